This design comes from an exercise in tuning for small area on the open sky130 flow, not from production work.
RTL that was checked went through simulation tests only; none was proved equivalent to the original.
Order is by start time. A run may have started before the one above it ended, and the first run may already hold edits.
Not every run is shown, and edits may drop behaviour that the tests do not exercise.
Only the layout flow was run in run 3; the RTL was not checked for function there.
Power and IR drop assume default switching activity.

==> flow/design.v <==
`timescale 1ns/1ps
module fmul (
    input  wire        clk,
    input  wire [31:0] a,
    input  wire [31:0] b,
    output reg  [31:0] s
);
  reg [31:0] ra, rb;
  always @(posedge clk) begin
    ra <= a;
    rb <= b;
  end
  function [22:0] round_even(input [25:0] num);
    begin
      if ((4 < num[3:0] && num[3:0] < 8) || (11 < num[3:0]))
        round_even = num[25:3] + 23'd1;
      else
        round_even = num[25:3];
    end
  endfunction
  function round_even_carry(input [25:0] num);
    begin
      if (num[25:0] > 26'h3fffffb)
        round_even_carry = 1'b1;
      else
        round_even_carry = 1'b0;
    end
  endfunction
  localparam [31:0] NAN   = 32'h7fffffff;
  localparam [31:0] ZERO  = 32'h00000000;
  localparam [31:0] NZERO = 32'h80000000;
  localparam [31:0] INF   = 32'h7f800000;
  localparam [31:0] NINF  = 32'hff800000;
  reg [31:0] result;
  reg [8:0]  a_exp, b_exp, exp;
  reg [13:0] a_hmant, b_hmant, a_lmant, b_lmant;
  reg [27:0] product, ah_bh, ah_bl, al_bh;
  reg        s_bit;
  reg [25:0] mant;
  always @* begin
    result  = ZERO;
    a_exp   = 9'd0;
    b_exp   = 9'd0;
    exp     = 9'd0;
    a_hmant = 14'd0;
    b_hmant = 14'd0;
    a_lmant = 14'd0;
    b_lmant = 14'd0;
    product = 28'd0;
    ah_bh   = 28'd0;
    ah_bl   = 28'd0;
    al_bh   = 28'd0;
    s_bit   = 1'b0;
    mant    = 26'd0;
    if ((ra[30:23] == 8'd255 && ra[22:0] != 23'd0) ||
        (rb[30:23] == 8'd255 && rb[22:0] != 23'd0)) begin
      result = NAN;
    end else if ((ra[30:23] == 8'd255 && rb[30:23] == 8'd0) ||
                 (ra[30:23] == 8'd0 && rb[30:23] == 8'd255)) begin
      result = NAN;
    end else if (ra[30:23] == 8'd255 || rb[30:23] == 8'd255) begin
      if (ra[31] == rb[31])
        result = INF;
      else
        result = NINF;
    end else if (ra[30:23] == 8'd0 || rb[30:23] == 8'd0) begin
      if (ra[31] == rb[31])
        result = ZERO;
      else
        result = NZERO;
    end else begin
      result[31] = ra[31] ^ rb[31];
      a_exp = {1'b0, ra[30:23]};
      b_exp = {1'b0, rb[30:23]};
      exp   = a_exp + b_exp;
      a_hmant = {1'b1, ra[22:10]};
      b_hmant = {1'b1, rb[22:10]};
      a_lmant = {4'b0000, ra[9:0]};
      b_lmant = {4'b0000, rb[9:0]};
      ah_bh = a_hmant * b_hmant;
      ah_bl = a_hmant * b_lmant;
      al_bh = a_lmant * b_hmant;
      product = ah_bh + (ah_bl >> 10) + (al_bh >> 10);
      if (product[27] == 1'b1) begin
        s_bit = product[1] | product[0];
        mant  = {product[26:2], s_bit};
        result[22:0] = round_even(mant);
        exp = exp + 9'd1;
        if (round_even_carry(mant) == 1'b1)
          exp = exp + 9'd1;
      end else begin
        mant = product[25:0];
        result[22:0] = round_even(mant);
        if (round_even_carry(mant) == 1'b1)
          exp = exp + 9'd1;
      end
      if (exp > 9'd127) begin
        if ({1'b0, exp} - 10'd127 > 10'd254) begin
          if (ra[31] == rb[31])
            result = INF;
          else
            result = NINF;
        end else begin
          exp = exp - 9'd127;
          result[30:23] = exp[7:0];
        end
      end else begin
        if (ra[31] == rb[31])
          result = ZERO;
        else
          result = NZERO;
      end
    end
    s = result;
  end
endmodule
==> flow/run.sh <==
#!/bin/bash
# synth_recipe.tcl (not shown) runs the flow's synth.tcl, then flattens the netlist and writes it again
# the make line also repeats each setting of config.mk as NAME=value (left out here)
make -C /OpenROAD-flow-scripts/flow DESIGN_CONFIG=/design/flow/config.mk WORK_HOME=/design/flow/orfs CLKGATE_MAP_FILE= SYNTH_SCRIPT=/design/flow/synth_recipe.tcl finish
==> flow/config.mk <==
export PLATFORM = sky130hd
export DESIGN_NAME = fmul
export DESIGN_NICKNAME = fmul
export VERILOG_FILES = /design/flow/design.v
export SDC_FILE = /design/flow/constraint.sdc
export NUM_CORES = 4
export LEC_CHECK = 0
export CAP_MARGIN = 20
export CORE_MARGIN = 2
export CORE_UTILIZATION = 40
export SLEW_MARGIN = 20
==> flow/constraint.sdc <==
create_clock -name core_clock -period 18.0 [get_ports {clk}]
set_input_delay 3.6000 -clock core_clock [delete_from_list [all_inputs] [get_ports {clk}]]
set_output_delay 3.6000 -clock core_clock [all_outputs]
set_load 0.01 [all_outputs]
==> flow_summary_export.csv, run 1 <==
group,metric,value,unit
route,num_vias,16170,
clock_tree,clockBufferDepth,2,
route,drc,0,
synth,syn_area,19870,um2
setup_path,critical_path_required,14.40,ns
clock_tree,root_buffer,"clkbuf_16",
synth,avgSynthCellArea,8.594,um2
synth,ys.flop_type,"dfxtp_1",
setup_path,worstSetupStartpointType,"flip-flop",
setup_path,critPathCaptureType,"output port",
cells_and_area,nets,3048,
sta,setup_slack,0.4499,ns
route,via_per_inst,5.269,
setup_path,cp_common_cell,"fa_1",
floorplanning,die_area,51470,um2
run,maxCapViolCount,0,
synth,synth.largest_area_cell,"fa_1",
floorplanning,std_cell_rows,81,
floorplanning,die_y,226.9,um
cells_and_area,areaGrowthSynthToFinish,14.63,%
synth,synth_edf_count,0,
synth,synthCells,2312,
setup_path,critPathMaxFanout,8,
sta,finalCriticalPeriod,17.55,ns
placed_design,dp_hpwl,44.25,mm
cells_and_area,layout-drive-gt1-share,8.111,%
global_routing,grt_max_degree,41,
setup_path,critPathSlowestCell,"or4_4",
synth,synthDominantCellAreaShare,35.87,%
synth,synth-seq-cells,64,
synth,synth_warnings,1,
synth,synth_cell_types,80,
route,drtPass1Iterations,5,
sta,timing.slew.headroom,35.51,%
global_routing,overflow,0,
synth,yosysSeqAreaShare,6.448,%
setup_path,crit_path_max_incr_delay,0.62,ns
clock_tree,cts.clk_slew.worst_paths,0.07,ns
setup_path,cp.arrival,13.95,ns
placed_design,place_ws,-0.1860,ns
sta,finalMaxSlewViolations,0,
floorplanning,dieWidth,226.9,um
setup_path,critPathKind,"reg2out",
min_path,min_path_type,"in2reg",
placed_design,port_buffers,96,
sta,setup_viol,0,
min_path,holdPathStages,1,
floorplanning,initial_core_util,40.59,%
sta,hold_viol,0,
clock_tree,cts_tree,"built",
synth,synth_area_leaders,"fa_1 36%, ha_1 14%, inv_1 7.8%, and2_1 6.6%, dfxtp_1 6.4%",
sta,worst_pin_slew,0.9661,ns
sta,fmax,0.05698,GHz
route,wirelength,55.74,mm
clock_tree,cts_hold_buf,0,
global_routing,grt_use_total,22.62,%
floorplanning,core,48950,um2
route,drt_first_iter_violations,814,
placed_design,gp_congestion,0.8863,
route,ant_nets,0,
synth,ys_async_sr_fraction,0,%
clock_tree,clkSinkCount,64,
clock_tree,cts_buffers,9,
global_routing,grt_pass1_vias,16950,
global_routing,grt_pass1_wl,90.58,mm
clock_tree,cts_max_level,3,
floorplanning,ios,97,
global_routing,antenna_found_initial,1,
sta,fin_crit_sh,97.50,%
route,wl_per_cell,18.17,um
outcome,status,"finished clean",
cells_and_area,diodes,0,
-- per-stage QoR --
stage / TNS, ns / util (%) / instance area, um2 / instances / hold WS [ns]
finish: 0 / 46.53 / 22780 / 3068 / 3.651
global route: -0.8796 / 46.53 / 22780 / 3068 / 3.643
CTS: 0 / 45.21 / 22130 / 3045 / 3.630
detailed placement: -3.436 / 44.34 / 21700 / 3027 / 4.052
global placement: -0.06046 / 44.34 / 21700 / 3027 / 4.049
floorplan: 0 / - / 19870 / 2312 / 3.628
-- synth_stat cells, types with 10 or more instances --
library cell    n
a21o_1         17
fa_1          356
and3_1         14
or3_1          13
o21a_1         15
o21ai_0        38
nand3_1        34
o2111ai_1      19
nand2b_1       10
nand2_1       308
ha_1          227
nor3_1         28
inv_1         411
o21ai_1        27
or4_1          10
nor4_1         20
xnor2_1        55
nand4_1        17
a211oi_1       12
clkbuf_1       95
nor2_1         76
xor2_1         46
dfxtp_1        64
a21oi_1        58
and2_1        210
-- routing by layer --
layer | track usage [%] | share of wire (%) | vias up
met4 | 7.067 | 2.6 | 2
met2 | 37.89 | 49 | 443
met5 | 0 | 0.014 | -
met3 | 3.836 | 5.6 | 84
li1 | - | - | 7498
met1 | 29.78 | 43 | 8138
-- cell families after synthesis --
family                     synth area share, %
DFF                                      6.448
adders and majority gates                50.16
muxes                                   0.1511
AOI/OAI and AO/OA                        9.289
xor gates and xnor gates                 4.452
and+or+nand+nor                          19.48
buffers and inverters                    10.01
-- sequential cells by signal (all words and copies together), names as in the netlist --
register / cells
ra: 32
rb: 32
-- timing repair --
action / in CTS / in global routing
setup endpoints to repair: 31 / 31
buffers inserted: 2 / 20
resized for setup: 20 / 96
pin swaps: 3 / 24
hold endpoints to repair: 0 / 0
cloned: 1 / 3
-- cells in the final DEF, fill, tap and decap left out, types with 6 or more instances in the layout --
cell type / synthesis / layout
buf_6: 3 / 7
o21ai_0: 38 / 36
or3_1: 13 / 11
clkbuf_16: 0 / 12
o21ai_1: 27 / 26
or2_2: 7 / 6
nand3_1: 34 / 33
and3_1: 14 / 13
buf_4: 3 / 74
nor4_1: 20 / 17
or4_1: 10 / 7
dlymetal6s2s_1: 0 / 7
o211ai_1: 8 / 8
o21a_1: 15 / 14
nor3_1: 28 / 27
a211oi_1: 12 / 8
o31ai_1: 6 / 6
nand4_1: 17 / 17
inv_1: 411 / 411
nor2b_1: 7 / 7
xor2_1: 46 / 46
and2_1: 210 / 210
a21oi_1: 58 / 49
o21bai_1: 6 / 6
dfxtp_1: 64 / 54
ha_1: 227 / 221
nor2_1: 76 / 74
fa_1: 356 / 356
clkdlybuf4s50_1: 0 / 87
nand2b_1: 10 / 10
a21oi_2: 0 / 7
dfxtp_2: 0 / 9
xnor2_1: 55 / 48
a21o_1: 17 / 17
nand2_1: 308 / 307
xnor2_2: 0 / 7
o2111ai_1: 19 / 16
-- critical path, delay by kind of cell, from the launching register on --
| family | cells | cell delay (ns) |
|---|---|---|
| AOI/OAI and AO/OA | 14 | 2.38 |
| xor gates and xnor gates | 1 | 0.18 |
| adders and majority gates | 14 | 6.27 |
| buffers and inverters | 11 | 1.34 |
| DFF | 1 | 0.41 |
| and+or+nand+nor | 8 | 2.96 |
-- final cells by class --
type,count,area [um2]
well taps,664,830.8
multi-input cells,1730,17050
inverters,411,1543
repair buffers,184,1740
clock inverters,5,81.33
flip-flops and latches,64,1296
clock buffers,10,239.0
fillers,4855,26170
-- worst paths after layout --
kind | start | endpoint | slack, ns
setup / recovery | ra[15] | s[5] | 0.45
hold / removal | a[8] | ra[8] | 3.65
Power of run 1 is not shown: default switching activity piles up to over one toggle a cycle in this logic, so the estimate is an artifact.
==> run 2: changes to the inputs <==
==> flow/design.v (replaced) <==
`timescale 1ns/1ps
module fmul (
    input  wire        clk,
    input  wire [31:0] a,
    input  wire [31:0] b,
    output reg  [31:0] s
);
  wire [22:0] x = a[22:0];
  wire [22:0] y = b[22:0];
  wire q1;
  wire q2;
  wire q3;
  wire q4;
  wire q5;
  wire q6;
  wire q7;
  wire q8;
  wire q9;
  wire q10;
  wire q11;
  wire q12;
  wire q13;
  wire q14;
  wire q15;
  wire q16;
  wire q17;
  wire q18;
  wire q19;
  wire q20;
  wire q21;
  wire q22;
  wire q23;
  wire q24;
  wire q25;
  wire q26;
  wire q27;
  wire q28;
  wire q29;
  wire q30;
  wire q31;
  wire q32;
  wire q33;
  wire q34;
  wire q35;
  wire q36;
  wire q37;
  wire q38;
  wire q39;
  wire q40;
  wire q41;
  wire q42;
  wire q43;
  wire q44;
  wire q45;
  wire q46;
  wire q47;
  wire q48;
  wire q49;
  wire q50;
  wire q51;
  wire q52;
  wire q53;
  wire q54;
  wire q55;
  wire q56;
  wire q57;
  wire q58;
  wire q59;
  wire q60;
  wire q61;
  wire q62;
  wire q63;
  wire q64;
  wire q65;
  wire q66;
  wire q67;
  wire q68;
  wire q69;
  wire q70;
  wire q71;
  wire q72;
  wire q73;
  wire q74;
  wire q75;
  wire q76;
  wire q77;
  wire q78;
  wire q79;
  wire q80;
  wire q81;
  wire q82;
  wire q83;
  wire q84;
  wire q85;
  wire q86;
  wire q87;
  wire q88;
  wire q89;
  wire q90;
  wire q91;
  wire q92;
  wire q93;
  wire q94;
  wire q95;
  wire q96;
  wire q97;
  wire q98;
  wire q99;
  wire q100;
  wire q101;
  wire q102;
  wire q103;
  wire q104;
  wire q105;
  wire q106;
  wire q107;
  wire q108;
  wire q109;
  wire q110;
  wire q111;
  wire q112;
  wire q113;
  wire q114;
  wire q115;
  wire q116;
  wire q117;
  wire q118;
  wire q119;
  wire q120;
  wire q121;
  wire q122;
  wire q123;
  wire q124;
  wire q125;
  wire q126;
  wire q127;
  wire q128;
  wire q129;
  wire q130;
  wire q131;
  wire q132;
  wire q133;
  wire q134;
  wire q135;
  wire q136;
  wire q137;
  wire q138;
  wire q139;
  wire q140;
  wire q141;
  wire q142;
  wire q143;
  wire q144;
  wire q145;
  wire q146;
  wire q147;
  wire q148;
  wire q149;
  wire q150;
  wire q151;
  wire q152;
  wire q153;
  wire q154;
  wire q155;
  wire q156;
  wire q157;
  wire q158;
  wire q159;
  wire q160;
  wire q161;
  wire q162;
  wire q163;
  wire q164;
  wire q165;
  wire q166;
  wire q167;
  wire q168;
  wire q169;
  wire l170;
  wire l171;
  wire l172;
  wire l173;
  wire l174;
  wire l175;
  wire l176;
  wire l177;
  wire l178;
  wire l179;
  wire l180;
  wire l181;
  wire l182;
  wire l183;
  wire l184;
  wire l185;
  wire l186;
  wire l187;
  wire l188;
  wire l189;
  wire l190;
  wire l191;
  wire l192;
  wire l193;
  wire l194;
  wire l195;
  wire l196;
  wire l197;
  wire l198;
  wire l199;
  wire l200;
  wire l201;
  wire l202;
  wire l203;
  wire l204;
  wire l205;
  wire l206;
  wire l207;
  wire l208;
  wire l209;
  wire l210;
  wire l211;
  wire l212;
  wire l213;
  wire l214;
  wire l215;
  wire q216;
  wire q217;
  wire q218;
  wire q219;
  wire q220;
  wire q221;
  wire q222;
  wire q223;
  wire q224;
  wire q225;
  wire q226;
  wire q227;
  wire q228;
  wire q229;
  wire q230;
  wire q231;
  wire q232;
  wire q233;
  wire q234;
  wire q235;
  wire q236;
  wire q237;
  wire q238;
  wire q239;
  wire q240;
  wire q241;
  wire q242;
  wire q243;
  wire q244;
  wire q245;
  wire q246;
  wire q247;
  wire q248;
  wire q249;
  wire q250;
  wire q251;
  wire q252;
  wire q253;
  wire q254;
  wire q255;
  wire q256;
  wire q257;
  wire q258;
  wire q259;
  wire q260;
  wire q261;
  wire q262;
  wire q263;
  wire q264;
  wire q265;
  wire q266;
  wire q267;
  wire q268;
  wire q269;
  wire q270;
  wire q271;
  wire q272;
  wire q273;
  wire q274;
  wire q275;
  wire q276;
  wire q277;
  wire q278;
  wire q279;
  wire q280;
  wire q281;
  wire q282;
  wire q283;
  wire q284;
  wire q285;
  wire q286;
  wire q287;
  wire q288;
  wire q289;
  wire q290;
  wire q291;
  wire q292;
  wire q293;
  wire q294;
  wire q295;
  wire q296;
  wire q297;
  wire q298;
  wire q299;
  wire q300;
  wire q301;
  wire q302;
  wire q303;
  wire q304;
  wire q305;
  wire q306;
  wire q307;
  wire q308;
  wire q309;
  wire q310;
  wire q311;
  wire q312;
  wire q313;
  wire q314;
  wire q315;
  wire q316;
  wire q317;
  wire q318;
  wire q319;
  wire q320;
  wire q321;
  wire q322;
  wire q323;
  wire q324;
  wire q325;
  wire q326;
  wire q327;
  wire q328;
  wire q329;
  wire q330;
  wire q331;
  wire q332;
  wire q333;
  wire q334;
  wire q335;
  wire q336;
  wire q337;
  wire q338;
  wire q339;
  wire q340;
  wire q341;
  wire q342;
  wire q343;
  wire q344;
  wire q345;
  wire q346;
  wire q347;
  wire q348;
  wire q349;
  wire q350;
  wire q351;
  wire q352;
  wire q353;
  wire q354;
  wire q355;
  wire q356;
  wire q357;
  wire q358;
  wire q359;
  wire q360;
  wire q361;
  wire q362;
  wire q363;
  wire q364;
  wire q365;
  wire q366;
  wire q367;
  wire q368;
  wire q369;
  wire q370;
  wire q371;
  wire q372;
  wire q373;
  wire q374;
  wire q375;
  wire q376;
  wire q377;
  wire q378;
  wire q379;
  wire q380;
  wire q381;
  wire q382;
  wire q383;
  wire q384;
  wire q385;
  wire q386;
  wire q387;
  wire q388;
  wire q389;
  wire q390;
  wire q391;
  wire q392;
  wire q393;
  wire q394;
  wire q395;
  wire q396;
  wire q397;
  wire q398;
  wire q399;
  wire q400;
  wire q401;
  wire q402;
  wire q403;
  wire q404;
  wire q405;
  wire q406;
  wire q407;
  wire q408;
  wire q409;
  wire q410;
  wire q411;
  wire q412;
  wire q413;
  wire q414;
  wire q415;
  wire q416;
  wire q417;
  wire q418;
  wire q419;
  wire q420;
  wire q421;
  wire q422;
  wire q423;
  wire q424;
  wire q425;
  wire q426;
  wire q427;
  wire q428;
  wire q429;
  wire q430;
  wire q431;
  wire q432;
  wire q433;
  wire q434;
  wire q435;
  wire q436;
  wire q437;
  wire q438;
  wire q439;
  wire q440;
  wire q441;
  wire q442;
  wire q443;
  wire q444;
  wire q445;
  wire q446;
  wire q447;
  wire q448;
  wire q449;
  wire q450;
  wire q451;
  wire q452;
  wire q453;
  wire q454;
  wire q455;
  wire q456;
  wire q457;
  wire q458;
  wire q459;
  wire q460;
  wire q461;
  wire q462;
  wire q463;
  wire q464;
  wire q465;
  wire q466;
  wire q467;
  wire q468;
  wire q469;
  wire q470;
  wire q471;
  wire q472;
  wire q473;
  wire q474;
  wire q475;
  wire c476;
  wire s477;
  wire c478;
  wire c479;
  wire s480;
  wire c481;
  wire s482;
  wire c483;
  wire c484;
  wire s485;
  wire c486;
  wire s487;
  wire c488;
  wire s489;
  wire c490;
  wire c491;
  wire s492;
  wire c493;
  wire s494;
  wire c495;
  wire s496;
  wire c497;
  wire s498;
  wire c499;
  wire c500;
  wire s501;
  wire c502;
  wire s503;
  wire c504;
  wire s505;
  wire c506;
  wire s507;
  wire c508;
  wire s509;
  wire c510;
  wire c511;
  wire s512;
  wire c513;
  wire s514;
  wire c515;
  wire s516;
  wire c517;
  wire s518;
  wire c519;
  wire s520;
  wire c521;
  wire s522;
  wire c523;
  wire c524;
  wire s525;
  wire c526;
  wire s527;
  wire c528;
  wire s529;
  wire c530;
  wire s531;
  wire c532;
  wire s533;
  wire c534;
  wire s535;
  wire c536;
  wire s537;
  wire c538;
  wire c539;
  wire s540;
  wire c541;
  wire s542;
  wire c543;
  wire s544;
  wire c545;
  wire s546;
  wire c547;
  wire s548;
  wire c549;
  wire s550;
  wire c551;
  wire s552;
  wire c553;
  wire s554;
  wire c555;
  wire c556;
  wire c557;
  wire s558;
  wire c559;
  wire c560;
  wire s561;
  wire c562;
  wire s563;
  wire c564;
  wire c565;
  wire s566;
  wire c567;
  wire s568;
  wire c569;
  wire s570;
  wire c571;
  wire c572;
  wire s573;
  wire c574;
  wire s575;
  wire c576;
  wire s577;
  wire c578;
  wire s579;
  wire c580;
  wire c581;
  wire s582;
  wire c583;
  wire s584;
  wire c585;
  wire s586;
  wire c587;
  wire s588;
  wire c589;
  wire s590;
  wire c591;
  wire c592;
  wire s593;
  wire c594;
  wire s595;
  wire c596;
  wire s597;
  wire c598;
  wire s599;
  wire c600;
  wire s601;
  wire c602;
  wire s603;
  wire c604;
  wire c605;
  wire s606;
  wire c607;
  wire s608;
  wire c609;
  wire s610;
  wire c611;
  wire s612;
  wire c613;
  wire s614;
  wire c615;
  wire s616;
  wire c617;
  wire s618;
  wire c619;
  wire c620;
  wire s621;
  wire c622;
  wire s623;
  wire c624;
  wire s625;
  wire c626;
  wire s627;
  wire c628;
  wire s629;
  wire c630;
  wire s631;
  wire c632;
  wire s633;
  wire c634;
  wire s635;
  wire c636;
  wire c637;
  wire s638;
  wire c639;
  wire s640;
  wire c641;
  wire s642;
  wire c643;
  wire s644;
  wire c645;
  wire s646;
  wire c647;
  wire s648;
  wire c649;
  wire s650;
  wire c651;
  wire s652;
  wire c653;
  wire s654;
  wire c655;
  wire s656;
  wire c657;
  wire s658;
  wire c659;
  wire s660;
  wire c661;
  wire s662;
  wire c663;
  wire s664;
  wire c665;
  wire s666;
  wire c667;
  wire s668;
  wire c669;
  wire s670;
  wire c671;
  wire s672;
  wire c673;
  wire s674;
  wire c675;
  wire s676;
  wire c677;
  wire s678;
  wire c679;
  wire s680;
  wire c681;
  wire s682;
  wire c683;
  wire s684;
  wire c685;
  wire s686;
  wire c687;
  wire s688;
  wire c689;
  wire s690;
  wire c691;
  wire s692;
  wire c693;
  wire s694;
  wire c695;
  wire s696;
  wire c697;
  wire s698;
  wire c699;
  wire s700;
  wire c701;
  wire s702;
  wire c703;
  wire s704;
  wire c705;
  wire s706;
  wire c707;
  wire s708;
  wire c709;
  wire s710;
  wire c711;
  wire s712;
  wire c713;
  wire s714;
  wire c715;
  wire s716;
  wire c717;
  wire s718;
  wire c719;
  wire s720;
  wire c721;
  wire s722;
  wire c723;
  wire s724;
  wire c725;
  wire s726;
  wire c727;
  wire s728;
  wire c729;
  wire s730;
  wire c731;
  wire s732;
  wire c733;
  wire s734;
  wire c735;
  wire s736;
  wire c737;
  wire s738;
  wire c739;
  wire s740;
  wire c741;
  wire s742;
  wire c743;
  wire s744;
  wire c745;
  wire s746;
  wire c747;
  wire s748;
  wire c749;
  wire s750;
  wire c751;
  wire s752;
  wire c753;
  wire s754;
  wire c755;
  wire s756;
  wire c757;
  wire s758;
  wire c759;
  wire s760;
  wire c761;
  wire s762;
  wire c763;
  wire s764;
  wire c765;
  wire s766;
  wire c767;
  wire s768;
  wire c769;
  wire s770;
  wire c771;
  wire s772;
  wire c773;
  wire s774;
  wire c775;
  wire s776;
  wire c777;
  wire s778;
  wire c779;
  wire s780;
  wire c781;
  wire s782;
  wire c783;
  wire s784;
  wire c785;
  wire s786;
  wire c787;
  wire s788;
  wire c789;
  wire s790;
  wire c791;
  wire s792;
  wire c793;
  wire s794;
  wire c795;
  wire s796;
  wire c797;
  wire s798;
  wire c799;
  wire s800;
  wire c801;
  wire s802;
  wire c803;
  wire s804;
  wire c805;
  wire s806;
  wire c807;
  wire s808;
  wire c809;
  wire s810;
  wire c811;
  wire s812;
  wire c813;
  wire s814;
  wire c815;
  wire s816;
  wire c817;
  wire s818;
  wire c819;
  wire s820;
  wire c821;
  wire s822;
  wire c823;
  wire s824;
  wire c825;
  wire s826;
  wire c827;
  wire s828;
  wire c829;
  wire s830;
  wire c831;
  wire s832;
  wire c833;
  wire s834;
  wire c835;
  wire s836;
  wire c837;
  wire s838;
  wire c839;
  wire s840;
  wire c841;
  wire s842;
  wire c843;
  wire s844;
  wire c845;
  wire s846;
  wire c847;
  wire s848;
  wire c849;
  wire s850;
  wire c851;
  wire s852;
  wire c853;
  wire s854;
  wire c855;
  wire s856;
  wire c857;
  wire s858;
  wire c859;
  wire s860;
  wire c861;
  wire s862;
  wire c863;
  wire s864;
  wire c865;
  wire s866;
  wire c867;
  wire s868;
  wire c869;
  wire s870;
  wire c871;
  wire s872;
  wire c873;
  wire s874;
  wire c875;
  wire s876;
  wire c877;
  wire s878;
  wire c879;
  wire s880;
  wire c881;
  wire s882;
  wire c883;
  wire s884;
  wire c885;
  wire s886;
  wire c887;
  wire s888;
  wire c889;
  wire s890;
  wire c891;
  wire s892;
  wire c893;
  wire s894;
  wire c895;
  wire s896;
  wire c897;
  wire s898;
  wire c899;
  wire s900;
  wire c901;
  wire s902;
  wire c903;
  wire s904;
  wire c905;
  wire s906;
  wire c907;
  wire s908;
  wire c909;
  wire s910;
  wire c911;
  wire s912;
  wire c913;
  wire s914;
  wire c915;
  wire s916;
  wire c917;
  wire s918;
  wire c919;
  wire s920;
  wire c921;
  wire s922;
  wire c923;
  wire s924;
  wire c925;
  wire s926;
  wire c927;
  wire s928;
  wire c929;
  wire s930;
  wire c931;
  wire s932;
  wire c933;
  wire s934;
  wire c935;
  wire s936;
  wire c937;
  wire s938;
  wire c939;
  wire s940;
  wire c941;
  wire s942;
  wire c943;
  wire s944;
  wire c945;
  wire s946;
  wire c947;
  wire s948;
  wire c949;
  wire s950;
  wire c951;
  wire s952;
  wire c953;
  wire s954;
  wire c955;
  wire s956;
  wire c957;
  wire s958;
  wire c959;
  wire s960;
  wire c961;
  wire s962;
  wire c963;
  wire s964;
  wire c965;
  wire s966;
  wire c967;
  wire s968;
  wire c969;
  wire s970;
  wire c971;
  wire s972;
  wire c973;
  wire s974;
  wire c975;
  wire s976;
  wire c977;
  wire s978;
  wire c979;
  wire s980;
  wire c981;
  wire s982;
  wire c983;
  wire s984;
  wire c985;
  wire s986;
  wire c987;
  wire s988;
  wire c989;
  wire s990;
  wire c991;
  wire s992;
  wire c993;
  wire s994;
  wire c995;
  wire s996;
  wire c997;
  wire s998;
  wire c999;
  wire s1000;
  wire c1001;
  wire s1002;
  wire c1003;
  wire s1004;
  wire c1005;
  wire s1006;
  wire c1007;
  wire s1008;
  wire c1009;
  wire s1010;
  wire c1011;
  wire s1012;
  wire c1013;
  wire s1014;
  wire c1015;
  wire s1016;
  wire c1017;
  wire s1018;
  wire c1019;
  wire s1020;
  wire c1021;
  wire s1022;
  wire c1023;
  wire s1024;
  wire c1025;
  wire s1026;
  wire c1027;
  wire s1028;
  wire c1029;
  wire s1030;
  wire c1031;
  wire s1032;
  wire c1033;
  wire s1034;
  wire c1035;
  wire s1036;
  wire c1037;
  wire s1038;
  wire c1039;
  wire s1040;
  wire c1041;
  wire s1042;
  wire c1043;
  wire s1044;
  wire c1045;
  wire s1046;
  wire c1047;
  wire s1048;
  wire c1049;
  wire s1050;
  wire c1051;
  wire s1052;
  wire c1053;
  wire s1054;
  wire c1055;
  wire s1056;
  wire c1057;
  wire s1058;
  wire c1059;
  wire s1060;
  wire c1061;
  wire s1062;
  wire c1063;
  wire s1064;
  wire c1065;
  wire s1066;
  wire c1067;
  wire s1068;
  wire c1069;
  wire s1070;
  wire c1071;
  wire s1072;
  wire c1073;
  wire s1074;
  wire c1075;
  wire s1076;
  wire c1077;
  wire s1078;
  wire c1079;
  wire s1080;
  wire c1081;
  wire s1082;
  wire c1083;
  wire s1084;
  wire c1085;
  wire s1086;
  wire c1087;
  wire s1088;
  wire c1089;
  wire s1090;
  wire c1091;
  wire s1092;
  wire c1093;
  wire s1094;
  wire c1095;
  wire s1096;
  wire c1097;
  wire s1098;
  wire c1099;
  wire s1100;
  wire c1101;
  wire s1102;
  wire c1103;
  wire s1104;
  wire c1105;
  wire s1106;
  wire c1107;
  wire s1108;
  wire c1109;
  wire s1110;
  wire c1111;
  wire s1112;
  wire c1113;
  wire s1114;
  wire c1115;
  wire s1116;
  wire c1117;
  wire s1118;
  wire c1119;
  wire s1120;
  wire c1121;
  wire s1122;
  wire c1123;
  wire s1124;
  wire c1125;
  wire s1126;
  wire c1127;
  wire s1128;
  wire c1129;
  wire s1130;
  wire c1131;
  wire s1132;
  wire c1133;
  wire s1134;
  wire c1135;
  wire s1136;
  wire c1137;
  wire s1138;
  wire c1139;
  wire s1140;
  wire c1141;
  wire s1142;
  wire c1143;
  wire s1144;
  wire c1145;
  wire s1146;
  wire c1147;
  wire s1148;
  wire c1149;
  wire s1150;
  wire c1151;
  wire s1152;
  wire c1153;
  wire s1154;
  wire c1155;
  wire s1156;
  wire c1157;
  wire s1158;
  wire c1159;
  wire s1160;
  wire c1161;
  wire s1162;
  wire c1163;
  wire s1164;
  wire c1165;
  wire s1166;
  wire c1167;
  wire s1168;
  wire c1169;
  wire s1170;
  wire c1171;
  wire s1172;
  wire c1173;
  wire s1174;
  wire c1175;
  wire s1176;
  wire c1177;
  wire s1178;
  wire c1179;
  wire s1180;
  wire c1181;
  wire s1182;
  wire c1183;
  wire s1184;
  wire c1185;
  wire s1186;
  wire c1187;
  wire s1188;
  wire c1189;
  wire s1190;
  wire c1191;
  wire s1192;
  wire c1193;
  wire s1194;
  wire c1195;
  wire s1196;
  wire c1197;
  wire s1198;
  wire c1199;
  wire s1200;
  wire c1201;
  wire s1202;
  wire c1203;
  wire s1204;
  wire c1205;
  wire s1206;
  wire c1207;
  wire s1208;
  wire c1209;
  wire s1210;
  wire c1211;
  wire s1212;
  wire c1213;
  wire s1214;
  wire c1215;
  wire s1216;
  wire c1217;
  wire s1218;
  wire c1219;
  wire s1220;
  wire c1221;
  wire s1222;
  wire c1223;
  wire s1224;
  wire c1225;
  wire s1226;
  wire c1227;
  wire s1228;
  wire c1229;
  wire s1230;
  wire c1231;
  wire s1232;
  wire c1233;
  wire s1234;
  wire c1235;
  wire s1236;
  wire c1237;
  wire s1238;
  wire c1239;
  wire s1240;
  wire c1241;
  wire s1242;
  wire c1243;
  wire s1244;
  wire c1245;
  wire s1246;
  wire c1247;
  wire s1248;
  wire c1249;
  wire s1250;
  wire c1251;
  wire s1252;
  wire c1253;
  wire s1254;
  wire c1255;
  wire s1256;
  wire c1257;
  wire s1258;
  wire c1259;
  wire s1260;
  wire c1261;
  wire s1262;
  wire c1263;
  wire s1264;
  wire c1265;
  wire s1266;
  wire c1267;
  wire s1268;
  wire c1269;
  wire s1270;
  wire c1271;
  wire s1272;
  wire c1273;
  wire s1274;
  wire c1275;
  wire s1276;
  wire c1277;
  wire s1278;
  wire c1279;
  wire s1280;
  wire c1281;
  wire s1282;
  wire c1283;
  wire s1284;
  wire c1285;
  wire s1286;
  wire c1287;
  wire s1288;
  wire c1289;
  wire s1290;
  wire c1291;
  wire s1292;
  wire c1293;
  wire s1294;
  wire c1295;
  wire s1296;
  wire c1297;
  wire s1298;
  wire c1299;
  wire s1300;
  wire c1301;
  wire s1302;
  wire c1303;
  wire s1304;
  wire c1305;
  wire s1306;
  wire c1307;
  wire s1308;
  wire c1309;
  wire s1310;
  wire c1311;
  wire s1312;
  wire c1313;
  wire s1314;
  wire c1315;
  wire s1316;
  wire c1317;
  wire s1318;
  wire c1319;
  wire s1320;
  wire c1321;
  wire s1322;
  wire c1323;
  wire s1324;
  wire c1325;
  wire s1326;
  wire c1327;
  wire s1328;
  wire c1329;
  wire s1330;
  wire c1331;
  wire s1332;
  wire c1333;
  wire s1334;
  wire c1335;
  wire s1336;
  wire c1337;
  wire s1338;
  wire c1339;
  wire s1340;
  wire c1341;
  wire s1342;
  wire c1343;
  wire s1344;
  wire c1345;
  wire s1346;
  wire c1347;
  wire s1348;
  wire c1349;
  wire s1350;
  wire c1351;
  assign q1 = ~(x[10] & y[10]);
  assign q2 = ~(x[10] & y[11]);
  assign q3 = ~(x[10] & y[12]);
  assign q4 = ~(x[10] & y[13]);
  assign q5 = ~(x[10] & y[14]);
  assign q6 = ~(x[10] & y[15]);
  assign q7 = ~(x[10] & y[16]);
  assign q8 = ~(x[10] & y[17]);
  assign q9 = ~(x[10] & y[18]);
  assign q10 = ~(x[10] & y[19]);
  assign q11 = ~(x[10] & y[20]);
  assign q12 = ~(x[10] & y[21]);
  assign q13 = ~(x[10] & y[22]);
  assign q14 = ~(x[11] & y[10]);
  assign q15 = ~(x[11] & y[11]);
  assign q16 = ~(x[11] & y[12]);
  assign q17 = ~(x[11] & y[13]);
  assign q18 = ~(x[11] & y[14]);
  assign q19 = ~(x[11] & y[15]);
  assign q20 = ~(x[11] & y[16]);
  assign q21 = ~(x[11] & y[17]);
  assign q22 = ~(x[11] & y[18]);
  assign q23 = ~(x[11] & y[19]);
  assign q24 = ~(x[11] & y[20]);
  assign q25 = ~(x[11] & y[21]);
  assign q26 = ~(x[11] & y[22]);
  assign q27 = ~(x[12] & y[10]);
  assign q28 = ~(x[12] & y[11]);
  assign q29 = ~(x[12] & y[12]);
  assign q30 = ~(x[12] & y[13]);
  assign q31 = ~(x[12] & y[14]);
  assign q32 = ~(x[12] & y[15]);
  assign q33 = ~(x[12] & y[16]);
  assign q34 = ~(x[12] & y[17]);
  assign q35 = ~(x[12] & y[18]);
  assign q36 = ~(x[12] & y[19]);
  assign q37 = ~(x[12] & y[20]);
  assign q38 = ~(x[12] & y[21]);
  assign q39 = ~(x[12] & y[22]);
  assign q40 = ~(x[13] & y[10]);
  assign q41 = ~(x[13] & y[11]);
  assign q42 = ~(x[13] & y[12]);
  assign q43 = ~(x[13] & y[13]);
  assign q44 = ~(x[13] & y[14]);
  assign q45 = ~(x[13] & y[15]);
  assign q46 = ~(x[13] & y[16]);
  assign q47 = ~(x[13] & y[17]);
  assign q48 = ~(x[13] & y[18]);
  assign q49 = ~(x[13] & y[19]);
  assign q50 = ~(x[13] & y[20]);
  assign q51 = ~(x[13] & y[21]);
  assign q52 = ~(x[13] & y[22]);
  assign q53 = ~(x[14] & y[10]);
  assign q54 = ~(x[14] & y[11]);
  assign q55 = ~(x[14] & y[12]);
  assign q56 = ~(x[14] & y[13]);
  assign q57 = ~(x[14] & y[14]);
  assign q58 = ~(x[14] & y[15]);
  assign q59 = ~(x[14] & y[16]);
  assign q60 = ~(x[14] & y[17]);
  assign q61 = ~(x[14] & y[18]);
  assign q62 = ~(x[14] & y[19]);
  assign q63 = ~(x[14] & y[20]);
  assign q64 = ~(x[14] & y[21]);
  assign q65 = ~(x[14] & y[22]);
  assign q66 = ~(x[15] & y[10]);
  assign q67 = ~(x[15] & y[11]);
  assign q68 = ~(x[15] & y[12]);
  assign q69 = ~(x[15] & y[13]);
  assign q70 = ~(x[15] & y[14]);
  assign q71 = ~(x[15] & y[15]);
  assign q72 = ~(x[15] & y[16]);
  assign q73 = ~(x[15] & y[17]);
  assign q74 = ~(x[15] & y[18]);
  assign q75 = ~(x[15] & y[19]);
  assign q76 = ~(x[15] & y[20]);
  assign q77 = ~(x[15] & y[21]);
  assign q78 = ~(x[15] & y[22]);
  assign q79 = ~(x[16] & y[10]);
  assign q80 = ~(x[16] & y[11]);
  assign q81 = ~(x[16] & y[12]);
  assign q82 = ~(x[16] & y[13]);
  assign q83 = ~(x[16] & y[14]);
  assign q84 = ~(x[16] & y[15]);
  assign q85 = ~(x[16] & y[16]);
  assign q86 = ~(x[16] & y[17]);
  assign q87 = ~(x[16] & y[18]);
  assign q88 = ~(x[16] & y[19]);
  assign q89 = ~(x[16] & y[20]);
  assign q90 = ~(x[16] & y[21]);
  assign q91 = ~(x[16] & y[22]);
  assign q92 = ~(x[17] & y[10]);
  assign q93 = ~(x[17] & y[11]);
  assign q94 = ~(x[17] & y[12]);
  assign q95 = ~(x[17] & y[13]);
  assign q96 = ~(x[17] & y[14]);
  assign q97 = ~(x[17] & y[15]);
  assign q98 = ~(x[17] & y[16]);
  assign q99 = ~(x[17] & y[17]);
  assign q100 = ~(x[17] & y[18]);
  assign q101 = ~(x[17] & y[19]);
  assign q102 = ~(x[17] & y[20]);
  assign q103 = ~(x[17] & y[21]);
  assign q104 = ~(x[17] & y[22]);
  assign q105 = ~(x[18] & y[10]);
  assign q106 = ~(x[18] & y[11]);
  assign q107 = ~(x[18] & y[12]);
  assign q108 = ~(x[18] & y[13]);
  assign q109 = ~(x[18] & y[14]);
  assign q110 = ~(x[18] & y[15]);
  assign q111 = ~(x[18] & y[16]);
  assign q112 = ~(x[18] & y[17]);
  assign q113 = ~(x[18] & y[18]);
  assign q114 = ~(x[18] & y[19]);
  assign q115 = ~(x[18] & y[20]);
  assign q116 = ~(x[18] & y[21]);
  assign q117 = ~(x[18] & y[22]);
  assign q118 = ~(x[19] & y[10]);
  assign q119 = ~(x[19] & y[11]);
  assign q120 = ~(x[19] & y[12]);
  assign q121 = ~(x[19] & y[13]);
  assign q122 = ~(x[19] & y[14]);
  assign q123 = ~(x[19] & y[15]);
  assign q124 = ~(x[19] & y[16]);
  assign q125 = ~(x[19] & y[17]);
  assign q126 = ~(x[19] & y[18]);
  assign q127 = ~(x[19] & y[19]);
  assign q128 = ~(x[19] & y[20]);
  assign q129 = ~(x[19] & y[21]);
  assign q130 = ~(x[19] & y[22]);
  assign q131 = ~(x[20] & y[10]);
  assign q132 = ~(x[20] & y[11]);
  assign q133 = ~(x[20] & y[12]);
  assign q134 = ~(x[20] & y[13]);
  assign q135 = ~(x[20] & y[14]);
  assign q136 = ~(x[20] & y[15]);
  assign q137 = ~(x[20] & y[16]);
  assign q138 = ~(x[20] & y[17]);
  assign q139 = ~(x[20] & y[18]);
  assign q140 = ~(x[20] & y[19]);
  assign q141 = ~(x[20] & y[20]);
  assign q142 = ~(x[20] & y[21]);
  assign q143 = ~(x[20] & y[22]);
  assign q144 = ~(x[21] & y[10]);
  assign q145 = ~(x[21] & y[11]);
  assign q146 = ~(x[21] & y[12]);
  assign q147 = ~(x[21] & y[13]);
  assign q148 = ~(x[21] & y[14]);
  assign q149 = ~(x[21] & y[15]);
  assign q150 = ~(x[21] & y[16]);
  assign q151 = ~(x[21] & y[17]);
  assign q152 = ~(x[21] & y[18]);
  assign q153 = ~(x[21] & y[19]);
  assign q154 = ~(x[21] & y[20]);
  assign q155 = ~(x[21] & y[21]);
  assign q156 = ~(x[21] & y[22]);
  assign q157 = ~(x[22] & y[10]);
  assign q158 = ~(x[22] & y[11]);
  assign q159 = ~(x[22] & y[12]);
  assign q160 = ~(x[22] & y[13]);
  assign q161 = ~(x[22] & y[14]);
  assign q162 = ~(x[22] & y[15]);
  assign q163 = ~(x[22] & y[16]);
  assign q164 = ~(x[22] & y[17]);
  assign q165 = ~(x[22] & y[18]);
  assign q166 = ~(x[22] & y[19]);
  assign q167 = ~(x[22] & y[20]);
  assign q168 = ~(x[22] & y[21]);
  assign q169 = ~(x[22] & y[22]);
  assign l170 = ~x[10];
  assign l171 = ~y[10];
  assign l172 = ~x[11];
  assign l173 = ~y[11];
  assign l174 = ~x[12];
  assign l175 = ~y[12];
  assign l176 = ~x[13];
  assign l177 = ~y[13];
  assign l178 = ~x[14];
  assign l179 = ~y[14];
  assign l180 = ~x[15];
  assign l181 = ~y[15];
  assign l182 = ~x[16];
  assign l183 = ~y[16];
  assign l184 = ~x[17];
  assign l185 = ~y[17];
  assign l186 = ~x[18];
  assign l187 = ~y[18];
  assign l188 = ~x[19];
  assign l189 = ~y[19];
  assign l190 = ~x[20];
  assign l191 = ~y[20];
  assign l192 = ~x[21];
  assign l193 = ~y[21];
  assign l194 = ~x[22];
  assign l195 = ~y[22];
  assign l196 = ~y[0];
  assign l197 = ~x[0];
  assign l198 = ~y[1];
  assign l199 = ~x[1];
  assign l200 = ~y[2];
  assign l201 = ~x[2];
  assign l202 = ~y[3];
  assign l203 = ~x[3];
  assign l204 = ~y[4];
  assign l205 = ~x[4];
  assign l206 = ~y[5];
  assign l207 = ~x[5];
  assign l208 = ~y[6];
  assign l209 = ~x[6];
  assign l210 = ~y[7];
  assign l211 = ~x[7];
  assign l212 = ~y[8];
  assign l213 = ~x[8];
  assign l214 = ~y[9];
  assign l215 = ~x[9];
  assign q216 = ~(x[10] & y[0]);
  assign q217 = ~(y[10] & x[0]);
  assign q218 = ~(x[10] & y[1]);
  assign q219 = ~(y[10] & x[1]);
  assign q220 = ~(x[10] & y[2]);
  assign q221 = ~(y[10] & x[2]);
  assign q222 = ~(x[10] & y[3]);
  assign q223 = ~(y[10] & x[3]);
  assign q224 = ~(x[10] & y[4]);
  assign q225 = ~(y[10] & x[4]);
  assign q226 = ~(x[10] & y[5]);
  assign q227 = ~(y[10] & x[5]);
  assign q228 = ~(x[10] & y[6]);
  assign q229 = ~(y[10] & x[6]);
  assign q230 = ~(x[10] & y[7]);
  assign q231 = ~(y[10] & x[7]);
  assign q232 = ~(x[10] & y[8]);
  assign q233 = ~(y[10] & x[8]);
  assign q234 = ~(x[10] & y[9]);
  assign q235 = ~(y[10] & x[9]);
  assign q236 = ~(x[11] & y[0]);
  assign q237 = ~(y[11] & x[0]);
  assign q238 = ~(x[11] & y[1]);
  assign q239 = ~(y[11] & x[1]);
  assign q240 = ~(x[11] & y[2]);
  assign q241 = ~(y[11] & x[2]);
  assign q242 = ~(x[11] & y[3]);
  assign q243 = ~(y[11] & x[3]);
  assign q244 = ~(x[11] & y[4]);
  assign q245 = ~(y[11] & x[4]);
  assign q246 = ~(x[11] & y[5]);
  assign q247 = ~(y[11] & x[5]);
  assign q248 = ~(x[11] & y[6]);
  assign q249 = ~(y[11] & x[6]);
  assign q250 = ~(x[11] & y[7]);
  assign q251 = ~(y[11] & x[7]);
  assign q252 = ~(x[11] & y[8]);
  assign q253 = ~(y[11] & x[8]);
  assign q254 = ~(x[11] & y[9]);
  assign q255 = ~(y[11] & x[9]);
  assign q256 = ~(x[12] & y[0]);
  assign q257 = ~(y[12] & x[0]);
  assign q258 = ~(x[12] & y[1]);
  assign q259 = ~(y[12] & x[1]);
  assign q260 = ~(x[12] & y[2]);
  assign q261 = ~(y[12] & x[2]);
  assign q262 = ~(x[12] & y[3]);
  assign q263 = ~(y[12] & x[3]);
  assign q264 = ~(x[12] & y[4]);
  assign q265 = ~(y[12] & x[4]);
  assign q266 = ~(x[12] & y[5]);
  assign q267 = ~(y[12] & x[5]);
  assign q268 = ~(x[12] & y[6]);
  assign q269 = ~(y[12] & x[6]);
  assign q270 = ~(x[12] & y[7]);
  assign q271 = ~(y[12] & x[7]);
  assign q272 = ~(x[12] & y[8]);
  assign q273 = ~(y[12] & x[8]);
  assign q274 = ~(x[12] & y[9]);
  assign q275 = ~(y[12] & x[9]);
  assign q276 = ~(x[13] & y[0]);
  assign q277 = ~(y[13] & x[0]);
  assign q278 = ~(x[13] & y[1]);
  assign q279 = ~(y[13] & x[1]);
  assign q280 = ~(x[13] & y[2]);
  assign q281 = ~(y[13] & x[2]);
  assign q282 = ~(x[13] & y[3]);
  assign q283 = ~(y[13] & x[3]);
  assign q284 = ~(x[13] & y[4]);
  assign q285 = ~(y[13] & x[4]);
  assign q286 = ~(x[13] & y[5]);
  assign q287 = ~(y[13] & x[5]);
  assign q288 = ~(x[13] & y[6]);
  assign q289 = ~(y[13] & x[6]);
  assign q290 = ~(x[13] & y[7]);
  assign q291 = ~(y[13] & x[7]);
  assign q292 = ~(x[13] & y[8]);
  assign q293 = ~(y[13] & x[8]);
  assign q294 = ~(x[13] & y[9]);
  assign q295 = ~(y[13] & x[9]);
  assign q296 = ~(x[14] & y[0]);
  assign q297 = ~(y[14] & x[0]);
  assign q298 = ~(x[14] & y[1]);
  assign q299 = ~(y[14] & x[1]);
  assign q300 = ~(x[14] & y[2]);
  assign q301 = ~(y[14] & x[2]);
  assign q302 = ~(x[14] & y[3]);
  assign q303 = ~(y[14] & x[3]);
  assign q304 = ~(x[14] & y[4]);
  assign q305 = ~(y[14] & x[4]);
  assign q306 = ~(x[14] & y[5]);
  assign q307 = ~(y[14] & x[5]);
  assign q308 = ~(x[14] & y[6]);
  assign q309 = ~(y[14] & x[6]);
  assign q310 = ~(x[14] & y[7]);
  assign q311 = ~(y[14] & x[7]);
  assign q312 = ~(x[14] & y[8]);
  assign q313 = ~(y[14] & x[8]);
  assign q314 = ~(x[14] & y[9]);
  assign q315 = ~(y[14] & x[9]);
  assign q316 = ~(x[15] & y[0]);
  assign q317 = ~(y[15] & x[0]);
  assign q318 = ~(x[15] & y[1]);
  assign q319 = ~(y[15] & x[1]);
  assign q320 = ~(x[15] & y[2]);
  assign q321 = ~(y[15] & x[2]);
  assign q322 = ~(x[15] & y[3]);
  assign q323 = ~(y[15] & x[3]);
  assign q324 = ~(x[15] & y[4]);
  assign q325 = ~(y[15] & x[4]);
  assign q326 = ~(x[15] & y[5]);
  assign q327 = ~(y[15] & x[5]);
  assign q328 = ~(x[15] & y[6]);
  assign q329 = ~(y[15] & x[6]);
  assign q330 = ~(x[15] & y[7]);
  assign q331 = ~(y[15] & x[7]);
  assign q332 = ~(x[15] & y[8]);
  assign q333 = ~(y[15] & x[8]);
  assign q334 = ~(x[15] & y[9]);
  assign q335 = ~(y[15] & x[9]);
  assign q336 = ~(x[16] & y[0]);
  assign q337 = ~(y[16] & x[0]);
  assign q338 = ~(x[16] & y[1]);
  assign q339 = ~(y[16] & x[1]);
  assign q340 = ~(x[16] & y[2]);
  assign q341 = ~(y[16] & x[2]);
  assign q342 = ~(x[16] & y[3]);
  assign q343 = ~(y[16] & x[3]);
  assign q344 = ~(x[16] & y[4]);
  assign q345 = ~(y[16] & x[4]);
  assign q346 = ~(x[16] & y[5]);
  assign q347 = ~(y[16] & x[5]);
  assign q348 = ~(x[16] & y[6]);
  assign q349 = ~(y[16] & x[6]);
  assign q350 = ~(x[16] & y[7]);
  assign q351 = ~(y[16] & x[7]);
  assign q352 = ~(x[16] & y[8]);
  assign q353 = ~(y[16] & x[8]);
  assign q354 = ~(x[16] & y[9]);
  assign q355 = ~(y[16] & x[9]);
  assign q356 = ~(x[17] & y[0]);
  assign q357 = ~(y[17] & x[0]);
  assign q358 = ~(x[17] & y[1]);
  assign q359 = ~(y[17] & x[1]);
  assign q360 = ~(x[17] & y[2]);
  assign q361 = ~(y[17] & x[2]);
  assign q362 = ~(x[17] & y[3]);
  assign q363 = ~(y[17] & x[3]);
  assign q364 = ~(x[17] & y[4]);
  assign q365 = ~(y[17] & x[4]);
  assign q366 = ~(x[17] & y[5]);
  assign q367 = ~(y[17] & x[5]);
  assign q368 = ~(x[17] & y[6]);
  assign q369 = ~(y[17] & x[6]);
  assign q370 = ~(x[17] & y[7]);
  assign q371 = ~(y[17] & x[7]);
  assign q372 = ~(x[17] & y[8]);
  assign q373 = ~(y[17] & x[8]);
  assign q374 = ~(x[17] & y[9]);
  assign q375 = ~(y[17] & x[9]);
  assign q376 = ~(x[18] & y[0]);
  assign q377 = ~(y[18] & x[0]);
  assign q378 = ~(x[18] & y[1]);
  assign q379 = ~(y[18] & x[1]);
  assign q380 = ~(x[18] & y[2]);
  assign q381 = ~(y[18] & x[2]);
  assign q382 = ~(x[18] & y[3]);
  assign q383 = ~(y[18] & x[3]);
  assign q384 = ~(x[18] & y[4]);
  assign q385 = ~(y[18] & x[4]);
  assign q386 = ~(x[18] & y[5]);
  assign q387 = ~(y[18] & x[5]);
  assign q388 = ~(x[18] & y[6]);
  assign q389 = ~(y[18] & x[6]);
  assign q390 = ~(x[18] & y[7]);
  assign q391 = ~(y[18] & x[7]);
  assign q392 = ~(x[18] & y[8]);
  assign q393 = ~(y[18] & x[8]);
  assign q394 = ~(x[18] & y[9]);
  assign q395 = ~(y[18] & x[9]);
  assign q396 = ~(x[19] & y[0]);
  assign q397 = ~(y[19] & x[0]);
  assign q398 = ~(x[19] & y[1]);
  assign q399 = ~(y[19] & x[1]);
  assign q400 = ~(x[19] & y[2]);
  assign q401 = ~(y[19] & x[2]);
  assign q402 = ~(x[19] & y[3]);
  assign q403 = ~(y[19] & x[3]);
  assign q404 = ~(x[19] & y[4]);
  assign q405 = ~(y[19] & x[4]);
  assign q406 = ~(x[19] & y[5]);
  assign q407 = ~(y[19] & x[5]);
  assign q408 = ~(x[19] & y[6]);
  assign q409 = ~(y[19] & x[6]);
  assign q410 = ~(x[19] & y[7]);
  assign q411 = ~(y[19] & x[7]);
  assign q412 = ~(x[19] & y[8]);
  assign q413 = ~(y[19] & x[8]);
  assign q414 = ~(x[19] & y[9]);
  assign q415 = ~(y[19] & x[9]);
  assign q416 = ~(x[20] & y[0]);
  assign q417 = ~(y[20] & x[0]);
  assign q418 = ~(x[20] & y[1]);
  assign q419 = ~(y[20] & x[1]);
  assign q420 = ~(x[20] & y[2]);
  assign q421 = ~(y[20] & x[2]);
  assign q422 = ~(x[20] & y[3]);
  assign q423 = ~(y[20] & x[3]);
  assign q424 = ~(x[20] & y[4]);
  assign q425 = ~(y[20] & x[4]);
  assign q426 = ~(x[20] & y[5]);
  assign q427 = ~(y[20] & x[5]);
  assign q428 = ~(x[20] & y[6]);
  assign q429 = ~(y[20] & x[6]);
  assign q430 = ~(x[20] & y[7]);
  assign q431 = ~(y[20] & x[7]);
  assign q432 = ~(x[20] & y[8]);
  assign q433 = ~(y[20] & x[8]);
  assign q434 = ~(x[20] & y[9]);
  assign q435 = ~(y[20] & x[9]);
  assign q436 = ~(x[21] & y[0]);
  assign q437 = ~(y[21] & x[0]);
  assign q438 = ~(x[21] & y[1]);
  assign q439 = ~(y[21] & x[1]);
  assign q440 = ~(x[21] & y[2]);
  assign q441 = ~(y[21] & x[2]);
  assign q442 = ~(x[21] & y[3]);
  assign q443 = ~(y[21] & x[3]);
  assign q444 = ~(x[21] & y[4]);
  assign q445 = ~(y[21] & x[4]);
  assign q446 = ~(x[21] & y[5]);
  assign q447 = ~(y[21] & x[5]);
  assign q448 = ~(x[21] & y[6]);
  assign q449 = ~(y[21] & x[6]);
  assign q450 = ~(x[21] & y[7]);
  assign q451 = ~(y[21] & x[7]);
  assign q452 = ~(x[21] & y[8]);
  assign q453 = ~(y[21] & x[8]);
  assign q454 = ~(x[21] & y[9]);
  assign q455 = ~(y[21] & x[9]);
  assign q456 = ~(x[22] & y[0]);
  assign q457 = ~(y[22] & x[0]);
  assign q458 = ~(x[22] & y[1]);
  assign q459 = ~(y[22] & x[1]);
  assign q460 = ~(x[22] & y[2]);
  assign q461 = ~(y[22] & x[2]);
  assign q462 = ~(x[22] & y[3]);
  assign q463 = ~(y[22] & x[3]);
  assign q464 = ~(x[22] & y[4]);
  assign q465 = ~(y[22] & x[4]);
  assign q466 = ~(x[22] & y[5]);
  assign q467 = ~(y[22] & x[5]);
  assign q468 = ~(x[22] & y[6]);
  assign q469 = ~(y[22] & x[6]);
  assign q470 = ~(x[22] & y[7]);
  assign q471 = ~(y[22] & x[7]);
  assign q472 = ~(x[22] & y[8]);
  assign q473 = ~(y[22] & x[8]);
  assign q474 = ~(x[22] & y[9]);
  assign q475 = ~(y[22] & x[9]);
  assign c476 = q218 | q236;
  fmul_fa u478 (.a(q220), .b(q238), .ci(q256), .s(s477), .co(c478));
  assign c479 = c476 | s477;
  fmul_fa u481 (.a(q222), .b(q240), .ci(q258), .s(s480), .co(c481));
  fmul_fa u483 (.a(q276), .b(c478), .ci(s480), .s(s482), .co(c483));
  assign c484 = c479 | s482;
  fmul_fa u486 (.a(q224), .b(q242), .ci(q260), .s(s485), .co(c486));
  fmul_fa u488 (.a(q278), .b(q296), .ci(c481), .s(s487), .co(c488));
  fmul_fa u490 (.a(s485), .b(c483), .ci(s487), .s(s489), .co(c490));
  assign c491 = c484 | s489;
  fmul_fa u493 (.a(q226), .b(q244), .ci(q262), .s(s492), .co(c493));
  fmul_fa u495 (.a(q280), .b(q298), .ci(q316), .s(s494), .co(c495));
  fmul_fa u497 (.a(c486), .b(s492), .ci(s494), .s(s496), .co(c497));
  fmul_fa u499 (.a(c488), .b(s496), .ci(c490), .s(s498), .co(c499));
  assign c500 = c491 | s498;
  fmul_fa u502 (.a(q228), .b(q246), .ci(q264), .s(s501), .co(c502));
  fmul_fa u504 (.a(q282), .b(q300), .ci(q318), .s(s503), .co(c504));
  fmul_fa u506 (.a(q336), .b(c493), .ci(c495), .s(s505), .co(c506));
  fmul_fa u508 (.a(s501), .b(s503), .ci(c497), .s(s507), .co(c508));
  fmul_fa u510 (.a(s505), .b(s507), .ci(c499), .s(s509), .co(c510));
  assign c511 = c500 | s509;
  fmul_fa u513 (.a(q230), .b(q248), .ci(q266), .s(s512), .co(c513));
  fmul_fa u515 (.a(q284), .b(q302), .ci(q320), .s(s514), .co(c515));
  fmul_fa u517 (.a(q338), .b(q356), .ci(c502), .s(s516), .co(c517));
  fmul_fa u519 (.a(c504), .b(s512), .ci(s514), .s(s518), .co(c519));
  fmul_fa u521 (.a(c506), .b(s516), .ci(s518), .s(s520), .co(c521));
  fmul_fa u523 (.a(c508), .b(s520), .ci(c510), .s(s522), .co(c523));
  assign c524 = c511 | s522;
  fmul_fa u526 (.a(q232), .b(q250), .ci(q268), .s(s525), .co(c526));
  fmul_fa u528 (.a(q286), .b(q304), .ci(q322), .s(s527), .co(c528));
  fmul_fa u530 (.a(q340), .b(q358), .ci(q376), .s(s529), .co(c530));
  fmul_fa u532 (.a(c513), .b(c515), .ci(s525), .s(s531), .co(c532));
  fmul_fa u534 (.a(s527), .b(s529), .ci(c517), .s(s533), .co(c534));
  fmul_fa u536 (.a(c519), .b(s531), .ci(s533), .s(s535), .co(c536));
  fmul_fa u538 (.a(c521), .b(s535), .ci(c523), .s(s537), .co(c538));
  assign c539 = c524 | s537;
  fmul_fa u541 (.a(q234), .b(q252), .ci(q270), .s(s540), .co(c541));
  fmul_fa u543 (.a(q288), .b(q306), .ci(q324), .s(s542), .co(c543));
  fmul_fa u545 (.a(q342), .b(q360), .ci(q378), .s(s544), .co(c545));
  fmul_fa u547 (.a(q396), .b(c526), .ci(c528), .s(s546), .co(c547));
  fmul_fa u549 (.a(c530), .b(s540), .ci(s542), .s(s548), .co(c549));
  fmul_fa u551 (.a(s544), .b(c532), .ci(s546), .s(s550), .co(c551));
  fmul_fa u553 (.a(s548), .b(c534), .ci(s550), .s(s552), .co(c553));
  fmul_fa u555 (.a(c536), .b(s552), .ci(c538), .s(s554), .co(c555));
  assign c556 = c539 | s554;
  assign c557 = q219 | q237;
  fmul_fa u559 (.a(q221), .b(q239), .ci(q257), .s(s558), .co(c559));
  assign c560 = c557 | s558;
  fmul_fa u562 (.a(q223), .b(q241), .ci(q259), .s(s561), .co(c562));
  fmul_fa u564 (.a(q277), .b(c559), .ci(s561), .s(s563), .co(c564));
  assign c565 = c560 | s563;
  fmul_fa u567 (.a(q225), .b(q243), .ci(q261), .s(s566), .co(c567));
  fmul_fa u569 (.a(q279), .b(q297), .ci(c562), .s(s568), .co(c569));
  fmul_fa u571 (.a(s566), .b(c564), .ci(s568), .s(s570), .co(c571));
  assign c572 = c565 | s570;
  fmul_fa u574 (.a(q227), .b(q245), .ci(q263), .s(s573), .co(c574));
  fmul_fa u576 (.a(q281), .b(q299), .ci(q317), .s(s575), .co(c576));
  fmul_fa u578 (.a(c567), .b(s573), .ci(s575), .s(s577), .co(c578));
  fmul_fa u580 (.a(c569), .b(s577), .ci(c571), .s(s579), .co(c580));
  assign c581 = c572 | s579;
  fmul_fa u583 (.a(q229), .b(q247), .ci(q265), .s(s582), .co(c583));
  fmul_fa u585 (.a(q283), .b(q301), .ci(q319), .s(s584), .co(c585));
  fmul_fa u587 (.a(q337), .b(c574), .ci(c576), .s(s586), .co(c587));
  fmul_fa u589 (.a(s582), .b(s584), .ci(c578), .s(s588), .co(c589));
  fmul_fa u591 (.a(s586), .b(s588), .ci(c580), .s(s590), .co(c591));
  assign c592 = c581 | s590;
  fmul_fa u594 (.a(q231), .b(q249), .ci(q267), .s(s593), .co(c594));
  fmul_fa u596 (.a(q285), .b(q303), .ci(q321), .s(s595), .co(c596));
  fmul_fa u598 (.a(q339), .b(q357), .ci(c583), .s(s597), .co(c598));
  fmul_fa u600 (.a(c585), .b(s593), .ci(s595), .s(s599), .co(c600));
  fmul_fa u602 (.a(c587), .b(s597), .ci(s599), .s(s601), .co(c602));
  fmul_fa u604 (.a(c589), .b(s601), .ci(c591), .s(s603), .co(c604));
  assign c605 = c592 | s603;
  fmul_fa u607 (.a(q233), .b(q251), .ci(q269), .s(s606), .co(c607));
  fmul_fa u609 (.a(q287), .b(q305), .ci(q323), .s(s608), .co(c609));
  fmul_fa u611 (.a(q341), .b(q359), .ci(q377), .s(s610), .co(c611));
  fmul_fa u613 (.a(c594), .b(c596), .ci(s606), .s(s612), .co(c613));
  fmul_fa u615 (.a(s608), .b(s610), .ci(c598), .s(s614), .co(c615));
  fmul_fa u617 (.a(c600), .b(s612), .ci(s614), .s(s616), .co(c617));
  fmul_fa u619 (.a(c602), .b(s616), .ci(c604), .s(s618), .co(c619));
  assign c620 = c605 | s618;
  fmul_fa u622 (.a(q235), .b(q253), .ci(q271), .s(s621), .co(c622));
  fmul_fa u624 (.a(q289), .b(q307), .ci(q325), .s(s623), .co(c624));
  fmul_fa u626 (.a(q343), .b(q361), .ci(q379), .s(s625), .co(c626));
  fmul_fa u628 (.a(q397), .b(c607), .ci(c609), .s(s627), .co(c628));
  fmul_fa u630 (.a(c611), .b(s621), .ci(s623), .s(s629), .co(c630));
  fmul_fa u632 (.a(s625), .b(c613), .ci(s627), .s(s631), .co(c632));
  fmul_fa u634 (.a(s629), .b(c615), .ci(s631), .s(s633), .co(c634));
  fmul_fa u636 (.a(c617), .b(s633), .ci(c619), .s(s635), .co(c636));
  assign c637 = c620 | s635;
  fmul_fa u639 (.a(q1), .b(q254), .ci(q255), .s(s638), .co(c639));
  fmul_fa u641 (.a(q272), .b(q273), .ci(q290), .s(s640), .co(c641));
  fmul_fa u643 (.a(q291), .b(q308), .ci(q309), .s(s642), .co(c643));
  fmul_fa u645 (.a(q326), .b(q327), .ci(q344), .s(s644), .co(c645));
  fmul_fa u647 (.a(q345), .b(q362), .ci(q363), .s(s646), .co(c647));
  fmul_fa u649 (.a(q380), .b(q381), .ci(q398), .s(s648), .co(c649));
  fmul_fa u651 (.a(q399), .b(q416), .ci(q417), .s(s650), .co(c651));
  fmul_fa u653 (.a(c541), .b(c543), .ci(c545), .s(s652), .co(c653));
  fmul_fa u655 (.a(c622), .b(c624), .ci(c626), .s(s654), .co(c655));
  fmul_fa u657 (.a(s638), .b(s640), .ci(s642), .s(s656), .co(c657));
  fmul_fa u659 (.a(s644), .b(s646), .ci(s648), .s(s658), .co(c659));
  fmul_fa u661 (.a(s650), .b(c547), .ci(c628), .s(s660), .co(c661));
  fmul_fa u663 (.a(c549), .b(c630), .ci(s652), .s(s662), .co(c663));
  fmul_fa u665 (.a(s654), .b(s656), .ci(s658), .s(s664), .co(c665));
  fmul_fa u667 (.a(c551), .b(c632), .ci(s660), .s(s666), .co(c667));
  fmul_fa u669 (.a(s662), .b(s664), .ci(c553), .s(s668), .co(c669));
  fmul_fa u671 (.a(c634), .b(s666), .ci(s668), .s(s670), .co(c671));
  fmul_fa u673 (.a(s670), .b(c555), .ci(c636), .s(s672), .co(c673));
  fmul_fa u675 (.a(c556), .b(c637), .ci(s672), .s(s674), .co(c675));
  fmul_fa u677 (.a(q14), .b(q2), .ci(q274), .s(s676), .co(c677));
  fmul_fa u679 (.a(q275), .b(q292), .ci(q293), .s(s678), .co(c679));
  fmul_fa u681 (.a(q310), .b(q311), .ci(q328), .s(s680), .co(c681));
  fmul_fa u683 (.a(q329), .b(q346), .ci(q347), .s(s682), .co(c683));
  fmul_fa u685 (.a(q364), .b(q365), .ci(q382), .s(s684), .co(c685));
  fmul_fa u687 (.a(q383), .b(q400), .ci(q401), .s(s686), .co(c687));
  fmul_fa u689 (.a(q418), .b(q419), .ci(q436), .s(s688), .co(c689));
  fmul_fa u691 (.a(q437), .b(c639), .ci(c641), .s(s690), .co(c691));
  fmul_fa u693 (.a(c643), .b(c645), .ci(c647), .s(s692), .co(c693));
  fmul_fa u695 (.a(c649), .b(c651), .ci(s676), .s(s694), .co(c695));
  fmul_fa u697 (.a(s678), .b(s680), .ci(s682), .s(s696), .co(c697));
  fmul_fa u699 (.a(s684), .b(s686), .ci(s688), .s(s698), .co(c699));
  fmul_fa u701 (.a(c653), .b(c655), .ci(c657), .s(s700), .co(c701));
  fmul_fa u703 (.a(c659), .b(s690), .ci(s692), .s(s702), .co(c703));
  fmul_fa u705 (.a(s694), .b(s696), .ci(s698), .s(s704), .co(c705));
  fmul_fa u707 (.a(c661), .b(c663), .ci(s700), .s(s706), .co(c707));
  fmul_fa u709 (.a(s702), .b(c665), .ci(s704), .s(s708), .co(c709));
  fmul_fa u711 (.a(c667), .b(s706), .ci(s708), .s(s710), .co(c711));
  fmul_fa u713 (.a(c669), .b(s710), .ci(c671), .s(s712), .co(c713));
  fmul_fa u715 (.a(s712), .b(c673), .ci(c675), .s(s714), .co(c715));
  fmul_fa u717 (.a(q15), .b(q27), .ci(q294), .s(s716), .co(c717));
  fmul_fa u719 (.a(q295), .b(q3), .ci(q312), .s(s718), .co(c719));
  fmul_fa u721 (.a(q313), .b(q330), .ci(q331), .s(s720), .co(c721));
  fmul_fa u723 (.a(q348), .b(q349), .ci(q366), .s(s722), .co(c723));
  fmul_fa u725 (.a(q367), .b(q384), .ci(q385), .s(s724), .co(c725));
  fmul_fa u727 (.a(q402), .b(q403), .ci(q420), .s(s726), .co(c727));
  fmul_fa u729 (.a(q421), .b(q438), .ci(q439), .s(s728), .co(c729));
  fmul_fa u731 (.a(q456), .b(q457), .ci(c677), .s(s730), .co(c731));
  fmul_fa u733 (.a(c679), .b(c681), .ci(c683), .s(s732), .co(c733));
  fmul_fa u735 (.a(c685), .b(c687), .ci(c689), .s(s734), .co(c735));
  fmul_fa u737 (.a(s716), .b(s718), .ci(s720), .s(s736), .co(c737));
  fmul_fa u739 (.a(s722), .b(s724), .ci(s726), .s(s738), .co(c739));
  fmul_fa u741 (.a(s728), .b(c691), .ci(c693), .s(s740), .co(c741));
  fmul_fa u743 (.a(c695), .b(c697), .ci(c699), .s(s742), .co(c743));
  fmul_fa u745 (.a(s730), .b(s732), .ci(s734), .s(s744), .co(c745));
  fmul_fa u747 (.a(s736), .b(s738), .ci(c701), .s(s746), .co(c747));
  fmul_fa u749 (.a(c703), .b(s740), .ci(s742), .s(s748), .co(c749));
  fmul_fa u751 (.a(s744), .b(c705), .ci(s746), .s(s750), .co(c751));
  fmul_fa u753 (.a(c707), .b(c709), .ci(s748), .s(s752), .co(c753));
  fmul_fa u755 (.a(s750), .b(c711), .ci(s752), .s(s754), .co(c755));
  fmul_fa u757 (.a(s754), .b(c713), .ci(c715), .s(s756), .co(c757));
  fmul_fa u759 (.a(l196), .b(l197), .ci(q16), .s(s758), .co(c759));
  fmul_fa u761 (.a(q28), .b(q314), .ci(q315), .s(s760), .co(c761));
  fmul_fa u763 (.a(q332), .b(q333), .ci(q350), .s(s762), .co(c763));
  fmul_fa u765 (.a(q351), .b(q368), .ci(q369), .s(s764), .co(c765));
  fmul_fa u767 (.a(q386), .b(q387), .ci(q4), .s(s766), .co(c767));
  fmul_fa u769 (.a(q40), .b(q404), .ci(q405), .s(s768), .co(c769));
  fmul_fa u771 (.a(q422), .b(q423), .ci(q440), .s(s770), .co(c771));
  fmul_fa u773 (.a(q441), .b(q458), .ci(q459), .s(s772), .co(c773));
  fmul_fa u775 (.a(c717), .b(c719), .ci(c721), .s(s774), .co(c775));
  fmul_fa u777 (.a(c723), .b(c725), .ci(c727), .s(s776), .co(c777));
  fmul_fa u779 (.a(c729), .b(s758), .ci(s760), .s(s778), .co(c779));
  fmul_fa u781 (.a(s762), .b(s764), .ci(s766), .s(s780), .co(c781));
  fmul_fa u783 (.a(s768), .b(s770), .ci(s772), .s(s782), .co(c783));
  fmul_fa u785 (.a(c731), .b(c733), .ci(c735), .s(s784), .co(c785));
  fmul_fa u787 (.a(c737), .b(c739), .ci(s774), .s(s786), .co(c787));
  fmul_fa u789 (.a(s776), .b(s778), .ci(s780), .s(s788), .co(c789));
  fmul_fa u791 (.a(s782), .b(c741), .ci(c743), .s(s790), .co(c791));
  fmul_fa u793 (.a(c745), .b(s784), .ci(s786), .s(s792), .co(c793));
  fmul_fa u795 (.a(s788), .b(c747), .ci(s790), .s(s794), .co(c795));
  fmul_fa u797 (.a(c749), .b(s792), .ci(c751), .s(s796), .co(c797));
  fmul_fa u799 (.a(c753), .b(s794), .ci(s796), .s(s798), .co(c799));
  fmul_fa u801 (.a(c755), .b(s798), .ci(c757), .s(s800), .co(c801));
  fmul_fa u803 (.a(l198), .b(l199), .ci(q17), .s(s802), .co(c803));
  fmul_fa u805 (.a(q29), .b(q334), .ci(q335), .s(s804), .co(c805));
  fmul_fa u807 (.a(q352), .b(q353), .ci(q370), .s(s806), .co(c807));
  fmul_fa u809 (.a(q371), .b(q388), .ci(q389), .s(s808), .co(c809));
  fmul_fa u811 (.a(q406), .b(q407), .ci(q41), .s(s810), .co(c811));
  fmul_fa u813 (.a(q424), .b(q425), .ci(q442), .s(s812), .co(c813));
  fmul_fa u815 (.a(q443), .b(q460), .ci(q461), .s(s814), .co(c815));
  fmul_fa u817 (.a(q5), .b(q53), .ci(c759), .s(s816), .co(c817));
  fmul_fa u819 (.a(c761), .b(c763), .ci(c765), .s(s818), .co(c819));
  fmul_fa u821 (.a(c767), .b(c769), .ci(c771), .s(s820), .co(c821));
  fmul_fa u823 (.a(c773), .b(s802), .ci(s804), .s(s822), .co(c823));
  fmul_fa u825 (.a(s806), .b(s808), .ci(s810), .s(s824), .co(c825));
  fmul_fa u827 (.a(s812), .b(s814), .ci(c775), .s(s826), .co(c827));
  fmul_fa u829 (.a(c777), .b(c779), .ci(c781), .s(s828), .co(c829));
  fmul_fa u831 (.a(c783), .b(s816), .ci(s818), .s(s830), .co(c831));
  fmul_fa u833 (.a(s820), .b(s822), .ci(s824), .s(s832), .co(c833));
  fmul_fa u835 (.a(c785), .b(c787), .ci(s826), .s(s834), .co(c835));
  fmul_fa u837 (.a(s828), .b(s830), .ci(c789), .s(s836), .co(c837));
  fmul_fa u839 (.a(s832), .b(c791), .ci(c793), .s(s838), .co(c839));
  fmul_fa u841 (.a(s834), .b(s836), .ci(c795), .s(s840), .co(c841));
  fmul_fa u843 (.a(s838), .b(c797), .ci(s840), .s(s842), .co(c843));
  fmul_fa u845 (.a(c799), .b(s842), .ci(c801), .s(s844), .co(c845));
  fmul_fa u847 (.a(l200), .b(l201), .ci(q18), .s(s846), .co(c847));
  fmul_fa u849 (.a(q30), .b(q354), .ci(q355), .s(s848), .co(c849));
  fmul_fa u851 (.a(q372), .b(q373), .ci(q390), .s(s850), .co(c851));
  fmul_fa u853 (.a(q391), .b(q408), .ci(q409), .s(s852), .co(c853));
  fmul_fa u855 (.a(q42), .b(q426), .ci(q427), .s(s854), .co(c855));
  fmul_fa u857 (.a(q444), .b(q445), .ci(q462), .s(s856), .co(c857));
  fmul_fa u859 (.a(q463), .b(q54), .ci(q6), .s(s858), .co(c859));
  fmul_fa u861 (.a(q66), .b(c803), .ci(c805), .s(s860), .co(c861));
  fmul_fa u863 (.a(c807), .b(c809), .ci(c811), .s(s862), .co(c863));
  fmul_fa u865 (.a(c813), .b(c815), .ci(s846), .s(s864), .co(c865));
  fmul_fa u867 (.a(s848), .b(s850), .ci(s852), .s(s866), .co(c867));
  fmul_fa u869 (.a(s854), .b(s856), .ci(s858), .s(s868), .co(c869));
  fmul_fa u871 (.a(c817), .b(c819), .ci(c821), .s(s870), .co(c871));
  fmul_fa u873 (.a(c823), .b(c825), .ci(s860), .s(s872), .co(c873));
  fmul_fa u875 (.a(s862), .b(s864), .ci(s866), .s(s874), .co(c875));
  fmul_fa u877 (.a(s868), .b(c827), .ci(c829), .s(s876), .co(c877));
  fmul_fa u879 (.a(c831), .b(s870), .ci(s872), .s(s878), .co(c879));
  fmul_fa u881 (.a(c833), .b(s874), .ci(c835), .s(s880), .co(c881));
  fmul_fa u883 (.a(s876), .b(c837), .ci(s878), .s(s882), .co(c883));
  fmul_fa u885 (.a(c839), .b(s880), .ci(s882), .s(s884), .co(c885));
  fmul_fa u887 (.a(c841), .b(s884), .ci(c843), .s(s886), .co(c887));
  fmul_hn u889 (.a(s886), .b(c845), .s(s888), .co(c889));
  fmul_fa u891 (.a(l202), .b(l203), .ci(q19), .s(s890), .co(c891));
  fmul_fa u893 (.a(q31), .b(q374), .ci(q375), .s(s892), .co(c893));
  fmul_fa u895 (.a(q392), .b(q393), .ci(q410), .s(s894), .co(c895));
  fmul_fa u897 (.a(q411), .b(q428), .ci(q429), .s(s896), .co(c897));
  fmul_fa u899 (.a(q43), .b(q446), .ci(q447), .s(s898), .co(c899));
  fmul_fa u901 (.a(q464), .b(q465), .ci(q55), .s(s900), .co(c901));
  fmul_fa u903 (.a(q67), .b(q7), .ci(q79), .s(s902), .co(c903));
  fmul_fa u905 (.a(c847), .b(c849), .ci(c851), .s(s904), .co(c905));
  fmul_fa u907 (.a(c853), .b(c855), .ci(c857), .s(s906), .co(c907));
  fmul_fa u909 (.a(c859), .b(s890), .ci(s892), .s(s908), .co(c909));
  fmul_fa u911 (.a(s894), .b(s896), .ci(s898), .s(s910), .co(c911));
  fmul_fa u913 (.a(s900), .b(s902), .ci(c861), .s(s912), .co(c913));
  fmul_fa u915 (.a(c863), .b(c865), .ci(c867), .s(s914), .co(c915));
  fmul_fa u917 (.a(c869), .b(s904), .ci(s906), .s(s916), .co(c917));
  fmul_fa u919 (.a(s908), .b(s910), .ci(c871), .s(s918), .co(c919));
  fmul_fa u921 (.a(c873), .b(s912), .ci(s914), .s(s920), .co(c921));
  fmul_fa u923 (.a(s916), .b(c875), .ci(c877), .s(s922), .co(c923));
  fmul_fa u925 (.a(s918), .b(c879), .ci(s920), .s(s924), .co(c925));
  fmul_fa u927 (.a(c881), .b(s922), .ci(c883), .s(s926), .co(c927));
  fmul_fa u929 (.a(s924), .b(c885), .ci(s926), .s(s928), .co(c929));
  fmul_fa u931 (.a(s928), .b(c887), .ci(c889), .s(s930), .co(c931));
  fmul_fa u933 (.a(l204), .b(l205), .ci(q20), .s(s932), .co(c933));
  fmul_fa u935 (.a(q32), .b(q394), .ci(q395), .s(s934), .co(c935));
  fmul_fa u937 (.a(q412), .b(q413), .ci(q430), .s(s936), .co(c937));
  fmul_fa u939 (.a(q431), .b(q44), .ci(q448), .s(s938), .co(c939));
  fmul_fa u941 (.a(q449), .b(q466), .ci(q467), .s(s940), .co(c941));
  fmul_fa u943 (.a(q56), .b(q68), .ci(q8), .s(s942), .co(c943));
  fmul_fa u945 (.a(q80), .b(q92), .ci(c891), .s(s944), .co(c945));
  fmul_fa u947 (.a(c893), .b(c895), .ci(c897), .s(s946), .co(c947));
  fmul_fa u949 (.a(c899), .b(c901), .ci(c903), .s(s948), .co(c949));
  fmul_fa u951 (.a(s932), .b(s934), .ci(s936), .s(s950), .co(c951));
  fmul_fa u953 (.a(s938), .b(s940), .ci(s942), .s(s952), .co(c953));
  fmul_fa u955 (.a(c905), .b(c907), .ci(c909), .s(s954), .co(c955));
  fmul_fa u957 (.a(c911), .b(s944), .ci(s946), .s(s956), .co(c957));
  fmul_fa u959 (.a(s948), .b(s950), .ci(s952), .s(s958), .co(c959));
  fmul_fa u961 (.a(c913), .b(c915), .ci(c917), .s(s960), .co(c961));
  fmul_fa u963 (.a(s954), .b(s956), .ci(s958), .s(s962), .co(c963));
  fmul_fa u965 (.a(c919), .b(s960), .ci(c921), .s(s964), .co(c965));
  fmul_fa u967 (.a(s962), .b(c923), .ci(c925), .s(s966), .co(c967));
  fmul_fa u969 (.a(s964), .b(c927), .ci(s966), .s(s968), .co(c969));
  fmul_fa u971 (.a(c929), .b(s968), .ci(c931), .s(s970), .co(c971));
  fmul_fa u973 (.a(l206), .b(l207), .ci(q105), .s(s972), .co(c973));
  fmul_fa u975 (.a(q21), .b(q33), .ci(q414), .s(s974), .co(c975));
  fmul_fa u977 (.a(q415), .b(q432), .ci(q433), .s(s976), .co(c977));
  fmul_fa u979 (.a(q45), .b(q450), .ci(q451), .s(s978), .co(c979));
  fmul_fa u981 (.a(q468), .b(q469), .ci(q57), .s(s980), .co(c981));
  fmul_fa u983 (.a(q69), .b(q81), .ci(q9), .s(s982), .co(c983));
  fmul_fa u985 (.a(q93), .b(c933), .ci(c935), .s(s984), .co(c985));
  fmul_fa u987 (.a(c937), .b(c939), .ci(c941), .s(s986), .co(c987));
  fmul_fa u989 (.a(c943), .b(s972), .ci(s974), .s(s988), .co(c989));
  fmul_fa u991 (.a(s976), .b(s978), .ci(s980), .s(s990), .co(c991));
  fmul_fa u993 (.a(s982), .b(c945), .ci(c947), .s(s992), .co(c993));
  fmul_fa u995 (.a(c949), .b(c951), .ci(c953), .s(s994), .co(c995));
  fmul_fa u997 (.a(s984), .b(s986), .ci(s988), .s(s996), .co(c997));
  fmul_fa u999 (.a(s990), .b(c955), .ci(c957), .s(s998), .co(c999));
  fmul_fa u1001 (.a(s992), .b(s994), .ci(c959), .s(s1000), .co(c1001));
  fmul_fa u1003 (.a(s996), .b(c961), .ci(s998), .s(s1002), .co(c1003));
  fmul_fa u1005 (.a(c963), .b(s1000), .ci(c965), .s(s1004), .co(c1005));
  fmul_fa u1007 (.a(s1002), .b(c967), .ci(s1004), .s(s1006), .co(c1007));
  fmul_fa u1009 (.a(c969), .b(s1006), .ci(c971), .s(s1008), .co(c1009));
  fmul_fa u1011 (.a(l208), .b(l209), .ci(q10), .s(s1010), .co(c1011));
  fmul_fa u1013 (.a(q106), .b(q118), .ci(q22), .s(s1012), .co(c1013));
  fmul_fa u1015 (.a(q34), .b(q434), .ci(q435), .s(s1014), .co(c1015));
  fmul_fa u1017 (.a(q452), .b(q453), .ci(q46), .s(s1016), .co(c1017));
  fmul_fa u1019 (.a(q470), .b(q471), .ci(q58), .s(s1018), .co(c1019));
  fmul_fa u1021 (.a(q70), .b(q82), .ci(q94), .s(s1020), .co(c1021));
  fmul_fa u1023 (.a(c973), .b(c975), .ci(c977), .s(s1022), .co(c1023));
  fmul_fa u1025 (.a(c979), .b(c981), .ci(c983), .s(s1024), .co(c1025));
  fmul_fa u1027 (.a(s1010), .b(s1012), .ci(s1014), .s(s1026), .co(c1027));
  fmul_fa u1029 (.a(s1016), .b(s1018), .ci(s1020), .s(s1028), .co(c1029));
  fmul_fa u1031 (.a(c985), .b(c987), .ci(c989), .s(s1030), .co(c1031));
  fmul_fa u1033 (.a(c991), .b(s1022), .ci(s1024), .s(s1032), .co(c1033));
  fmul_fa u1035 (.a(s1026), .b(s1028), .ci(c993), .s(s1034), .co(c1035));
  fmul_fa u1037 (.a(c995), .b(s1030), .ci(s1032), .s(s1036), .co(c1037));
  fmul_fa u1039 (.a(c997), .b(c999), .ci(s1034), .s(s1038), .co(c1039));
  fmul_fa u1041 (.a(c1001), .b(s1036), .ci(c1003), .s(s1040), .co(c1041));
  fmul_fa u1043 (.a(s1038), .b(c1005), .ci(s1040), .s(s1042), .co(c1043));
  fmul_fa u1045 (.a(c1007), .b(s1042), .ci(c1009), .s(s1044), .co(c1045));
  fmul_fa u1047 (.a(l210), .b(l211), .ci(q107), .s(s1046), .co(c1047));
  fmul_fa u1049 (.a(q11), .b(q119), .ci(q131), .s(s1048), .co(c1049));
  fmul_fa u1051 (.a(q23), .b(q35), .ci(q454), .s(s1050), .co(c1051));
  fmul_fa u1053 (.a(q455), .b(q47), .ci(q472), .s(s1052), .co(c1053));
  fmul_fa u1055 (.a(q473), .b(q59), .ci(q71), .s(s1054), .co(c1055));
  fmul_fa u1057 (.a(q83), .b(q95), .ci(c1011), .s(s1056), .co(c1057));
  fmul_fa u1059 (.a(c1013), .b(c1015), .ci(c1017), .s(s1058), .co(c1059));
  fmul_fa u1061 (.a(c1019), .b(c1021), .ci(s1046), .s(s1060), .co(c1061));
  fmul_fa u1063 (.a(s1048), .b(s1050), .ci(s1052), .s(s1062), .co(c1063));
  fmul_fa u1065 (.a(s1054), .b(c1023), .ci(c1025), .s(s1064), .co(c1065));
  fmul_fa u1067 (.a(c1027), .b(c1029), .ci(s1056), .s(s1066), .co(c1067));
  fmul_fa u1069 (.a(s1058), .b(s1060), .ci(s1062), .s(s1068), .co(c1069));
  fmul_fa u1071 (.a(c1031), .b(c1033), .ci(s1064), .s(s1070), .co(c1071));
  fmul_fa u1073 (.a(s1066), .b(s1068), .ci(c1035), .s(s1072), .co(c1073));
  fmul_fa u1075 (.a(c1037), .b(s1070), .ci(c1039), .s(s1074), .co(c1075));
  fmul_fa u1077 (.a(s1072), .b(c1041), .ci(s1074), .s(s1076), .co(c1077));
  fmul_fa u1079 (.a(c1043), .b(s1076), .ci(c1045), .s(s1078), .co(c1079));
  fmul_fa u1081 (.a(l212), .b(l213), .ci(q108), .s(s1080), .co(c1081));
  fmul_fa u1083 (.a(q12), .b(q120), .ci(q132), .s(s1082), .co(c1083));
  fmul_fa u1085 (.a(q144), .b(q24), .ci(q36), .s(s1084), .co(c1085));
  fmul_fa u1087 (.a(q474), .b(q475), .ci(q48), .s(s1086), .co(c1087));
  fmul_fa u1089 (.a(q60), .b(q72), .ci(q84), .s(s1088), .co(c1089));
  fmul_fa u1091 (.a(q96), .b(c1047), .ci(c1049), .s(s1090), .co(c1091));
  fmul_fa u1093 (.a(c1051), .b(c1053), .ci(c1055), .s(s1092), .co(c1093));
  fmul_fa u1095 (.a(s1080), .b(s1082), .ci(s1084), .s(s1094), .co(c1095));
  fmul_fa u1097 (.a(s1086), .b(s1088), .ci(c1057), .s(s1096), .co(c1097));
  fmul_fa u1099 (.a(c1059), .b(c1061), .ci(c1063), .s(s1098), .co(c1099));
  fmul_fa u1101 (.a(s1090), .b(s1092), .ci(s1094), .s(s1100), .co(c1101));
  fmul_fa u1103 (.a(c1065), .b(c1067), .ci(s1096), .s(s1102), .co(c1103));
  fmul_fa u1105 (.a(s1098), .b(c1069), .ci(s1100), .s(s1104), .co(c1105));
  fmul_fa u1107 (.a(c1071), .b(s1102), .ci(s1104), .s(s1106), .co(c1107));
  fmul_fa u1109 (.a(c1073), .b(s1106), .ci(c1075), .s(s1108), .co(c1109));
  fmul_fa u1111 (.a(c1077), .b(s1108), .ci(c1079), .s(s1110), .co(c1111));
  fmul_fa u1113 (.a(l214), .b(l215), .ci(q109), .s(s1112), .co(c1113));
  fmul_fa u1115 (.a(q121), .b(q13), .ci(q133), .s(s1114), .co(c1115));
  fmul_fa u1117 (.a(q145), .b(q157), .ci(q25), .s(s1116), .co(c1117));
  fmul_fa u1119 (.a(q37), .b(q49), .ci(q61), .s(s1118), .co(c1119));
  fmul_fa u1121 (.a(q73), .b(q85), .ci(q97), .s(s1120), .co(c1121));
  fmul_fa u1123 (.a(c1081), .b(c1083), .ci(c1085), .s(s1122), .co(c1123));
  fmul_fa u1125 (.a(c1087), .b(c1089), .ci(s1112), .s(s1124), .co(c1125));
  fmul_fa u1127 (.a(s1114), .b(s1116), .ci(s1118), .s(s1126), .co(c1127));
  fmul_fa u1129 (.a(s1120), .b(c1091), .ci(c1093), .s(s1128), .co(c1129));
  fmul_fa u1131 (.a(c1095), .b(s1122), .ci(s1124), .s(s1130), .co(c1131));
  fmul_fa u1133 (.a(s1126), .b(c1097), .ci(c1099), .s(s1132), .co(c1133));
  fmul_fa u1135 (.a(s1128), .b(c1101), .ci(s1130), .s(s1134), .co(c1135));
  fmul_fa u1137 (.a(c1103), .b(s1132), .ci(c1105), .s(s1136), .co(c1137));
  fmul_fa u1139 (.a(s1134), .b(c1107), .ci(s1136), .s(s1138), .co(c1139));
  fmul_fa u1141 (.a(s1138), .b(c1109), .ci(c1111), .s(s1140), .co(c1141));
  fmul_fa u1143 (.a(l170), .b(l171), .ci(q110), .s(s1142), .co(c1143));
  fmul_fa u1145 (.a(q122), .b(q134), .ci(q146), .s(s1144), .co(c1145));
  fmul_fa u1147 (.a(q158), .b(q26), .ci(q38), .s(s1146), .co(c1147));
  fmul_fa u1149 (.a(q50), .b(q62), .ci(q74), .s(s1148), .co(c1149));
  fmul_fa u1151 (.a(q86), .b(q98), .ci(c1113), .s(s1150), .co(c1151));
  fmul_fa u1153 (.a(c1115), .b(c1117), .ci(c1119), .s(s1152), .co(c1153));
  fmul_fa u1155 (.a(c1121), .b(s1142), .ci(s1144), .s(s1154), .co(c1155));
  fmul_fa u1157 (.a(s1146), .b(s1148), .ci(c1123), .s(s1156), .co(c1157));
  fmul_fa u1159 (.a(c1125), .b(c1127), .ci(s1150), .s(s1158), .co(c1159));
  fmul_fa u1161 (.a(s1152), .b(s1154), .ci(c1129), .s(s1160), .co(c1161));
  fmul_fa u1163 (.a(s1156), .b(s1158), .ci(c1131), .s(s1162), .co(c1163));
  fmul_fa u1165 (.a(c1133), .b(s1160), .ci(c1135), .s(s1164), .co(c1165));
  fmul_fa u1167 (.a(s1162), .b(c1137), .ci(s1164), .s(s1166), .co(c1167));
  fmul_fa u1169 (.a(c1139), .b(s1166), .ci(c1141), .s(s1168), .co(c1169));
  fmul_fa u1171 (.a(l172), .b(l173), .ci(q111), .s(s1170), .co(c1171));
  fmul_fa u1173 (.a(q123), .b(q135), .ci(q147), .s(s1172), .co(c1173));
  fmul_fa u1175 (.a(q159), .b(q39), .ci(q51), .s(s1174), .co(c1175));
  fmul_fa u1177 (.a(q63), .b(q75), .ci(q87), .s(s1176), .co(c1177));
  fmul_fa u1179 (.a(q99), .b(c1143), .ci(c1145), .s(s1178), .co(c1179));
  fmul_fa u1181 (.a(c1147), .b(c1149), .ci(s1170), .s(s1180), .co(c1181));
  fmul_fa u1183 (.a(s1172), .b(s1174), .ci(s1176), .s(s1182), .co(c1183));
  fmul_fa u1185 (.a(c1151), .b(c1153), .ci(c1155), .s(s1184), .co(c1185));
  fmul_fa u1187 (.a(s1178), .b(s1180), .ci(s1182), .s(s1186), .co(c1187));
  fmul_fa u1189 (.a(c1157), .b(c1159), .ci(s1184), .s(s1188), .co(c1189));
  fmul_fa u1191 (.a(s1186), .b(c1161), .ci(c1163), .s(s1190), .co(c1191));
  fmul_fa u1193 (.a(s1188), .b(c1165), .ci(s1190), .s(s1192), .co(c1193));
  fmul_fa u1195 (.a(c1167), .b(s1192), .ci(c1169), .s(s1194), .co(c1195));
  fmul_fa u1197 (.a(l174), .b(l175), .ci(q100), .s(s1196), .co(c1197));
  fmul_fa u1199 (.a(q112), .b(q124), .ci(q136), .s(s1198), .co(c1199));
  fmul_fa u1201 (.a(q148), .b(q160), .ci(q52), .s(s1200), .co(c1201));
  fmul_fa u1203 (.a(q64), .b(q76), .ci(q88), .s(s1202), .co(c1203));
  fmul_fa u1205 (.a(c1171), .b(c1173), .ci(c1175), .s(s1204), .co(c1205));
  fmul_fa u1207 (.a(c1177), .b(s1196), .ci(s1198), .s(s1206), .co(c1207));
  fmul_fa u1209 (.a(s1200), .b(s1202), .ci(c1179), .s(s1208), .co(c1209));
  fmul_fa u1211 (.a(c1181), .b(c1183), .ci(s1204), .s(s1210), .co(c1211));
  fmul_fa u1213 (.a(s1206), .b(c1185), .ci(s1208), .s(s1212), .co(c1213));
  fmul_fa u1215 (.a(s1210), .b(c1187), .ci(c1189), .s(s1214), .co(c1215));
  fmul_fa u1217 (.a(s1212), .b(c1191), .ci(s1214), .s(s1216), .co(c1217));
  fmul_fa u1219 (.a(c1193), .b(s1216), .ci(c1195), .s(s1218), .co(c1219));
  fmul_fa u1221 (.a(l176), .b(l177), .ci(q101), .s(s1220), .co(c1221));
  fmul_fa u1223 (.a(q113), .b(q125), .ci(q137), .s(s1222), .co(c1223));
  fmul_fa u1225 (.a(q149), .b(q161), .ci(q65), .s(s1224), .co(c1225));
  fmul_fa u1227 (.a(q77), .b(q89), .ci(c1197), .s(s1226), .co(c1227));
  fmul_fa u1229 (.a(c1199), .b(c1201), .ci(c1203), .s(s1228), .co(c1229));
  fmul_fa u1231 (.a(s1220), .b(s1222), .ci(s1224), .s(s1230), .co(c1231));
  fmul_fa u1233 (.a(c1205), .b(c1207), .ci(s1226), .s(s1232), .co(c1233));
  fmul_fa u1235 (.a(s1228), .b(s1230), .ci(c1209), .s(s1234), .co(c1235));
  fmul_fa u1237 (.a(c1211), .b(s1232), .ci(s1234), .s(s1236), .co(c1237));
  fmul_fa u1239 (.a(c1213), .b(c1215), .ci(s1236), .s(s1238), .co(c1239));
  fmul_fa u1241 (.a(c1217), .b(s1238), .ci(c1219), .s(s1240), .co(c1241));
  fmul_fa u1243 (.a(l178), .b(l179), .ci(q102), .s(s1242), .co(c1243));
  fmul_fa u1245 (.a(q114), .b(q126), .ci(q138), .s(s1244), .co(c1245));
  fmul_fa u1247 (.a(q150), .b(q162), .ci(q78), .s(s1246), .co(c1247));
  fmul_fa u1249 (.a(q90), .b(c1221), .ci(c1223), .s(s1248), .co(c1249));
  fmul_fa u1251 (.a(c1225), .b(s1242), .ci(s1244), .s(s1250), .co(c1251));
  fmul_fa u1253 (.a(s1246), .b(c1227), .ci(c1229), .s(s1252), .co(c1253));
  fmul_fa u1255 (.a(c1231), .b(s1248), .ci(s1250), .s(s1254), .co(c1255));
  fmul_fa u1257 (.a(c1233), .b(s1252), .ci(s1254), .s(s1256), .co(c1257));
  fmul_fa u1259 (.a(c1235), .b(s1256), .ci(c1237), .s(s1258), .co(c1259));
  fmul_fa u1261 (.a(c1239), .b(s1258), .ci(c1241), .s(s1260), .co(c1261));
  fmul_fa u1263 (.a(l180), .b(l181), .ci(q103), .s(s1262), .co(c1263));
  fmul_fa u1265 (.a(q115), .b(q127), .ci(q139), .s(s1264), .co(c1265));
  fmul_fa u1267 (.a(q151), .b(q163), .ci(q91), .s(s1266), .co(c1267));
  fmul_fa u1269 (.a(c1243), .b(c1245), .ci(c1247), .s(s1268), .co(c1269));
  fmul_fa u1271 (.a(s1262), .b(s1264), .ci(s1266), .s(s1270), .co(c1271));
  fmul_fa u1273 (.a(c1249), .b(c1251), .ci(s1268), .s(s1272), .co(c1273));
  fmul_fa u1275 (.a(s1270), .b(c1253), .ci(s1272), .s(s1274), .co(c1275));
  fmul_fa u1277 (.a(c1255), .b(c1257), .ci(s1274), .s(s1276), .co(c1277));
  fmul_fa u1279 (.a(s1276), .b(c1259), .ci(c1261), .s(s1278), .co(c1279));
  fmul_fa u1281 (.a(l182), .b(l183), .ci(q104), .s(s1280), .co(c1281));
  fmul_fa u1283 (.a(q116), .b(q128), .ci(q140), .s(s1282), .co(c1283));
  fmul_fa u1285 (.a(q152), .b(q164), .ci(c1263), .s(s1284), .co(c1285));
  fmul_fa u1287 (.a(c1265), .b(c1267), .ci(s1280), .s(s1286), .co(c1287));
  fmul_fa u1289 (.a(s1282), .b(c1269), .ci(c1271), .s(s1288), .co(c1289));
  fmul_fa u1291 (.a(s1284), .b(s1286), .ci(c1273), .s(s1290), .co(c1291));
  fmul_fa u1293 (.a(s1288), .b(s1290), .ci(c1275), .s(s1292), .co(c1293));
  fmul_fa u1295 (.a(c1277), .b(s1292), .ci(c1279), .s(s1294), .co(c1295));
  fmul_fa u1297 (.a(l184), .b(l185), .ci(q117), .s(s1296), .co(c1297));
  fmul_fa u1299 (.a(q129), .b(q141), .ci(q153), .s(s1298), .co(c1299));
  fmul_fa u1301 (.a(q165), .b(c1281), .ci(c1283), .s(s1300), .co(c1301));
  fmul_fa u1303 (.a(s1296), .b(s1298), .ci(c1285), .s(s1302), .co(c1303));
  fmul_fa u1305 (.a(c1287), .b(s1300), .ci(c1289), .s(s1304), .co(c1305));
  fmul_fa u1307 (.a(s1302), .b(c1291), .ci(s1304), .s(s1306), .co(c1307));
  fmul_fa u1309 (.a(c1293), .b(s1306), .ci(c1295), .s(s1308), .co(c1309));
  fmul_fa u1311 (.a(l186), .b(l187), .ci(q130), .s(s1310), .co(c1311));
  fmul_fa u1313 (.a(q142), .b(q154), .ci(q166), .s(s1312), .co(c1313));
  fmul_fa u1315 (.a(c1297), .b(c1299), .ci(s1310), .s(s1314), .co(c1315));
  fmul_fa u1317 (.a(s1312), .b(c1301), .ci(s1314), .s(s1316), .co(c1317));
  fmul_fa u1319 (.a(c1303), .b(s1316), .ci(c1305), .s(s1318), .co(c1319));
  fmul_fa u1321 (.a(c1307), .b(s1318), .ci(c1309), .s(s1320), .co(c1321));
  fmul_fa u1323 (.a(l188), .b(l189), .ci(q143), .s(s1322), .co(c1323));
  fmul_fa u1325 (.a(q155), .b(q167), .ci(c1311), .s(s1324), .co(c1325));
  fmul_fa u1327 (.a(c1313), .b(s1322), .ci(c1315), .s(s1326), .co(c1327));
  fmul_fa u1329 (.a(s1324), .b(s1326), .ci(c1317), .s(s1328), .co(c1329));
  fmul_fa u1331 (.a(s1328), .b(c1319), .ci(c1321), .s(s1330), .co(c1331));
  fmul_fa u1333 (.a(l190), .b(l191), .ci(q156), .s(s1332), .co(c1333));
  fmul_fa u1335 (.a(q168), .b(c1323), .ci(s1332), .s(s1334), .co(c1335));
  fmul_fa u1337 (.a(c1325), .b(s1334), .ci(c1327), .s(s1336), .co(c1337));
  fmul_fa u1339 (.a(s1336), .b(c1329), .ci(c1331), .s(s1338), .co(c1339));
  fmul_fa u1341 (.a(l192), .b(l193), .ci(q169), .s(s1340), .co(c1341));
  fmul_fa u1343 (.a(c1333), .b(s1340), .ci(c1335), .s(s1342), .co(c1343));
  fmul_fa u1345 (.a(s1342), .b(c1337), .ci(c1339), .s(s1344), .co(c1345));
  fmul_fa u1347 (.a(l194), .b(l195), .ci(c1341), .s(s1346), .co(c1347));
  fmul_fa u1349 (.a(s1346), .b(c1343), .ci(c1345), .s(s1348), .co(c1349));
  fmul_ha u1351 (.a(c1347), .b(c1349), .s(s1350), .co(c1351));
  wire [27:0] pt;
  assign pt[0] = ~s674;
  assign pt[1] = ~s714;
  assign pt[2] = ~s756;
  assign pt[3] = ~s800;
  assign pt[4] = ~s844;
  assign pt[5] = ~s888;
  assign pt[6] = ~s930;
  assign pt[7] = ~s970;
  assign pt[8] = ~s1008;
  assign pt[9] = ~s1044;
  assign pt[10] = ~s1078;
  assign pt[11] = ~s1110;
  assign pt[12] = ~s1140;
  assign pt[13] = ~s1168;
  assign pt[14] = ~s1194;
  assign pt[15] = ~s1218;
  assign pt[16] = ~s1240;
  assign pt[17] = ~s1260;
  assign pt[18] = ~s1278;
  assign pt[19] = ~s1294;
  assign pt[20] = ~s1308;
  assign pt[21] = ~s1320;
  assign pt[22] = ~s1330;
  assign pt[23] = ~s1338;
  assign pt[24] = ~s1344;
  assign pt[25] = ~s1348;
  assign pt[26] = ~s1350;
  assign pt[27] = ~c1351;
  wire [7:0]  ea  = a[30:23];
  wire [7:0]  eb  = b[30:23];
  wire ea_max = &ea;
  wire eb_max = &eb;
  wire ea_z   = ~|ea;
  wire eb_z   = ~|eb;
  wire a_nan  = ea_max & (|a[22:0]);
  wire b_nan  = eb_max & (|b[22:0]);
  reg  [25:0] rp;
  reg         rst;
  reg  [8:0]  re0;
  reg         rsg, rnan, rinf, rzer;
  always @(posedge clk) begin
    rp   <= pt[27:2];
    rst  <= pt[1] | pt[0];
    re0  <= {1'b0, ea} + {1'b0, eb};
    rsg  <= a[31] ^ b[31];
    rnan <= a_nan | b_nan | (ea_max & eb_z) | (ea_z & eb_max);
    rinf <= ea_max | eb_max;
    rzer <= ea_z | eb_z;
  end
  wire        p27 = rp[25];
  wire [22:0] fr  = p27 ? rp[24:2] : rp[23:1];
  wire        g   = p27 ? rp[1] : rp[0];
  wire        st  = rst | (p27 & rp[0]);
  wire        rup = g & (fr[0] | st);
  wire [23:0] fi  = {1'b0, fr} + {23'd0, rup};
  wire        rc  = fi[23];
  wire [8:0]  e   = re0 + {8'd0, p27} + {8'd0, rc};
  wire [8:0]  em  = e - 9'd127;
  wire        uf  = (e <= 9'd127);
  wire        of  = (e > 9'd381);
  always @* begin
    if (rnan)
      s = 32'h7fffffff;
    else if (rinf)
      s = {rsg, 8'hff, 23'd0};
    else if (rzer || uf)
      s = {rsg, 31'd0};
    else if (of)
      s = {rsg, 8'hff, 23'd0};
    else
      s = {rsg, em[7:0], fi[22:0]};
  end
endmodule
module fmul_fa (input wire a, input wire b, input wire ci, output wire s, output wire co);
  assign s  = a ^ b ^ ci;
  assign co = (a & b) | (a & ci) | (b & ci);
endmodule
module fmul_ha (input wire a, input wire b, output wire s, output wire co);
  assign s  = a ^ b;
  assign co = a & b;
endmodule
module fmul_hn (input wire a, input wire b, output wire s, output wire co);
  assign s  = ~(a ^ b);
  assign co = a | b;
endmodule
--- a/flow/config.mk
+++ b/flow/config.mk
@@ -9,3 +9,4 @@
 export CORE_MARGIN = 2
 export CORE_UTILIZATION = 40
 export SLEW_MARGIN = 20
+export SYNTH_HIERARCHICAL = 1
==> run 2 against run 1 <==
  * Routed wire length shrank 18%
  * Count of clock-buffer cells in the layout shrank 5
  * Non-clock buffer count grew 14
  * Synthesized cell count shrank 39%
  * Critical path type is now in2reg
==> flow_summary_export.csv, run 2 <==
group,metric,value,unit
outcome,status,"finished clean",
clock_tree,cts_hold_buf,0,
cells_and_area,nets,2000,
cells_and_area,areaGrowthSynthToFinish,14.71,%
placed_design,port_buffers,96,
synth,synth_warnings,7,
synth,syn_area,13990,um2
placed_design,placed_cell_area,15800,um2
synth,synth_area_leaders,"fa_1 61%, nand2_1 12%, dfxtp_1 5.7%, clkbuf_1 2.6%, inv_1 2.3%",
cells_and_area,nFillCells,3191,
global_routing,antenna_found_initial,2,
min_path,min_path_type,"in2reg",
sta,setup_slack,0.4094,ns
route,drt_first_iter_violations,885,
clock_tree,clkSinkCount,40,
floorplanning,die_area,36490,um2
cells_and_area,final_area,16050,um2
sta,timing.slew.headroom,38.85,%
synth,synthDominantCellAreaShare,61.38,%
placed_design,gp_congestion,0.9976,
floorplanning,std_cell_rows,68,
setup_path,cp.arrival,17.78,ns
synth,synth.largest_area_cell,"fa_1",
synth,synth_cell_types,60,
setup_path,critical_path_required,18.18,ns
clock_tree,cts_tree,"built",
min_path,hold_end,"rsg",
synth,ys_async_sr_fraction,0,%
route,wirelength,45.79,mm
cells_and_area,mostFrequentLayoutCells,"456 x nand2_1, 404 x fa_1, 99 x buf_4",
clock_tree,postCtsSetupBuffers,0,
floorplanning,core,34460,um2
global_routing,overflow,0,
setup_path,critPathSlowestCell,"clkdlybuf4s50_1",
synth,synth-seq-cells,40,
synth,synth_edf_count,0,
route,via_per_inst,5.626,
cells_and_area,largest_reg_flops,26,
cells_and_area,layout_commonest_cell,"nand2_1",
global_routing,grt_pass1_wl,70.90,mm
synth,synthCells,1400,
synth,yosysSeqAreaShare,5.723,%
route,drc,0,
synth,avgSynthCellArea,9.994,um2
global_routing,grt_max_degree,38,
synth,synth.most_common_cell,"nand2_1",
sta,setup_viol,0,
clock_tree,root_buffer,"clkbuf_16",
min_path,holdPathStages,2,
setup_path,critPathCaptureType,"flip-flop",
sta,hold_viol,0,
setup_path,crit_start,"a[2]",
setup_path,crit_path_max_incr_delay,0.51,ns
sta,finalCriticalPeriod,17.59,ns
cells_and_area,layout-drive-gt1-share,10.52,%
route,wl_per_cell,23.49,um
cells_and_area,utilization,46.58,%
synth,synth_common_cells,"457 x nand2_1, 429 x fa_1, 98 x clkbuf_1",
route,ant_nets,0,
placed_design,place_ws,-0.9365,ns
clock_tree,cts.clk_slew.worst_paths,0.06,ns
sta,finalMaxSlewViolations,0,
cells_and_area,top_register,"rp",
clock_tree,clockBufferDepth,2,
min_path,min_from,"a[31]",
global_routing,grt_use_total,26.15,%
global_routing,grt_pass1_vias,12170,
clock_tree,cts_buffers,5,
sta,rsz0062_at_grt,"false",
floorplanning,initial_core_util,40.60,%
route,num_vias,10970,
sta,fin_crit_sh,97.73,%
run,maxCapViolCount,0,
sta,worst_pin_slew,0.9160,ns
floorplanning,ios,97,
setup_path,critPathKind,"in2reg",
setup_path,critPathMaxFanout,3,
placed_design,dp_hpwl,36.10,mm
route,drtPass1Iterations,6,
floorplanning,die_y,191.0,um
sta,fmax,0.05685,GHz
synth,ys.flop_type,"dfxtp_1",
floorplanning,dieWidth,191.0,um
setup_path,worstSetupStartpointType,"primary input",
cells_and_area,reg_top3,"rp x26, re0 x9",
clock_tree,cts_max_level,2,
sta,tns,0,ns
[run 2: area by class of cell]
class / count / area, um2 / area share [%]
Multi-Input combinational cell: 1161 / 12440 / 77.53
Clock inverter: 3 / 42.54 / 0.2651
Clock buffer: 5 / 125.1 / 0.7796
Inverter: 86 / 322.8 / 2.011
Antenna cell: 1 / 2.502 / 0.01559
Timing Repair Buffer: 198 / 1743 / 10.86
Sequential cell: 40 / 800.8 / 4.989
Tap cell: 455 / 569.3 / 3.547
[run 2: metal layers]
| layer | wire length, um | global-route usage [%] | vias up | part of all wire (%) |
|---|---|---|---|---|
| li1 | - | - | 4462 | - |
| met1 | 17930 | 34.44 | 5654 | 39 |
| met2 | 21060 | 42.47 | 717 | 46 |
| met3 | 4740 | 5.122 | 131 | 10 |
| met4 | 2044 | 10.61 | 2 | 4.5 |
| met5 | 13 | 0 | - | 0.028 |
[run 2: timing repair]
| item | 4_1_cts | 5_1_grt |
|---|---|---|
| endpoints found under the setup margin | 4 | 3 |
| cloned | 0 | 0 |
| pin swaps | 5 | 3 |
| resized for setup | 19 | 15 |
[run 2: per-stage QoR]
stage / hold slack, ns / cells
global route: 3.907 / 1948
CTS: 3.898 / 1947
detailed placement: 4.183 / 1939
finish: 3.898 / 1949
floorplan: 3.693 / 1400
global placement: 4.186 / 1939
[run 2: how the worst max path moves through the flow]
stage,endpoint,slack [ns],depth (start not counted)
6_report,rp[24],0.41,41
5_1_grt,rp[24],0.06,41
4_1_cts,rp[24],0.004,42
3_5_place_dp,rp[24],-0.94,41
3_3_place_gp,rp[24],-0.70,41
2_1_floorplan,rp[24],0.13,42
[run 2: cells by family (layout without fill, tap and decap cells)]
group | after synthesis | after routing | share of synthesized area [%]
simple gates | 575 | 575 | 17.62
fa+ha+maj | 443 | 443 | 62.64
buf+inv | 199 | 292 | 5.804
compound gates | 78 | 78 | 3.908
xor+xnor | 42 | 42 | 2.629
flops | 40 | 40 | 5.723
mux | 23 | 23 | 1.681
other cells | 0 | 1 | 0
[run 2: critical path, delay by kind of cell]
| kind | cells | cell delay (ns) |
|---|---|---|
| fa+ha+maj | 36 | 13.41 |
| simple gates | 1 | 0.09 |
| buf+inv | 4 | 0.66 |
[run 2: per-module statistics from Yosys, one instance, submodules excluded]
module	cell area [um2]	times used	flops+latches
fmul_hn	27.53	1	0
fmul_fa	20.02	427	0
fmul	5403	1	40
fmul_ha	12.51	1	0
Power of run 2 is not shown: the default activity estimate is doubtful for this run.
==> run 3: changes to the inputs <==
--- a/flow/design.v
+++ b/flow/design.v
@@ -2315,20 +2315,22 @@
   wire eb_max = &eb;
   wire ea_z   = ~|ea;
   wire eb_z   = ~|eb;
-  wire a_nan  = ea_max & (|a[22:0]);
-  wire b_nan  = eb_max & (|b[22:0]);
+  wire nan    = (ea_max & (|a[22:0])) | (eb_max & (|b[22:0])) |
+                (ea_max & eb_z) | (ea_z & eb_max);
+  wire inf    = ea_max | eb_max;
+  wire zer    = ea_z | eb_z;
+  wire [8:0]  es  = {1'b0, ea} + {1'b0, eb} + 9'd1;
+  wire [8:0]  ef  = zer ? 9'd0 : (inf ? 9'd400 : es);
   reg  [25:0] rp;
   reg         rst;
-  reg  [8:0]  re0;
-  reg         rsg, rnan, rinf, rzer;
+  reg  [8:0]  re;
+  reg         rsg, rnan;
   always @(posedge clk) begin
     rp   <= pt[27:2];
     rst  <= pt[1] | pt[0];
-    re0  <= {1'b0, ea} + {1'b0, eb};
-    rsg  <= a[31] ^ b[31];
-    rnan <= a_nan | b_nan | (ea_max & eb_z) | (ea_z & eb_max);
-    rinf <= ea_max | eb_max;
-    rzer <= ea_z | eb_z;
+    re   <= ef;
+    rsg  <= (a[31] ^ b[31]) & ~nan;
+    rnan <= nan;
   end
   wire        p27 = rp[25];
   wire [22:0] fr  = p27 ? rp[24:2] : rp[23:1];
@@ -2337,21 +2339,13 @@
   wire        rup = g & (fr[0] | st);
   wire [23:0] fi  = {1'b0, fr} + {23'd0, rup};
   wire        rc  = fi[23];
-  wire [8:0]  e   = re0 + {8'd0, p27} + {8'd0, rc};
-  wire [8:0]  em  = e - 9'd127;
-  wire        uf  = (e <= 9'd127);
-  wire        of  = (e > 9'd381);
+  wire [8:0]  xe  = re + {8'd0, p27} + {8'd0, rc};
+  wire        uf  = (xe <= 9'd128);
+  wire        of  = (xe >= 9'd383);
   always @* begin
-    if (rnan)
-      s = 32'h7fffffff;
-    else if (rinf)
-      s = {rsg, 8'hff, 23'd0};
-    else if (rzer || uf)
-      s = {rsg, 31'd0};
-    else if (of)
-      s = {rsg, 8'hff, 23'd0};
-    else
-      s = {rsg, em[7:0], fi[22:0]};
+    s[31]    = rsg;
+    s[30:23] = (rnan | of) ? 8'hff : (uf ? 8'h00 : {~xe[7], xe[6:0]});
+    s[22:0]  = rnan ? 23'h7fffff : ((uf | of) ? 23'd0 : fi[22:0]);
   end
 endmodule
 module fmul_fa (input wire a, input wire b, input wire ci, output wire s, output wire co);
==> flow/flow/run.sh (new file) <==
#!/bin/bash
# Layout flow: the standard flow (standard.sh, unchanged synthesis) with
# two placement settings changed:
#  - every input and output port is buffered with buf_2 (buffer_ports -buffer_cell)
#  - the buffers Yosys/ABC inserted are removed at floorplan (REMOVE_ABC_BUFFERS),
#    so repair_design re-buffers only where the layout needs it
# All make output goes to standard.log in the work folder; ORFS's per-step logs
# stay under orfs/logs.
set -euo pipefail
cd "$(dirname "$0")/.."
bash standard.sh \
  BUFFER_PORTS_ARGS="-buffer_cell sky130_fd_sc_hd__buf_2" \
  REMOVE_ABC_BUFFERS=1 \
  finish > standard.log 2>&1
==> flow/standard.sh (new file) <==
#!/bin/bash
# synth_recipe.tcl (not shown) runs the flow's synth.tcl, then flattens the netlist and writes it again
# the make line also repeats each setting of config.mk as NAME=value (left out here)
make -C /OpenROAD-flow-scripts/flow DESIGN_CONFIG=/design/flow/config.mk WORK_HOME=/design/flow/orfs CLKGATE_MAP_FILE= SYNTH_SCRIPT=/design/flow/synth_recipe.tcl "${@:-finish}"
--- a/flow/config.mk
+++ b/flow/config.mk
@@ -8,5 +8,6 @@
 export CAP_MARGIN = 20
 export CORE_MARGIN = 2
 export CORE_UTILIZATION = 40
+export GPL_TIMING_DRIVEN = 0
 export SLEW_MARGIN = 20
 export SYNTH_HIERARCHICAL = 1
removed: flow/run.sh
==> run 3 against run 2 <==
  * Routed wire length is 11% lower
  * Sequential share of layout area increased by 0.19 points
  * Design area is 8.3% lower
  * Still clean on timing, DRC and antenna
  * Synthesized cell count is 1.3% lower
  * Maximum frequency fell by 0.34%
  * Final cell count down 6.5%
  * Sequential cell count down 2
  * Utilization fell by 2.9 points
  * Setup slack lost 0.061 ns
  * Critical path depth is the same
==> flow_summary_export.csv, run 3 <==
group,metric,value,unit
outcome,status,"finished clean",
floorplanning,die_y,189.4,um
clock_tree,cts_hold_buf,0,
clock_tree,cts_tree,"built",
clock_tree,clockBufferDepth,2,
sta,hold_viol,0,
setup_path,cpLargestDelayFamily,"adder cells",
setup_path,critPathSlowestCell,"fa_1",
floorplanning,initial_core_util,40.79,%
setup_path,cp.arrival,17.83,ns
floorplanning,core,33700,um2
global_routing,grt_max_degree,34,
synth,synth_edf_count,0,
synth,avgSynthCellArea,9.946,um2
cells_and_area,layout_commonest_cell,"nand2_1",
route,drtPass1Iterations,5,
route,num_vias,10160,
global_routing,antenna_found_initial,0,
synth,synth.most_common_cell,"nand2_1",
clock_tree,clkSinkCount,38,
setup_path,cp_num_buf_inv,4,
synth,synthCells,1382,
synth,muxShareOfSynthArea,2.257,%
placed_design,port_buffers,96,
synth,synth_cell_types,52,
cells_and_area,layout-drive-gt1-share,9.818,%
cells_and_area,diodes,0,
cells_and_area,mostFrequentLayoutCells,"454 x nand2_1, 416 x fa_1, 88 x inv_1",
synth,yosysSeqAreaShare,5.534,%
sta,setup_slack,0.3487,ns
route,wl_per_cell,22.33,um
floorplanning,ios,97,
cells_and_area,nFillCells,3262,
setup_path,crit_path_max_incr_delay,0.49,ns
setup_path,cp_common_cell,"fa_1",
synth,ys_async_sr_fraction,0,%
synth,synth.largest_area_cell,"fa_1",
synth,synthAdderAreaFrac,63.57,%
sta,setup_viol,0,
synth,synth_common_cells,"454 x nand2_1, 429 x fa_1, 100 x clkbuf_1",
clock_tree,cts.clk_slew.worst_paths,0.05,ns
synth,syn_area,13750,um2
synth,synth-compound-area-share,2.931,%
clock_tree,cts_max_level,2,
setup_path,worstSetupStartpointType,"primary input",
cells_and_area,reg_top3,"rp x26, re x9",
sta,finalMaxSlewViolations,0,
floorplanning,die_area,35860,um2
run,maxCapViolCount,0,
global_routing,grt_pass1_vias,11390,
floorplanning,std_cell_rows,67,
synth,synth_xor_area_share,2.358,%
sta,fin_crit_sh,98.06,%
placed_design,gp_congestion,0.8370,
setup_path,critPathKind,"in2reg",
route,wirelength,40.71,mm
cells_and_area,fin_cells,1823,
cells_and_area,largest_reg_flops,26,
route,via_per_inst,5.574,
sta,finalCriticalPeriod,17.65,ns
sta,rsz0062_at_grt,"false",
setup_path,critical_path_required,18.18,ns
placed_design,dp_hpwl,29.37,mm
route,ant_nets,0,
synth,synth_area_leaders,"fa_1 62%, nand2_1 12%, dfxtp_1 5.5%, clkbuf_1 2.7%, inv_1 2.4%",
clock_tree,cts_buffers,5,
synth,synth_top_family_by_area,"adder cells",
sta,timing.slew.headroom,43.21,%
synth,ys.flop_type,"dfxtp_1",
global_routing,overflow,0,
cells_and_area,top_register,"rp",
route,drc,0,
cells_and_area,nets,1881,
setup_path,critPathMaxFanout,23,
synth,yosys.area_share.simple,17.70,%
global_routing,grt_pass1_wl,64.09,mm
min_path,min_from,"a[31]",
clock_tree,root_buffer,"clkbuf_16",
setup_path,critPathCaptureType,"flip-flop",
sta,fmax,0.05665,GHz
floorplanning,dieWidth,189.4,um
synth,synth-seq-cells,38,
synth,synthDominantCellAreaShare,62.48,%
placed_design,place_inst,1816,
placed_design,place_ws,-0.8317,ns
route,drt_first_iter_violations,733,
sta,worst_pin_slew,0.8440,ns
setup_path,crit_start,"b[10]",
cells_and_area,areaGrowthSynthToFinish,7.118,%
synth,synth_warnings,7,
global_routing,grt_use_total,23.44,%
sta,worst_hold_slack,3.556,ns
min_path,min_path_type,"in2reg",
==> run 3: cell count changes after synthesis, sizes merged, moves of 3 or more <==
cell,before,now
xor2,24,16
nor2b,7,4
nor3,14,18
a31o,7,2
mux2i,19,23
or4,0,6
nor4b,3,0
nand2,457,454
nand3,16,13
buf,14,11
inv,85,88
a21oi,13,7
o21ai,19,13
xnor2,18,21
==> run 3: layout make-up <==
class,count,area [um2],share of cell area [%]
clock buffers,6,138.9,0.9432
clock inverters,1,30.03,0.2039
inverters,89,334.1,2.269
multi-input cells,1144,12240,83.13
flip-flops and latches,38,762.0,5.175
well taps,448,560.5,3.807
repair buffers,97,658.1,4.470
==> run 3: stage by stage <==
stage               util, %  TNS, ns  cell area [um2]
floorplan                 -        0            13300
global placement      42.56   -2.030            14340
detailed placement    42.63   -2.455            14370
CTS                   43.48        0            14650
global route          43.69        0            14720
finish                43.69        0            14720
==> run 3: final timing paths <==
kind,end,cells after the start
worst min-delay path,rsg,3
worst max-delay path,rp[24],41
==> run 3: cells by family after synthesis <==
family / Yosys count
adder cells (fa/ha/maj): 441
AO/OA/AOI/OAI: 59
AND/OR/NAND/NOR: 578
multiplexers: 29
XOR/XNOR: 37
flip-flops: 38
buffers and inverters: 200
==> run 3: per-module statistics from Yosys, one instance, submodules excluded <==
| module | cells | copies in the design |
|---|---|---|
| fmul | 949 | 1 |
| fmul_ha | 1 | 1 |
| fmul_hn | 5 | 1 |
| fmul_fa | 1 | 427 |
==> run 3: timing repair <==
item,4_1_cts,5_1_grt
resized for setup,39,21
setup endpoints to repair,4,3
pin swaps,0,3
gates cloned,0,0
buffers inserted,0,0
==> run 3: per-layer routing <==
metal,up-vias,GRT usage [%],share of wire [%]
met5,-,0,0
met4,0,7.633,3.4
met3,101,5.320,8.2
met2,485,38.84,49
met1,5375,30.63,40
li1,4200,-,-
Power of run 3 is not shown: the default activity estimate is doubtful for this run.
==> run 4: changes to the inputs <==
--- a/flow/design.v
+++ b/flow/design.v
@@ -5,8 +5,6 @@
     input  wire [31:0] b,
     output reg  [31:0] s
 );
-  wire [22:0] x = a[22:0];
-  wire [22:0] y = b[22:0];
   wire q1;
   wire q2;
   wire q3;
@@ -1358,481 +1356,481 @@
   wire c1349;
   wire s1350;
   wire c1351;
-  assign q1 = ~(x[10] & y[10]);
-  assign q2 = ~(x[10] & y[11]);
-  assign q3 = ~(x[10] & y[12]);
-  assign q4 = ~(x[10] & y[13]);
-  assign q5 = ~(x[10] & y[14]);
-  assign q6 = ~(x[10] & y[15]);
-  assign q7 = ~(x[10] & y[16]);
-  assign q8 = ~(x[10] & y[17]);
-  assign q9 = ~(x[10] & y[18]);
-  assign q10 = ~(x[10] & y[19]);
-  assign q11 = ~(x[10] & y[20]);
-  assign q12 = ~(x[10] & y[21]);
-  assign q13 = ~(x[10] & y[22]);
-  assign q14 = ~(x[11] & y[10]);
-  assign q15 = ~(x[11] & y[11]);
-  assign q16 = ~(x[11] & y[12]);
-  assign q17 = ~(x[11] & y[13]);
-  assign q18 = ~(x[11] & y[14]);
-  assign q19 = ~(x[11] & y[15]);
-  assign q20 = ~(x[11] & y[16]);
-  assign q21 = ~(x[11] & y[17]);
-  assign q22 = ~(x[11] & y[18]);
-  assign q23 = ~(x[11] & y[19]);
-  assign q24 = ~(x[11] & y[20]);
-  assign q25 = ~(x[11] & y[21]);
-  assign q26 = ~(x[11] & y[22]);
-  assign q27 = ~(x[12] & y[10]);
-  assign q28 = ~(x[12] & y[11]);
-  assign q29 = ~(x[12] & y[12]);
-  assign q30 = ~(x[12] & y[13]);
-  assign q31 = ~(x[12] & y[14]);
-  assign q32 = ~(x[12] & y[15]);
-  assign q33 = ~(x[12] & y[16]);
-  assign q34 = ~(x[12] & y[17]);
-  assign q35 = ~(x[12] & y[18]);
-  assign q36 = ~(x[12] & y[19]);
-  assign q37 = ~(x[12] & y[20]);
-  assign q38 = ~(x[12] & y[21]);
-  assign q39 = ~(x[12] & y[22]);
-  assign q40 = ~(x[13] & y[10]);
-  assign q41 = ~(x[13] & y[11]);
-  assign q42 = ~(x[13] & y[12]);
-  assign q43 = ~(x[13] & y[13]);
-  assign q44 = ~(x[13] & y[14]);
-  assign q45 = ~(x[13] & y[15]);
-  assign q46 = ~(x[13] & y[16]);
-  assign q47 = ~(x[13] & y[17]);
-  assign q48 = ~(x[13] & y[18]);
-  assign q49 = ~(x[13] & y[19]);
-  assign q50 = ~(x[13] & y[20]);
-  assign q51 = ~(x[13] & y[21]);
-  assign q52 = ~(x[13] & y[22]);
-  assign q53 = ~(x[14] & y[10]);
-  assign q54 = ~(x[14] & y[11]);
-  assign q55 = ~(x[14] & y[12]);
-  assign q56 = ~(x[14] & y[13]);
-  assign q57 = ~(x[14] & y[14]);
-  assign q58 = ~(x[14] & y[15]);
-  assign q59 = ~(x[14] & y[16]);
-  assign q60 = ~(x[14] & y[17]);
-  assign q61 = ~(x[14] & y[18]);
-  assign q62 = ~(x[14] & y[19]);
-  assign q63 = ~(x[14] & y[20]);
-  assign q64 = ~(x[14] & y[21]);
-  assign q65 = ~(x[14] & y[22]);
-  assign q66 = ~(x[15] & y[10]);
-  assign q67 = ~(x[15] & y[11]);
-  assign q68 = ~(x[15] & y[12]);
-  assign q69 = ~(x[15] & y[13]);
-  assign q70 = ~(x[15] & y[14]);
-  assign q71 = ~(x[15] & y[15]);
-  assign q72 = ~(x[15] & y[16]);
-  assign q73 = ~(x[15] & y[17]);
-  assign q74 = ~(x[15] & y[18]);
-  assign q75 = ~(x[15] & y[19]);
-  assign q76 = ~(x[15] & y[20]);
-  assign q77 = ~(x[15] & y[21]);
-  assign q78 = ~(x[15] & y[22]);
-  assign q79 = ~(x[16] & y[10]);
-  assign q80 = ~(x[16] & y[11]);
-  assign q81 = ~(x[16] & y[12]);
-  assign q82 = ~(x[16] & y[13]);
-  assign q83 = ~(x[16] & y[14]);
-  assign q84 = ~(x[16] & y[15]);
-  assign q85 = ~(x[16] & y[16]);
-  assign q86 = ~(x[16] & y[17]);
-  assign q87 = ~(x[16] & y[18]);
-  assign q88 = ~(x[16] & y[19]);
-  assign q89 = ~(x[16] & y[20]);
-  assign q90 = ~(x[16] & y[21]);
-  assign q91 = ~(x[16] & y[22]);
-  assign q92 = ~(x[17] & y[10]);
-  assign q93 = ~(x[17] & y[11]);
-  assign q94 = ~(x[17] & y[12]);
-  assign q95 = ~(x[17] & y[13]);
-  assign q96 = ~(x[17] & y[14]);
-  assign q97 = ~(x[17] & y[15]);
-  assign q98 = ~(x[17] & y[16]);
-  assign q99 = ~(x[17] & y[17]);
-  assign q100 = ~(x[17] & y[18]);
-  assign q101 = ~(x[17] & y[19]);
-  assign q102 = ~(x[17] & y[20]);
-  assign q103 = ~(x[17] & y[21]);
-  assign q104 = ~(x[17] & y[22]);
-  assign q105 = ~(x[18] & y[10]);
-  assign q106 = ~(x[18] & y[11]);
-  assign q107 = ~(x[18] & y[12]);
-  assign q108 = ~(x[18] & y[13]);
-  assign q109 = ~(x[18] & y[14]);
-  assign q110 = ~(x[18] & y[15]);
-  assign q111 = ~(x[18] & y[16]);
-  assign q112 = ~(x[18] & y[17]);
-  assign q113 = ~(x[18] & y[18]);
-  assign q114 = ~(x[18] & y[19]);
-  assign q115 = ~(x[18] & y[20]);
-  assign q116 = ~(x[18] & y[21]);
-  assign q117 = ~(x[18] & y[22]);
-  assign q118 = ~(x[19] & y[10]);
-  assign q119 = ~(x[19] & y[11]);
-  assign q120 = ~(x[19] & y[12]);
-  assign q121 = ~(x[19] & y[13]);
-  assign q122 = ~(x[19] & y[14]);
-  assign q123 = ~(x[19] & y[15]);
-  assign q124 = ~(x[19] & y[16]);
-  assign q125 = ~(x[19] & y[17]);
-  assign q126 = ~(x[19] & y[18]);
-  assign q127 = ~(x[19] & y[19]);
-  assign q128 = ~(x[19] & y[20]);
-  assign q129 = ~(x[19] & y[21]);
-  assign q130 = ~(x[19] & y[22]);
-  assign q131 = ~(x[20] & y[10]);
-  assign q132 = ~(x[20] & y[11]);
-  assign q133 = ~(x[20] & y[12]);
-  assign q134 = ~(x[20] & y[13]);
-  assign q135 = ~(x[20] & y[14]);
-  assign q136 = ~(x[20] & y[15]);
-  assign q137 = ~(x[20] & y[16]);
-  assign q138 = ~(x[20] & y[17]);
-  assign q139 = ~(x[20] & y[18]);
-  assign q140 = ~(x[20] & y[19]);
-  assign q141 = ~(x[20] & y[20]);
-  assign q142 = ~(x[20] & y[21]);
-  assign q143 = ~(x[20] & y[22]);
-  assign q144 = ~(x[21] & y[10]);
-  assign q145 = ~(x[21] & y[11]);
-  assign q146 = ~(x[21] & y[12]);
-  assign q147 = ~(x[21] & y[13]);
-  assign q148 = ~(x[21] & y[14]);
-  assign q149 = ~(x[21] & y[15]);
-  assign q150 = ~(x[21] & y[16]);
-  assign q151 = ~(x[21] & y[17]);
-  assign q152 = ~(x[21] & y[18]);
-  assign q153 = ~(x[21] & y[19]);
-  assign q154 = ~(x[21] & y[20]);
-  assign q155 = ~(x[21] & y[21]);
-  assign q156 = ~(x[21] & y[22]);
-  assign q157 = ~(x[22] & y[10]);
-  assign q158 = ~(x[22] & y[11]);
-  assign q159 = ~(x[22] & y[12]);
-  assign q160 = ~(x[22] & y[13]);
-  assign q161 = ~(x[22] & y[14]);
-  assign q162 = ~(x[22] & y[15]);
-  assign q163 = ~(x[22] & y[16]);
-  assign q164 = ~(x[22] & y[17]);
-  assign q165 = ~(x[22] & y[18]);
-  assign q166 = ~(x[22] & y[19]);
-  assign q167 = ~(x[22] & y[20]);
-  assign q168 = ~(x[22] & y[21]);
-  assign q169 = ~(x[22] & y[22]);
-  assign l170 = ~x[10];
-  assign l171 = ~y[10];
-  assign l172 = ~x[11];
-  assign l173 = ~y[11];
-  assign l174 = ~x[12];
-  assign l175 = ~y[12];
-  assign l176 = ~x[13];
-  assign l177 = ~y[13];
-  assign l178 = ~x[14];
-  assign l179 = ~y[14];
-  assign l180 = ~x[15];
-  assign l181 = ~y[15];
-  assign l182 = ~x[16];
-  assign l183 = ~y[16];
-  assign l184 = ~x[17];
-  assign l185 = ~y[17];
-  assign l186 = ~x[18];
-  assign l187 = ~y[18];
-  assign l188 = ~x[19];
-  assign l189 = ~y[19];
-  assign l190 = ~x[20];
-  assign l191 = ~y[20];
-  assign l192 = ~x[21];
-  assign l193 = ~y[21];
-  assign l194 = ~x[22];
-  assign l195 = ~y[22];
-  assign l196 = ~y[0];
-  assign l197 = ~x[0];
-  assign l198 = ~y[1];
-  assign l199 = ~x[1];
-  assign l200 = ~y[2];
-  assign l201 = ~x[2];
-  assign l202 = ~y[3];
-  assign l203 = ~x[3];
-  assign l204 = ~y[4];
-  assign l205 = ~x[4];
-  assign l206 = ~y[5];
-  assign l207 = ~x[5];
-  assign l208 = ~y[6];
-  assign l209 = ~x[6];
-  assign l210 = ~y[7];
-  assign l211 = ~x[7];
-  assign l212 = ~y[8];
-  assign l213 = ~x[8];
-  assign l214 = ~y[9];
-  assign l215 = ~x[9];
-  assign q216 = ~(x[10] & y[0]);
-  assign q217 = ~(y[10] & x[0]);
-  assign q218 = ~(x[10] & y[1]);
-  assign q219 = ~(y[10] & x[1]);
-  assign q220 = ~(x[10] & y[2]);
-  assign q221 = ~(y[10] & x[2]);
-  assign q222 = ~(x[10] & y[3]);
-  assign q223 = ~(y[10] & x[3]);
-  assign q224 = ~(x[10] & y[4]);
-  assign q225 = ~(y[10] & x[4]);
-  assign q226 = ~(x[10] & y[5]);
-  assign q227 = ~(y[10] & x[5]);
-  assign q228 = ~(x[10] & y[6]);
-  assign q229 = ~(y[10] & x[6]);
-  assign q230 = ~(x[10] & y[7]);
-  assign q231 = ~(y[10] & x[7]);
-  assign q232 = ~(x[10] & y[8]);
-  assign q233 = ~(y[10] & x[8]);
-  assign q234 = ~(x[10] & y[9]);
-  assign q235 = ~(y[10] & x[9]);
-  assign q236 = ~(x[11] & y[0]);
-  assign q237 = ~(y[11] & x[0]);
-  assign q238 = ~(x[11] & y[1]);
-  assign q239 = ~(y[11] & x[1]);
-  assign q240 = ~(x[11] & y[2]);
-  assign q241 = ~(y[11] & x[2]);
-  assign q242 = ~(x[11] & y[3]);
-  assign q243 = ~(y[11] & x[3]);
-  assign q244 = ~(x[11] & y[4]);
-  assign q245 = ~(y[11] & x[4]);
-  assign q246 = ~(x[11] & y[5]);
-  assign q247 = ~(y[11] & x[5]);
-  assign q248 = ~(x[11] & y[6]);
-  assign q249 = ~(y[11] & x[6]);
-  assign q250 = ~(x[11] & y[7]);
-  assign q251 = ~(y[11] & x[7]);
-  assign q252 = ~(x[11] & y[8]);
-  assign q253 = ~(y[11] & x[8]);
-  assign q254 = ~(x[11] & y[9]);
-  assign q255 = ~(y[11] & x[9]);
-  assign q256 = ~(x[12] & y[0]);
-  assign q257 = ~(y[12] & x[0]);
-  assign q258 = ~(x[12] & y[1]);
-  assign q259 = ~(y[12] & x[1]);
-  assign q260 = ~(x[12] & y[2]);
-  assign q261 = ~(y[12] & x[2]);
-  assign q262 = ~(x[12] & y[3]);
-  assign q263 = ~(y[12] & x[3]);
-  assign q264 = ~(x[12] & y[4]);
-  assign q265 = ~(y[12] & x[4]);
-  assign q266 = ~(x[12] & y[5]);
-  assign q267 = ~(y[12] & x[5]);
-  assign q268 = ~(x[12] & y[6]);
-  assign q269 = ~(y[12] & x[6]);
-  assign q270 = ~(x[12] & y[7]);
-  assign q271 = ~(y[12] & x[7]);
-  assign q272 = ~(x[12] & y[8]);
-  assign q273 = ~(y[12] & x[8]);
-  assign q274 = ~(x[12] & y[9]);
-  assign q275 = ~(y[12] & x[9]);
-  assign q276 = ~(x[13] & y[0]);
-  assign q277 = ~(y[13] & x[0]);
-  assign q278 = ~(x[13] & y[1]);
-  assign q279 = ~(y[13] & x[1]);
-  assign q280 = ~(x[13] & y[2]);
-  assign q281 = ~(y[13] & x[2]);
-  assign q282 = ~(x[13] & y[3]);
-  assign q283 = ~(y[13] & x[3]);
-  assign q284 = ~(x[13] & y[4]);
-  assign q285 = ~(y[13] & x[4]);
-  assign q286 = ~(x[13] & y[5]);
-  assign q287 = ~(y[13] & x[5]);
-  assign q288 = ~(x[13] & y[6]);
-  assign q289 = ~(y[13] & x[6]);
-  assign q290 = ~(x[13] & y[7]);
-  assign q291 = ~(y[13] & x[7]);
-  assign q292 = ~(x[13] & y[8]);
-  assign q293 = ~(y[13] & x[8]);
-  assign q294 = ~(x[13] & y[9]);
-  assign q295 = ~(y[13] & x[9]);
-  assign q296 = ~(x[14] & y[0]);
-  assign q297 = ~(y[14] & x[0]);
-  assign q298 = ~(x[14] & y[1]);
-  assign q299 = ~(y[14] & x[1]);
-  assign q300 = ~(x[14] & y[2]);
-  assign q301 = ~(y[14] & x[2]);
-  assign q302 = ~(x[14] & y[3]);
-  assign q303 = ~(y[14] & x[3]);
-  assign q304 = ~(x[14] & y[4]);
-  assign q305 = ~(y[14] & x[4]);
-  assign q306 = ~(x[14] & y[5]);
-  assign q307 = ~(y[14] & x[5]);
-  assign q308 = ~(x[14] & y[6]);
-  assign q309 = ~(y[14] & x[6]);
-  assign q310 = ~(x[14] & y[7]);
-  assign q311 = ~(y[14] & x[7]);
-  assign q312 = ~(x[14] & y[8]);
-  assign q313 = ~(y[14] & x[8]);
-  assign q314 = ~(x[14] & y[9]);
-  assign q315 = ~(y[14] & x[9]);
-  assign q316 = ~(x[15] & y[0]);
-  assign q317 = ~(y[15] & x[0]);
-  assign q318 = ~(x[15] & y[1]);
-  assign q319 = ~(y[15] & x[1]);
-  assign q320 = ~(x[15] & y[2]);
-  assign q321 = ~(y[15] & x[2]);
-  assign q322 = ~(x[15] & y[3]);
-  assign q323 = ~(y[15] & x[3]);
-  assign q324 = ~(x[15] & y[4]);
-  assign q325 = ~(y[15] & x[4]);
-  assign q326 = ~(x[15] & y[5]);
-  assign q327 = ~(y[15] & x[5]);
-  assign q328 = ~(x[15] & y[6]);
-  assign q329 = ~(y[15] & x[6]);
-  assign q330 = ~(x[15] & y[7]);
-  assign q331 = ~(y[15] & x[7]);
-  assign q332 = ~(x[15] & y[8]);
-  assign q333 = ~(y[15] & x[8]);
-  assign q334 = ~(x[15] & y[9]);
-  assign q335 = ~(y[15] & x[9]);
-  assign q336 = ~(x[16] & y[0]);
-  assign q337 = ~(y[16] & x[0]);
-  assign q338 = ~(x[16] & y[1]);
-  assign q339 = ~(y[16] & x[1]);
-  assign q340 = ~(x[16] & y[2]);
-  assign q341 = ~(y[16] & x[2]);
-  assign q342 = ~(x[16] & y[3]);
-  assign q343 = ~(y[16] & x[3]);
-  assign q344 = ~(x[16] & y[4]);
-  assign q345 = ~(y[16] & x[4]);
-  assign q346 = ~(x[16] & y[5]);
-  assign q347 = ~(y[16] & x[5]);
-  assign q348 = ~(x[16] & y[6]);
-  assign q349 = ~(y[16] & x[6]);
-  assign q350 = ~(x[16] & y[7]);
-  assign q351 = ~(y[16] & x[7]);
-  assign q352 = ~(x[16] & y[8]);
-  assign q353 = ~(y[16] & x[8]);
-  assign q354 = ~(x[16] & y[9]);
-  assign q355 = ~(y[16] & x[9]);
-  assign q356 = ~(x[17] & y[0]);
-  assign q357 = ~(y[17] & x[0]);
-  assign q358 = ~(x[17] & y[1]);
-  assign q359 = ~(y[17] & x[1]);
-  assign q360 = ~(x[17] & y[2]);
-  assign q361 = ~(y[17] & x[2]);
-  assign q362 = ~(x[17] & y[3]);
-  assign q363 = ~(y[17] & x[3]);
-  assign q364 = ~(x[17] & y[4]);
-  assign q365 = ~(y[17] & x[4]);
-  assign q366 = ~(x[17] & y[5]);
-  assign q367 = ~(y[17] & x[5]);
-  assign q368 = ~(x[17] & y[6]);
-  assign q369 = ~(y[17] & x[6]);
-  assign q370 = ~(x[17] & y[7]);
-  assign q371 = ~(y[17] & x[7]);
-  assign q372 = ~(x[17] & y[8]);
-  assign q373 = ~(y[17] & x[8]);
-  assign q374 = ~(x[17] & y[9]);
-  assign q375 = ~(y[17] & x[9]);
-  assign q376 = ~(x[18] & y[0]);
-  assign q377 = ~(y[18] & x[0]);
-  assign q378 = ~(x[18] & y[1]);
-  assign q379 = ~(y[18] & x[1]);
-  assign q380 = ~(x[18] & y[2]);
-  assign q381 = ~(y[18] & x[2]);
-  assign q382 = ~(x[18] & y[3]);
-  assign q383 = ~(y[18] & x[3]);
-  assign q384 = ~(x[18] & y[4]);
-  assign q385 = ~(y[18] & x[4]);
-  assign q386 = ~(x[18] & y[5]);
-  assign q387 = ~(y[18] & x[5]);
-  assign q388 = ~(x[18] & y[6]);
-  assign q389 = ~(y[18] & x[6]);
-  assign q390 = ~(x[18] & y[7]);
-  assign q391 = ~(y[18] & x[7]);
-  assign q392 = ~(x[18] & y[8]);
-  assign q393 = ~(y[18] & x[8]);
-  assign q394 = ~(x[18] & y[9]);
-  assign q395 = ~(y[18] & x[9]);
-  assign q396 = ~(x[19] & y[0]);
-  assign q397 = ~(y[19] & x[0]);
-  assign q398 = ~(x[19] & y[1]);
-  assign q399 = ~(y[19] & x[1]);
-  assign q400 = ~(x[19] & y[2]);
-  assign q401 = ~(y[19] & x[2]);
-  assign q402 = ~(x[19] & y[3]);
-  assign q403 = ~(y[19] & x[3]);
-  assign q404 = ~(x[19] & y[4]);
-  assign q405 = ~(y[19] & x[4]);
-  assign q406 = ~(x[19] & y[5]);
-  assign q407 = ~(y[19] & x[5]);
-  assign q408 = ~(x[19] & y[6]);
-  assign q409 = ~(y[19] & x[6]);
-  assign q410 = ~(x[19] & y[7]);
-  assign q411 = ~(y[19] & x[7]);
-  assign q412 = ~(x[19] & y[8]);
-  assign q413 = ~(y[19] & x[8]);
-  assign q414 = ~(x[19] & y[9]);
-  assign q415 = ~(y[19] & x[9]);
-  assign q416 = ~(x[20] & y[0]);
-  assign q417 = ~(y[20] & x[0]);
-  assign q418 = ~(x[20] & y[1]);
-  assign q419 = ~(y[20] & x[1]);
-  assign q420 = ~(x[20] & y[2]);
-  assign q421 = ~(y[20] & x[2]);
-  assign q422 = ~(x[20] & y[3]);
-  assign q423 = ~(y[20] & x[3]);
-  assign q424 = ~(x[20] & y[4]);
-  assign q425 = ~(y[20] & x[4]);
-  assign q426 = ~(x[20] & y[5]);
-  assign q427 = ~(y[20] & x[5]);
-  assign q428 = ~(x[20] & y[6]);
-  assign q429 = ~(y[20] & x[6]);
-  assign q430 = ~(x[20] & y[7]);
-  assign q431 = ~(y[20] & x[7]);
-  assign q432 = ~(x[20] & y[8]);
-  assign q433 = ~(y[20] & x[8]);
-  assign q434 = ~(x[20] & y[9]);
-  assign q435 = ~(y[20] & x[9]);
-  assign q436 = ~(x[21] & y[0]);
-  assign q437 = ~(y[21] & x[0]);
-  assign q438 = ~(x[21] & y[1]);
-  assign q439 = ~(y[21] & x[1]);
-  assign q440 = ~(x[21] & y[2]);
-  assign q441 = ~(y[21] & x[2]);
-  assign q442 = ~(x[21] & y[3]);
-  assign q443 = ~(y[21] & x[3]);
-  assign q444 = ~(x[21] & y[4]);
-  assign q445 = ~(y[21] & x[4]);
-  assign q446 = ~(x[21] & y[5]);
-  assign q447 = ~(y[21] & x[5]);
-  assign q448 = ~(x[21] & y[6]);
-  assign q449 = ~(y[21] & x[6]);
-  assign q450 = ~(x[21] & y[7]);
-  assign q451 = ~(y[21] & x[7]);
-  assign q452 = ~(x[21] & y[8]);
-  assign q453 = ~(y[21] & x[8]);
-  assign q454 = ~(x[21] & y[9]);
-  assign q455 = ~(y[21] & x[9]);
-  assign q456 = ~(x[22] & y[0]);
-  assign q457 = ~(y[22] & x[0]);
-  assign q458 = ~(x[22] & y[1]);
-  assign q459 = ~(y[22] & x[1]);
-  assign q460 = ~(x[22] & y[2]);
-  assign q461 = ~(y[22] & x[2]);
-  assign q462 = ~(x[22] & y[3]);
-  assign q463 = ~(y[22] & x[3]);
-  assign q464 = ~(x[22] & y[4]);
-  assign q465 = ~(y[22] & x[4]);
-  assign q466 = ~(x[22] & y[5]);
-  assign q467 = ~(y[22] & x[5]);
-  assign q468 = ~(x[22] & y[6]);
-  assign q469 = ~(y[22] & x[6]);
-  assign q470 = ~(x[22] & y[7]);
-  assign q471 = ~(y[22] & x[7]);
-  assign q472 = ~(x[22] & y[8]);
-  assign q473 = ~(y[22] & x[8]);
-  assign q474 = ~(x[22] & y[9]);
-  assign q475 = ~(y[22] & x[9]);
+  assign q1 = ~(a[10] & b[10]);
+  assign q2 = ~(a[10] & b[11]);
+  assign q3 = ~(a[10] & b[12]);
+  assign q4 = ~(a[10] & b[13]);
+  assign q5 = ~(a[10] & b[14]);
+  assign q6 = ~(a[10] & b[15]);
+  assign q7 = ~(a[10] & b[16]);
+  assign q8 = ~(a[10] & b[17]);
+  assign q9 = ~(a[10] & b[18]);
+  assign q10 = ~(a[10] & b[19]);
+  assign q11 = ~(a[10] & b[20]);
+  assign q12 = ~(a[10] & b[21]);
+  assign q13 = ~(a[10] & b[22]);
+  assign q14 = ~(a[11] & b[10]);
+  assign q15 = ~(a[11] & b[11]);
+  assign q16 = ~(a[11] & b[12]);
+  assign q17 = ~(a[11] & b[13]);
+  assign q18 = ~(a[11] & b[14]);
+  assign q19 = ~(a[11] & b[15]);
+  assign q20 = ~(a[11] & b[16]);
+  assign q21 = ~(a[11] & b[17]);
+  assign q22 = ~(a[11] & b[18]);
+  assign q23 = ~(a[11] & b[19]);
+  assign q24 = ~(a[11] & b[20]);
+  assign q25 = ~(a[11] & b[21]);
+  assign q26 = ~(a[11] & b[22]);
+  assign q27 = ~(a[12] & b[10]);
+  assign q28 = ~(a[12] & b[11]);
+  assign q29 = ~(a[12] & b[12]);
+  assign q30 = ~(a[12] & b[13]);
+  assign q31 = ~(a[12] & b[14]);
+  assign q32 = ~(a[12] & b[15]);
+  assign q33 = ~(a[12] & b[16]);
+  assign q34 = ~(a[12] & b[17]);
+  assign q35 = ~(a[12] & b[18]);
+  assign q36 = ~(a[12] & b[19]);
+  assign q37 = ~(a[12] & b[20]);
+  assign q38 = ~(a[12] & b[21]);
+  assign q39 = ~(a[12] & b[22]);
+  assign q40 = ~(a[13] & b[10]);
+  assign q41 = ~(a[13] & b[11]);
+  assign q42 = ~(a[13] & b[12]);
+  assign q43 = ~(a[13] & b[13]);
+  assign q44 = ~(a[13] & b[14]);
+  assign q45 = ~(a[13] & b[15]);
+  assign q46 = ~(a[13] & b[16]);
+  assign q47 = ~(a[13] & b[17]);
+  assign q48 = ~(a[13] & b[18]);
+  assign q49 = ~(a[13] & b[19]);
+  assign q50 = ~(a[13] & b[20]);
+  assign q51 = ~(a[13] & b[21]);
+  assign q52 = ~(a[13] & b[22]);
+  assign q53 = ~(a[14] & b[10]);
+  assign q54 = ~(a[14] & b[11]);
+  assign q55 = ~(a[14] & b[12]);
+  assign q56 = ~(a[14] & b[13]);
+  assign q57 = ~(a[14] & b[14]);
+  assign q58 = ~(a[14] & b[15]);
+  assign q59 = ~(a[14] & b[16]);
+  assign q60 = ~(a[14] & b[17]);
+  assign q61 = ~(a[14] & b[18]);
+  assign q62 = ~(a[14] & b[19]);
+  assign q63 = ~(a[14] & b[20]);
+  assign q64 = ~(a[14] & b[21]);
+  assign q65 = ~(a[14] & b[22]);
+  assign q66 = ~(a[15] & b[10]);
+  assign q67 = ~(a[15] & b[11]);
+  assign q68 = ~(a[15] & b[12]);
+  assign q69 = ~(a[15] & b[13]);
+  assign q70 = ~(a[15] & b[14]);
+  assign q71 = ~(a[15] & b[15]);
+  assign q72 = ~(a[15] & b[16]);
+  assign q73 = ~(a[15] & b[17]);
+  assign q74 = ~(a[15] & b[18]);
+  assign q75 = ~(a[15] & b[19]);
+  assign q76 = ~(a[15] & b[20]);
+  assign q77 = ~(a[15] & b[21]);
+  assign q78 = ~(a[15] & b[22]);
+  assign q79 = ~(a[16] & b[10]);
+  assign q80 = ~(a[16] & b[11]);
+  assign q81 = ~(a[16] & b[12]);
+  assign q82 = ~(a[16] & b[13]);
+  assign q83 = ~(a[16] & b[14]);
+  assign q84 = ~(a[16] & b[15]);
+  assign q85 = ~(a[16] & b[16]);
+  assign q86 = ~(a[16] & b[17]);
+  assign q87 = ~(a[16] & b[18]);
+  assign q88 = ~(a[16] & b[19]);
+  assign q89 = ~(a[16] & b[20]);
+  assign q90 = ~(a[16] & b[21]);
+  assign q91 = ~(a[16] & b[22]);
+  assign q92 = ~(a[17] & b[10]);
+  assign q93 = ~(a[17] & b[11]);
+  assign q94 = ~(a[17] & b[12]);
+  assign q95 = ~(a[17] & b[13]);
+  assign q96 = ~(a[17] & b[14]);
+  assign q97 = ~(a[17] & b[15]);
+  assign q98 = ~(a[17] & b[16]);
+  assign q99 = ~(a[17] & b[17]);
+  assign q100 = ~(a[17] & b[18]);
+  assign q101 = ~(a[17] & b[19]);
+  assign q102 = ~(a[17] & b[20]);
+  assign q103 = ~(a[17] & b[21]);
+  assign q104 = ~(a[17] & b[22]);
+  assign q105 = ~(a[18] & b[10]);
+  assign q106 = ~(a[18] & b[11]);
+  assign q107 = ~(a[18] & b[12]);
+  assign q108 = ~(a[18] & b[13]);
+  assign q109 = ~(a[18] & b[14]);
+  assign q110 = ~(a[18] & b[15]);
+  assign q111 = ~(a[18] & b[16]);
+  assign q112 = ~(a[18] & b[17]);
+  assign q113 = ~(a[18] & b[18]);
+  assign q114 = ~(a[18] & b[19]);
+  assign q115 = ~(a[18] & b[20]);
+  assign q116 = ~(a[18] & b[21]);
+  assign q117 = ~(a[18] & b[22]);
+  assign q118 = ~(a[19] & b[10]);
+  assign q119 = ~(a[19] & b[11]);
+  assign q120 = ~(a[19] & b[12]);
+  assign q121 = ~(a[19] & b[13]);
+  assign q122 = ~(a[19] & b[14]);
+  assign q123 = ~(a[19] & b[15]);
+  assign q124 = ~(a[19] & b[16]);
+  assign q125 = ~(a[19] & b[17]);
+  assign q126 = ~(a[19] & b[18]);
+  assign q127 = ~(a[19] & b[19]);
+  assign q128 = ~(a[19] & b[20]);
+  assign q129 = ~(a[19] & b[21]);
+  assign q130 = ~(a[19] & b[22]);
+  assign q131 = ~(a[20] & b[10]);
+  assign q132 = ~(a[20] & b[11]);
+  assign q133 = ~(a[20] & b[12]);
+  assign q134 = ~(a[20] & b[13]);
+  assign q135 = ~(a[20] & b[14]);
+  assign q136 = ~(a[20] & b[15]);
+  assign q137 = ~(a[20] & b[16]);
+  assign q138 = ~(a[20] & b[17]);
+  assign q139 = ~(a[20] & b[18]);
+  assign q140 = ~(a[20] & b[19]);
+  assign q141 = ~(a[20] & b[20]);
+  assign q142 = ~(a[20] & b[21]);
+  assign q143 = ~(a[20] & b[22]);
+  assign q144 = ~(a[21] & b[10]);
+  assign q145 = ~(a[21] & b[11]);
+  assign q146 = ~(a[21] & b[12]);
+  assign q147 = ~(a[21] & b[13]);
+  assign q148 = ~(a[21] & b[14]);
+  assign q149 = ~(a[21] & b[15]);
+  assign q150 = ~(a[21] & b[16]);
+  assign q151 = ~(a[21] & b[17]);
+  assign q152 = ~(a[21] & b[18]);
+  assign q153 = ~(a[21] & b[19]);
+  assign q154 = ~(a[21] & b[20]);
+  assign q155 = ~(a[21] & b[21]);
+  assign q156 = ~(a[21] & b[22]);
+  assign q157 = ~(a[22] & b[10]);
+  assign q158 = ~(a[22] & b[11]);
+  assign q159 = ~(a[22] & b[12]);
+  assign q160 = ~(a[22] & b[13]);
+  assign q161 = ~(a[22] & b[14]);
+  assign q162 = ~(a[22] & b[15]);
+  assign q163 = ~(a[22] & b[16]);
+  assign q164 = ~(a[22] & b[17]);
+  assign q165 = ~(a[22] & b[18]);
+  assign q166 = ~(a[22] & b[19]);
+  assign q167 = ~(a[22] & b[20]);
+  assign q168 = ~(a[22] & b[21]);
+  assign q169 = ~(a[22] & b[22]);
+  assign l170 = ~a[10];
+  assign l171 = ~b[10];
+  assign l172 = ~a[11];
+  assign l173 = ~b[11];
+  assign l174 = ~a[12];
+  assign l175 = ~b[12];
+  assign l176 = ~a[13];
+  assign l177 = ~b[13];
+  assign l178 = ~a[14];
+  assign l179 = ~b[14];
+  assign l180 = ~a[15];
+  assign l181 = ~b[15];
+  assign l182 = ~a[16];
+  assign l183 = ~b[16];
+  assign l184 = ~a[17];
+  assign l185 = ~b[17];
+  assign l186 = ~a[18];
+  assign l187 = ~b[18];
+  assign l188 = ~a[19];
+  assign l189 = ~b[19];
+  assign l190 = ~a[20];
+  assign l191 = ~b[20];
+  assign l192 = ~a[21];
+  assign l193 = ~b[21];
+  assign l194 = ~a[22];
+  assign l195 = ~b[22];
+  assign l196 = ~b[0];
+  assign l197 = ~a[0];
+  assign l198 = ~b[1];
+  assign l199 = ~a[1];
+  assign l200 = ~b[2];
+  assign l201 = ~a[2];
+  assign l202 = ~b[3];
+  assign l203 = ~a[3];
+  assign l204 = ~b[4];
+  assign l205 = ~a[4];
+  assign l206 = ~b[5];
+  assign l207 = ~a[5];
+  assign l208 = ~b[6];
+  assign l209 = ~a[6];
+  assign l210 = ~b[7];
+  assign l211 = ~a[7];
+  assign l212 = ~b[8];
+  assign l213 = ~a[8];
+  assign l214 = ~b[9];
+  assign l215 = ~a[9];
+  assign q216 = ~(a[10] & b[0]);
+  assign q217 = ~(b[10] & a[0]);
+  assign q218 = ~(a[10] & b[1]);
+  assign q219 = ~(b[10] & a[1]);
+  assign q220 = ~(a[10] & b[2]);
+  assign q221 = ~(b[10] & a[2]);
+  assign q222 = ~(a[10] & b[3]);
+  assign q223 = ~(b[10] & a[3]);
+  assign q224 = ~(a[10] & b[4]);
+  assign q225 = ~(b[10] & a[4]);
+  assign q226 = ~(a[10] & b[5]);
+  assign q227 = ~(b[10] & a[5]);
+  assign q228 = ~(a[10] & b[6]);
+  assign q229 = ~(b[10] & a[6]);
+  assign q230 = ~(a[10] & b[7]);
+  assign q231 = ~(b[10] & a[7]);
+  assign q232 = ~(a[10] & b[8]);
+  assign q233 = ~(b[10] & a[8]);
+  assign q234 = ~(a[10] & b[9]);
+  assign q235 = ~(b[10] & a[9]);
+  assign q236 = ~(a[11] & b[0]);
+  assign q237 = ~(b[11] & a[0]);
+  assign q238 = ~(a[11] & b[1]);
+  assign q239 = ~(b[11] & a[1]);
+  assign q240 = ~(a[11] & b[2]);
+  assign q241 = ~(b[11] & a[2]);
+  assign q242 = ~(a[11] & b[3]);
+  assign q243 = ~(b[11] & a[3]);
+  assign q244 = ~(a[11] & b[4]);
+  assign q245 = ~(b[11] & a[4]);
+  assign q246 = ~(a[11] & b[5]);
+  assign q247 = ~(b[11] & a[5]);
+  assign q248 = ~(a[11] & b[6]);
+  assign q249 = ~(b[11] & a[6]);
+  assign q250 = ~(a[11] & b[7]);
+  assign q251 = ~(b[11] & a[7]);
+  assign q252 = ~(a[11] & b[8]);
+  assign q253 = ~(b[11] & a[8]);
+  assign q254 = ~(a[11] & b[9]);
+  assign q255 = ~(b[11] & a[9]);
+  assign q256 = ~(a[12] & b[0]);
+  assign q257 = ~(b[12] & a[0]);
+  assign q258 = ~(a[12] & b[1]);
+  assign q259 = ~(b[12] & a[1]);
+  assign q260 = ~(a[12] & b[2]);
+  assign q261 = ~(b[12] & a[2]);
+  assign q262 = ~(a[12] & b[3]);
+  assign q263 = ~(b[12] & a[3]);
+  assign q264 = ~(a[12] & b[4]);
+  assign q265 = ~(b[12] & a[4]);
+  assign q266 = ~(a[12] & b[5]);
+  assign q267 = ~(b[12] & a[5]);
+  assign q268 = ~(a[12] & b[6]);
+  assign q269 = ~(b[12] & a[6]);
+  assign q270 = ~(a[12] & b[7]);
+  assign q271 = ~(b[12] & a[7]);
+  assign q272 = ~(a[12] & b[8]);
+  assign q273 = ~(b[12] & a[8]);
+  assign q274 = ~(a[12] & b[9]);
+  assign q275 = ~(b[12] & a[9]);
+  assign q276 = ~(a[13] & b[0]);
+  assign q277 = ~(b[13] & a[0]);
+  assign q278 = ~(a[13] & b[1]);
+  assign q279 = ~(b[13] & a[1]);
+  assign q280 = ~(a[13] & b[2]);
+  assign q281 = ~(b[13] & a[2]);
+  assign q282 = ~(a[13] & b[3]);
+  assign q283 = ~(b[13] & a[3]);
+  assign q284 = ~(a[13] & b[4]);
+  assign q285 = ~(b[13] & a[4]);
+  assign q286 = ~(a[13] & b[5]);
+  assign q287 = ~(b[13] & a[5]);
+  assign q288 = ~(a[13] & b[6]);
+  assign q289 = ~(b[13] & a[6]);
+  assign q290 = ~(a[13] & b[7]);
+  assign q291 = ~(b[13] & a[7]);
+  assign q292 = ~(a[13] & b[8]);
+  assign q293 = ~(b[13] & a[8]);
+  assign q294 = ~(a[13] & b[9]);
+  assign q295 = ~(b[13] & a[9]);
+  assign q296 = ~(a[14] & b[0]);
+  assign q297 = ~(b[14] & a[0]);
+  assign q298 = ~(a[14] & b[1]);
+  assign q299 = ~(b[14] & a[1]);
+  assign q300 = ~(a[14] & b[2]);
+  assign q301 = ~(b[14] & a[2]);
+  assign q302 = ~(a[14] & b[3]);
+  assign q303 = ~(b[14] & a[3]);
+  assign q304 = ~(a[14] & b[4]);
+  assign q305 = ~(b[14] & a[4]);
+  assign q306 = ~(a[14] & b[5]);
+  assign q307 = ~(b[14] & a[5]);
+  assign q308 = ~(a[14] & b[6]);
+  assign q309 = ~(b[14] & a[6]);
+  assign q310 = ~(a[14] & b[7]);
+  assign q311 = ~(b[14] & a[7]);
+  assign q312 = ~(a[14] & b[8]);
+  assign q313 = ~(b[14] & a[8]);
+  assign q314 = ~(a[14] & b[9]);
+  assign q315 = ~(b[14] & a[9]);
+  assign q316 = ~(a[15] & b[0]);
+  assign q317 = ~(b[15] & a[0]);
+  assign q318 = ~(a[15] & b[1]);
+  assign q319 = ~(b[15] & a[1]);
+  assign q320 = ~(a[15] & b[2]);
+  assign q321 = ~(b[15] & a[2]);
+  assign q322 = ~(a[15] & b[3]);
+  assign q323 = ~(b[15] & a[3]);
+  assign q324 = ~(a[15] & b[4]);
+  assign q325 = ~(b[15] & a[4]);
+  assign q326 = ~(a[15] & b[5]);
+  assign q327 = ~(b[15] & a[5]);
+  assign q328 = ~(a[15] & b[6]);
+  assign q329 = ~(b[15] & a[6]);
+  assign q330 = ~(a[15] & b[7]);
+  assign q331 = ~(b[15] & a[7]);
+  assign q332 = ~(a[15] & b[8]);
+  assign q333 = ~(b[15] & a[8]);
+  assign q334 = ~(a[15] & b[9]);
+  assign q335 = ~(b[15] & a[9]);
+  assign q336 = ~(a[16] & b[0]);
+  assign q337 = ~(b[16] & a[0]);
+  assign q338 = ~(a[16] & b[1]);
+  assign q339 = ~(b[16] & a[1]);
+  assign q340 = ~(a[16] & b[2]);
+  assign q341 = ~(b[16] & a[2]);
+  assign q342 = ~(a[16] & b[3]);
+  assign q343 = ~(b[16] & a[3]);
+  assign q344 = ~(a[16] & b[4]);
+  assign q345 = ~(b[16] & a[4]);
+  assign q346 = ~(a[16] & b[5]);
+  assign q347 = ~(b[16] & a[5]);
+  assign q348 = ~(a[16] & b[6]);
+  assign q349 = ~(b[16] & a[6]);
+  assign q350 = ~(a[16] & b[7]);
+  assign q351 = ~(b[16] & a[7]);
+  assign q352 = ~(a[16] & b[8]);
+  assign q353 = ~(b[16] & a[8]);
+  assign q354 = ~(a[16] & b[9]);
+  assign q355 = ~(b[16] & a[9]);
+  assign q356 = ~(a[17] & b[0]);
+  assign q357 = ~(b[17] & a[0]);
+  assign q358 = ~(a[17] & b[1]);
+  assign q359 = ~(b[17] & a[1]);
+  assign q360 = ~(a[17] & b[2]);
+  assign q361 = ~(b[17] & a[2]);
+  assign q362 = ~(a[17] & b[3]);
+  assign q363 = ~(b[17] & a[3]);
+  assign q364 = ~(a[17] & b[4]);
+  assign q365 = ~(b[17] & a[4]);
+  assign q366 = ~(a[17] & b[5]);
+  assign q367 = ~(b[17] & a[5]);
+  assign q368 = ~(a[17] & b[6]);
+  assign q369 = ~(b[17] & a[6]);
+  assign q370 = ~(a[17] & b[7]);
+  assign q371 = ~(b[17] & a[7]);
+  assign q372 = ~(a[17] & b[8]);
+  assign q373 = ~(b[17] & a[8]);
+  assign q374 = ~(a[17] & b[9]);
+  assign q375 = ~(b[17] & a[9]);
+  assign q376 = ~(a[18] & b[0]);
+  assign q377 = ~(b[18] & a[0]);
+  assign q378 = ~(a[18] & b[1]);
+  assign q379 = ~(b[18] & a[1]);
+  assign q380 = ~(a[18] & b[2]);
+  assign q381 = ~(b[18] & a[2]);
+  assign q382 = ~(a[18] & b[3]);
+  assign q383 = ~(b[18] & a[3]);
+  assign q384 = ~(a[18] & b[4]);
+  assign q385 = ~(b[18] & a[4]);
+  assign q386 = ~(a[18] & b[5]);
+  assign q387 = ~(b[18] & a[5]);
+  assign q388 = ~(a[18] & b[6]);
+  assign q389 = ~(b[18] & a[6]);
+  assign q390 = ~(a[18] & b[7]);
+  assign q391 = ~(b[18] & a[7]);
+  assign q392 = ~(a[18] & b[8]);
+  assign q393 = ~(b[18] & a[8]);
+  assign q394 = ~(a[18] & b[9]);
+  assign q395 = ~(b[18] & a[9]);
+  assign q396 = ~(a[19] & b[0]);
+  assign q397 = ~(b[19] & a[0]);
+  assign q398 = ~(a[19] & b[1]);
+  assign q399 = ~(b[19] & a[1]);
+  assign q400 = ~(a[19] & b[2]);
+  assign q401 = ~(b[19] & a[2]);
+  assign q402 = ~(a[19] & b[3]);
+  assign q403 = ~(b[19] & a[3]);
+  assign q404 = ~(a[19] & b[4]);
+  assign q405 = ~(b[19] & a[4]);
+  assign q406 = ~(a[19] & b[5]);
+  assign q407 = ~(b[19] & a[5]);
+  assign q408 = ~(a[19] & b[6]);
+  assign q409 = ~(b[19] & a[6]);
+  assign q410 = ~(a[19] & b[7]);
+  assign q411 = ~(b[19] & a[7]);
+  assign q412 = ~(a[19] & b[8]);
+  assign q413 = ~(b[19] & a[8]);
+  assign q414 = ~(a[19] & b[9]);
+  assign q415 = ~(b[19] & a[9]);
+  assign q416 = ~(a[20] & b[0]);
+  assign q417 = ~(b[20] & a[0]);
+  assign q418 = ~(a[20] & b[1]);
+  assign q419 = ~(b[20] & a[1]);
+  assign q420 = ~(a[20] & b[2]);
+  assign q421 = ~(b[20] & a[2]);
+  assign q422 = ~(a[20] & b[3]);
+  assign q423 = ~(b[20] & a[3]);
+  assign q424 = ~(a[20] & b[4]);
+  assign q425 = ~(b[20] & a[4]);
+  assign q426 = ~(a[20] & b[5]);
+  assign q427 = ~(b[20] & a[5]);
+  assign q428 = ~(a[20] & b[6]);
+  assign q429 = ~(b[20] & a[6]);
+  assign q430 = ~(a[20] & b[7]);
+  assign q431 = ~(b[20] & a[7]);
+  assign q432 = ~(a[20] & b[8]);
+  assign q433 = ~(b[20] & a[8]);
+  assign q434 = ~(a[20] & b[9]);
+  assign q435 = ~(b[20] & a[9]);
+  assign q436 = ~(a[21] & b[0]);
+  assign q437 = ~(b[21] & a[0]);
+  assign q438 = ~(a[21] & b[1]);
+  assign q439 = ~(b[21] & a[1]);
+  assign q440 = ~(a[21] & b[2]);
+  assign q441 = ~(b[21] & a[2]);
+  assign q442 = ~(a[21] & b[3]);
+  assign q443 = ~(b[21] & a[3]);
+  assign q444 = ~(a[21] & b[4]);
+  assign q445 = ~(b[21] & a[4]);
+  assign q446 = ~(a[21] & b[5]);
+  assign q447 = ~(b[21] & a[5]);
+  assign q448 = ~(a[21] & b[6]);
+  assign q449 = ~(b[21] & a[6]);
+  assign q450 = ~(a[21] & b[7]);
+  assign q451 = ~(b[21] & a[7]);
+  assign q452 = ~(a[21] & b[8]);
+  assign q453 = ~(b[21] & a[8]);
+  assign q454 = ~(a[21] & b[9]);
+  assign q455 = ~(b[21] & a[9]);
+  assign q456 = ~(a[22] & b[0]);
+  assign q457 = ~(b[22] & a[0]);
+  assign q458 = ~(a[22] & b[1]);
+  assign q459 = ~(b[22] & a[1]);
+  assign q460 = ~(a[22] & b[2]);
+  assign q461 = ~(b[22] & a[2]);
+  assign q462 = ~(a[22] & b[3]);
+  assign q463 = ~(b[22] & a[3]);
+  assign q464 = ~(a[22] & b[4]);
+  assign q465 = ~(b[22] & a[4]);
+  assign q466 = ~(a[22] & b[5]);
+  assign q467 = ~(b[22] & a[5]);
+  assign q468 = ~(a[22] & b[6]);
+  assign q469 = ~(b[22] & a[6]);
+  assign q470 = ~(a[22] & b[7]);
+  assign q471 = ~(b[22] & a[7]);
+  assign q472 = ~(a[22] & b[8]);
+  assign q473 = ~(b[22] & a[8]);
+  assign q474 = ~(a[22] & b[9]);
+  assign q475 = ~(b[22] & a[9]);
   assign c476 = q218 | q236;
   fmul_fa u478 (.a(q220), .b(q238), .ci(q256), .s(s477), .co(c478));
   assign c479 = c476 | s477;
@@ -2048,7 +2046,8 @@
   fmul_fa u883 (.a(s876), .b(c837), .ci(s878), .s(s882), .co(c883));
   fmul_fa u885 (.a(c839), .b(s880), .ci(s882), .s(s884), .co(c885));
   fmul_fa u887 (.a(c841), .b(s884), .ci(c843), .s(s886), .co(c887));
-  fmul_hn u889 (.a(s886), .b(c845), .s(s888), .co(c889));
+  assign s888 = ~(s886 ^ c845);
+  assign c889 = s886 | c845;
   fmul_fa u891 (.a(l202), .b(l203), .ci(q19), .s(s890), .co(c891));
   fmul_fa u893 (.a(q31), .b(q374), .ci(q375), .s(s892), .co(c893));
   fmul_fa u895 (.a(q392), .b(q393), .ci(q410), .s(s894), .co(c895));
@@ -2280,35 +2279,35 @@
   fmul_fa u1347 (.a(l194), .b(l195), .ci(c1341), .s(s1346), .co(c1347));
   fmul_fa u1349 (.a(s1346), .b(c1343), .ci(c1345), .s(s1348), .co(c1349));
   fmul_ha u1351 (.a(c1347), .b(c1349), .s(s1350), .co(c1351));
-  wire [27:0] pt;
-  assign pt[0] = ~s674;
-  assign pt[1] = ~s714;
-  assign pt[2] = ~s756;
-  assign pt[3] = ~s800;
-  assign pt[4] = ~s844;
-  assign pt[5] = ~s888;
-  assign pt[6] = ~s930;
-  assign pt[7] = ~s970;
-  assign pt[8] = ~s1008;
-  assign pt[9] = ~s1044;
-  assign pt[10] = ~s1078;
-  assign pt[11] = ~s1110;
-  assign pt[12] = ~s1140;
-  assign pt[13] = ~s1168;
-  assign pt[14] = ~s1194;
-  assign pt[15] = ~s1218;
-  assign pt[16] = ~s1240;
-  assign pt[17] = ~s1260;
-  assign pt[18] = ~s1278;
-  assign pt[19] = ~s1294;
-  assign pt[20] = ~s1308;
-  assign pt[21] = ~s1320;
-  assign pt[22] = ~s1330;
-  assign pt[23] = ~s1338;
-  assign pt[24] = ~s1344;
-  assign pt[25] = ~s1348;
-  assign pt[26] = ~s1350;
-  assign pt[27] = ~c1351;
+  wire [27:0] pn;
+  assign pn[0] = s674;
+  assign pn[1] = s714;
+  assign pn[2] = s756;
+  assign pn[3] = s800;
+  assign pn[4] = s844;
+  assign pn[5] = s888;
+  assign pn[6] = s930;
+  assign pn[7] = s970;
+  assign pn[8] = s1008;
+  assign pn[9] = s1044;
+  assign pn[10] = s1078;
+  assign pn[11] = s1110;
+  assign pn[12] = s1140;
+  assign pn[13] = s1168;
+  assign pn[14] = s1194;
+  assign pn[15] = s1218;
+  assign pn[16] = s1240;
+  assign pn[17] = s1260;
+  assign pn[18] = s1278;
+  assign pn[19] = s1294;
+  assign pn[20] = s1308;
+  assign pn[21] = s1320;
+  assign pn[22] = s1330;
+  assign pn[23] = s1338;
+  assign pn[24] = s1344;
+  assign pn[25] = s1348;
+  assign pn[26] = s1350;
+  assign pn[27] = c1351;
   wire [7:0]  ea  = a[30:23];
   wire [7:0]  eb  = b[30:23];
   wire ea_max = &ea;
@@ -2321,25 +2320,37 @@
   wire zer    = ea_z | eb_z;
   wire [8:0]  es  = {1'b0, ea} + {1'b0, eb} + 9'd1;
   wire [8:0]  ef  = zer ? 9'd0 : (inf ? 9'd400 : es);
-  reg  [25:0] rp;
-  reg         rst;
+  reg  [25:0] rpn;    
+  reg         rst;    
   reg  [8:0]  re;
   reg         rsg, rnan;
   always @(posedge clk) begin
-    rp   <= pt[27:2];
-    rst  <= pt[1] | pt[0];
+    rpn  <= pn[27:2];
+    rst  <= ~(pn[1] & pn[0]);
     re   <= ef;
     rsg  <= (a[31] ^ b[31]) & ~nan;
     rnan <= nan;
   end
-  wire        p27 = rp[25];
-  wire [22:0] fr  = p27 ? rp[24:2] : rp[23:1];
-  wire        g   = p27 ? rp[1] : rp[0];
-  wire        st  = rst | (p27 & rp[0]);
+  wire        p27 = ~rpn[25];
+  wire [22:0] fr  = ~(p27 ? rpn[24:2] : rpn[23:1]);
+  wire        g   = ~(p27 ? rpn[1] : rpn[0]);
+  wire        st  = rst | (p27 & ~rpn[0]);
   wire        rup = g & (fr[0] | st);
-  wire [23:0] fi  = {1'b0, fr} + {23'd0, rup};
+  wire [23:0] fi;
+  wire [23:0] ic;
+  assign ic[0] = rup;
+  genvar k;
+  generate for (k = 0; k < 23; k = k + 1) begin : inc
+    fmul_ha h (.a(fr[k]), .b(ic[k]), .s(fi[k]), .co(ic[k+1]));
+  end endgenerate
+  assign fi[23] = ic[23];
   wire        rc  = fi[23];
-  wire [8:0]  xe  = re + {8'd0, p27} + {8'd0, rc};
+  wire [8:0]  xe;
+  wire [9:0]  xc;
+  fmul_fa xf (.a(re[0]), .b(p27), .ci(rc), .s(xe[0]), .co(xc[1]));
+  generate for (k = 1; k < 9; k = k + 1) begin : xinc
+    fmul_ha h (.a(re[k]), .b(xc[k]), .s(xe[k]), .co(xc[k+1]));
+  end endgenerate
   wire        uf  = (xe <= 9'd128);
   wire        of  = (xe >= 9'd383);
   always @* begin
@@ -2356,7 +2367,3 @@
   assign s  = a ^ b;
   assign co = a & b;
 endmodule
-module fmul_hn (input wire a, input wire b, output wire s, output wire co);
-  assign s  = ~(a ^ b);
-  assign co = a | b;
-endmodule
==> run 4 against run 3 <==
  * Utilization hardly changed
  * Design area is 3.8% lower
  * Maximum frequency is 0.39% higher
  * Non-clock buffer count stayed put
  * Synthesized cell count is 9.5% lower
  * Setup slack better by 0.069 ns
  * Count of clock-buffer cells in the layout is 1 lower
  * Sequential share of layout area is 0.20 points higher
  * Sequential cell count stayed put
  * Area after synthesis is 4.4% lower
  * Critical path type unchanged
  * Critical endpoint is now rpn[24]
==> flow_summary_export.csv, run 4 <==
group,metric,value,unit
outcome,status,"finished clean",
route,drtPass1Iterations,5,
floorplanning,ios,97,
synth,synth_cell_types,39,
synth,synth-seq-cells,38,
route,ant_nets,0,
setup_path,cp.arrival,17.75,ns
sta,finalCriticalPeriod,17.58,ns
clock_tree,cts_tree,"built",
setup_path,critPathCaptureType,"flip-flop",
route,via_per_inst,5.643,
synth,ys_async_sr_fraction,0,%
cells_and_area,fin_cells,1694,
global_routing,grt_max_degree,26,
floorplanning,die_y,185.3,um
synth,synthCells,1251,
floorplanning,std_cell_rows,66,
synth,synthDominantCellAreaShare,65.32,%
synth,synth_warnings,7,
cells_and_area,utilization,43.64,%
setup_path,crit_start,"b[14]",
clock_tree,postCtsSetupBuffers,0,
sta,worst_pin_slew,0.9727,ns
min_path,min_from,"a[31]",
sta,finalMaxSlewViolations,0,
synth,yosysSeqAreaShare,5.786,%
floorplanning,die_area,34340,um2
min_path,min_path_type,"in2reg",
setup_path,critPathSlowestCell,"fa_1",
global_routing,grt_pass1_vias,10780,
setup_path,worstSetupStartpointType,"primary input",
floorplanning,initial_core_util,40.51,%
placed_design,port_buffers,96,
global_routing,antenna_found_initial,0,
floorplanning,core,32450,um2
synth,syn_area,13150,um2
clock_tree,root_buffer,"clkbuf_16",
cells_and_area,diodes,0,
clock_tree,cts_max_level,2,
power_and_ir_drop,worst_ir_drop_vdd,0.1838,mV
synth,synth.largest_area_cell,"fa_1",
setup_path,critPathKind,"in2reg",
clock_tree,cts.clk_slew.worst_paths,0.06,ns
synth,ys.flop_type,"dfxtp_1",
global_routing,grt_pass1_wl,61.00,mm
cells_and_area,mostFrequentLayoutCells,"436 x nand2_1, 419 x fa_1, 74 x buf_2",
synth,synth.most_common_cell,"nand2_1",
cells_and_area,largest_reg_flops,26,
synth,avgSynthCellArea,10.51,um2
clock_tree,clockBufferDepth,2,
power_and_ir_drop,p_per_area,182.5,nW/um2
cells_and_area,layout-drive-gt1-share,10.86,%
sta,timing.slew.headroom,35.06,%
synth,synth_common_cells,"438 x nand2_1, 429 x fa_1, 98 x clkbuf_1",
placed_design,gp_congestion,0.8382,
route,num_vias,9559,
route,drc,0,
global_routing,overflow,0,
sta,worst_hold_slack,3.558,ns
sta,fin_crit_sh,97.68,%
sta,tns,0,ns
cells_and_area,reg_top3,"rpn x26, re x9",
placed_design,dp_hpwl,27.38,mm
clock_tree,clkSinkCount,38,
synth,synth_edf_count,0,
floorplanning,dieWidth,185.3,um
route,wirelength,39.06,mm
run,maxCapViolCount,0,
placed_design,place_inst,1686,
sta,hold_viol,0,
sta,fmax,0.05687,GHz
global_routing,grt_use_total,23.94,%
setup_path,critPathMaxFanout,25,
route,drt_first_iter_violations,700,
cells_and_area,nets,1786,
cells_and_area,top_register,"rpn",
power_and_ir_drop,p_total,2.585,mW
cells_and_area,areaGrowthSynthToFinish,7.728,%
clock_tree,cts_buffers,5,
route,wl_per_cell,23.06,um
setup_path,critical_path_required,18.16,ns
cells_and_area,layout_commonest_cell,"nand2_1",
clock_tree,cts_hold_buf,0,
power_and_ir_drop,p_leak,5.400,nW
setup_path,cp_common_cell,"fa_1",
setup_path,crit_path_max_incr_delay,0.50,ns
sta,setup_viol,0,
synth,synth_area_leaders,"fa_1 65%, nand2_1 13%, dfxtp_1 5.8%, ha_1 3.9%, clkbuf_1 2.8%",
==> run 4: cell count changes in the layout (fill, tap and decap cells not counted), moves of 5 or more <==
cell / previous run / this run
a21oi_1: 7 / 2
ha_1: 12 / 41
inv_1: 88 / 57
nand2_1: 454 / 436
nand3_1: 13 / 2
nand4_1: 17 / 7
nor2_1: 23 / 11
nor3_1: 18 / 9
xnor2_1: 21 / 1
xor2_1: 16 / 0
==> run 4: cells by family (layout without fill, tap and decap cells) <==
| family | count (synthesis) | count (layout) | share of synthesized area [%] |
|---|---|---|---|
| multiplexers | 24 | 24 | 1.837 |
| adder cells (fa/ha/maj) | 470 | 470 | 69.22 |
| AND/OR/NAND/NOR | 505 | 505 | 15.56 |
| AO/OA/AOI/OAI | 52 | 52 | 2.864 |
| flip-flops | 38 | 38 | 5.786 |
| XOR/XNOR | 1 | 1 | 0.06663 |
| buffers and inverters | 161 | 162 | 4.663 |
==> run 4: per-module statistics from Yosys (local to each module, per instance) <==
| module | flops+latches | copies in the design | area, um2 |
|---|---|---|---|
| fmul_fa | 0 | 428 | 20.02 |
| fmul_ha | 0 | 32 | 12.51 |
| fmul | 38 | 1 | 4179 |
==> run 4: worst max-delay path, delay by kind of cell <==
family	cells	cell delay, ns
fa+ha+maj	35	13.49
buf+inv	3	0.47
simple gates	1	0.15
==> run 4: worst paths after layout <==
kind,end,slack [ns],cells past startpoint
setup / recovery,rpn[24],0.42,39
hold / removal,rsg,3.56,3
==> run 4: layout make-up <==
class	count	area [um2]
inverters	57	214.0
clock buffers	5	125.1
clock inverters	3	40.04
well taps	442	553.0
fillers	3109	18290
multi-input cells	1052	11820
repair buffers	97	648.1
flip-flops and latches	38	762.0
==> run 4: metal layers <==
| layer | vias up | global-route usage, % | share of wire, % |
|---|---|---|---|
| met5 | - | 0 | 0 |
| met4 | 0 | 7.492 | 3.4 |
| met3 | 85 | 5.210 | 9.8 |
| met2 | 545 | 38.93 | 48 |
| met1 | 5128 | 32.12 | 39 |
| li1 | 3801 | - | - |
==> run 4: through the flow <==
| step | area (um2) | setup slack, ns |
|---|---|---|
| after global routing | 14160 | -0.005688 |
| after global placement | 13780 | -0.7857 |
| final | 14160 | 0.4175 |
| after CTS | 14100 | 0.03582 |
| after floorplan | 12750 | 0.6246 |
| after detailed placement | 13800 | -0.8518 |
==> run 4: timing repair <==
item                                    in CTS  in global routing
pin swaps                                    0                  2
resized for setup                           44                 18
endpoints found under the setup margin       3                  3
==> run 4: power by group <==
part | total, mW | switching [mW] | internal, mW
registers | 0.216 | 0.0273 | 0.189
clock network | 0.101 | 0.0360 | 0.0649
logic | 2.27 | 1.20 | 1.06
==> run 5: changes to the inputs <==
==> flow/flow/run.sh (replaced) <==
#!/bin/bash
# Layout flow: the standard flow (standard.sh, with its unchanged
# synthesis) with these placement and clock-tree settings changed:
#  - every input and output port is buffered with buf_1 (buffer_ports
#    -buffer_cell); repair_design upsizes the ones that need more drive
#  - the buffers Yosys/ABC inserted are removed at floorplan
#    (REMOVE_ABC_BUFFERS), so repair_design re-buffers only where the layout
#    needs it
#  - the clock tree is built from clkbuf_8 without dummy loads (CTS_ARGS);
#    it stays a balanced tree from the clock port
# All make output goes to standard.log in the work folder; ORFS's per-step
# logs stay under orfs/logs.
set -euo pipefail
cd "$(dirname "$0")/.."
bash standard.sh \
  BUFFER_PORTS_ARGS="-buffer_cell sky130_fd_sc_hd__buf_1" \
  REMOVE_ABC_BUFFERS=1 \
  CTS_ARGS="-sink_clustering_enable -repair_clock_nets -buf_list sky130_fd_sc_hd__clkbuf_8 -dont_use_dummy_load" \
  finish > standard.log 2>&1
==> run 5 against run 4 <==
  * Still clean
  * Count of clock-buffer cells in the layout unchanged
  * Clock power decreased by 47%
  * Global-route usage increased by 0.27 points
  * Critical path depth decreased by 2
  * Total power decreased by 1.3%
  * Synthesized cell count unchanged
  * Combinational power about the same
  * Largest cell class unchanged
==> flow_summary_export.csv, run 5 <==
group,metric,value,unit
global_routing,grt_pass1_vias,10870,
route,drc,0,
floorplanning,die_area,34340,um2
synth,synth_edf_count,0,
synth,synthDominantCellAreaShare,65.32,%
cells_and_area,fin_cells,1691,
cells_and_area,diodes,0,
cells_and_area,reg_top3,"rpn x26, re x9",
sta,setup_viol,0,
clock_tree,clkSinkCount,38,
floorplanning,ios,97,
floorplanning,core,32450,um2
sta,timing.slew.headroom,36.61,%
power_and_ir_drop,p_total,2.552,mW
floorplanning,dieWidth,185.3,um
placed_design,gp_congestion,0.8427,
sta,worst_hold_slack,3.577,ns
sta,hold_viol,0,
placed_design,dp_hpwl,27.66,mm
placed_design,port_buffers,96,
synth,yosysSeqAreaShare,5.786,%
clock_tree,cts.clk_slew.worst_paths,0.08,ns
sta,finalMaxSlewViolations,0,
global_routing,grt_max_degree,26,
floorplanning,die_y,185.3,um
clock_tree,cts_max_level,2,
run,maxCapViolCount,0,
setup_path,critical_path_required,18.19,ns
global_routing,antenna_found_initial,0,
clock_tree,root_buffer,"clkbuf_8",
clock_tree,cts_tree,"built",
synth,synthCells,1251,
cells_and_area,nFillCells,3107,
sta,finalCriticalPeriod,17.59,ns
cells_and_area,mostFrequentLayoutCells,"437 x nand2_1, 417 x fa_1, 57 x inv_1",
clock_tree,postCtsSetupBuffers,0,
cells_and_area,areaGrowthSynthToFinish,6.690,%
cells_and_area,nets,1786,
setup_path,critPathKind,"in2reg",
setup_path,cp_common_cell,"fa_1",
global_routing,overflow,0,
cells_and_area,largest_reg_flops,26,
setup_path,critPathMaxFanout,15,
power_and_ir_drop,p_per_area,181.9,nW/um2
synth,ys_async_sr_fraction,0,%
sta,rsz0062_at_grt,"false",
sta,fmax,0.05686,GHz
floorplanning,std_cell_rows,66,
floorplanning,initial_core_util,40.51,%
clock_tree,cts_hold_buf,0,
global_routing,grt_pass1_wl,61.98,mm
clock_tree,clockBufferDepth,2,
setup_path,cp.arrival,17.78,ns
power_and_ir_drop,p_leak,5.198,nW
synth,synth.largest_area_cell,"fa_1",
route,ant_nets,0,
cells_and_area,final_area,14030,um2
min_path,min_path_type,"in2reg",
setup_path,critPathSlowestCell,"clkdlybuf4s15_1",
synth,synth_area_leaders,"fa_1 65%, nand2_1 13%, dfxtp_1 5.8%, ha_1 3.9%, clkbuf_1 2.8%",
route,drtPass1Iterations,5,
synth,synth.most_common_cell,"nand2_1",
placed_design,place_inst,1686,
sta,fin_crit_sh,97.71,%
cells_and_area,layout_commonest_cell,"nand2_1",
setup_path,worstSetupStartpointType,"primary input",
outcome,status,"finished clean",
setup_path,crit_path_max_incr_delay,0.77,ns
sta,worst_pin_slew,0.9495,ns
route,drt_first_iter_violations,753,
synth,synth-seq-cells,38,
synth,syn_area,13150,um2
synth,synth_warnings,7,
placed_design,placed_cell_area,13710,um2
setup_path,critPathCaptureType,"flip-flop",
route,wirelength,39.23,mm
route,wl_per_cell,23.20,um
power_and_ir_drop,worst_ir_drop_vdd,0.1701,mV
cells_and_area,layout-drive-gt1-share,6.325,%
synth,avgSynthCellArea,10.51,um2
global_routing,grt_use_total,24.20,%
clock_tree,cts_buffers,5,
synth,synth_common_cells,"438 x nand2_1, 429 x fa_1, 98 x clkbuf_1",
cells_and_area,top_register,"rpn",
synth,synth_cell_types,39,
route,via_per_inst,5.685,
synth,ys.flop_type,"dfxtp_1",
setup_path,cp_num_buf_inv,3,
route,num_vias,9613,
setup_path,cpLargestDelayFamily,"adder cells",
[run 5: path summary, 6_finish.rpt]
check	cells past startpoint	startpoint	to
max	37	b[9]	rpn[24]
min	3	a[31]	rsg
[run 5: stage by stage]
stage	utilization, %	setup WS [ns]	setup TNS, ns
6_report	43.22	0.4122	0
5_1_grt	43.22	0.007059	0
4_1_cts	43.03	0.04859	0
3_5_place_dp	42.24	-1.061	-3.356
3_3_place_gp	42.10	-1.535	-5.881
2_1_floorplan	-	0.6246	0
[run 5: routing by layer]
| metal | global-route usage, % | wire, um | vias up |
|---|---|---|---|
| li1 | - | - | 3802 |
| met1 | 32.75 | 15160 | 5104 |
| met2 | 39.13 | 18860 | 604 |
| met3 | 5.151 | 3951 | 103 |
| met4 | 7.556 | 1254 | 0 |
| met5 | 0 | 0 | - |
[run 5: final cells by class]
class / instances / area (um2) / share of cell area [%]
clock buffers: 5 / 68.82 / 0.4906
flip-flops and latches: 38 / 762.0 / 5.432
inverters: 57 / 214.0 / 1.525
repair buffers: 97 / 620.6 / 4.424
well taps: 442 / 553.0 / 3.943
multi-input cells: 1052 / 11810 / 84.19
[run 5: what timing repair did]
action | in CTS | in global routing
cloned | 0 | 0
setup endpoints to repair | 4 | 3
pin swaps | 0 | 1
resized for setup | 84 | 26
[run 5: cells by family after synthesis]
group / synth area share, %
AOI/OAI and AO/OA: 2.864
xor gates and xnor gates: 0.06663
adders and majority gates: 69.22
buffers and inverters: 4.663
DFF: 5.786
muxes: 1.837
and+or+nand+nor: 15.56
[run 5: worst min-delay path, cell delays in order]
cell	delay (ns)
buf_1	0.08
xnor2_1	0.06
nor2_1	0.07
[run 5: Yosys stat by module (local to each module, per instance)]
module | cells | flops+latches | cell area, um2 | times used
fmul_fa | 1 | 0 | 20.02 | 428
fmul_ha | 1 | 0 | 12.51 | 32
fmul | 791 | 38 | 4179 | 1
[run 5: where the power goes]
group          switching [mW]  internal, mW  leakage, nW
logic                    1.22          1.07         4.84
registers              0.0275         0.189        0.320
clock network          0.0282        0.0250       0.0359
==> run 6: changes to the inputs <==
--- a/flow/design.v
+++ b/flow/design.v
@@ -1352,10 +1352,6 @@
   wire c1345;
   wire s1346;
   wire c1347;
-  wire s1348;
-  wire c1349;
-  wire s1350;
-  wire c1351;
   assign q1 = ~(a[10] & b[10]);
   assign q2 = ~(a[10] & b[11]);
   assign q3 = ~(a[10] & b[12]);
@@ -2277,9 +2273,7 @@
   fmul_fa u1343 (.a(c1333), .b(s1340), .ci(c1335), .s(s1342), .co(c1343));
   fmul_fa u1345 (.a(s1342), .b(c1337), .ci(c1339), .s(s1344), .co(c1345));
   fmul_fa u1347 (.a(l194), .b(l195), .ci(c1341), .s(s1346), .co(c1347));
-  fmul_fa u1349 (.a(s1346), .b(c1343), .ci(c1345), .s(s1348), .co(c1349));
-  fmul_ha u1351 (.a(c1347), .b(c1349), .s(s1350), .co(c1351));
-  wire [27:0] pn;
+  wire [24:0] pn;
   assign pn[0] = s674;
   assign pn[1] = s714;
   assign pn[2] = s756;
@@ -2305,9 +2299,8 @@
   assign pn[22] = s1330;
   assign pn[23] = s1338;
   assign pn[24] = s1344;
-  assign pn[25] = s1348;
-  assign pn[26] = s1350;
-  assign pn[27] = c1351;
+  wire [2:0] csv = {c1347, s1346, c1343};
+  wire        csc = c1345;
   wire [7:0]  ea  = a[30:23];
   wire [7:0]  eb  = b[30:23];
   wire ea_max = &ea;
@@ -2320,21 +2313,31 @@
   wire zer    = ea_z | eb_z;
   wire [8:0]  es  = {1'b0, ea} + {1'b0, eb} + 9'd1;
   wire [8:0]  ef  = zer ? 9'd0 : (inf ? 9'd400 : es);
-  reg  [25:0] rpn;    
+  reg  [22:0] rpn;    
+  reg  [2:0] rcv;    
+  reg         rcc;
   reg         rst;    
   reg  [8:0]  re;
   reg         rsg, rnan;
   always @(posedge clk) begin
-    rpn  <= pn[27:2];
+    rpn  <= pn[24:2];
+    rcv  <= csv;
+    rcc  <= csc;
     rst  <= ~(pn[1] & pn[0]);
     re   <= ef;
     rsg  <= (a[31] ^ b[31]) & ~nan;
     rnan <= nan;
   end
-  wire        p27 = ~rpn[25];
-  wire [22:0] fr  = ~(p27 ? rpn[24:2] : rpn[23:1]);
-  wire        g   = ~(p27 ? rpn[1] : rpn[0]);
-  wire        st  = rst | (p27 & ~rpn[0]);
+  wire [3:0] ptt = ((4'd1 << 0) & {4{~rcv[0]}}) +
+      ((4'd1 << 0) & {4{~rcv[1]}}) +
+      ((4'd1 << 1) & {4{~rcv[2]}}) +
+      {3'd0, ~rcc} +
+      4'd2;
+  wire [25:0] rpf = {~ptt[2:0], rpn};    
+  wire        p27 = ~rpf[25];
+  wire [22:0] fr  = ~(p27 ? rpf[24:2] : rpf[23:1]);
+  wire        g   = ~(p27 ? rpf[1] : rpf[0]);
+  wire        st  = rst | (p27 & ~rpf[0]);
   wire        rup = g & (fr[0] | st);
   wire [23:0] fi;
   wire [23:0] ic;
==> run 6 against run 5 <==
  * Sequential power down 4%
  * Combinational power about the same
  * Worst hold slack worse by 0.019 ns
  * Synthesized cell count about the same
  * Final cell count up 0.12%
  * Utilization down 0.61 points
  * Die area up 0.33%
  * Area after synthesis up 0.34%
==> flow_summary_export.csv, run 6 <==
group,metric,value,unit
outcome,status,"finished clean",
global_routing,overflow,0,
setup_path,critPathSlowestCell,"fa_1",
cells_and_area,mostFrequentLayoutCells,"438 x nand2_1, 429 x fa_1, 57 x inv_1",
route,drt_first_iter_violations,667,
run,maxCapViolCount,0,
setup_path,critical_path_required,18.18,ns
clock_tree,cts_tree,"built",
clock_tree,root_buffer,"clkbuf_8",
power_and_ir_drop,p_total,2.546,mW
route,wirelength,39.31,mm
synth,yosysSeqAreaShare,5.918,%
power_and_ir_drop,worst_ir_drop_vdd,0.2178,mV
sta,hold_viol,0,
sta,rsz0062_at_grt,"false",
synth,synth.most_common_cell,"nand2_1",
setup_path,critPathKind,"in2reg",
sta,worst_hold_slack,3.558,ns
cells_and_area,utilization,42.61,%
global_routing,antenna_found_initial,1,
global_routing,grt_max_degree,26,
synth,syn_area,13190,um2
sta,fin_crit_sh,97.67,%
synth,synthDominantCellAreaShare,65.10,%
route,wl_per_cell,23.22,um
route,via_per_inst,5.609,
setup_path,worstSetupStartpointType,"primary input",
global_routing,grt_use_total,24.12,%
sta,worst_pin_slew,1.207,ns
cells_and_area,layout_commonest_cell,"nand2_1",
setup_path,crit_end,"rpn[22]",
cells_and_area,final_area,13860,um2
cells_and_area,layout-drive-gt1-share,5.280,%
route,drc,0,
route,num_vias,9496,
sta,finalCriticalPeriod,17.58,ns
cells_and_area,top_register,"rpn",
cells_and_area,reg_top3,"rpn x23, re x9, rcv x3",
cells_and_area,areaGrowthSynthToFinish,5.083,%
synth,synth.largest_area_cell,"fa_1",
setup_path,critPathCaptureType,"flip-flop",
placed_design,placed_cell_area,13760,um2
floorplanning,initial_core_util,40.55,%
synth,ys_async_sr_fraction,0,%
clock_tree,postCtsSetupBuffers,0,
clock_tree,clkSinkCount,39,
floorplanning,die_y,185.6,um
placed_design,port_buffers,96,
synth,ys.flop_type,"dfxtp_1",
synth,synth_warnings,7,
synth,synth_edf_count,0,
floorplanning,ios,97,
setup_path,crit_path_max_incr_delay,0.46,ns
clock_tree,clockBufferDepth,2,
floorplanning,std_cell_rows,66,
cells_and_area,nets,1787,
min_path,min_path_type,"in2reg",
power_and_ir_drop,p_per_area,183.6,nW/um2
cells_and_area,largest_reg_flops,23,
route,drtPass1Iterations,7,
setup_path,crit_start,"b[12]",
floorplanning,die_area,34450,um2
setup_path,critPathMaxFanout,25,
placed_design,gp_congestion,0.8497,
power_and_ir_drop,p_leak,5.148,nW
clock_tree,cts_max_level,2,
route,ant_nets,0,
global_routing,grt_pass1_wl,61.48,mm
cells_and_area,nFillCells,3168,
global_routing,grt_pass1_vias,10830,
synth,synth_common_cells,"438 x nand2_1, 429 x fa_1, 98 x clkbuf_1",
floorplanning,dieWidth,185.6,um
clock_tree,cts_buffers,5,
synth,synth_area_leaders,"fa_1 65%, nand2_1 12%, dfxtp_1 5.9%, ha_1 3.9%, clkbuf_1 2.8%",
sta,timing.slew.headroom,19.50,%
min_path,min_from,"a[31]",
setup_path,cp_common_cell,"fa_1",
setup_path,cp.arrival,17.76,ns
clock_tree,cts.clk_slew.worst_paths,0.08,ns
sta,fmax,0.05688,GHz
placed_design,dp_hpwl,27.54,mm
sta,setup_viol,0,
sta,finalMaxSlewViolations,0,
synth,synthCells,1252,
synth,synth-seq-cells,39,
synth,avgSynthCellArea,10.54,um2
synth,synth_cell_types,42,
floorplanning,core,32540,um2
-- run 6: power by group --
group	switching [mW]	internal [mW]	leakage [nW]
combinational	1.24	1.05	4.78
clock	0.0302	0.0250	0.0360
sequential	0.0174	0.189	0.328
-- run 6: modules after synthesis, one instance, submodules excluded --
module,cells inside,flops+latches,copies in the design,cell area (um2)
fmul,794,39,1,4257
fmul_fa,1,0,427,20.02
fmul_ha,1,0,31,12.51
-- run 6: worst min path at each step --
stage	cells past startpoint	end
6_report	3	rsg
2_1_floorplan	2	rsg
3_3_place_gp	3	rsg
3_5_place_dp	3	rsg
5_1_grt	3	rsg
4_1_cts	3	rsg
-- run 6: kinds of logic after synthesis --
kind of cell	count (synthesis)	share of synthesized area (%)
xor+xnor	1	0.06640
flops	39	5.918
simple gates	505	15.71
buf+inv	161	4.647
compound gates	52	2.845
fa+ha+maj	470	68.99
mux	24	1.830
-- run 6: per-stage QoR --
step | setup slack (ns) | cells | setup TNS (ns)
after floorplan | 1.205 | 1148 | 0
after global placement | -0.9254 | 1686 | -2.453
after detailed placement | -0.3451 | 1687 | -0.6288
after CTS | 0.008882 | 1692 | 0
after global routing | 0.005420 | 1692 | 0
final | 0.4199 | 1693 | 0
-- run 6: critical path: cells and delay by family --
family                     cells  cell delay, ns
adders and majority gates     34           13.43
buffers and inverters          3            0.52
and+or+nand+nor                1            0.14
-- run 6: what timing repair did --
action,in CTS,in global routing
gates resized for setup,6,25
setup endpoints to repair,1,2
pin swaps,0,0
hold endpoints to repair,0,0
hold buffers,0,0
-- run 6: layer usage --
metal  GRT usage (%)  wire, um  up-vias
met1           32.16     15420     5078
met5               0         0        -
met4           8.315      1349        0
met2           39.42     18890      525
li1                -         -     3806
met3           4.950      3645       87
-- run 6: layout make-up --
cell class	count	area, um2	share of cell area, %
Inverter	57	214.0	1.543
Tap cell	442	553.0	3.989
Multi-Input combinational cell	1052	11800	85.14
Clock buffer	5	68.82	0.4964
Sequential cell	39	780.7	5.632
Antenna cell	1	2.502	0.01805
Timing Repair Buffer	97	440.4	3.177
==> run 7: changes to the inputs <==
--- a/flow/flow/run.sh
+++ b/flow/flow/run.sh
@@ -6,6 +6,9 @@
 #  - the buffers Yosys/ABC inserted are removed at floorplan
 #    (REMOVE_ABC_BUFFERS), so repair_design re-buffers only where the layout
 #    needs it
+#  - after floorplan, flow/downsize.tcl sets the combinational cells that
+#    ABC mapped at a higher drive strength back to their smallest variant;
+#    the later repair steps upsize where needed
 #  - the clock tree is built from clkbuf_8 without dummy loads (CTS_ARGS);
 #    it stays a balanced tree from the clock port
 # All make output goes to standard.log in the work folder; ORFS's per-step
@@ -15,5 +18,6 @@
 bash standard.sh \
   BUFFER_PORTS_ARGS="-buffer_cell sky130_fd_sc_hd__buf_1" \
   REMOVE_ABC_BUFFERS=1 \
+  POST_FLOORPLAN_TCL="$(pwd)/flow/downsize.tcl" \
   CTS_ARGS="-sink_clustering_enable -repair_clock_nets -buf_list sky130_fd_sc_hd__clkbuf_8 -dont_use_dummy_load" \
   finish > standard.log 2>&1
==> flow/flow/downsize.tcl (new file) <==
# Set every combinational cell that synthesis mapped at a higher drive
# strength back to its smallest variant; later repair steps upsize again
# where timing, slew or capacitance need it. Flip-flops, buffers and
# inverters are left alone.
set db [ord::get_db]
set block [ord::get_db_block]
set n 0
foreach inst [$block getInsts] {
  set m [[$inst getMaster] getName]
  if {[regexp {^(sky130_fd_sc_hd__[a-z0-9]+)_([0-9]+)$} $m -> base drv]} {
    if {$drv <= 1} continue
    if {[regexp {df|dl|buf|inv|conb|tap|fill|decap|diode} $base]} continue
    foreach d {1 0} {
      set new [$db findMaster ${base}_$d]
      if {$new != "NULL"} { $inst swapMaster $new; incr n; break }
    }
  }
}
puts "downsize: $n cells set to their smallest drive strength"
==> run 7 against run 6 <==
  * Die area stayed put
  * Area after synthesis stayed put
  * Largest cell class unchanged
  * Highest routed layer unchanged
  * Critical path type unchanged
  * Design area is 0.35% lower
==> flow_summary_export.csv, run 7 <==
group,metric,value,unit
synth,synth.most_common_cell,"nand2_1",
clock_tree,root_buffer,"clkbuf_8",
clock_tree,cts_max_level,2,
cells_and_area,regArea,780.7,um2
clock_tree,cts_hold_buf,0,
global_routing,grt_pass1_wl,61.80,mm
synth,synth_area_leaders,"fa_1 65%, nand2_1 12%, dfxtp_1 5.9%, ha_1 3.9%, clkbuf_1 2.8%",
sta,timing.slew.headroom,19.83,%
setup_path,critical_path_required,18.17,ns
cells_and_area,layout_commonest_cell,"nand2_1",
cells_and_area,mostFrequentLayoutCells,"438 x nand2_1, 429 x fa_1, 57 x inv_1",
sta,finalMaxSlewViolations,0,
cells_and_area,diodes,0,
clock_tree,cts.clk_slew.worst_paths,0.07,ns
global_routing,grt_max_degree,26,
power_and_ir_drop,worst_ir_drop_vdd,0.1821,mV
setup_path,cp_common_cell,"fa_1",
global_routing,grt_pass1_vias,10760,
cells_and_area,layout-drive-gt1-share,3.997,%
floorplanning,std_cell_rows,66,
sta,setup_slack,0.4001,ns
route,wl_per_cell,23.23,um
sta,rsz0062_at_grt,"false",
outcome,status,"finished clean",
global_routing,antenna_found_initial,0,
route,num_vias,9524,
setup_path,critPathMaxFanout,23,
cells_and_area,reg_top3,"rpn x23, re x9, rcv x3",
cells_and_area,top_register,"rpn",
sta,fin_crit_sh,97.78,%
route,via_per_inst,5.626,
synth,synth.largest_area_cell,"fa_1",
synth,avgSynthCellArea,10.54,um2
min_path,min_path_type,"in2reg",
synth,synth_cell_types,42,
synth,yosysSeqAreaShare,5.918,%
min_path,min_from,"a[31]",
clock_tree,cts_tree,"built",
route,wirelength,39.33,mm
floorplanning,die_area,34450,um2
clock_tree,cts_buffers,5,
global_routing,grt_use_total,24.12,%
setup_path,critPathKind,"in2reg",
power_and_ir_drop,p_per_area,176.8,nW/um2
sta,hold_viol,0,
synth,syn_area,13190,um2
setup_path,cp.arrival,17.77,ns
synth,ys.flop_type,"dfxtp_1",
min_path,hold_end,"rsg",
clock_tree,clockBufferDepth,2,
global_routing,overflow,0,
floorplanning,die_y,185.6,um
route,ant_nets,0,
route,drc,0,
synth,synth_warnings,7,
placed_design,place_ws,-0.3875,ns
placed_design,gp_congestion,0.8441,
setup_path,critPathSlowestCell,"fa_1",
cells_and_area,multi_input_area,11730,um2
sta,fmax,0.05682,GHz
synth,synthDominantCellAreaShare,65.10,%
cells_and_area,areaGrowthSynthToFinish,4.714,%
run,maxCapViolCount,0,
floorplanning,initial_core_util,40.55,%
floorplanning,ios,97,
floorplanning,core,32540,um2
route,drt_first_iter_violations,820,
sta,setup_viol,0,
sta,worst_pin_slew,1.203,ns
cells_and_area,utilization,42.46,%
synth,ys_async_sr_fraction,0,%
cells_and_area,largest_reg_flops,23,
setup_path,worstSetupStartpointType,"primary input",
synth,synth-seq-cells,39,
setup_path,crit_path_max_incr_delay,0.51,ns
min_path,holdPathStages,3,
setup_path,critPathCaptureType,"flip-flop",
synth,synthCells,1252,
cells_and_area,nets,1788,
placed_design,port_buffers,96,
route,drtPass1Iterations,6,
synth,synth_common_cells,"438 x nand2_1, 429 x fa_1, 98 x clkbuf_1",
floorplanning,dieWidth,185.6,um
cells_and_area,nFillCells,3175,
power_and_ir_drop,p_leak,5.143,nW
synth,synth_edf_count,0,
sta,finalCriticalPeriod,17.60,ns
placed_design,dp_hpwl,27.71,mm
clock_tree,clkSinkCount,39,
==> run 7: cell counts after synthesis <==
No cell type changed its count.
==> run 7: modules after synthesis, one instance, submodules excluded <==
module   cell area, um2  times used
fmul               4257           1
fmul_ha           12.51          31
fmul_fa           20.02         427
==> run 7: per-layer routing <==
layer	GRT usage (%)	routed length, um	up-vias	share of wire, %
met4	6.047	1000	0	2.5
met3	4.520	4066	69	10
met2	40.46	19000	556	48
met5	0	0	-	0
li1	-	-	3801	-
met1	32.47	15260	5098	39
==> run 7: how the worst max path moves through the flow <==
stage / from / endpoint / slack [ns]
6_report: b[10] / rpn[22] / 0.40
5_1_grt: b[10] / rpn[22] / 0.01
4_1_cts: a[2] / rpn[22] / 0.03
3_5_place_dp: a[3] / rpn[22] / -0.39
3_3_place_gp: a[12] / rpn[22] / -0.91
2_1_floorplan: b[3] / rpn[22] / 1.20
==> run 7: repair_timing <==
action,in CTS,in global routing
setup endpoints to repair,2,2
gates resized for setup,4,29
pin swaps,0,0
buffers inserted,0,0
==> run 7: power by group <==
part / internal (mW) / switching (mW)
clock: 0.0250 / 0.0288
sequential: 0.189 / 0.0175
combinational: 1.01 / 1.17
==> run 7: cell type report <==
cell class,count,area share [%]
clock buffers,5,0.4981
inverters,57,1.549
multi-input cells,1052,84.94
flip-flops and latches,39,5.652
well taps,442,4.003
repair buffers,98,3.360
==> run 7: stage by stage <==
step | hold WS [ns] | area, um2 | TNS, ns | total power [mW] | cells
3_3_place_gp | 3.863 | 13640 | -2.421 | 2.437 | 1686
4_1_cts | 3.547 | 13800 | 0 | 2.521 | 1693
2_1_floorplan | 3.737 | 12790 | 0 | 1.743 | 1148
5_1_grt | 3.618 | 13810 | 0 | 2.817 | 1693
3_5_place_dp | 3.857 | 13710 | -0.7270 | 2.464 | 1688
6_report | 3.562 | 13810 | 0 | 2.442 | 1693
==> run 7: logic make-up (layout without fill, tap and decap cells) <==
group,after synthesis,in the layout,share of synthesized area [%]
AOI/OAI and AO/OA,52,52,2.845
xor gates and xnor gates,1,1,0.06640
adders and majority gates,470,470,68.99
buffers and inverters,161,160,4.647
DFF,39,39,5.918
muxes,24,24,1.830
and+or+nand+nor,505,505,15.71
==> run 7: worst max-delay path: cells and delay by family <==
| kind | cells | cell delay [ns] |
|---|---|---|
| adder cells (fa/ha/maj) | 34 | 13.53 |
| buffers and inverters | 3 | 0.47 |
| AND/OR/NAND/NOR | 1 | 0.14 |
==> run 8: changes to the inputs <==
--- a/flow/config.mk
+++ b/flow/config.mk
@@ -9,5 +9,6 @@
 export CORE_MARGIN = 2
 export CORE_UTILIZATION = 40
 export GPL_TIMING_DRIVEN = 0
+export PLACE_DENSITY = 0.75
 export SLEW_MARGIN = 20
 export SYNTH_HIERARCHICAL = 1
==> run 8 against run 7 <==
  * Design area is 0.11% lower
  * Highest routed layer unchanged
  * Die area did not move
  * Final cell count unchanged
  * Worst hold slack better by 0.0039 ns
  * Area after synthesis stayed put
  * First-iteration DRC count is 7.8% lower
  * Critical path depth unchanged
  * Still clean on timing, DRC and antenna
  * Via count grew 2.6%
  * Global-route usage fell by 1.1 points
==> flow_summary_export.csv, run 8 <==
group,metric,value,unit
clock_tree,cts_buffers,5,
synth,synthCells,1252,
power_and_ir_drop,worst_ir_drop_vdd,0.1658,mV
synth,synth.most_common_cell,"nand2_1",
setup_path,worstSetupStartpointType,"primary input",
cells_and_area,nets,1788,
cells_and_area,largest_reg_flops,23,
synth,syn_area,13190,um2
cells_and_area,diodes,0,
synth,synth-seq-cells,39,
power_and_ir_drop,seqPwrFrac,8.3,%
power_and_ir_drop,p_sw,1.241,mW
floorplanning,dieWidth,185.6,um
power_and_ir_drop,p_total,2.487,mW
setup_path,crit_path_max_incr_delay,0.48,ns
floorplanning,die_area,34450,um2
cells_and_area,layout_commonest_cell,"nand2_1",
power_and_ir_drop,combPwrFrac,89.5,%
cells_and_area,areaGrowthSynthToFinish,4.600,%
setup_path,cp_num_buf_inv,3,
global_routing,grt_pass1_wl,59.75,mm
clock_tree,clkSinkCount,39,
placed_design,placed_cell_area,13690,um2
synth,synth_cell_types,42,
power_and_ir_drop,swShare,49.90,%
synth,synthDominantCellAreaShare,65.10,%
run,maxCapViolCount,0,
sta,fmax,0.05669,GHz
synth,avgSynthCellArea,10.54,um2
setup_path,cpLargestDelayFamily,"adder cells",
cells_and_area,final_area,13800,um2
synth,synth_area_leaders,"fa_1 65%, nand2_1 12%, dfxtp_1 5.9%, ha_1 3.9%, clkbuf_1 2.8%",
setup_path,critPathCaptureType,"flip-flop",
power_and_ir_drop,internal_power,1.246,mW
route,drt_first_iter_violations,756,
global_routing,antenna_found_initial,0,
setup_path,critPathSlowestCell,"buf_1",
global_routing,gr-usage-met3,7.161,%
cells_and_area,multi_input_area,11730,um2
synth,ys.flop_type,"dfxtp_1",
setup_path,critPathKind,"in2reg",
global_routing,grt_pass1_vias,11130,
global_routing,grt_max_degree,26,
placed_design,dp_hpwl,27.05,mm
sta,rsz0062_at_grt,"false",
global_routing,met1_usage,28.77,%
synth,synth_warnings,7,
cells_and_area,top_register,"rpn",
route,ant_nets,0,
route,num_vias,9774,
global_routing,grtUsageMet2,37.81,%
cells_and_area,utilization,42.41,%
cells_and_area,nFillCells,3099,
sta,hold_viol,0,
route,wirelength,37.70,mm
setup_path,critical_path_required,18.18,ns
power_and_ir_drop,p_clk_share,2.2,%
floorplanning,ios,97,
sta,fin_crit_sh,98.00,%
floorplanning,core,32540,um2
sta,setup_viol,0,
route,wl_per_cell,22.27,um
synth,yosysSeqAreaShare,5.918,%
outcome,status,"finished clean",
placed_design,port_buffers,96,
sta,finalMaxSlewViolations,0,
power_and_ir_drop,p_per_area,180.2,nW/um2
route,drc,0,
setup_path,critPathMaxFanout,13,
cells_and_area,layout-drive-gt1-share,3.757,%
global_routing,overflow,0,
placed_design,gp_congestion,0.8676,
min_path,min_path_type,"in2reg",
route,drtPass1Iterations,5,
route,via_per_inst,5.773,
setup_path,cp_common_cell,"fa_1",
floorplanning,initial_core_util,40.55,%
clock_tree,cts.clk_slew.worst_paths,0.08,ns
clock_tree,cts_hold_buf,0,
setup_path,cp.arrival,17.82,ns
cells_and_area,mostFrequentLayoutCells,"438 x nand2_1, 429 x fa_1, 58 x buf_1",
global_routing,top_usage_layer,"met2",
floorplanning,die_y,185.6,um
synth,ys_async_sr_fraction,0,%
clock_tree,clockBufferDepth,2,
floorplanning,std_cell_rows,66,
power_and_ir_drop,p_leak,5.130,nW
cells_and_area,regArea,780.7,um2
global_routing,grt_use_total,22.97,%
sta,timing.slew.headroom,19.72,%
clock_tree,cts_max_level,2,
sta,worst_pin_slew,1.204,ns
sta,finalCriticalPeriod,17.64,ns
synth,synth_common_cells,"438 x nand2_1, 429 x fa_1, 98 x clkbuf_1",
clock_tree,root_buffer,"clkbuf_8",
clock_tree,cts_tree,"built",
synth,synth.largest_area_cell,"fa_1",
synth,synth_edf_count,0,
cells_and_area,reg_top3,"rpn x23, re x9, rcv x3",
## run 8: cell types whose count changed in the layout (fill, tap and decap cells not counted), sizes merged
cell    before  now
buf         83   80
clkbuf      20   23
## run 8: per-stage QoR
stage | setup TNS (ns) | hold slack (ns) | setup WS [ns] | std cells
floorplan | 0 | 3.737 | 1.205 | 1148
detailed placement | -0.5759 | 3.867 | -0.3190 | 1687
finish | 0 | 3.566 | 0.3606 | 1693
global placement | -1.716 | 3.863 | -0.7180 | 1686
CTS | 0 | 3.559 | 0.004196 | 1692
global route | 0 | 3.612 | 0.02994 | 1693
## run 8: routing by layer
| layer | share of wire, % | wire length [um] |
|---|---|---|
| met4 | 3.6 | 1375 |
| met1 | 36 | 13390 |
| met3 | 13 | 4715 |
| met2 | 48 | 18210 |
| met5 | 0 | 0 |
## run 8: worst paths after layout
kind               from      end  slack [ns]  cells past startpoint
setup / recovery   a[0]  rpn[22]        0.36                     38
hold / removal    a[31]      rsg        3.57                      3
## run 8: worst min-delay path: cells and delay by family
family        cells  cell delay (ns)
xor+xnor          1             0.07
simple gates      1             0.07
buf+inv           1             0.08
## run 8: cell families (layout without fill, tap and decap cells)
| kind of cell | after synthesis | count (layout) | synth area share [%] |
|---|---|---|---|
| adder cells (fa/ha/maj) | 470 | 470 | 68.99 |
| buffers and inverters | 161 | 160 | 4.647 |
| multiplexers | 24 | 24 | 1.830 |
| XOR/XNOR | 1 | 1 | 0.06640 |
| flip-flops | 39 | 39 | 5.918 |
| AND/OR/NAND/NOR | 505 | 505 | 15.71 |
| AO/OA/AOI/OAI | 52 | 52 | 2.845 |
## run 8: cell type report
type,count,share of cell area [%]
flip-flops and latches,39,5.658
clock buffers,5,0.4987
repair buffers,98,3.255
multi-input cells,1052,85.03
inverters,57,1.550
well taps,442,4.008
## run 8: Yosys stat by module (local to each module, per instance)
module / cells / area [um2] / copies in the design / flops+latches
fmul_ha: 1 / 12.51 / 31 / 0
fmul: 794 / 4257 / 1 / 39
fmul_fa: 1 / 20.02 / 427 / 0
## run 8: power by group through the flow
stage	clock network, mW	logic (mW)	registers [mW]
3_3_place_gp	0	2.18	0.208
4_1_cts	0.0571	2.28	0.207
5_1_grt	0.0598	2.54	0.211
2_1_floorplan	0	1.54	0.203
3_5_place_dp	0	2.28	0.208
6_report	0.0543	2.23	0.206
## run 8: repair_timing
action	CTS	global route
gates resized for setup	0	23
buffers inserted	0	0
endpoints found under the setup margin	0	2

==> port drivers added, routing unchanged <==
In the flow no input, the clock included, has a driving cell. The finished layouts below were timed again as built, in two steps.
Step 1 sets driving cells, clkbuf_16 on the clock port and buf_2 on the other inputs (assumed; they add their load-dependent delay and slew).
Step 2, shift: input delay + t, output delay - t, t = (earliest + latest rising clock arrival at the registers) / 2. This alone moves slack from input paths to output paths.
Slacks: no drivers / after step 1 / after step 2; pairs: no drivers / after step 1.
run | t (ns) | setup slack, ns | latest minus earliest clock arrival (ns) | worst register clock-pin slew, ns
run 1 | 0.437 | 0.450 / 0.393 / 0.830 | 0.014 / 0.014 | 0.07 / 0.07
run 2 | 0.314 | 0.409 / 0.402 / 0.089 | 0.005 / 0.005 | 0.06 / 0.06
run 3 | 0.319 | 0.349 / 0.301 / -0.017 | 0.009 / 0.009 | 0.06 / 0.06
run 4 | 0.317 | 0.417 / 0.390 / 0.074 | 0.007 / 0.007 | 0.06 / 0.06
run 5 | 0.322 | 0.412 / 0.388 / 0.067 | 0.021 / 0.021 | 0.08 / 0.08
run 6 | 0.318 | 0.420 / 0.419 / 0.102 | 0.015 / 0.015 | 0.08 / 0.08
run 7 | 0.320 | 0.400 / 0.404 / 0.084 | 0.019 / 0.019 | 0.09 / 0.09
run 8 | 0.321 | 0.361 / 0.355 / 0.035 | 0.014 / 0.015 | 0.08 / 0.08
Met with ideal ports but missed after step 2: setup timing in run 3. For run 3, which loses most, drivers alone change the setup slack by -0.048 ns; drivers and shift together by -0.366 ns.
